From an optimization exercise on the open Yosys and OpenROAD flow, aimed at small area; shortcuts taken in it are not production practice. The RTL was checked by simulation tests, not by an equivalence proof against the original design. Runs are listed by start time; runs that overlapped did not see each other's results, and the first one shown may already differ from the original design. Not every run is shown, and edits may drop behaviour that the tests do not exercise.

**flow/run.sh**
```bash
#!/bin/bash
# synth_recipe.tcl (not shown) runs the flow's synth.tcl, then flattens the netlist and writes it again
# the make line also repeats each setting of config.mk as NAME=value (left out here)
make -C /OpenROAD-flow-scripts/flow DESIGN_CONFIG=/design/flow/config.mk WORK_HOME=/design/flow/orfs CLKGATE_MAP_FILE= SYNTH_SCRIPT=/design/flow/synth_recipe.tcl finish
```
**flow/config.mk**
```make
export PLATFORM = sky130hd
export DESIGN_NAME = CORDIC_top
export DESIGN_NICKNAME = CORDIC_top
export VERILOG_FILES = /design/flow/design.v
export SDC_FILE = /design/flow/constraint.sdc
export NUM_CORES = 4
export LEC_CHECK = 0
export CAP_MARGIN = 20
export CORE_MARGIN = 2
export CORE_UTILIZATION = 40
export SLEW_MARGIN = 20
```
**flow/constraint.sdc**
```tcl
create_clock -name core_clock -period 6.0 [get_ports {clk}]
set_input_delay 1.2000 -clock core_clock [delete_from_list [all_inputs] [get_ports {clk}]]
set_output_delay 1.2000 -clock core_clock [all_outputs]
set_load 0.01 [all_outputs]
```
**flow/design.v**
```verilog
module quad_logic (
    input signed [31:0] angle_in,               
    output reg signed [31:0] angle_cordic_out,  
    output reg sin_sign, cos_sign              
);
localparam signed [31:0] PI = 32'h1921FB54;            
localparam signed [31:0] PI_2 = 32'h0C90FDAA;          
localparam signed [31:0] TWO_PI = 32'h3243F6A9;        
localparam signed [31:0] THREE_PI_2 = 32'h25B2F8FE;    
reg signed [31:0] angle_norm;
always @(*) begin
    if (angle_in < 0) begin
        angle_norm = angle_in + TWO_PI;
    end
    else if (angle_in >= TWO_PI) begin
        angle_norm = angle_in - TWO_PI;
    end
    else begin
        angle_norm = angle_in;
    end
    if (angle_norm <= PI_2) begin   
        angle_cordic_out = angle_norm;
        sin_sign = 1'b0;   
        cos_sign = 1'b0;   
    end
    else if (angle_norm <= PI) begin   
        angle_cordic_out = PI - angle_norm;
        sin_sign = 1'b0;   
        cos_sign = 1'b1;   
    end
    else if (angle_norm <= THREE_PI_2) begin   
        angle_cordic_out = angle_norm - PI;
        sin_sign = 1'b1;   
        cos_sign = 1'b1;   
    end
    else begin   
        angle_cordic_out = TWO_PI - angle_norm;
        sin_sign = 1'b1;   
        cos_sign = 1'b0;   
    end
end
endmodule
module CORDIC #(parameter WIDTH = 16 , parameter ITERATIONS = 32) (
    input clk,                               
    input signed [WIDTH-1:0] x_start,        
    input signed [WIDTH-1:0] y_start,        
    input signed [31:0] angle_after_map,     
    input sin_sign, cos_sign,                
    output reg signed [WIDTH-1:0] sine,      
    output reg signed [WIDTH-1:0] cosine     
);
reg signed [31:0] x [0:ITERATIONS];
reg signed [31:0] y [0:ITERATIONS];  
reg signed [31:0] z [0:ITERATIONS];
integer i;
reg [ITERATIONS:0] sin_sign_d;
reg [ITERATIONS:0] cos_sign_d;
function signed [31:0] atan_table;
    input integer idx;
    begin
        case (idx)
             0: atan_table = 32'h06487ED5;
             1: atan_table = 32'h03B58CE1;
             2: atan_table = 32'h01F5B760;
             3: atan_table = 32'h00FEADD5;
             4: atan_table = 32'h007FD56F;
             5: atan_table = 32'h003FFAAB;
             6: atan_table = 32'h001FFF55;
             7: atan_table = 32'h000FFFEB;
             8: atan_table = 32'h0007FFFD;
             9: atan_table = 32'h00040000;
            10: atan_table = 32'h00020000;
            11: atan_table = 32'h00010000;
            12: atan_table = 32'h00008000;
            13: atan_table = 32'h00004000;
            14: atan_table = 32'h00002000;
            15: atan_table = 32'h00001000;
            16: atan_table = 32'h00000800;
            17: atan_table = 32'h00000400;
            18: atan_table = 32'h00000200;
            19: atan_table = 32'h00000100;
            20: atan_table = 32'h00000080;
            21: atan_table = 32'h00000040;
            22: atan_table = 32'h00000020;
            23: atan_table = 32'h00000010;
            24: atan_table = 32'h00000008;
            25: atan_table = 32'h00000004;
            26: atan_table = 32'h00000002;
            27: atan_table = 32'h00000001;
            28: atan_table = 32'h00000000;
            29: atan_table = 32'h00000000;
            30: atan_table = 32'h00000000;
            31: atan_table = 32'h00000000;
            default: atan_table = 32'h00000000;
        endcase
    end
endfunction
always @(posedge clk) begin
    x[0] <= {{1{x_start[WIDTH-1]}}, x_start, 15'b0};
    y[0] <= {{1{y_start[WIDTH-1]}}, y_start, 15'b0};
    z[0] <= angle_after_map;
    sin_sign_d <= {sin_sign_d[ITERATIONS-1:0], sin_sign};
    cos_sign_d <= {cos_sign_d[ITERATIONS-1:0], cos_sign};
    for (i = 0; i < ITERATIONS; i = i + 1) begin
        if (z[i][31] == 1'b1) begin      
            x[i+1] <= x[i] + (y[i] >>> i);
            y[i+1] <= y[i] - (x[i] >>> i);
            z[i+1] <= z[i] + atan_table(i);
        end
        else begin                       
            x[i+1] <= x[i] - (y[i] >>> i);
            y[i+1] <= y[i] + (x[i] >>> i);
            z[i+1] <= z[i] - atan_table(i);
        end
    end
    if (sin_sign_d[ITERATIONS]) begin
        sine <= -y[ITERATIONS][30:15];   
    end else begin
        sine <= y[ITERATIONS][30:15];
    end
    if (cos_sign_d[ITERATIONS]) begin
        cosine <= -x[ITERATIONS][30:15];
    end else begin
        cosine <= x[ITERATIONS][30:15];
    end
end
endmodule
module CORDIC_top #(parameter WIDTH = 16 , parameter ITERATIONS = 32) (
    input clk,
    input signed [WIDTH-1:0] x_start,
    input signed [WIDTH-1:0] y_start,
    input signed [31:0] angle_in,
    output signed [WIDTH-1:0] sine,
    output signed [WIDTH-1:0] cosine
);
wire signed [31:0] angle_cordic_out;
wire sin_sign, cos_sign;
quad_logic quad_logic_DUT(
    .angle_in(angle_in),
    .angle_cordic_out(angle_cordic_out),
    .sin_sign(sin_sign),
    .cos_sign(cos_sign)
);
CORDIC #(.WIDTH(WIDTH), .ITERATIONS(ITERATIONS)) CORDIC_DUT(
    .clk(clk),
    .x_start(x_start),
    .y_start(y_start),
    .angle_after_map(angle_cordic_out),
    .sin_sign(sin_sign),
    .cos_sign(cos_sign),
    .sine(sine),
    .cosine(cosine)
);
endmodule
```
==> out/metrics.yaml, run 1 <==
synthesis:
  ys_ff_latch: 2930
  yosys_warnings: 5
  synth_top_area_frac: 0.300
  async_flop_share: 0
  ys_top_cells_by_count: "dfxtp_1, ha_1, a21oi_1"
  yosysMostFrequentCell: "dfxtp_1"
  syn_inst: 22300
  netlist_area_um2: 195000
  ys_types: 104
  synth_top_cell_by_area: "dfxtp_1"
  synth_flop_cell: "dfxtp_1"
  synth_edf_count: 0
  yosysSeqAreaShare: 0.300
  ys_top_cells_by_area: "dfxtp_1, ha_1, xnor2_1, a21oi_1, xor2_1"
  synth.avg_cell_area_um2: 8.76
sta:
  fin_skew_ps: 64.1
  worst_pin_slew_ps: 1120
  rsz0062_at_grt: "no"
  maxSlewViolCount: 0
  hold_violations: 0
  slew_headroom: 0.249
  setup_viol: 0
  fin_crit_ps: 5530
  fin_crit_sh: 0.922
  timing.fmax_ghz: 0.181
drt:
  num_vias: 158000
  wirelength_mm: 492
  drt_iter0_markers: 8366
  remaining_drc_errors: 0
  drt-vias-per-instance: 5.32
  dr.pass1.iters: 5
  ant_nets: 0
  routedWlPerCell_um: 16.6
global_route:
  grt_start_max_net_pins: 61
  grt_pass1_vias: 151000
  grt.total_usage: 0.192
  grt-ovfl-total: 0
  grt_pass1_wl_mm: 786
  antenna_found_initial: 10
die:
  die_height_um: 703
  num_rows: 256
  start_util: 0.402
  die-area_um2: 494000
  pin_count: 97
  core_area_um2: 486000
  die_x_um: 703
setup_path:
  cp.arrival_ps: 6450
  end_kind: "register"
  critPathRequiredTime_ps: 6920
  r2r_slack_ps: 470
  crit_type: "reg2reg"
  crit_start: "CORDIC_DUT.x[21][22]"
  r2r_start: "CORDIC_DUT.x[21][22]"
  crit_fanout: 6
  critPathLaunchType: "register"
clock_tree:
  cts-buffers-inserted: 344
  root_buffer: "clkbuf_16"
  h-tree-depth: 5
  clock_path_buffers: 4
  cts.sinks: 2930
  cts.clk_slew.worst_paths_ps: 60
  cts_tree: "yes"
  clk-insertion-delay-late_ps: 1010
job:
  cap_violations: 0
placement:
  port_buffers: 96
  gp_congestion: 0.898
  dpl.hpwl_mm: 397
layout:
  fin_nets: 25800
  area_delta_synth_final_pct: 11.9
  fill_cells: 47400
  drive_above_1_share: 0.0581
  final_util: 0.450
hold_path:
  hold_path_class: "reg2reg"
  min_from: "CORDIC_DUT.cos_sign_d[28]"
status:
  outcome: "finished clean"
==> path summary, 6_finish.rpt <==
kind	to	cells after the start
hold / removal	CORDIC_DUT.cos_sign_d[29]	0
setup reg to reg	CORDIC_DUT.y[22][31]	21
setup / recovery	CORDIC_DUT.y[22][31]	21
hold reg to reg	CORDIC_DUT.cos_sign_d[29]	0
==> metal layers <==
layer	part of all wire	global-route usage
met4	0.037	0.0663
met2	0.49	0.350
met1	0.44	0.234
met5	0.000053	0
met3	0.035	0.0186
==> worst max-delay path, stage by stage, from the launching register on <==
cell and delay (ps):
dfxtp_1 370, inv_1 80, ha_1 150, nor3b_1 400, or4b_2 740, nand2b_1 200
ha_1 290, inv_1 30, o21ai_0 260, ha_1 340, a21o_1 170, a21oi_1 190
o21ai_0 100, a311oi_1 460, a21oi_1 210, a41oi_1 330, a21oi_1 180, a211o_1 290
a21oi_1 250, o21bai_1 90, a21oi_1 180, xnor2_1 130
==> sequential cells by signal (all words and copies together), names as in the netlist <==
name,flops
CORDIC_DUT.cos_sign_d,33
CORDIC_DUT.cosine,16
CORDIC_DUT.sin_sign_d,33
CORDIC_DUT.sine,16
CORDIC_DUT.x,964
CORDIC_DUT.y,968
CORDIC_DUT.z,900
==> through the flow <==
| stage | TNS, ps | area, um^2 | hold WS [ps] | setup WS, ps | std cells |
|---|---|---|---|---|---|
| after detailed placement | -6780 | 207000 | 312 | -383 | 29000 |
| after floorplan | 0 | 195000 | 310 | 367 | 22300 |
| final | 0 | 219000 | 304 | 469 | 29600 |
| after CTS | 0 | 219000 | 310 | 205 | 29600 |
| after global routing | 0 | 219000 | 319 | 58.0 | 29600 |
| after global placement | -9250 | 207000 | 310 | -451 | 29000 |
==> final cells by class <==
cell class	instances	area, um^2	area share
Clock inverter	151	2080	0.00953
Sequential cell	2930	58700	0.268
Timing Repair Buffer	559	4490	0.0205
Antenna cell	9	22.5	0.000103
Clock buffer	467	9730	0.0445
Tap cell	6450	8070	0.0369
Multi-Input combinational cell	18000	131000	0.601
Inverter	1108	4160	0.0190
==> logic make-up (layout without fill, tap and decap cells) <==
| logic type | Yosys count | in the layout | share of synthesized area |
|---|---|---|---|
| xor+xnor | 3039 | 3039 | 0.136 |
| fa+ha+maj | 2811 | 2811 | 0.183 |
| simple gates | 5717 | 5717 | 0.140 |
| buf+inv | 1408 | 2285 | 0.0273 |
| flops | 2930 | 2930 | 0.300 |
| compound gates | 6261 | 6261 | 0.205 |
| other cells | 0 | 9 | 0 |
| mux | 137 | 137 | 0.00747 |
==> repair_timing <==
item | CTS | global route
endpoints found under the setup margin | 0 | 5
setup buffers | 0 | 0
gates resized for setup | 0 | 7
hold buffers | 0 | 0
==> cells in the final DEF, fill, tap and decap left out, types with 238 or more instances in the layout <==
master and n:
o21bai_1 375, inv_1 1091, xnor2_1 2192, nand3_1 573
dfxtp_1 2918, nor3_1 673, o21ai_0 995, a21o_1 616
nand2_1 1047, buf_4 459, nor2b_1 238, xor2_1 845
nand2b_1 317, nor2_1 1880, a21oi_1 2236, o21a_1 443
clkbuf_16 345, ha_1 2726
Power of run 1 is left out: the tool's default activity adds up to more than one toggle a clock period on the data nets, which glitch-free logic cannot reach.
==> inputs of run 2 (changes only) <==
==> flow/design.v (replaced) <==
module quad_logic (
    input signed [31:0] angle_in,
    output [27:0] z1_out,
    output reg sin_sign, cos_sign
);
localparam signed [31:0] PI = 32'h1921FB54;
localparam signed [31:0] PI_2 = 32'h0C90FDAA;
localparam signed [31:0] TWO_PI = 32'h3243F6A9;
localparam signed [31:0] THREE_PI_2 = 32'h25B2F8FE;
localparam signed [31:0] AT0 = 32'h06487ED5;
reg signed [31:0] f;      
reg signed [31:0] c;      
reg neg;
always @(*) begin
    if (angle_in < 0) f = TWO_PI;
    else if (angle_in >= TWO_PI) f = -TWO_PI;
    else f = 32'sd0;
    if (angle_in <= PI_2 - f) begin
        neg = 1'b0; c = f - AT0; sin_sign = 1'b0; cos_sign = 1'b0;
    end else if (angle_in <= PI - f) begin
        neg = 1'b1; c = PI - f - AT0 + 1; sin_sign = 1'b0; cos_sign = 1'b1;
    end else if (angle_in <= THREE_PI_2 - f) begin
        neg = 1'b0; c = f - PI - AT0; sin_sign = 1'b1; cos_sign = 1'b1;
    end else begin
        neg = 1'b1; c = TWO_PI - f - AT0 + 1; sin_sign = 1'b1; cos_sign = 1'b0;
    end
end
wire [31:0] z1 = (angle_in ^ {32{neg}}) + c;
assign z1_out = z1[27:0];
endmodule
module CORDIC (
    input clk,
    input signed [15:0] x_start,
    input signed [15:0] y_start,
    input [27:0] z1_in,       
    input sin_sign, cos_sign,
    output [15:0] sine,
    output [15:0] cosine
);
function [31:0] add32;
    input [31:0] a, b;
    input cin;
    add32 = a + b + {31'b0, cin};
endfunction
wire signed [31:0] x0 = {x_start[15], x_start, 15'b0};
wire signed [31:0] y0 = {y_start[15], y_start, 15'b0};
reg [31:15] x1, y1;
reg signed [27:0] z1;
wire [31:0] x1_n = add32(x0, ~y0, 1'b1);
wire [31:0] y1_n = add32(y0, x0, 1'b0);
reg [31:0] sgn_s, sgn_c;   
always @(posedge clk) begin
    x1 <= x1_n[31:15]; y1 <= y1_n[31:15]; z1 <= z1_in;
    sgn_s <= {sgn_s[30:0], sin_sign}; sgn_c <= {sgn_c[30:0], cos_sign};
end
wire s1 = ~z1[27];
wire [27:0] z2_n = s1 ? z1 - 28'd62229729 : z1 + 28'd62229729;
reg signed [26:0] z2;
always @(posedge clk) z2 <= z2_n[26:0];
wire signed [31:0] xk1 = {x1, 15'b0};
wire signed [31:0] yk1 = {y1, 15'b0};
wire [31:0] xsh1 = xk1 >>> 1;
wire [31:0] ysh1 = yk1 >>> 1;
wire [31:0] x2_n = add32(xk1, ysh1 ^ {32{s1}}, s1);
wire [31:0] y2_n = add32(yk1, xsh1 ^ {32{~s1}}, ~s1);
reg [31:14] x2, y2;
always @(posedge clk) begin x2 <= x2_n[31:14]; y2 <= y2_n[31:14]; end
wire s2 = ~z2[26];
wire [26:0] z3_n = s2 ? z2 - 27'd32880480 : z2 + 27'd32880480;
reg signed [25:0] z3;
always @(posedge clk) z3 <= z3_n[25:0];
wire signed [31:0] xk2 = {x2, 14'b0};
wire signed [31:0] yk2 = {y2, 14'b0};
wire [31:0] xsh2 = xk2 >>> 2;
wire [31:0] ysh2 = yk2 >>> 2;
wire [31:0] x3_n = add32(xk2, ysh2 ^ {32{s2}}, s2);
wire [31:0] y3_n = add32(yk2, xsh2 ^ {32{~s2}}, ~s2);
reg [31:12] x3, y3;
always @(posedge clk) begin x3 <= x3_n[31:12]; y3 <= y3_n[31:12]; end
wire s3 = ~z3[25];
wire [25:0] z4_n = s3 ? z3 - 26'd16690645 : z3 + 26'd16690645;
reg signed [24:0] z4;
always @(posedge clk) z4 <= z4_n[24:0];
wire signed [31:0] xk3 = {x3, 12'b0};
wire signed [31:0] yk3 = {y3, 12'b0};
wire [31:0] xsh3 = xk3 >>> 3;
wire [31:0] ysh3 = yk3 >>> 3;
wire [31:0] x4_n = add32(xk3, ysh3 ^ {32{s3}}, s3);
wire [31:0] y4_n = add32(yk3, xsh3 ^ {32{~s3}}, ~s3);
reg [31:9] x4, y4;
always @(posedge clk) begin x4 <= x4_n[31:9]; y4 <= y4_n[31:9]; end
wire s4 = ~z4[24];
wire [24:0] z5_n = s4 ? z4 - 25'd8377711 : z4 + 25'd8377711;
reg signed [23:0] z5;
always @(posedge clk) z5 <= z5_n[23:0];
wire signed [31:0] xk4 = {x4, 9'b0};
wire signed [31:0] yk4 = {y4, 9'b0};
wire [31:0] xsh4 = xk4 >>> 4;
wire [31:0] ysh4 = yk4 >>> 4;
wire [31:0] x5_n = add32(xk4, ysh4 ^ {32{s4}}, s4);
wire [31:0] y5_n = add32(yk4, xsh4 ^ {32{~s4}}, ~s4);
reg [31:5] x5, y5;
always @(posedge clk) begin x5 <= x5_n[31:5]; y5 <= y5_n[31:5]; end
wire s5 = ~z5[23];
wire [23:0] z6_n = s5 ? z5 - 24'd4192939 : z5 + 24'd4192939;
reg signed [22:0] z6;
always @(posedge clk) z6 <= z6_n[22:0];
wire signed [31:0] xk5 = {x5, 5'b0};
wire signed [31:0] yk5 = {y5, 5'b0};
wire [31:0] xsh5 = xk5 >>> 5;
wire [31:0] ysh5 = yk5 >>> 5;
wire [31:0] x6_n = add32(xk5, ysh5 ^ {32{s5}}, s5);
wire [31:0] y6_n = add32(yk5, xsh5 ^ {32{~s5}}, ~s5);
reg [31:0] x6, y6;
always @(posedge clk) begin x6 <= x6_n[31:0]; y6 <= y6_n[31:0]; end
wire s6 = ~z6[22];
wire [22:0] z7_n = s6 ? z6 - 23'd2096981 : z6 + 23'd2096981;
reg signed [21:0] z7;
always @(posedge clk) z7 <= z7_n[21:0];
wire signed [31:0] xk6 = x6;
wire signed [31:0] yk6 = y6;
wire [31:0] xsh6 = xk6 >>> 6;
wire [31:0] ysh6 = yk6 >>> 6;
wire [31:0] x7_n = add32(xk6, ysh6 ^ {32{s6}}, s6);
wire [31:0] y7_n = add32(yk6, xsh6 ^ {32{~s6}}, ~s6);
reg [31:0] x7, y7;
always @(posedge clk) begin x7 <= x7_n[31:0]; y7 <= y7_n[31:0]; end
wire s7 = ~z7[21];
wire [21:0] z8_n = s7 ? z7 - 22'd1048555 : z7 + 22'd1048555;
reg signed [20:0] z8;
always @(posedge clk) z8 <= z8_n[20:0];
wire signed [31:0] xk7 = x7;
wire signed [31:0] yk7 = y7;
wire [31:0] xsh7 = xk7 >>> 7;
wire [31:0] ysh7 = yk7 >>> 7;
wire [31:0] x8_n = add32(xk7, ysh7 ^ {32{s7}}, s7);
wire [31:0] y8_n = add32(yk7, xsh7 ^ {32{~s7}}, ~s7);
reg [31:0] x8, y8;
always @(posedge clk) begin x8 <= x8_n[31:0]; y8 <= y8_n[31:0]; end
wire s8 = ~z8[20];
wire [20:0] z9_n = s8 ? z8 - 21'd524285 : z8 + 21'd524285;
reg [19:0] u9;
always @(posedge clk) u9 <= {~z9_n[19], z9_n[18:0]};
wire signed [31:0] xk8 = x8;
wire signed [31:0] yk8 = y8;
wire [31:0] xsh8 = xk8 >>> 8;
wire [31:0] ysh8 = yk8 >>> 8;
wire [31:0] x9_n = add32(xk8, ysh8 ^ {32{s8}}, s8);
wire [31:0] y9_n = add32(yk8, xsh8 ^ {32{~s8}}, ~s8);
reg [31:0] x9, y9;
always @(posedge clk) begin x9 <= x9_n[31:0]; y9 <= y9_n[31:0]; end
wire s9 = u9[19];
reg [18:0] u10;
always @(posedge clk) u10 <= u9[18:0];
wire signed [31:0] xk9 = x9;
wire signed [31:0] yk9 = y9;
wire [31:0] xsh9 = xk9 >>> 9;
wire [31:0] ysh9 = yk9 >>> 9;
wire [31:0] x10_n = add32(xk9, ysh9 ^ {32{s9}}, s9);
wire [31:0] y10_n = add32(yk9, xsh9 ^ {32{~s9}}, ~s9);
reg [31:0] x10, y10;
always @(posedge clk) begin x10 <= x10_n[31:0]; y10 <= y10_n[31:0]; end
wire s10 = u10[18];
reg [17:0] u11;
always @(posedge clk) u11 <= u10[17:0];
wire signed [31:0] xk10 = x10;
wire signed [31:0] yk10 = y10;
wire [31:0] xsh10 = xk10 >>> 10;
wire [31:0] ysh10 = yk10 >>> 10;
wire [31:0] x11_n = add32(xk10, ysh10 ^ {32{s10}}, s10);
wire [31:0] y11_n = add32(yk10, xsh10 ^ {32{~s10}}, ~s10);
reg [31:0] x11, y11;
always @(posedge clk) begin x11 <= x11_n[31:0]; y11 <= y11_n[31:0]; end
wire s11 = u11[17];
reg [16:0] u12;
always @(posedge clk) u12 <= u11[16:0];
wire signed [31:0] xk11 = x11;
wire signed [31:0] yk11 = y11;
wire [31:0] xsh11 = xk11 >>> 11;
wire [31:0] ysh11 = yk11 >>> 11;
wire [31:0] x12_n = add32(xk11, ysh11 ^ {32{s11}}, s11);
wire [31:0] y12_n = add32(yk11, xsh11 ^ {32{~s11}}, ~s11);
reg [31:0] x12, y12;
always @(posedge clk) begin x12 <= x12_n[31:0]; y12 <= y12_n[31:0]; end
wire s12 = u12[16];
reg [15:0] u13;
always @(posedge clk) u13 <= u12[15:0];
wire signed [31:0] xk12 = x12;
wire signed [31:0] yk12 = y12;
wire [31:0] xsh12 = xk12 >>> 12;
wire [31:0] ysh12 = yk12 >>> 12;
wire [31:0] x13_n = add32(xk12, ysh12 ^ {32{s12}}, s12);
wire [31:0] y13_n = add32(yk12, xsh12 ^ {32{~s12}}, ~s12);
reg [31:0] x13, y13;
always @(posedge clk) begin x13 <= x13_n[31:0]; y13 <= y13_n[31:0]; end
wire s13 = u13[15];
reg [14:0] u14;
always @(posedge clk) u14 <= u13[14:0];
wire signed [31:0] xk13 = x13;
wire signed [31:0] yk13 = y13;
wire [31:0] xsh13 = xk13 >>> 13;
wire [31:0] ysh13 = yk13 >>> 13;
wire [31:0] x14_n = add32(xk13, ysh13 ^ {32{s13}}, s13);
wire [31:0] y14_n = add32(yk13, xsh13 ^ {32{~s13}}, ~s13);
reg [31:0] x14, y14;
always @(posedge clk) begin x14 <= x14_n[31:0]; y14 <= y14_n[31:0]; end
wire s14 = u14[14];
reg [13:0] u15;
always @(posedge clk) u15 <= u14[13:0];
wire signed [31:0] xk14 = x14;
wire signed [31:0] yk14 = y14;
wire [31:0] xsh14 = xk14 >>> 14;
wire [31:0] ysh14 = yk14 >>> 14;
wire [31:0] x15_n = add32(xk14, ysh14 ^ {32{s14}}, s14);
wire [31:0] y15_n = add32(yk14, xsh14 ^ {32{~s14}}, ~s14);
reg [31:0] x15, y15;
always @(posedge clk) begin x15 <= x15_n[31:0]; y15 <= y15_n[31:0]; end
wire s15 = u15[13];
reg [12:0] u16;
always @(posedge clk) u16 <= u15[12:0];
wire signed [31:0] xk15 = x15;
wire signed [31:0] yk15 = y15;
wire [31:0] xsh15 = xk15 >>> 15;
wire [31:0] ysh15 = yk15 >>> 15;
wire [31:0] x16_n = add32(xk15, ysh15 ^ {32{s15}}, s15);
wire [31:0] y16_n = add32(yk15, xsh15 ^ {32{~s15}}, ~s15);
reg [31:0] x16, y16;
always @(posedge clk) begin x16 <= x16_n[31:0]; y16 <= y16_n[31:0]; end
wire s16 = u16[12];
reg [11:0] u17;
always @(posedge clk) u17 <= u16[11:0];
wire signed [31:0] xk16 = x16;
wire signed [31:0] yk16 = y16;
wire [31:0] xsh16 = xk16 >>> 16;
wire [31:0] ysh16 = yk16 >>> 16;
wire [31:0] x17_n = add32(xk16, ysh16 ^ {32{s16}}, s16);
wire [31:0] y17_n = add32(yk16, xsh16 ^ {32{~s16}}, ~s16);
reg [31:0] x17, y17;
always @(posedge clk) begin x17 <= x17_n[31:0]; y17 <= y17_n[31:0]; end
wire s17 = u17[11];
reg [10:0] u18;
always @(posedge clk) u18 <= u17[10:0];
wire signed [31:0] xk17 = x17;
wire signed [31:0] yk17 = y17;
wire [31:0] xsh17 = xk17 >>> 17;
wire [31:0] ysh17 = yk17 >>> 17;
wire [31:0] x18_n = add32(xk17, ysh17 ^ {32{s17}}, s17);
wire [31:0] y18_n = add32(yk17, xsh17 ^ {32{~s17}}, ~s17);
reg [31:0] x18, y18;
always @(posedge clk) begin x18 <= x18_n[31:0]; y18 <= y18_n[31:0]; end
wire s18 = u18[10];
reg [9:0] u19;
always @(posedge clk) u19 <= u18[9:0];
wire signed [31:0] xk18 = x18;
wire signed [31:0] yk18 = y18;
wire [31:0] xsh18 = xk18 >>> 18;
wire [31:0] ysh18 = yk18 >>> 18;
wire [31:0] x19_n = add32(xk18, ysh18 ^ {32{s18}}, s18);
wire [31:0] y19_n = add32(yk18, xsh18 ^ {32{~s18}}, ~s18);
reg [31:0] x19, y19;
always @(posedge clk) begin x19 <= x19_n[31:0]; y19 <= y19_n[31:0]; end
wire s19 = u19[9];
reg [8:0] u20;
always @(posedge clk) u20 <= u19[8:0];
wire signed [31:0] xk19 = x19;
wire signed [31:0] yk19 = y19;
wire [31:0] xsh19 = xk19 >>> 19;
wire [31:0] ysh19 = yk19 >>> 19;
wire [31:0] x20_n = add32(xk19, ysh19 ^ {32{s19}}, s19);
wire [31:0] y20_n = add32(yk19, xsh19 ^ {32{~s19}}, ~s19);
reg [31:0] x20, y20;
always @(posedge clk) begin x20 <= x20_n[31:0]; y20 <= y20_n[31:0]; end
wire s20 = u20[8];
reg [7:0] u21;
always @(posedge clk) u21 <= u20[7:0];
wire signed [31:0] xk20 = x20;
wire signed [31:0] yk20 = y20;
wire [31:0] xsh20 = xk20 >>> 20;
wire [31:0] ysh20 = yk20 >>> 20;
wire [31:0] x21_n = add32(xk20, ysh20 ^ {32{s20}}, s20);
wire [31:0] y21_n = add32(yk20, xsh20 ^ {32{~s20}}, ~s20);
reg [31:0] x21, y21;
always @(posedge clk) begin x21 <= x21_n[31:0]; y21 <= y21_n[31:0]; end
wire s21 = u21[7];
reg [6:0] u22;
always @(posedge clk) u22 <= u21[6:0];
wire signed [31:0] xk21 = x21;
wire signed [31:0] yk21 = y21;
wire [31:0] xsh21 = xk21 >>> 21;
wire [31:0] ysh21 = yk21 >>> 21;
wire [31:0] x22_n = add32(xk21, ysh21 ^ {32{s21}}, s21);
wire [31:0] y22_n = add32(yk21, xsh21 ^ {32{~s21}}, ~s21);
reg [31:0] x22, y22;
always @(posedge clk) begin x22 <= x22_n[31:0]; y22 <= y22_n[31:0]; end
wire s22 = u22[6];
reg [5:0] u23;
always @(posedge clk) u23 <= u22[5:0];
wire signed [31:0] xk22 = x22;
wire signed [31:0] yk22 = y22;
wire [31:0] xsh22 = xk22 >>> 22;
wire [31:0] ysh22 = yk22 >>> 22;
wire [31:0] x23_n = add32(xk22, ysh22 ^ {32{s22}}, s22);
wire [31:0] y23_n = add32(yk22, xsh22 ^ {32{~s22}}, ~s22);
reg [31:0] x23, y23;
always @(posedge clk) begin x23 <= x23_n[31:0]; y23 <= y23_n[31:0]; end
wire s23 = u23[5];
reg [4:0] u24;
always @(posedge clk) u24 <= u23[4:0];
wire signed [31:0] xk23 = x23;
wire signed [31:0] yk23 = y23;
wire [31:0] xsh23 = xk23 >>> 23;
wire [31:0] ysh23 = yk23 >>> 23;
wire [31:0] x24_n = add32(xk23, ysh23 ^ {32{s23}}, s23);
wire [31:0] y24_n = add32(yk23, xsh23 ^ {32{~s23}}, ~s23);
reg [31:0] x24, y24;
always @(posedge clk) begin x24 <= x24_n[31:0]; y24 <= y24_n[31:0]; end
wire s24 = u24[4];
reg [3:0] u25;
always @(posedge clk) u25 <= u24[3:0];
wire signed [31:0] xk24 = x24;
wire signed [31:0] yk24 = y24;
wire [31:0] xsh24 = xk24 >>> 24;
wire [31:0] ysh24 = yk24 >>> 24;
wire [31:0] x25_n = add32(xk24, ysh24 ^ {32{s24}}, s24);
wire [31:0] y25_n = add32(yk24, xsh24 ^ {32{~s24}}, ~s24);
reg [31:0] x25, y25;
always @(posedge clk) begin x25 <= x25_n[31:0]; y25 <= y25_n[31:0]; end
wire s25 = u25[3];
reg [2:0] u26;
always @(posedge clk) u26 <= u25[2:0];
wire signed [31:0] xk25 = x25;
wire signed [31:0] yk25 = y25;
wire [31:0] xsh25 = xk25 >>> 25;
wire [31:0] ysh25 = yk25 >>> 25;
wire [31:0] x26_n = add32(xk25, ysh25 ^ {32{s25}}, s25);
wire [31:0] y26_n = add32(yk25, xsh25 ^ {32{~s25}}, ~s25);
reg [31:0] x26, y26;
always @(posedge clk) begin x26 <= x26_n[31:0]; y26 <= y26_n[31:0]; end
wire s26 = u26[2];
reg [1:0] u27;
always @(posedge clk) u27 <= u26[1:0];
wire signed [31:0] xk26 = x26;
wire signed [31:0] yk26 = y26;
wire [31:0] xsh26 = xk26 >>> 26;
wire [31:0] ysh26 = yk26 >>> 26;
wire [31:0] x27_n = add32(xk26, ysh26 ^ {32{s26}}, s26);
wire [31:0] y27_n = add32(yk26, xsh26 ^ {32{~s26}}, ~s26);
reg [31:0] x27, y27;
always @(posedge clk) begin x27 <= x27_n[31:0]; y27 <= y27_n[31:0]; end
wire s27 = u27[1];
reg [0:0] u28;
always @(posedge clk) u28 <= u27[0:0];
wire signed [31:0] xk27 = x27;
wire signed [31:0] yk27 = y27;
wire [31:0] xsh27 = xk27 >>> 27;
wire [31:0] ysh27 = yk27 >>> 27;
wire [31:0] x28_n = add32(xk27, ysh27 ^ {32{s27}}, s27);
wire [31:0] y28_n = add32(yk27, xsh27 ^ {32{~s27}}, ~s27);
reg [31:0] x28, y28;
always @(posedge clk) begin x28 <= x28_n[31:0]; y28 <= y28_n[31:0]; end
wire s28 = u28[0];
reg [0:0] u29;
always @(posedge clk) u29 <= u28[0:0];
wire signed [31:0] xk28 = x28;
wire signed [31:0] yk28 = y28;
wire [31:0] xsh28 = xk28 >>> 28;
wire [31:0] ysh28 = yk28 >>> 28;
wire [31:0] x29_n = add32(xk28, ysh28 ^ {32{s28}}, s28);
wire [31:0] y29_n = add32(yk28, xsh28 ^ {32{~s28}}, ~s28);
reg [31:0] x29, y29;
always @(posedge clk) begin x29 <= x29_n[31:0]; y29 <= y29_n[31:0]; end
wire s29 = u29[0];
reg [0:0] u30;
always @(posedge clk) u30 <= u29[0:0];
wire signed [31:0] xk29 = x29;
wire signed [31:0] yk29 = y29;
wire [31:0] xsh29 = xk29 >>> 29;
wire [31:0] ysh29 = yk29 >>> 29;
wire [31:0] x30_n = add32(xk29, ysh29 ^ {32{s29}}, s29);
wire [31:0] y30_n = add32(yk29, xsh29 ^ {32{~s29}}, ~s29);
reg [31:0] x30, y30;
always @(posedge clk) begin x30 <= x30_n[31:0]; y30 <= y30_n[31:0]; end
wire s30 = u30[0];
reg [0:0] u31;
always @(posedge clk) u31 <= u30[0:0];
wire signed [31:0] xk30 = x30;
wire signed [31:0] yk30 = y30;
wire [31:0] xsh30 = xk30 >>> 30;
wire [31:0] ysh30 = yk30 >>> 30;
wire [31:0] x31_n = add32(xk30, ysh30 ^ {32{s30}}, s30);
wire [31:0] y31_n = add32(yk30, xsh30 ^ {32{~s30}}, ~s30);
reg [31:0] x31, y31;
always @(posedge clk) begin x31 <= x31_n[31:0]; y31 <= y31_n[31:0]; end
wire s31 = u31[0];
wire [31:0] x32_n = add32(x31, {32{y31[31]}} ^ {32{s31}}, s31);
wire [31:0] y32_n = add32(y31, {32{x31[31]}} ^ {32{~s31}}, ~s31);
reg [15:0] r31s, r31c, r32s, r32c, r33s, r33c;
reg [32:31] ng_s, ng_c;
always @(posedge clk) begin
    r31s <= y32_n[30:15]; r31c <= x32_n[30:15];
    ng_s <= {ng_s[31], sgn_s[30]}; ng_c <= {ng_c[31], sgn_c[30]};
    r32s <= r31s; r32c <= r31c;
    r33s <= ng_s[32] ? -r32s : r32s;
    r33c <= ng_c[32] ? -r32c : r32c;
end
assign sine = r33s;
assign cosine = r33c;
endmodule
module CORDIC_top #(parameter WIDTH = 16 , parameter ITERATIONS = 32) (
    input clk,
    input signed [WIDTH-1:0] x_start,
    input signed [WIDTH-1:0] y_start,
    input signed [31:0] angle_in,
    output signed [WIDTH-1:0] sine,
    output signed [WIDTH-1:0] cosine
);
wire [27:0] z1;
wire sin_sign, cos_sign;
quad_logic quad_logic_DUT(
    .angle_in(angle_in),
    .z1_out(z1),
    .sin_sign(sin_sign),
    .cos_sign(cos_sign)
);
CORDIC CORDIC_DUT(
    .clk(clk),
    .x_start(x_start),
    .y_start(y_start),
    .z1_in(z1),
    .sin_sign(sin_sign),
    .cos_sign(cos_sign),
    .sine(sine),
    .cosine(cosine)
);
endmodule
==> run 2 against run 1 <==
Now fails the layout checks on negative setup slack; clock-buffer cell count fell by 84; flip-flop and latch count shrank 486; fmax is 11% lower; critical endpoint is now CORDIC_DUT.z1[22]; utilization is 0.37 points higher; first-iteration DRC count is 26% lower.
==> out/metrics.yaml, run 2 <==
clock_tree:
  ctsHoldBuffers: 0  # unchanged
  clock_path_buffers: 4  # unchanged
  cts.clk_slew.worst_paths_ps: 60  # about the same
  root_buffer: "clkbuf_16"
  h-tree-depth: 5  # unchanged
  clk-insertion-delay-late_ps: 930  # -80 ps
  cts-buffers-inserted: 291  # -15%
  cts.sinks: 2444  # -17%
  cts_tree: "yes"
synthesis:
  async_flop_share: 0  # unchanged
  synth_edf_count: 0  # unchanged
  ys_types: 101  # -2.9%
  ys_top_cells_by_count: "dfxtp_1, ha_1, xnor2_1"
  synth.avg_cell_area_um2: 9.19  # +4.9%
  netlist_area_um2: 153000  # -21%
  synth_flop_cell: "dfxtp_1"
  yosysMostFrequentCell: "dfxtp_1"
  yosysSeqAreaShare: 0.319  # +0.0187
  ys_ff_latch: 2444  # -17%
  syn_inst: 16700  # -25%
  ys_top_cells_by_area: "dfxtp_1, ha_1, xnor2_1, xor2_1, a21oi_1"
  yosys_warnings: 2  # -3
  synth_top_area_frac: 0.319  # +0.0187
  synth_top_cell_by_area: "dfxtp_1"
hold_path:
  min_from: "CORDIC_DUT.u11[13]"
  hold_path_class: "reg2reg"
sta:
  setup_viol: 8  # +8
  layout_setup_ws_ps: -245  # -714 ps
  hold_violations: 0  # unchanged
  fin_hold_ws_ps: 286  # -17.9 ps
  fin_crit_sh: 1.04  # +0.119
  worst_pin_slew_ps: 1090  # -27.2 ps
  slew_headroom: 0.275  # +0.0260
  fin_crit_ps: 6250  # +714 ps
  fin_skew_ps: 61.6  # -2.52 ps
  rsz0062_at_grt: "yes"
  timing.fmax_ghz: 0.160  # -11%
  maxSlewViolCount: 0  # unchanged
drt:
  remaining_drc_errors: 0  # unchanged
  drt_iter0_markers: 6163  # -26%
  wirelength_mm: 370  # -25%
  routedWlPerCell_um: 16.5  # -0.79%
  dr.pass1.iters: 6  # +1
  ant_nets: 0  # unchanged
  num_vias: 118000  # -25%
  drt-vias-per-instance: 5.26  # -1.1%
status:
  so_faults: "negative setup slack"
  outcome: "finished with violations"
setup_path:
  r2r_start: "CORDIC_DUT.u13[15]"
  crit_path_max_incr_delay_ps: 540  # -200 ps
  cp.arrival_ps: 7090  # +640 ps
  crit_fanout: 5  # -1
  critPathRequiredTime_ps: 6840  # -80 ps
  crit_type: "in2reg"
  crit_start: "angle_in[19]"
  end_kind: "register"
  critPathLaunchType: "primary input"
  crit_slowest_cell: "or4_4"
die:
  core_area_um2: 382000  # -21%
  die-area_um2: 388000  # -21%
  die_x_um: 623  # -11%
  start_util: 0.402  # about the same
  num_rows: 227  # -11%
  pin_count: 97  # unchanged
  die_height_um: 623  # -11%
layout:
  layout_commonest_cell: "dfxtp_1"
  final_cells: 22500  # -24%
  regArea_um2: 49000  # -17%
  fin_nets: 19400  # -25%
  final_util: 0.453  # +0.00372
  area_delta_synth_final_pct: 12.9
  multi_input_area_um2: 102000  # -22%
  final_cell_mix: "dfxtp_1, ha_1, xnor2_1"
  drive_above_1_share: 0.0619  # +0.00374
  fill_cells: 36800  # -22%
global_route:
  grt_pass1_wl_mm: 598  # -24%
  grt_start_max_net_pins: 70  # +15%
  antenna_found_initial: 4  # -6
  grt-ovfl-total: 0  # unchanged
  grt_pass1_vias: 114000  # -25%
  grt.total_usage: 0.185  # -0.00681
placement:
  dpl.hpwl_mm: 297  # -25%
  dp.cells: 21900  # -24%
  port_buffers: 96  # unchanged
  gp_congestion: 0.882  # -1.8%
job:
  cap_violations: 0  # unchanged
run 2: changes by cell type in the layout (fill, tap and decap cells not counted), moves of 187 or more:
cell	change
inv_1	-526
xnor2_1	-448
a21oi_1	-685
buf_4	-208
nor3_1	-311
dfxtp_1	-491
ha_1	-664
o21ai_0	-286
nand3_1	-295
a21o_1	+187
nor2_1	-904
run 2: logic make-up (layout without fill, tap and decap cells):
logic type / Yosys count / count (layout) / share of synthesized area
flip-flops: 2444 / 2444 / 0.319
AND/OR/NAND/NOR: 3760 / 3760 / 0.120
multiplexers: 53 / 53 / 0.00371
XOR/XNOR: 2717 / 2717 / 0.155
buffers and inverters: 713 / 1456 / 0.0177
adder cells (fa/ha/maj): 2134 / 2134 / 0.177
other: 2 / 29 / 0.0000490
AO/OA/AOI/OAI: 4874 / 4874 / 0.208
run 2: path summary, 6_finish.rpt:
check / to / slack, ps / depth (start not counted)
max: CORDIC_DUT.z1[22] / -250 / 31
min: CORDIC_DUT.u12[13] / 290 / 0
max reg2reg: CORDIC_DUT.y14[30] / 1410 / 12
min reg2reg: CORDIC_DUT.u12[13] / 290 / 0
run 2: per-layer routing:
| layer | vias up | routed length [um] | global-route usage |
|---|---|---|---|
| met5 | - | 9 | 0 |
| met4 | 2 | 10600 | 0.0538 |
| met3 | 558 | 12400 | 0.0194 |
| met2 | 1815 | 173000 | 0.321 |
| met1 | 54500 | 174000 | 0.242 |
| li1 | 61600 | - | - |
run 2: per-stage QoR:
step	area, um^2	setup TNS [ps]	setup WS, ps
floorplan	154000	-8250	-899
global placement	162000	-32290	-1870
detailed placement	162000	-32830	-1880
CTS	173000	-1320	-289
global route	173000	-4210	-521
finish	173000	-1170	-245
run 2: worst max-delay path: cells and delay by family:
family	cells	cell delay, ps
buffers and inverters	4	440
and+or+nand+nor	11	2370
AOI/OAI and AO/OA	13	2450
adders and majority gates	2	500
xor gates and xnor gates	1	120
run 2: repair_timing:
item	in CTS	in global routing
setup endpoints to repair	19	17
gates resized for setup	75	18
gates cloned	1	0
pin swaps	46	22
setup buffers	14	2
run 2: area by class of cell:
type / count / share of cell area
inverter: 568 / 0.0123
clock inverter: 146 / 0.0120
sequential: 2444 / 0.283
multi-input combinational: 13500 / 0.591
tap: 5038 / 0.0364
timing repair buffer: 359 / 0.0173
clock buffer: 383 / 0.0476
antenna: 22 / 0.000318
Power of run 2 is left out for the same reason.
==> inputs of run 3 (changes only) <==
--- a/flow/design.v
+++ b/flow/design.v
@@ -1,7 +1,10 @@
 module quad_logic (
     input signed [31:0] angle_in,
-    output [27:0] z1_out,
+    output [27:0] za_out,
+    output [3:0] zsel_out,
+    output reg s1_out,
     output reg sin_sign, cos_sign
 );
+reg [1:0] quad;
 localparam signed [31:0] PI = 32'h1921FB54;
 localparam signed [31:0] PI_2 = 32'h0C90FDAA;
@@ -9,23 +12,26 @@
 localparam signed [31:0] THREE_PI_2 = 32'h25B2F8FE;
 localparam signed [31:0] AT0 = 32'h06487ED5;
-reg signed [31:0] f;      
-reg signed [31:0] c;      
-reg neg;
+wire fl_p = angle_in < 0;
+wire fl_m = angle_in >= TWO_PI;
+wire q1 = fl_p ? (angle_in <= PI_2 - TWO_PI) : fl_m ? (angle_in <= PI_2 + TWO_PI) : (angle_in <= PI_2);
+wire q2 = fl_p ? (angle_in <= PI - TWO_PI) : fl_m ? (angle_in <= PI + TWO_PI) : (angle_in <= PI);
+wire q3 = fl_p ? (angle_in <= THREE_PI_2 - TWO_PI) : fl_m ? (angle_in <= THREE_PI_2 + TWO_PI) : (angle_in <= THREE_PI_2);
+wire t0 = fl_p ? (angle_in >= AT0 - TWO_PI) : fl_m ? (angle_in >= AT0 + TWO_PI) : (angle_in >= AT0);
+wire t1 = fl_p ? (angle_in <= PI - AT0 - TWO_PI) : fl_m ? (angle_in <= PI - AT0 + TWO_PI) : (angle_in <= PI - AT0);
+wire t2 = fl_p ? (angle_in >= AT0 + PI - TWO_PI) : fl_m ? (angle_in >= AT0 + PI + TWO_PI) : (angle_in >= AT0 + PI);
+wire t3 = fl_p ? (angle_in <= -AT0) : fl_m ? (angle_in <= TWO_PI + TWO_PI - AT0) : (angle_in <= TWO_PI - AT0);
 always @(*) begin
-    if (angle_in < 0) f = TWO_PI;
-    else if (angle_in >= TWO_PI) f = -TWO_PI;
-    else f = 32'sd0;
-    if (angle_in <= PI_2 - f) begin
-        neg = 1'b0; c = f - AT0; sin_sign = 1'b0; cos_sign = 1'b0;
-    end else if (angle_in <= PI - f) begin
-        neg = 1'b1; c = PI - f - AT0 + 1; sin_sign = 1'b0; cos_sign = 1'b1;
-    end else if (angle_in <= THREE_PI_2 - f) begin
-        neg = 1'b0; c = f - PI - AT0; sin_sign = 1'b1; cos_sign = 1'b1;
+    if (q1) begin
+        quad = 2'd0; sin_sign = 1'b0; cos_sign = 1'b0; s1_out = t0;
+    end else if (q2) begin
+        quad = 2'd1; sin_sign = 1'b0; cos_sign = 1'b1; s1_out = t1;
+    end else if (q3) begin
+        quad = 2'd2; sin_sign = 1'b1; cos_sign = 1'b1; s1_out = t2;
     end else begin
-        neg = 1'b1; c = TWO_PI - f - AT0 + 1; sin_sign = 1'b1; cos_sign = 1'b0;
+        quad = 2'd3; sin_sign = 1'b1; cos_sign = 1'b0; s1_out = t3;
     end
 end
-wire [31:0] z1 = (angle_in ^ {32{neg}}) + c;
-assign z1_out = z1[27:0];
+assign za_out = angle_in[27:0] ^ {28{quad[0]}};
+assign zsel_out = {fl_m, fl_p, quad};
 endmodule
 module CORDIC (
@@ -33,27 +39,68 @@
     input signed [15:0] x_start,
     input signed [15:0] y_start,
-    input [27:0] z1_in,       
+    input [27:0] za_in,       
+    input [3:0] zsel_in,      
+    input s1_in,              
     input sin_sign, cos_sign,
     output [15:0] sine,
     output [15:0] cosine
 );
-function [31:0] add32;
+function [31:0] add32;   
     input [31:0] a, b;
     input cin;
-    add32 = a + b + {31'b0, cin};
+    integer k, j;
+    reg c, cb, G, P;
+    reg [31:0] p, g;
+    begin
+        p = a ^ b; g = a & b; c = cin;
+        for (k = 0; k < 32; k = k + 2) begin
+            cb = c;
+            for (j = k; j < k + 2 && j < 32; j = j + 1) begin
+                add32[j] = p[j] ^ cb; cb = g[j] | (p[j] & cb);
+            end
+            G = 1'b0; P = 1'b1;
+            for (j = k; j < k + 2 && j < 32; j = j + 1) begin
+                G = g[j] | (p[j] & G); P = P & p[j];
+            end
+            c = G | (P & c);
+        end
+    end
+endfunction
+function [27:0] quad_offset;
+    input [3:0] sel;
+    input s1;
+    reg [31:0] f, c;
+    begin
+        case (sel[3:2])
+            2'd1: f = 32'h3243F6A9;
+            2'd2: f = -32'h3243F6A9;
+            default: f = 32'h0;
+        endcase
+        case (sel[1:0])
+            2'd0: c = f - 32'h06487ED5;
+            2'd1: c = 32'h1921FB54 - f - 32'h06487ED5 + 1;
+            2'd2: c = f - 32'h1921FB54 - 32'h06487ED5;
+            default: c = 32'h3243F6A9 - f - 32'h06487ED5 + 1;
+        endcase
+        if (s1) c = c - 32'h03B58CE1;
+        else c = c + 32'h03B58CE1;
+        quad_offset = c[27:0];
+    end
 endfunction
 wire signed [31:0] x0 = {x_start[15], x_start, 15'b0};
 wire signed [31:0] y0 = {y_start[15], y_start, 15'b0};
 reg [31:15] x1, y1;
-reg signed [27:0] z1;
+reg [27:0] za;
+reg [3:0] zsel;
+reg s1r;         
 wire [31:0] x1_n = add32(x0, ~y0, 1'b1);
 wire [31:0] y1_n = add32(y0, x0, 1'b0);
 reg [31:0] sgn_s, sgn_c;   
 always @(posedge clk) begin
-    x1 <= x1_n[31:15]; y1 <= y1_n[31:15]; z1 <= z1_in;
+    x1 <= x1_n[31:15]; y1 <= y1_n[31:15]; za <= za_in; zsel <= zsel_in; s1r <= s1_in;
     sgn_s <= {sgn_s[30:0], sin_sign}; sgn_c <= {sgn_c[30:0], cos_sign};
 end
-wire s1 = ~z1[27];
-wire [27:0] z2_n = s1 ? z1 - 28'd62229729 : z1 + 28'd62229729;
+wire s1 = s1r;
+wire [27:0] z2_n = za + quad_offset(zsel, s1r);
 reg signed [26:0] z2;
 always @(posedge clk) z2 <= z2_n[26:0];
@@ -415,9 +462,13 @@
     output signed [WIDTH-1:0] cosine
 );
-wire [27:0] z1;
+wire [27:0] za;
+wire [3:0] zsel;
+wire s1;
 wire sin_sign, cos_sign;
 quad_logic quad_logic_DUT(
     .angle_in(angle_in),
-    .z1_out(z1),
+    .za_out(za),
+    .zsel_out(zsel),
+    .s1_out(s1),
     .sin_sign(sin_sign),
     .cos_sign(cos_sign)
@@ -427,5 +478,7 @@
     .x_start(x_start),
     .y_start(y_start),
-    .z1_in(z1),
+    .za_in(za),
+    .zsel_in(zsel),
+    .s1_in(s1),
     .sin_sign(sin_sign),
     .cos_sign(cos_sign),
==> flow/flow/run.sh (new file) <==
#!/bin/bash
# Own flow: the standard layout, with synthesis run through flow/my_synth.tcl
# (a different ABC script and no full-adder extraction). Registers and their
# names are those of the standard synthesis.
set -euo pipefail
W=$(pwd)
export MY_WORK=$W
export MY_ABC_SCRIPT=$W/flow/abc_area.script
# synthesis only, with our script; the remaining steps are standard.sh
make -C "$FLOW_HOME" DESIGN_CONFIG="$W/config.mk" WORK_HOME="$W/orfs" CLKGATE_MAP_FILE= \
  SYNTH_SCRIPT="$W/flow/my_synth.tcl" synth > "$W/own_synth.log" 2>&1
bash "$W/standard.sh" > "$W/own_standard.log" 2>&1
==> flow/flow/abc_area.script (new file) <==
strash
dch
map -D 4500
topo
buffer -N 10
upsize -D 4500
dnsize -D 4500
stime -p
==> flow/flow/my_synth.tcl (new file) <==
# The standard synthesis (synth_recipe.tcl) with two changes for area:
# Yosys's abc calls use this flow's ABC script, and full/half adders are not
# extracted into fa/ha cells (ABC maps the adder logic itself).
proc abc {args} {
  set i [lsearch -exact $args -script]
  if {$i >= 0} { lset args [expr {$i + 1}] $::env(MY_ABC_SCRIPT) }
  puts "flow/my_synth.tcl: abc $args"
  yosys abc {*}$args
}
proc extract_fa {args} { puts "flow/my_synth.tcl: extract_fa skipped" }
source $::env(MY_WORK)/synth_recipe.tcl
==> flow/standard.sh (new file) <==
#!/bin/bash
# synth_recipe.tcl (not shown) runs the flow's synth.tcl, then flattens the netlist and writes it again
# the make line also repeats each setting of config.mk as NAME=value (left out here)
make -C /OpenROAD-flow-scripts/flow DESIGN_CONFIG=/design/flow/config.mk WORK_HOME=/design/flow/orfs CLKGATE_MAP_FILE= SYNTH_SCRIPT=/design/flow/synth_recipe.tcl "${@:-finish}"
removed: flow/run.sh
==> run 3 against run 2 <==
The run now finishes clean; final cell count up 1.1%; worst setup slack better by 760 ps; via count down 14%; fmax up 14%; sequential share of layout area up 4.9 points; worst hold slack better by 30 ps; register-to-register slack worse by 900 ps; design area down 15%; routed wire length down 22%; critical path depth down 9; clock skew up 35 ps; synthesized cell count up 7.3%; largest cell class unchanged.
==> out/metrics.yaml, run 3 <==
setup_path:
  path_delay_family: "compound AO/OA/AOI/OAI gates"
  critPathRequiredTime_ps: 6750  # -90 ps
  critPathLaunchType: "register"
  path_depth: 22  # -29%
  rr_worst_depth: 22  # +10
  crit_buf_inv: 0  # -4
  cp_cell_sequence: "xnor2_1 > xor2_1 > nand2_1 > o21ai_0 > nand3_1 > a31oi_1 > a311oi_1 > o31ai_2 > a311oi_2 > o31ai_2 > a311oi_1 > o31ai_2 > a311oi_2 > o31ai_4 > a311oi_2 > o21bai_1 > a311oi_1 > o21bai_1 > nand3_1 > a31oi_1 > a21oi_1 > xnor2_1"
  crit_slowest_cell: "dfxtp_4"
  crit_fanout: 16  # +11
  end_kind: "register"
  r2r_slack_ps: 510  # -900 ps
  crit_path_max_incr_delay_ps: 520  # -20 ps
  cp.arrival_ps: 6240  # -850 ps
  crit_type: "reg2reg"
die:
  die_height_um: 576  # -7.6%
  core_area_um2: 327000  # -15%
  start_util: 0.401  # -0.000690
  die-area_um2: 332000  # -15%
  pin_count: 97  # unchanged
  num_rows: 210  # -7.5%
  die_x_um: 576  # -7.6%
layout:
  regArea_um2: 49000  # +0.18%
  final_cell_mix: "nor2_1, inv_1, dfxtp_1"
  fin_nets: 18200  # -6.0%
  multi_input_area_um2: 70100  # -32%
  area_delta_synth_final_pct: 12.9  # about the same
  fill_cells: 32500  # -12%
  layout_commonest_cell: "nor2_1"
  drive_above_1_share: 0.0484  # -0.0135
job:
  cap_violations: 0  # unchanged
synthesis:
  ys_top_cells_by_area: "dfxtp_1, xor2_1, nor2_1, xnor2_1, inv_1"
  ys_types: 65  # -36%
  ys_ff_latch: 2448  # +0.16%
  yosysSeqAreaShare: 0.374  # +0.0554
  yosysMostFrequentCell: "nor2_1"
  synth_edf_count: 0  # unchanged
  yosys_warnings: 2  # unchanged
  synth_top_cell_by_area: "dfxtp_1"
  synth_top_area_frac: 0.374  # +0.0554
  netlist_area_um2: 131000  # -15%
  synth.avg_cell_area_um2: 7.31  # -20%
  async_flop_share: 0  # unchanged
  syn_inst: 17900  # +7.3%
  ys_top_cells_by_count: "nor2_1, inv_1, dfxtp_1"
  synth_flop_cell: "dfxtp_1"
drt:
  ant_nets: 0  # unchanged
  num_vias: 102000  # -14%
  dr.pass1.iters: 5  # -1
  drt_iter0_markers: 4299  # -30%
  drt-vias-per-instance: 4.46  # -15%
  wirelength_mm: 289  # -22%
  routedWlPerCell_um: 12.7  # -23%
  remaining_drc_errors: 0  # unchanged
global_route:
  antenna_found_initial: 11  # +7
  grt_pass1_wl_mm: 471  # -21%
  grt_start_max_net_pins: 61  # -13%
  grt.total_usage: 0.172  # -0.0138
  grt-ovfl-total: 0  # unchanged
  grt_pass1_vias: 96400  # -16%
placement:
  port_buffers: 96  # unchanged
  pre_cts_ws_ps: 225  # +2100 ps
  gp_congestion: 0.888  # +0.66%
  dpl.hpwl_mm: 229  # -23%
sta:
  fin_crit_sh: 0.915  # -0.126
  worst_pin_slew_ps: 882  # -206 ps
  layout_setup_ws_ps: 512  # +757 ps
  maxSlewViolCount: 0  # unchanged
  timing.fmax_ghz: 0.182  # +14%
  hold_violations: 0  # unchanged
  slew_headroom: 0.408  # +0.133
  fin_crit_ps: 5490  # -757 ps
  setup_viol: 0  # -8
  fin_skew_ps: 96.6  # +35.0 ps
hold_path:
  hold_depth: 0  # unchanged
  hold_path_class: "reg2reg"
clock_tree:
  cts_tree: "yes"
  clock_path_buffers: 4  # unchanged
  cts-buffers-inserted: 283  # -2.7%
  h-tree-depth: 5  # unchanged
  post-cts-setup-buffers: 0  # -14
  clk-insertion-delay-late_ps: 920  # about the same
  cts.sinks: 2448  # +0.16%
  ctsHoldBuffers: 0  # unchanged
  cts.clk_slew.worst_paths_ps: 60  # about the same
  root_buffer: "clkbuf_16"
status:
  outcome: "finished clean"
[run 3: through the flow]
step / hold WS (ps) / instances / utilization / cell area [um^2] / setup TNS [ps]
floorplan: 310 / 17900 / - / 131000 / 0
global placement: 310 / 22200 / 0.421 / 137000 / 0
detailed placement: 312 / 22200 / 0.421 / 137000 / 0
CTS: 307 / 22800 / 0.451 / 147000 / 0
global route: 313 / 22800 / 0.452 / 148000 / -58.1
finish: 315 / 22800 / 0.452 / 148000 / 0
[run 3: cell families (layout without fill, tap and decap cells)]
family / Yosys count / count (layout) / share of synthesized area
flip-flops: 2448 / 2448 / 0.374
buffers and inverters: 3220 / 3708 / 0.0935
other: 0 / 11 / 0
AO/OA/AOI/OAI: 2177 / 2177 / 0.102
adder cells (fa/ha/maj): 5 / 5 / 0.000382
AND/OR/NAND/NOR: 6551 / 6551 / 0.195
XOR/XNOR: 3516 / 3516 / 0.235
[run 3: what timing repair did]
action / CTS / global route
setup endpoints to repair: 0 / 92
hold endpoints to repair: 0 / 0
resized for setup: 0 / 84
[run 3: worst paths after layout]
path,from,end
hold reg to reg,CORDIC_DUT.u11[10],CORDIC_DUT.u12[10]
setup reg to reg,CORDIC_DUT.u11[17],CORDIC_DUT.x12[31]
setup / recovery,CORDIC_DUT.u11[17],CORDIC_DUT.x12[31]
hold / removal,CORDIC_DUT.u11[10],CORDIC_DUT.u12[10]
[run 3: area by class of cell]
cell class,instances,share of cell area
Sequential cell,2448,0.332
Inverter,2914,0.0740
Tap cell,4346,0.0368
Antenna cell,11,0.000186
Clock buffer,382,0.0549
Multi-Input combinational cell,12200,0.474
Clock inverter,125,0.0114
Timing Repair Buffer,287,0.0164
[run 3: routing by layer]
layer	track usage	share of wire	vias up
met4	0.0523	0.029	0
met3	0.0209	0.031	458
met5	0	0	-
met2	0.319	0.49	1134
met1	0.204	0.45	44500
li1	-	-	55400
Power of run 3 is left out for the same reason.
==> inputs of run 4 (changes only) <==
==> flow/run.sh (new file) <==
#!/bin/bash
# synth_recipe.tcl (not shown) runs the flow's synth.tcl, then flattens the netlist and writes it again
# the make line also repeats each setting of config.mk as NAME=value (left out here)
make -C /OpenROAD-flow-scripts/flow DESIGN_CONFIG=/design/flow/config.mk WORK_HOME=/design/flow/orfs CLKGATE_MAP_FILE= SYNTH_SCRIPT=/design/flow/synth_recipe.tcl finish
removed: flow/flow/run.sh
removed: flow/flow/abc_area.script
removed: flow/flow/my_synth.tcl
removed: flow/standard.sh
==> run 4 against run 3 <==
Synthesized area is 14% higher; first-iteration DRC count decreased by 9.6%; via count fell by 3.7%; register-to-register slack gained 120 ps; non-clock buffer count down 80; worst setup slack improved by 120 ps; routed wire length grew 5.7%; flip-flop and latch count is the same; clock-buffer cell count down 21; synthesized cell count down 17%; clock skew is 24 ps lower; critical path depth stayed put; critical path type unchanged.
==> out/metrics.yaml, run 4 <==
status:
  outcome: "finished clean"
hold_path:
  hold_depth: 0  # unchanged
  min_from: "CORDIC_DUT.sgn_s[29]"
  holdPathEnd: "CORDIC_DUT.sgn_s[30]"
  hold_path_class: "reg2reg"
drt:
  remaining_drc_errors: 0  # unchanged
  drt-vias-per-instance: 4.77  # +7.0%
  wirelength_mm: 305  # +5.7%
  ant_nets: 0  # unchanged
  dr.pass1.iters: 7  # +2
  drt_iter0_markers: 3888  # -9.6%
  routedWlPerCell_um: 14.9  # +18%
  num_vias: 97700  # -3.7%
sta:
  slew_headroom: 0.312  # -0.0959
  fin_hold_ws_ps: 309  # -6.50 ps
  hold_violations: 0  # unchanged
  tns_ps: 0  # unchanged
  fin_crit_ps: 5370  # -118 ps
  maxSlewViolCount: 0  # unchanged
  setup_viol: 0  # unchanged
  rsz0062_at_grt: "no"
  timing.fmax_ghz: 0.186  # +2.2%
  fin_crit_sh: 0.895  # -0.0197
  worst_pin_slew_ps: 1020  # +143 ps
  fin_skew_ps: 72.8  # -23.8 ps
setup_path:
  r2r_start: "CORDIC_DUT.zsel[1]"
  rr_worst_depth: 22  # unchanged
  crit_path_max_incr_delay_ps: 460  # -60 ps
  crit_fanout: 11  # -5
  r2r_slack_ps: 630  # +120 ps
  critPathRequiredTime_ps: 6820  # +70 ps
  path_delay_family: "compound AO/OA/AOI/OAI gates"
  crit_buf_inv: 2  # +2
  crit_type: "reg2reg"
  end_kind: "register"
  crit_start: "CORDIC_DUT.zsel[1]"
  cp.arrival_ps: 6190  # -50 ps
  cp_cell_sequence: "inv_1 > ha_1 > buf_4 > o31a_1 > or2_2 > fa_1 > a211oi_1 > o211ai_1 > nand2_1 > a31oi_1 > o211ai_1 > nand2b_1 > a21oi_1 > xnor2_1 > ha_1 > a21o_1 > a21o_1 > or3_1 > nor3_1 > o41ai_1 > a21oi_1 > xnor2_1"
  critPathLaunchType: "register"
  timing.rr.end: "CORDIC_DUT.z2[25]"
  crit_slowest_cell: "fa_1"
synthesis:
  yosys_warnings: 2  # unchanged
  ys_top_cells_by_count: "dfxtp_1, inv_1, ha_1"
  synth_edf_count: 0  # unchanged
  yosysMostFrequentCell: "dfxtp_1"
  synth_top_area_frac: 0.329  # -0.0457
  async_flop_share: 0  # unchanged
  netlist_area_um2: 149000  # +14%
  synth.avg_cell_area_um2: 9.97  # +36%
  ys_top_cells_by_area: "dfxtp_1, ha_1, fa_1, xnor2_1, inv_1"
  ys_types: 95  # +46%
  syn_inst: 15000  # -17%
  ys_ff_latch: 2448  # unchanged
  synth_flop_cell: "dfxtp_1"
  synth_top_cell_by_area: "dfxtp_1"
  yosysSeqAreaShare: 0.329  # -0.0457
clock_tree:
  postCtsResizedCells: 0  # unchanged
  post-cts-setup-buffers: 0  # unchanged
  cts.sinks: 2448  # unchanged
  h-tree-depth: 5  # unchanged
  clk-insertion-delay-late_ps: 900  # -20 ps
  cts_tree: "yes"
  ctsHoldBuffers: 0  # unchanged
  cts-buffers-inserted: 286  # +1.1%
  cts.clk_slew.worst_paths_ps: 60  # about the same
  clock_path_buffers: 4  # unchanged
  root_buffer: "clkbuf_16"
die:
  die_height_um: 615  # +6.7%
  die-area_um2: 378000  # +14%
  core_area_um2: 372000  # +14%
  start_util: 0.401  # +0.000458
  pin_count: 97  # unchanged
  die_x_um: 615  # +6.7%
  num_rows: 224  # +6.7%
global_route:
  grt_pass1_wl_mm: 512  # +8.6%
  antenna_found_initial: 1  # -10
  grt_start_max_net_pins: 48  # -21%
  grt-ovfl-total: 0  # unchanged
  grt.total_usage: 0.163  # -0.00894
  grt_pass1_vias: 101000  # +4.8%
layout:
  fin_nets: 18200  # -0.038%
  layout_commonest_cell: "dfxtp_1"
  drive_above_1_share: 0.0474  # -0.000974
  final_cell_mix: "dfxtp_1, inv_1, ha_1"
  area_delta_synth_final_pct: 11.8
  final_util: 0.448  # -0.00392
job:
  cap_violations: 0  # unchanged
placement:
  port_buffers: 96  # unchanged
  gp_congestion: 0.857  # -3.4%
  dpl.hpwl_mm: 247  # +7.9%
==> run 4: cell count changes in the layout (fill, tap and decap cells not counted), moves of 147 or more <==
cell and delta:
inv_1 -529, o21ai_0 -147, a21oi_1 +206, nand2_1 -1724, ha_1 +2007, nor2_1 -3235
nand2b_1 +148, xor2_1 -1488, a21o_1 +379, fa_1 +893
==> run 4: worst reg2reg max path: stages, from the launching register on <==
cell      delay, ps
dfxtp_1         380
inv_1            80
ha_1            190
buf_4           180
o31a_1          290
or2_2           340
fa_1            460
a211oi_1        370
o211ai_1        200
nand2_1         180
a31oi_1         190
o211ai_1        300
nand2b_1         80
a21oi_1         190
xnor2_1          90
ha_1            380
a21o_1          170
a21o_1          200
or3_1           310
nor3_1          250
o41ai_1         130
a21oi_1         190
xnor2_1         130
==> run 4: kinds of logic (layout without fill, tap and decap cells) <==
family	count (synthesis)	after routing	share of synthesized area
AOI/OAI and AO/OA	2718	2718	0.119
xor gates and xnor gates	2181	2181	0.128
DFF	2448	2448	0.329
muxes	28	28	0.00189
adders and majority gates	2900	2900	0.288
and+or+nand+nor	2142	2142	0.0703
other	0	7	0
buffers and inverters	2540	3074	0.0643
==> run 4: final cells by class <==
cell class / count / area (um^2)
clock inverters: 142 / 2000
flip-flops and latches: 2448 / 49000
diodes: 7 / 17.5
repair buffers: 207 / 1810
fillers: 35500 / 205000
well taps: 4972 / 6220
multi-input cells: 9969 / 90700
inverters: 2364 / 8870
clock buffers: 361 / 7980
==> run 4: metal layers <==
| metal | wire (um) | global-route usage | up-vias |
|---|---|---|---|
| met2 | 155000 | 0.303 | 1065 |
| met5 | 0 | 0 | - |
| met1 | 135000 | 0.199 | 46000 |
| met4 | 6990 | 0.0398 | 0 |
| met3 | 8400 | 0.0172 | 429 |
| li1 | - | - | 50200 |
==> run 4: stage by stage <==
stage          setup WS [ps]  cell area (um^2)  cells
2_1_floorplan            877            149000  15000
3_3_place_gp             628            157000  20000
3_5_place_dp             683            157000  20000
4_1_cts                  659            167000  20500
5_1_grt                  119            167000  20500
6_report                 631            167000  20500
==> run 4: worst max-delay path by stage <==
stage | to | depth (start not counted)
2_1_floorplan | CORDIC_DUT.y28[30] | 16
3_3_place_gp | CORDIC_DUT.z2[26] | 23
3_5_place_dp | CORDIC_DUT.z2[26] | 23
4_1_cts | CORDIC_DUT.z2[25] | 22
5_1_grt | CORDIC_DUT.z2[26] | 23
6_report | CORDIC_DUT.z2[25] | 22
Power of run 4 is left out for the same reason.
==> inputs of run 5 (changes only) <==
--- a/flow/design.v
+++ b/flow/design.v
@@ -316,138 +316,521 @@
 wire [31:0] x20_n = add32(xk19, ysh19 ^ {32{s19}}, s19);
 wire [31:0] y20_n = add32(yk19, xsh19 ^ {32{~s19}}, ~s19);
-reg [31:0] x20, y20;
-always @(posedge clk) begin x20 <= x20_n[31:0]; y20 <= y20_n[31:0]; end
+reg [16:0] xh20;         
+reg [11:0] xl20;         
+reg xz20, xa20;         
+always @(posedge clk) begin
+    xh20 <= x20_n[31:15]; xl20 <= x20_n[11:0];
+    xz20 <= ~|x20_n[14:12]; xa20 <= &x20_n[14:12];
+end
+reg [16:0] yh20;         
+reg [11:0] yl20;         
+reg yz20, ya20;         
+always @(posedge clk) begin
+    yh20 <= y20_n[31:15]; yl20 <= y20_n[11:0];
+    yz20 <= ~|y20_n[14:12]; ya20 <= &y20_n[14:12];
+end
 wire s20 = u20[8];
 reg [7:0] u21;
 always @(posedge clk) u21 <= u20[7:0];
-wire signed [31:0] xk20 = x20;
-wire signed [31:0] yk20 = y20;
-wire [31:0] xsh20 = xk20 >>> 20;
-wire [31:0] ysh20 = yk20 >>> 20;
-wire [31:0] x21_n = add32(xk20, ysh20 ^ {32{s20}}, s20);
-wire [31:0] y21_n = add32(yk20, xsh20 ^ {32{~s20}}, ~s20);
-reg [31:0] x21, y21;
-always @(posedge clk) begin x21 <= x21_n[31:0]; y21 <= y21_n[31:0]; end
+wire signed [16:0] yq20 = yh20;
+wire signed [13:0] ysh20 = yq20 >>> 5;    
+wire signed [13:0] xt20 = s20 ? -ysh20 : ysh20;
+wire [13:0] xS20 = {2'b00, xl20} + xt20;
+wire xcp20 = xS20[13:12] == 2'b01;    
+wire xcm20 = xS20[13:12] == 2'b11;    
+wire xop20 = xa20 & xcp20;    
+wire xom20 = xz20 & xcm20;    
+wire xz20_c = (xz20 & ~xcp20 & ~xcm20) | xop20;
+wire xa20_c = (xa20 & ~xcp20 & ~xcm20) | xom20;
+wire [16:0] xh21_n = xh20 + {{16{xom20}}, xop20 | xom20};
+reg [16:0] xh21;
+reg [10:0] xl21;
+reg xz21, xa21;
+always @(posedge clk) begin
+    xh21 <= xh21_n;
+    xl21 <= xS20[10:0];
+    xz21 <= xz20_c & ~xS20[11];
+    xa21 <= xa20_c & xS20[11];
+end
+wire signed [16:0] xq20 = xh20;
+wire signed [13:0] xsh20 = xq20 >>> 5;    
+wire signed [13:0] yt20 = ~s20 ? -xsh20 : xsh20;
+wire [13:0] yS20 = {2'b00, yl20} + yt20;
+wire ycp20 = yS20[13:12] == 2'b01;    
+wire ycm20 = yS20[13:12] == 2'b11;    
+wire yop20 = ya20 & ycp20;    
+wire yom20 = yz20 & ycm20;    
+wire yz20_c = (yz20 & ~ycp20 & ~ycm20) | yop20;
+wire ya20_c = (ya20 & ~ycp20 & ~ycm20) | yom20;
+wire [16:0] yh21_n = yh20 + {{16{yom20}}, yop20 | yom20};
+reg [16:0] yh21;
+reg [10:0] yl21;
+reg yz21, ya21;
+always @(posedge clk) begin
+    yh21 <= yh21_n;
+    yl21 <= yS20[10:0];
+    yz21 <= yz20_c & ~yS20[11];
+    ya21 <= ya20_c & yS20[11];
+end
 wire s21 = u21[7];
 reg [6:0] u22;
 always @(posedge clk) u22 <= u21[6:0];
-wire signed [31:0] xk21 = x21;
-wire signed [31:0] yk21 = y21;
-wire [31:0] xsh21 = xk21 >>> 21;
-wire [31:0] ysh21 = yk21 >>> 21;
-wire [31:0] x22_n = add32(xk21, ysh21 ^ {32{s21}}, s21);
-wire [31:0] y22_n = add32(yk21, xsh21 ^ {32{~s21}}, ~s21);
-reg [31:0] x22, y22;
-always @(posedge clk) begin x22 <= x22_n[31:0]; y22 <= y22_n[31:0]; end
+wire signed [16:0] yq21 = yh21;
+wire signed [12:0] ysh21 = yq21 >>> 6;    
+wire signed [12:0] xt21 = s21 ? -ysh21 : ysh21;
+wire [12:0] xS21 = {2'b00, xl21} + xt21;
+wire xcp21 = xS21[12:11] == 2'b01;    
+wire xcm21 = xS21[12:11] == 2'b11;    
+wire xop21 = xa21 & xcp21;    
+wire xom21 = xz21 & xcm21;    
+wire xz21_c = (xz21 & ~xcp21 & ~xcm21) | xop21;
+wire xa21_c = (xa21 & ~xcp21 & ~xcm21) | xom21;
+wire [16:0] xh22_n = xh21 + {{16{xom21}}, xop21 | xom21};
+reg [16:0] xh22;
+reg [9:0] xl22;
+reg xz22, xa22;
+always @(posedge clk) begin
+    xh22 <= xh22_n;
+    xl22 <= xS21[9:0];
+    xz22 <= xz21_c & ~xS21[10];
+    xa22 <= xa21_c & xS21[10];
+end
+wire signed [16:0] xq21 = xh21;
+wire signed [12:0] xsh21 = xq21 >>> 6;    
+wire signed [12:0] yt21 = ~s21 ? -xsh21 : xsh21;
+wire [12:0] yS21 = {2'b00, yl21} + yt21;
+wire ycp21 = yS21[12:11] == 2'b01;    
+wire ycm21 = yS21[12:11] == 2'b11;    
+wire yop21 = ya21 & ycp21;    
+wire yom21 = yz21 & ycm21;    
+wire yz21_c = (yz21 & ~ycp21 & ~ycm21) | yop21;
+wire ya21_c = (ya21 & ~ycp21 & ~ycm21) | yom21;
+wire [16:0] yh22_n = yh21 + {{16{yom21}}, yop21 | yom21};
+reg [16:0] yh22;
+reg [9:0] yl22;
+reg yz22, ya22;
+always @(posedge clk) begin
+    yh22 <= yh22_n;
+    yl22 <= yS21[9:0];
+    yz22 <= yz21_c & ~yS21[10];
+    ya22 <= ya21_c & yS21[10];
+end
 wire s22 = u22[6];
 reg [5:0] u23;
 always @(posedge clk) u23 <= u22[5:0];
-wire signed [31:0] xk22 = x22;
-wire signed [31:0] yk22 = y22;
-wire [31:0] xsh22 = xk22 >>> 22;
-wire [31:0] ysh22 = yk22 >>> 22;
-wire [31:0] x23_n = add32(xk22, ysh22 ^ {32{s22}}, s22);
-wire [31:0] y23_n = add32(yk22, xsh22 ^ {32{~s22}}, ~s22);
-reg [31:0] x23, y23;
-always @(posedge clk) begin x23 <= x23_n[31:0]; y23 <= y23_n[31:0]; end
+wire signed [16:0] yq22 = yh22;
+wire signed [11:0] ysh22 = yq22 >>> 7;    
+wire signed [11:0] xt22 = s22 ? -ysh22 : ysh22;
+wire [11:0] xS22 = {2'b00, xl22} + xt22;
+wire xcp22 = xS22[11:10] == 2'b01;    
+wire xcm22 = xS22[11:10] == 2'b11;    
+wire xop22 = xa22 & xcp22;    
+wire xom22 = xz22 & xcm22;    
+wire xz22_c = (xz22 & ~xcp22 & ~xcm22) | xop22;
+wire xa22_c = (xa22 & ~xcp22 & ~xcm22) | xom22;
+wire [16:0] xh23_n = xh22 + {{16{xom22}}, xop22 | xom22};
+reg [16:0] xh23;
+reg [8:0] xl23;
+reg xz23, xa23;
+always @(posedge clk) begin
+    xh23 <= xh23_n;
+    xl23 <= xS22[8:0];
+    xz23 <= xz22_c & ~xS22[9];
+    xa23 <= xa22_c & xS22[9];
+end
+wire signed [16:0] xq22 = xh22;
+wire signed [11:0] xsh22 = xq22 >>> 7;    
+wire signed [11:0] yt22 = ~s22 ? -xsh22 : xsh22;
+wire [11:0] yS22 = {2'b00, yl22} + yt22;
+wire ycp22 = yS22[11:10] == 2'b01;    
+wire ycm22 = yS22[11:10] == 2'b11;    
+wire yop22 = ya22 & ycp22;    
+wire yom22 = yz22 & ycm22;    
+wire yz22_c = (yz22 & ~ycp22 & ~ycm22) | yop22;
+wire ya22_c = (ya22 & ~ycp22 & ~ycm22) | yom22;
+wire [16:0] yh23_n = yh22 + {{16{yom22}}, yop22 | yom22};
+reg [16:0] yh23;
+reg [8:0] yl23;
+reg yz23, ya23;
+always @(posedge clk) begin
+    yh23 <= yh23_n;
+    yl23 <= yS22[8:0];
+    yz23 <= yz22_c & ~yS22[9];
+    ya23 <= ya22_c & yS22[9];
+end
 wire s23 = u23[5];
 reg [4:0] u24;
 always @(posedge clk) u24 <= u23[4:0];
-wire signed [31:0] xk23 = x23;
-wire signed [31:0] yk23 = y23;
-wire [31:0] xsh23 = xk23 >>> 23;
-wire [31:0] ysh23 = yk23 >>> 23;
-wire [31:0] x24_n = add32(xk23, ysh23 ^ {32{s23}}, s23);
-wire [31:0] y24_n = add32(yk23, xsh23 ^ {32{~s23}}, ~s23);
-reg [31:0] x24, y24;
-always @(posedge clk) begin x24 <= x24_n[31:0]; y24 <= y24_n[31:0]; end
+wire signed [16:0] yq23 = yh23;
+wire signed [10:0] ysh23 = yq23 >>> 8;    
+wire signed [10:0] xt23 = s23 ? -ysh23 : ysh23;
+wire [10:0] xS23 = {2'b00, xl23} + xt23;
+wire xcp23 = xS23[10:9] == 2'b01;    
+wire xcm23 = xS23[10:9] == 2'b11;    
+wire xop23 = xa23 & xcp23;    
+wire xom23 = xz23 & xcm23;    
+wire xz23_c = (xz23 & ~xcp23 & ~xcm23) | xop23;
+wire xa23_c = (xa23 & ~xcp23 & ~xcm23) | xom23;
+wire [16:0] xh24_n = xh23 + {{16{xom23}}, xop23 | xom23};
+reg [16:0] xh24;
+reg [7:0] xl24;
+reg xz24, xa24;
+always @(posedge clk) begin
+    xh24 <= xh24_n;
+    xl24 <= xS23[7:0];
+    xz24 <= xz23_c & ~xS23[8];
+    xa24 <= xa23_c & xS23[8];
+end
+wire signed [16:0] xq23 = xh23;
+wire signed [10:0] xsh23 = xq23 >>> 8;    
+wire signed [10:0] yt23 = ~s23 ? -xsh23 : xsh23;
+wire [10:0] yS23 = {2'b00, yl23} + yt23;
+wire ycp23 = yS23[10:9] == 2'b01;    
+wire ycm23 = yS23[10:9] == 2'b11;    
+wire yop23 = ya23 & ycp23;    
+wire yom23 = yz23 & ycm23;    
+wire yz23_c = (yz23 & ~ycp23 & ~ycm23) | yop23;
+wire ya23_c = (ya23 & ~ycp23 & ~ycm23) | yom23;
+wire [16:0] yh24_n = yh23 + {{16{yom23}}, yop23 | yom23};
+reg [16:0] yh24;
+reg [7:0] yl24;
+reg yz24, ya24;
+always @(posedge clk) begin
+    yh24 <= yh24_n;
+    yl24 <= yS23[7:0];
+    yz24 <= yz23_c & ~yS23[8];
+    ya24 <= ya23_c & yS23[8];
+end
 wire s24 = u24[4];
 reg [3:0] u25;
 always @(posedge clk) u25 <= u24[3:0];
-wire signed [31:0] xk24 = x24;
-wire signed [31:0] yk24 = y24;
-wire [31:0] xsh24 = xk24 >>> 24;
-wire [31:0] ysh24 = yk24 >>> 24;
-wire [31:0] x25_n = add32(xk24, ysh24 ^ {32{s24}}, s24);
-wire [31:0] y25_n = add32(yk24, xsh24 ^ {32{~s24}}, ~s24);
-reg [31:0] x25, y25;
-always @(posedge clk) begin x25 <= x25_n[31:0]; y25 <= y25_n[31:0]; end
+wire signed [16:0] yq24 = yh24;
+wire signed [9:0] ysh24 = yq24 >>> 9;    
+wire signed [9:0] xt24 = s24 ? -ysh24 : ysh24;
+wire [9:0] xS24 = {2'b00, xl24} + xt24;
+wire xcp24 = xS24[9:8] == 2'b01;    
+wire xcm24 = xS24[9:8] == 2'b11;    
+wire xop24 = xa24 & xcp24;    
+wire xom24 = xz24 & xcm24;    
+wire xz24_c = (xz24 & ~xcp24 & ~xcm24) | xop24;
+wire xa24_c = (xa24 & ~xcp24 & ~xcm24) | xom24;
+wire [16:0] xh25_n = xh24 + {{16{xom24}}, xop24 | xom24};
+reg [16:0] xh25;
+reg [6:0] xl25;
+reg xz25, xa25;
+always @(posedge clk) begin
+    xh25 <= xh25_n;
+    xl25 <= xS24[6:0];
+    xz25 <= xz24_c & ~xS24[7];
+    xa25 <= xa24_c & xS24[7];
+end
+wire signed [16:0] xq24 = xh24;
+wire signed [9:0] xsh24 = xq24 >>> 9;    
+wire signed [9:0] yt24 = ~s24 ? -xsh24 : xsh24;
+wire [9:0] yS24 = {2'b00, yl24} + yt24;
+wire ycp24 = yS24[9:8] == 2'b01;    
+wire ycm24 = yS24[9:8] == 2'b11;    
+wire yop24 = ya24 & ycp24;    
+wire yom24 = yz24 & ycm24;    
+wire yz24_c = (yz24 & ~ycp24 & ~ycm24) | yop24;
+wire ya24_c = (ya24 & ~ycp24 & ~ycm24) | yom24;
+wire [16:0] yh25_n = yh24 + {{16{yom24}}, yop24 | yom24};
+reg [16:0] yh25;
+reg [6:0] yl25;
+reg yz25, ya25;
+always @(posedge clk) begin
+    yh25 <= yh25_n;
+    yl25 <= yS24[6:0];
+    yz25 <= yz24_c & ~yS24[7];
+    ya25 <= ya24_c & yS24[7];
+end
 wire s25 = u25[3];
 reg [2:0] u26;
 always @(posedge clk) u26 <= u25[2:0];
-wire signed [31:0] xk25 = x25;
-wire signed [31:0] yk25 = y25;
-wire [31:0] xsh25 = xk25 >>> 25;
-wire [31:0] ysh25 = yk25 >>> 25;
-wire [31:0] x26_n = add32(xk25, ysh25 ^ {32{s25}}, s25);
-wire [31:0] y26_n = add32(yk25, xsh25 ^ {32{~s25}}, ~s25);
-reg [31:0] x26, y26;
-always @(posedge clk) begin x26 <= x26_n[31:0]; y26 <= y26_n[31:0]; end
+wire signed [16:0] yq25 = yh25;
+wire signed [8:0] ysh25 = yq25 >>> 10;    
+wire signed [8:0] xt25 = s25 ? -ysh25 : ysh25;
+wire [8:0] xS25 = {2'b00, xl25} + xt25;
+wire xcp25 = xS25[8:7] == 2'b01;    
+wire xcm25 = xS25[8:7] == 2'b11;    
+wire xop25 = xa25 & xcp25;    
+wire xom25 = xz25 & xcm25;    
+wire xz25_c = (xz25 & ~xcp25 & ~xcm25) | xop25;
+wire xa25_c = (xa25 & ~xcp25 & ~xcm25) | xom25;
+wire [16:0] xh26_n = xh25 + {{16{xom25}}, xop25 | xom25};
+reg [16:0] xh26;
+reg [5:0] xl26;
+reg xz26, xa26;
+always @(posedge clk) begin
+    xh26 <= xh26_n;
+    xl26 <= xS25[5:0];
+    xz26 <= xz25_c & ~xS25[6];
+    xa26 <= xa25_c & xS25[6];
+end
+wire signed [16:0] xq25 = xh25;
+wire signed [8:0] xsh25 = xq25 >>> 10;    
+wire signed [8:0] yt25 = ~s25 ? -xsh25 : xsh25;
+wire [8:0] yS25 = {2'b00, yl25} + yt25;
+wire ycp25 = yS25[8:7] == 2'b01;    
+wire ycm25 = yS25[8:7] == 2'b11;    
+wire yop25 = ya25 & ycp25;    
+wire yom25 = yz25 & ycm25;    
+wire yz25_c = (yz25 & ~ycp25 & ~ycm25) | yop25;
+wire ya25_c = (ya25 & ~ycp25 & ~ycm25) | yom25;
+wire [16:0] yh26_n = yh25 + {{16{yom25}}, yop25 | yom25};
+reg [16:0] yh26;
+reg [5:0] yl26;
+reg yz26, ya26;
+always @(posedge clk) begin
+    yh26 <= yh26_n;
+    yl26 <= yS25[5:0];
+    yz26 <= yz25_c & ~yS25[6];
+    ya26 <= ya25_c & yS25[6];
+end
 wire s26 = u26[2];
 reg [1:0] u27;
 always @(posedge clk) u27 <= u26[1:0];
-wire signed [31:0] xk26 = x26;
-wire signed [31:0] yk26 = y26;
-wire [31:0] xsh26 = xk26 >>> 26;
-wire [31:0] ysh26 = yk26 >>> 26;
-wire [31:0] x27_n = add32(xk26, ysh26 ^ {32{s26}}, s26);
-wire [31:0] y27_n = add32(yk26, xsh26 ^ {32{~s26}}, ~s26);
-reg [31:0] x27, y27;
-always @(posedge clk) begin x27 <= x27_n[31:0]; y27 <= y27_n[31:0]; end
+wire signed [16:0] yq26 = yh26;
+wire signed [7:0] ysh26 = yq26 >>> 11;    
+wire signed [7:0] xt26 = s26 ? -ysh26 : ysh26;
+wire [7:0] xS26 = {2'b00, xl26} + xt26;
+wire xcp26 = xS26[7:6] == 2'b01;    
+wire xcm26 = xS26[7:6] == 2'b11;    
+wire xop26 = xa26 & xcp26;    
+wire xom26 = xz26 & xcm26;    
+wire xz26_c = (xz26 & ~xcp26 & ~xcm26) | xop26;
+wire xa26_c = (xa26 & ~xcp26 & ~xcm26) | xom26;
+wire [16:0] xh27_n = xh26 + {{16{xom26}}, xop26 | xom26};
+reg [16:0] xh27;
+reg [4:0] xl27;
+reg xz27, xa27;
+always @(posedge clk) begin
+    xh27 <= xh27_n;
+    xl27 <= xS26[4:0];
+    xz27 <= xz26_c & ~xS26[5];
+    xa27 <= xa26_c & xS26[5];
+end
+wire signed [16:0] xq26 = xh26;
+wire signed [7:0] xsh26 = xq26 >>> 11;    
+wire signed [7:0] yt26 = ~s26 ? -xsh26 : xsh26;
+wire [7:0] yS26 = {2'b00, yl26} + yt26;
+wire ycp26 = yS26[7:6] == 2'b01;    
+wire ycm26 = yS26[7:6] == 2'b11;    
+wire yop26 = ya26 & ycp26;    
+wire yom26 = yz26 & ycm26;    
+wire yz26_c = (yz26 & ~ycp26 & ~ycm26) | yop26;
+wire ya26_c = (ya26 & ~ycp26 & ~ycm26) | yom26;
+wire [16:0] yh27_n = yh26 + {{16{yom26}}, yop26 | yom26};
+reg [16:0] yh27;
+reg [4:0] yl27;
+reg yz27, ya27;
+always @(posedge clk) begin
+    yh27 <= yh27_n;
+    yl27 <= yS26[4:0];
+    yz27 <= yz26_c & ~yS26[5];
+    ya27 <= ya26_c & yS26[5];
+end
 wire s27 = u27[1];
 reg [0:0] u28;
 always @(posedge clk) u28 <= u27[0:0];
-wire signed [31:0] xk27 = x27;
-wire signed [31:0] yk27 = y27;
-wire [31:0] xsh27 = xk27 >>> 27;
-wire [31:0] ysh27 = yk27 >>> 27;
-wire [31:0] x28_n = add32(xk27, ysh27 ^ {32{s27}}, s27);
-wire [31:0] y28_n = add32(yk27, xsh27 ^ {32{~s27}}, ~s27);
-reg [31:0] x28, y28;
-always @(posedge clk) begin x28 <= x28_n[31:0]; y28 <= y28_n[31:0]; end
+wire signed [16:0] yq27 = yh27;
+wire signed [6:0] ysh27 = yq27 >>> 12;    
+wire signed [6:0] xt27 = s27 ? -ysh27 : ysh27;
+wire [6:0] xS27 = {2'b00, xl27} + xt27;
+wire xcp27 = xS27[6:5] == 2'b01;    
+wire xcm27 = xS27[6:5] == 2'b11;    
+wire xop27 = xa27 & xcp27;    
+wire xom27 = xz27 & xcm27;    
+wire xz27_c = (xz27 & ~xcp27 & ~xcm27) | xop27;
+wire xa27_c = (xa27 & ~xcp27 & ~xcm27) | xom27;
+wire [16:0] xh28_n = xh27 + {{16{xom27}}, xop27 | xom27};
+reg [16:0] xh28;
+reg [3:0] xl28;
+reg xz28, xa28;
+always @(posedge clk) begin
+    xh28 <= xh28_n;
+    xl28 <= xS27[3:0];
+    xz28 <= xz27_c & ~xS27[4];
+    xa28 <= xa27_c & xS27[4];
+end
+wire signed [16:0] xq27 = xh27;
+wire signed [6:0] xsh27 = xq27 >>> 12;    
+wire signed [6:0] yt27 = ~s27 ? -xsh27 : xsh27;
+wire [6:0] yS27 = {2'b00, yl27} + yt27;
+wire ycp27 = yS27[6:5] == 2'b01;    
+wire ycm27 = yS27[6:5] == 2'b11;    
+wire yop27 = ya27 & ycp27;    
+wire yom27 = yz27 & ycm27;    
+wire yz27_c = (yz27 & ~ycp27 & ~ycm27) | yop27;
+wire ya27_c = (ya27 & ~ycp27 & ~ycm27) | yom27;
+wire [16:0] yh28_n = yh27 + {{16{yom27}}, yop27 | yom27};
+reg [16:0] yh28;
+reg [3:0] yl28;
+reg yz28, ya28;
+always @(posedge clk) begin
+    yh28 <= yh28_n;
+    yl28 <= yS27[3:0];
+    yz28 <= yz27_c & ~yS27[4];
+    ya28 <= ya27_c & yS27[4];
+end
 wire s28 = u28[0];
 reg [0:0] u29;
 always @(posedge clk) u29 <= u28[0:0];
-wire signed [31:0] xk28 = x28;
-wire signed [31:0] yk28 = y28;
-wire [31:0] xsh28 = xk28 >>> 28;
-wire [31:0] ysh28 = yk28 >>> 28;
-wire [31:0] x29_n = add32(xk28, ysh28 ^ {32{s28}}, s28);
-wire [31:0] y29_n = add32(yk28, xsh28 ^ {32{~s28}}, ~s28);
-reg [31:0] x29, y29;
-always @(posedge clk) begin x29 <= x29_n[31:0]; y29 <= y29_n[31:0]; end
+wire signed [16:0] yq28 = yh28;
+wire signed [5:0] ysh28 = yq28 >>> 13;    
+wire signed [5:0] xt28 = s28 ? -ysh28 : ysh28;
+wire [5:0] xS28 = {2'b00, xl28} + xt28;
+wire xcp28 = xS28[5:4] == 2'b01;    
+wire xcm28 = xS28[5:4] == 2'b11;    
+wire xop28 = xa28 & xcp28;    
+wire xom28 = xz28 & xcm28;    
+wire xz28_c = (xz28 & ~xcp28 & ~xcm28) | xop28;
+wire xa28_c = (xa28 & ~xcp28 & ~xcm28) | xom28;
+wire [16:0] xh29_n = xh28 + {{16{xom28}}, xop28 | xom28};
+reg [16:0] xh29;
+reg [2:0] xl29;
+reg xz29, xa29;
+always @(posedge clk) begin
+    xh29 <= xh29_n;
+    xl29 <= xS28[2:0];
+    xz29 <= xz28_c & ~xS28[3];
+    xa29 <= xa28_c & xS28[3];
+end
+wire signed [16:0] xq28 = xh28;
+wire signed [5:0] xsh28 = xq28 >>> 13;    
+wire signed [5:0] yt28 = ~s28 ? -xsh28 : xsh28;
+wire [5:0] yS28 = {2'b00, yl28} + yt28;
+wire ycp28 = yS28[5:4] == 2'b01;    
+wire ycm28 = yS28[5:4] == 2'b11;    
+wire yop28 = ya28 & ycp28;    
+wire yom28 = yz28 & ycm28;    
+wire yz28_c = (yz28 & ~ycp28 & ~ycm28) | yop28;
+wire ya28_c = (ya28 & ~ycp28 & ~ycm28) | yom28;
+wire [16:0] yh29_n = yh28 + {{16{yom28}}, yop28 | yom28};
+reg [16:0] yh29;
+reg [2:0] yl29;
+reg yz29, ya29;
+always @(posedge clk) begin
+    yh29 <= yh29_n;
+    yl29 <= yS28[2:0];
+    yz29 <= yz28_c & ~yS28[3];
+    ya29 <= ya28_c & yS28[3];
+end
 wire s29 = u29[0];
 reg [0:0] u30;
 always @(posedge clk) u30 <= u29[0:0];
-wire signed [31:0] xk29 = x29;
-wire signed [31:0] yk29 = y29;
-wire [31:0] xsh29 = xk29 >>> 29;
-wire [31:0] ysh29 = yk29 >>> 29;
-wire [31:0] x30_n = add32(xk29, ysh29 ^ {32{s29}}, s29);
-wire [31:0] y30_n = add32(yk29, xsh29 ^ {32{~s29}}, ~s29);
-reg [31:0] x30, y30;
-always @(posedge clk) begin x30 <= x30_n[31:0]; y30 <= y30_n[31:0]; end
+wire signed [16:0] yq29 = yh29;
+wire signed [4:0] ysh29 = yq29 >>> 14;    
+wire signed [4:0] xt29 = s29 ? -ysh29 : ysh29;
+wire [4:0] xS29 = {2'b00, xl29} + xt29;
+wire xcp29 = xS29[4:3] == 2'b01;    
+wire xcm29 = xS29[4:3] == 2'b11;    
+wire xop29 = xa29 & xcp29;    
+wire xom29 = xz29 & xcm29;    
+wire xz29_c = (xz29 & ~xcp29 & ~xcm29) | xop29;
+wire xa29_c = (xa29 & ~xcp29 & ~xcm29) | xom29;
+wire [16:0] xh30_n = xh29 + {{16{xom29}}, xop29 | xom29};
+reg [16:0] xh30;
+reg [1:0] xl30;
+reg xz30, xa30;
+always @(posedge clk) begin
+    xh30 <= xh30_n;
+    xl30 <= xS29[1:0];
+    xz30 <= xz29_c & ~xS29[2];
+    xa30 <= xa29_c & xS29[2];
+end
+wire signed [16:0] xq29 = xh29;
+wire signed [4:0] xsh29 = xq29 >>> 14;    
+wire signed [4:0] yt29 = ~s29 ? -xsh29 : xsh29;
+wire [4:0] yS29 = {2'b00, yl29} + yt29;
+wire ycp29 = yS29[4:3] == 2'b01;    
+wire ycm29 = yS29[4:3] == 2'b11;    
+wire yop29 = ya29 & ycp29;    
+wire yom29 = yz29 & ycm29;    
+wire yz29_c = (yz29 & ~ycp29 & ~ycm29) | yop29;
+wire ya29_c = (ya29 & ~ycp29 & ~ycm29) | yom29;
+wire [16:0] yh30_n = yh29 + {{16{yom29}}, yop29 | yom29};
+reg [16:0] yh30;
+reg [1:0] yl30;
+reg yz30, ya30;
+always @(posedge clk) begin
+    yh30 <= yh30_n;
+    yl30 <= yS29[1:0];
+    yz30 <= yz29_c & ~yS29[2];
+    ya30 <= ya29_c & yS29[2];
+end
 wire s30 = u30[0];
 reg [0:0] u31;
 always @(posedge clk) u31 <= u30[0:0];
-wire signed [31:0] xk30 = x30;
-wire signed [31:0] yk30 = y30;
-wire [31:0] xsh30 = xk30 >>> 30;
-wire [31:0] ysh30 = yk30 >>> 30;
-wire [31:0] x31_n = add32(xk30, ysh30 ^ {32{s30}}, s30);
-wire [31:0] y31_n = add32(yk30, xsh30 ^ {32{~s30}}, ~s30);
-reg [31:0] x31, y31;
-always @(posedge clk) begin x31 <= x31_n[31:0]; y31 <= y31_n[31:0]; end
+wire signed [16:0] yq30 = yh30;
+wire signed [3:0] ysh30 = yq30 >>> 15;    
+wire signed [3:0] xt30 = s30 ? -ysh30 : ysh30;
+wire [3:0] xS30 = {2'b00, xl30} + xt30;
+wire xcp30 = xS30[3:2] == 2'b01;    
+wire xcm30 = xS30[3:2] == 2'b11;    
+wire xop30 = xa30 & xcp30;    
+wire xom30 = xz30 & xcm30;    
+wire xz30_c = (xz30 & ~xcp30 & ~xcm30) | xop30;
+wire xa30_c = (xa30 & ~xcp30 & ~xcm30) | xom30;
+wire [16:0] xh31_n = xh30 + {{16{xom30}}, xop30 | xom30};
+reg [16:0] xh31;
+reg [0:0] xl31;
+reg xz31, xa31;
+always @(posedge clk) begin
+    xh31 <= xh31_n;
+    xl31 <= xS30[0:0];
+    xz31 <= xz30_c & ~xS30[1];
+    xa31 <= xa30_c & xS30[1];
+end
+wire signed [16:0] xq30 = xh30;
+wire signed [3:0] xsh30 = xq30 >>> 15;    
+wire signed [3:0] yt30 = ~s30 ? -xsh30 : xsh30;
+wire [3:0] yS30 = {2'b00, yl30} + yt30;
+wire ycp30 = yS30[3:2] == 2'b01;    
+wire ycm30 = yS30[3:2] == 2'b11;    
+wire yop30 = ya30 & ycp30;    
+wire yom30 = yz30 & ycm30;    
+wire yz30_c = (yz30 & ~ycp30 & ~ycm30) | yop30;
+wire ya30_c = (ya30 & ~ycp30 & ~ycm30) | yom30;
+wire [16:0] yh31_n = yh30 + {{16{yom30}}, yop30 | yom30};
+reg [16:0] yh31;
+reg [0:0] yl31;
+reg yz31, ya31;
+always @(posedge clk) begin
+    yh31 <= yh31_n;
+    yl31 <= yS30[0:0];
+    yz31 <= yz30_c & ~yS30[1];
+    ya31 <= ya30_c & yS30[1];
+end
 wire s31 = u31[0];
-wire [31:0] x32_n = add32(x31, {32{y31[31]}} ^ {32{s31}}, s31);
-wire [31:0] y32_n = add32(y31, {32{x31[31]}} ^ {32{~s31}}, ~s31);
+wire signed [16:0] yq31 = yh31;
+wire signed [2:0] ysh31 = yq31 >>> 16;    
+wire signed [2:0] xt31 = s31 ? -ysh31 : ysh31;
+wire [2:0] xS31 = {2'b00, xl31} + xt31;
+wire xcp31 = xS31[2:1] == 2'b01;    
+wire xcm31 = xS31[2:1] == 2'b11;    
+wire xop31 = xa31 & xcp31;    
+wire xom31 = xz31 & xcm31;    
+wire xz31_c = (xz31 & ~xcp31 & ~xcm31) | xop31;
+wire xa31_c = (xa31 & ~xcp31 & ~xcm31) | xom31;
+wire [16:0] xh32_n = xh31 + {{16{xom31}}, xop31 | xom31};
+wire signed [16:0] xq31 = xh31;
+wire signed [2:0] xsh31 = xq31 >>> 16;    
+wire signed [2:0] yt31 = ~s31 ? -xsh31 : xsh31;
+wire [2:0] yS31 = {2'b00, yl31} + yt31;
+wire ycp31 = yS31[2:1] == 2'b01;    
+wire ycm31 = yS31[2:1] == 2'b11;    
+wire yop31 = ya31 & ycp31;    
+wire yom31 = yz31 & ycm31;    
+wire yz31_c = (yz31 & ~ycp31 & ~ycm31) | yop31;
+wire ya31_c = (ya31 & ~ycp31 & ~ycm31) | yom31;
+wire [16:0] yh32_n = yh31 + {{16{yom31}}, yop31 | yom31};
+wire [15:0] c32 = xh32_n[15:0], s32 = yh32_n[15:0];
 reg [15:0] r31s, r31c, r32s, r32c, r33s, r33c;
-reg [32:31] ng_s, ng_c;
 always @(posedge clk) begin
-    r31s <= y32_n[30:15]; r31c <= x32_n[30:15];
-    ng_s <= {ng_s[31], sgn_s[30]}; ng_c <= {ng_c[31], sgn_c[30]};
+    r31s <= sgn_s[30] ? -s32 : s32;
+    r31c <= sgn_c[30] ? -c32 : c32;
     r32s <= r31s; r32c <= r31c;
-    r33s <= ng_s[32] ? -r32s : r32s;
-    r33c <= ng_c[32] ? -r32c : r32c;
+    r33s <= r32s; r33c <= r32c;
 end
 assign sine = r33s;
==> flow/flow/run.sh (new file) <==
#!/bin/bash
# Own flow: the standard layout, with synthesis run through flow/my_synth.tcl
# (a different ABC script and no full-adder extraction). Registers and their
# names are those of the standard synthesis.
set -euo pipefail
W=$(pwd)
export MY_WORK=$W
export MY_ABC_SCRIPT=$W/flow/abc_area.script
# synthesis only, with our script; the remaining steps are standard.sh
make -C "$FLOW_HOME" DESIGN_CONFIG="$W/config.mk" WORK_HOME="$W/orfs" CLKGATE_MAP_FILE= \
  SYNTH_SCRIPT="$W/flow/my_synth.tcl" synth > "$W/own_synth.log" 2>&1
bash "$W/standard.sh" > "$W/own_standard.log" 2>&1
==> flow/flow/abc_area.script (new file) <==
strash
dch
map -D 4500
topo
buffer -N 10
upsize -D 4500
dnsize -D 4500
stime -p
==> flow/flow/my_synth.tcl (new file) <==
# The standard synthesis (synth_recipe.tcl) with two changes for area:
# Yosys's abc calls use this flow's ABC script, and full/half adders are not
# extracted into fa/ha cells (ABC maps the adder logic itself).
proc abc {args} {
  set i [lsearch -exact $args -script]
  if {$i >= 0} { lset args [expr {$i + 1}] $::env(MY_ABC_SCRIPT) }
  puts "flow/my_synth.tcl: abc $args"
  yosys abc {*}$args
}
proc extract_fa {args} { puts "flow/my_synth.tcl: extract_fa skipped" }
source $::env(MY_WORK)/synth_recipe.tcl
==> flow/standard.sh (new file) <==
#!/bin/bash
# synth_recipe.tcl (not shown) runs the flow's synth.tcl, then flattens the netlist and writes it again
# the make line also repeats each setting of config.mk as NAME=value (left out here)
make -C /OpenROAD-flow-scripts/flow DESIGN_CONFIG=/design/flow/config.mk WORK_HOME=/design/flow/orfs CLKGATE_MAP_FILE= SYNTH_SCRIPT=/design/flow/synth_recipe.tcl "${@:-finish}"
removed: flow/run.sh
==> run 5 against run 4 <==
Die area shrank 16%; routed wire length shrank 5.3%; register-to-register slack lost 98 ps; fmax shrank 1.8%; global-route usage grew 1.6 points; critical endpoint is now CORDIC_DUT.x14[31]; highest routed layer unchanged; sequential share of layout area grew 2.9 points; worst setup slack lost 98 ps; synthesized cell count grew 18%; non-clock buffer count grew 91; final cell count grew 9.0%; utilization grew 0.60 points; clock skew grew 28 ps.
==> out/metrics.yaml, run 5 <==
setup_path:
  crit_type: "reg2reg"
  crit_path_max_incr_delay_ps: 420  # -40 ps
  crit_fanout: 14  # +3
  cp_cell_sequence: "xnor2_1 > xor2_1 > nand2_1 > o21ai_0 > nand3_1 > a31oi_2 > a311oi_2 > o31ai_2 > a311oi_2 > o31ai_2 > a311oi_2 > o31ai_2 > a311oi_1 > o21bai_1 > a311oi_1 > o21bai_1 > a311oi_1 > o21bai_1 > nand3_1 > a31oi_1 > a21oi_1 > xnor2_1"
  rr_worst_depth: 22  # unchanged
  critPathLaunchType: "register"
  end_kind: "register"
  crit_slowest_cell: "dfxtp_4"
  cp.arrival_ps: 6150  # -40 ps
  critPathRequiredTime_ps: 6680  # -140 ps
hold_path:
  hold_path_class: "reg2reg"
  hold_depth: 0  # unchanged
placement:
  dp.cells: 21800  # +9.3%
  port_buffers: 96  # unchanged
  gp_congestion: 0.913  # +6.5%
  dpl.hpwl_mm: 230  # -6.8%
layout:
  area_delta_synth_final_pct: 13.1
  layout_commonest_cell: "nor2_1"
  final_util: 0.455  # +0.00605
  final_cells: 22300  # +9.0%
  drive_above_1_share: 0.0466  # -0.000820
  final_cell_mix: "nor2_1, inv_1, dfxtp_1"
  fin_nets: 18000  # -1.2%
status:
  outcome: "finished clean"
global_route:
  grt_start_max_net_pins: 68  # +42%
  grt.total_usage: 0.179  # +0.0164
  antenna_found_initial: 6  # +5
  grt_pass1_wl_mm: 471  # -8.1%
  grt_pass1_vias: 96100  # -4.9%
  grt-ovfl-total: 0  # unchanged
synthesis:
  ys_top_cells_by_area: "dfxtp_1, xor2_1, nor2_1, inv_1, xnor2_1"
  yosysSeqAreaShare: 0.366  # +0.0370
  syn_inst: 17700  # +18%
  synth_top_area_frac: 0.366  # +0.0370
  async_flop_share: 0  # unchanged
  synth_edf_count: 0  # unchanged
  netlist_area_um2: 125000  # -16%
  ys_top_cells_by_count: "nor2_1, inv_1, dfxtp_1"
  synth_top_cell_by_area: "dfxtp_1"
  synth.avg_cell_area_um2: 7.10  # -29%
  ys_types: 65  # -32%
  ys_ff_latch: 2288  # -6.5%
  yosys_warnings: 2  # unchanged
  yosysMostFrequentCell: "nor2_1"
  synth_flop_cell: "dfxtp_1"
sta:
  tns_ps: 0  # unchanged
  maxSlewViolCount: 0  # unchanged
  fin_crit_ps: 5470  # +98.0 ps
  fin_hold_ws_ps: 262  # -46.5 ps
  fin_skew_ps: 101  # +28.2 ps
  timing.fmax_ghz: 0.183  # -1.8%
  setup_viol: 0  # unchanged
  hold_violations: 0  # unchanged
  fin_crit_sh: 0.911  # +0.0163
  slew_headroom: 0.362  # +0.0503
  worst_pin_slew_ps: 957  # -68.1 ps
die:
  core_area_um2: 312000  # -16%
  die_height_um: 564  # -8.3%
  pin_count: 97  # unchanged
  start_util: 0.402  # +0.000674
  die_x_um: 564  # -8.3%
  die-area_um2: 318000  # -16%
  num_rows: 205  # -8.5%
clock_tree:
  root_buffer: "clkbuf_16"
  cts.clk_slew.worst_paths_ps: 60  # about the same
  cts_tree: "yes"
  ctsHoldBuffers: 0  # unchanged
  clk-insertion-delay-late_ps: 900  # about the same
  cts-buffers-inserted: 267  # -6.6%
  clock_path_buffers: 4  # unchanged
  h-tree-depth: 5  # unchanged
  cts.sinks: 2288  # -6.5%
drt:
  drt_iter0_markers: 4862  # +25%
  num_vias: 101000  # +3.5%
  remaining_drc_errors: 0  # unchanged
  routedWlPerCell_um: 13.0  # -13%
  drt-vias-per-instance: 4.53  # -5.0%
  ant_nets: 0  # unchanged
  dr.pass1.iters: 6  # -1
  wirelength_mm: 289  # -5.3%
job:
  cap_violations: 0  # unchanged
==> run 5: timing repair <==
| item | CTS | global route |
|---|---|---|
| buffers inserted | 0 | 12 |
| gates resized for setup | 0 | 102 |
| endpoints found under the setup margin | 0 | 100 |
==> run 5: cell type report <==
cell class                 count  area (um^2)
timing repair buffer         298         2530
tap                         4140         5180
fill                       31400       170000
sequential                  2288        45900
multi-input combinational  12100        67600
inverter                    2992        11200
clock buffer                 345         7490
antenna                        4         10.0
clock inverter               139         1770
==> run 5: path summary, 6_finish.rpt <==
kind | slack (ps) | from | endpoint
hold reg to reg | 260 | CORDIC_DUT.sgn_s[16] | CORDIC_DUT.sgn_s[17]
setup / recovery | 530 | CORDIC_DUT.u13[15] | CORDIC_DUT.x14[31]
setup reg to reg | 530 | CORDIC_DUT.u13[15] | CORDIC_DUT.x14[31]
hold / removal | 260 | CORDIC_DUT.sgn_s[16] | CORDIC_DUT.sgn_s[17]
==> run 5: cells by family (layout without fill, tap and decap cells) <==
group,count (synthesis),after routing,synth area share
compound gates,2052,2052,0.102
xor+xnor,3089,3089,0.216
flops,2288,2288,0.366
simple gates,6949,6949,0.217
fa+ha+maj,17,17,0.00136
other cells,0,4,0
buf+inv,3255,3774,0.0984
==> run 5: critical path: cells and delay by family (launching register included) <==
family | cells | cell delay (ps)
compound gates | 16 | 3850
xor+xnor | 3 | 610
flops | 1 | 420
simple gates | 3 | 380
==> run 5: per-layer routing <==
metal | track usage | up-vias | wire (um)
met5 | 0 | - | 0
met4 | 0.0573 | 0 | 8980
met3 | 0.0180 | 497 | 8900
met2 | 0.336 | 1325 | 144000
met1 | 0.212 | 44600 | 127000
li1 | - | 54800 | -
==> run 5: stage by stage <==
step	setup WS (ps)	instance area, um^2
final	533	142000
after global routing	-20.8	142000
after CTS	111	141000
after detailed placement	238	132000
after global placement	317	132000
after floorplan	1150	125000
Power of run 5 is left out for the same reason.
==> inputs of run 6 (changes only) <==
==> flow/flow/abc_area.script (replaced) <==
&get -n
&st
&dch
&nf -R 1000
&put
topo
buffer -N 10
upsize -D 4500
dnsize -D 4500
stime -p
==> run 6 against run 5 <==
Still clean; synthesized area shrank 5.0%; clock-buffer cell count shrank 17; worst hold slack lost 14 ps; global-route usage shrank 1.2 points; flip-flop and latch count is the same.
==> out/metrics.yaml, run 6 <==
sta:
  worst_pin_slew_ps: 935  # -21.8 ps
  setup_viol: 0  # unchanged
  maxSlewViolCount: 0  # unchanged
  slew_headroom: 0.372  # +0.0100
  fin_skew_ps: 108  # +7.48 ps
  fin_crit_ps: 5750  # +284 ps
  tns_ps: 0  # unchanged
  hold_violations: 0  # unchanged
  fin_crit_sh: 0.959  # +0.0473
  timing.fmax_ghz: 0.174  # -4.9%
  rsz0062_at_grt: "yes"
  fin_hold_ws_ps: 249  # -13.7 ps
setup_path:
  cp.arrival_ps: 6540  # +390 ps
  crit_slowest_cell: "o311a_4"
  end_kind: "register"
  critPathLaunchType: "register"
  critPathRequiredTime_ps: 6790  # +110 ps
  cp_cell_sequence: "buf_12 > buf_4 > xor2_2 > xnor2_1 > nor2_1 > a21oi_1 > o31ai_4 > nor3b_2 > a211oi_1 > o31ai_2 > nor3b_2 > a211oi_1 > nor3b_2 > a211oi_1 > o311a_1 > o311a_1 > o311a_1 > o311a_1 > o311a_1 > o311a_1 > o311a_4 > o311ai_4 > maj3_2 > xnor2_1"
  crit_type: "reg2reg"
  critPathMostFrequentCell: "o311a_1"
  crit_fanout: 7  # -7
  crit_path_max_incr_delay_ps: 410  # about the same
  path_delay_family: "compound AO/OA/AOI/OAI gates"
  crit_buf_inv: 2  # +2
placement:
  dpl.hpwl_mm: 202  # -12%
  port_buffers: 96  # unchanged
  gp_congestion: 0.874  # -4.3%
clock_tree:
  h-tree-depth: 4  # -1
  cts_tree: "yes"
  clock_path_buffers: 4  # unchanged
  clk-insertion-delay-late_ps: 920  # +20 ps
  ctsHoldBuffers: 0  # unchanged
  cts-buffers-inserted: 245  # -8.2%
  cts.sinks: 2288  # unchanged
  cts.clk_slew.worst_paths_ps: 60  # about the same
  root_buffer: "clkbuf_16"
drt:
  num_vias: 85100  # -16%
  routedWlPerCell_um: 14.4  # +11%
  wirelength_mm: 258  # -11%
  ant_nets: 0  # unchanged
  drt-vias-per-instance: 4.74  # +4.5%
  dr.pass1.iters: 6  # unchanged
  drt_iter0_markers: 3739  # -23%
  remaining_drc_errors: 0  # unchanged
global_route:
  antenna_found_initial: 7  # +1
  globalRouteMet1Util: 0.204  # -0.00792
  grt_pass1_wl_mm: 417  # -11%
  grt.total_usage: 0.167  # -0.0122
  grt.met2_usage: 0.303  # -0.0324
  grt_pass1_vias: 82600  # -14%
  grt-busiest-layer: "met2"
  grt_use_met3: 0.0188  # +0.000746
  grt_start_max_net_pins: 65  # -4.4%
  grt-ovfl-total: 0  # unchanged
synthesis:
  synth_flop_cell: "dfxtp_1"
  synth_top_cell_by_area: "dfxtp_1"
  yosysMostFrequentCell: "xnor2_1"
  synth_edf_count: 0  # unchanged
  ys_top_cells_by_count: "xnor2_1, dfxtp_1, xor2_1"
  yosys_warnings: 2  # unchanged
  async_flop_share: 0  # unchanged
  ys_types: 97  # +49%
  ys_ff_latch: 2288  # unchanged
  synth_top_area_frac: 0.385  # +0.0191
  ys_top_cells_by_area: "dfxtp_1, xnor2_1, xor2_1, nand2_1, o21ai_0"
  netlist_area_um2: 119000  # -5.0%
  syn_inst: 13300  # -25%
  synth.avg_cell_area_um2: 8.98  # +26%
  yosysSeqAreaShare: 0.385  # +0.0191
job:
  cap_violations: 0  # unchanged
layout:
  layout_commonest_cell: "xnor2_1"
  area_delta_synth_final_pct: 16.7
  final_cell_mix: "xnor2_1, dfxtp_1, xor2_1"
  drive_above_1_share: 0.102  # +0.0552
  fin_nets: 13900  # -23%
die:
  die_height_um: 550  # -2.5%
  die-area_um2: 302000  # -4.9%
  die_x_um: 550  # -2.5%
  pin_count: 97  # unchanged
  core_area_um2: 297000  # -4.8%
  start_util: 0.401  # -0.000528
  num_rows: 200  # -2.4%
status:
  outcome: "finished clean"
hold_path:
  hold_path_class: "reg2reg"
## run 6: changes by cell type in the layout (fill, tap and decap cells not counted), sizes merged, moves of 241 or more
cell   delta
nor2   -3192
inv    -2676
xnor2  +1523
nand2   -710
buf     +408
a21oi   -244
maj3    +241
## run 6: cell type report
class                           instances  area, um^2
Sequential cell                      2288       45900
Fill cell                           28300      158000
Timing Repair Buffer                  707        5690
Multi-Input combinational cell      10300       72200
Clock buffer                          328        7020
Clock inverter                        126        2090
Antenna cell                            2        5.00
Tap cell                             3939        4930
Inverter                              300        1130
## run 6: path summary, 6_finish.rpt
kind	from	end	slack, ps	cells after the start
setup / recovery	CORDIC_DUT.u18[10]	CORDIC_DUT.x19[31]	250	24
hold / removal	CORDIC_DUT.sgn_c[10]	CORDIC_DUT.sgn_c[11]	250	0
setup reg to reg	CORDIC_DUT.u18[10]	CORDIC_DUT.x19[31]	250	24
hold reg to reg	CORDIC_DUT.sgn_c[10]	CORDIC_DUT.sgn_c[11]	250	0
## run 6: per-layer routing
layer | share of wire | vias to the layer above
met5 | 0 | -
met4 | 0.030 | 0
met3 | 0.030 | 447
met2 | 0.49 | 1053
met1 | 0.45 | 38600
li1 | - | 45000
## run 6: through the flow
| step | utilization | std cells | area, um^2 | setup WS (ps) |
|---|---|---|---|---|
| global placement | 0.432 | 17500 | 128000 | -132 |
| CTS | 0.463 | 17900 | 137000 | -26.6 |
| floorplan | - | 13300 | 119000 | -11.8 |
| global route | 0.468 | 18000 | 139000 | -90.7 |
| detailed placement | 0.432 | 17500 | 128000 | -125 |
| finish | 0.468 | 18000 | 139000 | 248 |
## run 6: cell families (layout without fill, tap and decap cells)
kind of cell,after synthesis,after routing,synth area share
muxes,19,19,0.00161
adders and majority gates,258,258,0.0217
buffers and inverters,697,1461,0.0236
and+or+nand+nor,3352,3352,0.124
AOI/OAI and AO/OA,2158,2158,0.114
xor gates and xnor gates,4489,4489,0.331
other,0,2,0
DFF,2288,2288,0.385
## run 6: timing repair
item	CTS	global route
setup endpoints to repair	12	161
pin swaps	6	115
buffers inserted	1	35
resized for setup	15	276
Power of run 6 is left out for the same reason.
==> inputs of run 7 (changes only) <==
--- a/flow/config.mk
+++ b/flow/config.mk
@@ -8,4 +8,6 @@
 export CAP_MARGIN = 20
 export CORE_MARGIN = 2
-export CORE_UTILIZATION = 40
+export CORE_UTILIZATION = 55
+export CTS_BUF_LIST = sky130_fd_sc_hd__clkbuf_4 sky130_fd_sc_hd__clkbuf_8
+export CTS_CLUSTER_SIZE = 20
 export SLEW_MARGIN = 20
==> run 7 against run 6 <==
Critical path depth increased by 8; routed wire length increased by 11%; utilization increased by 17 points; sequential share of layout area increased by 0.37 points; clock skew decreased by 4.4 ps; via count increased by 4.6%; global-route usage increased by 8.3 points; synthesized area unchanged; non-clock buffer count decreased by 4; first-iteration DRC count increased by 2.0%; highest routed layer unchanged.
==> out/metrics.yaml, run 7 <==
status:
  outcome: "finished clean"
layout:
  area_delta_synth_final_pct: 15.4
  fin_nets: 14000  # +0.99%
  final_cells: 17100  # -4.9%
  final_cell_mix: "xnor2_1, dfxtp_1, xor2_1"
  final_area_um2: 137000  # -1.1%
  drive_above_1_share: 0.122  # +0.0199
  final_util: 0.640  # +0.171
  layout_commonest_cell: "xnor2_1"
synthesis:
  synth_edf_count: 0  # unchanged
  ys_ff_latch: 2288  # unchanged
  synth.avg_cell_area_um2: 8.98  # unchanged
  async_flop_share: 0  # unchanged
  synth_top_area_frac: 0.385  # unchanged
  ys_top_cells_by_area: "dfxtp_1, xnor2_1, xor2_1, nand2_1, o21ai_0"
  netlist_area_um2: 119000  # unchanged
  yosysSeqAreaShare: 0.385  # unchanged
  synth_top_cell_by_area: "dfxtp_1"
  ys_types: 97  # unchanged
  yosysMostFrequentCell: "xnor2_1"
  synth_flop_cell: "dfxtp_1"
  ys_top_cells_by_count: "xnor2_1, dfxtp_1, xor2_1"
  syn_inst: 13300  # unchanged
  yosys_warnings: 2  # unchanged
drt:
  num_vias: 89000  # +4.6%
  dr.pass1.iters: 7  # +1
  remaining_drc_errors: 0  # unchanged
  routedWlPerCell_um: 16.8  # +17%
  drt_iter0_markers: 3815  # +2.0%
  ant_nets: 0  # unchanged
  wirelength_mm: 287  # +11%
  drt-vias-per-instance: 5.21  # +9.9%
setup_path:
  end_kind: "register"
  critPathRequiredTime_ps: 6890  # +100 ps
  cp.arrival_ps: 6690  # +150 ps
  crit_path_max_incr_delay_ps: 410  # about the same
  crit_buf_inv: 4  # +2
  r2r_start: "CORDIC_DUT.u10[18]"
  crit_start: "CORDIC_DUT.u10[18]"
  crit_fanout: 8  # +1
  critPathLaunchType: "register"
  crit_type: "reg2reg"
  crit_slowest_cell: "dfxtp_4"
  path_delay_family: "compound AO/OA/AOI/OAI gates"
clock_tree:
  clk-insertion-delay-late_ps: 1070  # +150 ps
  cts.sinks: 2288  # unchanged
  clock_path_buffers: 4  # unchanged
  cts_tree: "yes"
  cts.clk_slew.worst_paths_ps: 60  # about the same
  cts-buffers-inserted: 386  # +58%
  h-tree-depth: 5  # +1
  root_buffer: "clkbuf_8"
  ctsHoldBuffers: 0  # unchanged
sta:
  worst_pin_slew_ps: 1070  # +136 ps
  fin_skew_ps: 104  # -4.36 ps
  fin_crit_sh: 0.967  # +0.00817
  rsz0062_at_grt: "yes"
  fin_crit_ps: 5800  # +49.0 ps
  setup_viol: 0  # unchanged
  fin_hold_ws_ps: 248  # -1.10 ps
  hold_violations: 0  # unchanged
  slew_headroom: 0.281  # -0.0913
  timing.fmax_ghz: 0.172  # -0.84%
  maxSlewViolCount: 0  # unchanged
placement:
  port_buffers: 96  # unchanged
  dp.cells: 16400  # -6.4%
  gp_congestion: 0.892  # +2.0%
  dpl.hpwl_mm: 223  # +11%
  post_dp_cell_area_um2: 126000  # -1.2%
global_route:
  antenna_found_initial: 5  # -2
  grt-ovfl-total: 0  # unchanged
  grt_pass1_wl_mm: 451  # +8.1%
  grt_start_max_net_pins: 78  # +20%
  grt_pass1_vias: 89000  # +7.8%
  grt.total_usage: 0.250  # +0.0834
die:
  pin_count: 97  # unchanged
  die-area_um2: 220000  # -27%
  num_rows: 170  # -15%
  die_height_um: 469  # -15%
  die_x_um: 469  # -15%
  core_area_um2: 215000  # -28%
  start_util: 0.554  # +0.153
hold_path:
  hold_path_class: "reg2reg"
  min_from: "CORDIC_DUT.sgn_s[7]"
job:
  cap_violations: 0  # unchanged
## run 7: final timing paths
kind,endpoint,slack [ps],cells after the start
worst max-delay path,CORDIC_DUT.y11[31],200,32
worst min-delay path,CORDIC_DUT.sgn_s[8],250,0
worst max register to register,CORDIC_DUT.y11[31],200,32
worst min register to register,CORDIC_DUT.sgn_s[8],250,0
## run 7: metal layers
| layer | GRT usage | wire, um |
|---|---|---|
| met5 | 0 | 0 |
| met4 | 0.103 | 11200 |
| met3 | 0.0288 | 8220 |
| met2 | 0.474 | 149000 |
| met1 | 0.282 | 118000 |
## run 7: worst reg2reg max path: cells and delay by family (launching register included)
family / cells / cell delay [ps]
compound gates: 13 / 2700
xor+xnor: 3 / 460
simple gates: 11 / 990
fa+ha+maj: 1 / 390
buf+inv: 4 / 710
flops: 1 / 410
## run 7: area by class of cell
class                   instances  area (um^2)
clock inverters               102         1210
well taps                    2838         3550
fillers                     18100        77400
multi-input cells           10300        72500
clock buffers                 575         7400
flip-flops and latches       2288        45900
diodes                         11         27.5
repair buffers                703         5700
inverters                     300         1130
## run 7: cells by family (layout without fill, tap and decap cells)
kind of cell	after synthesis	after routing	synth area share
buf+inv	697	1680	0.0236
fa+ha+maj	258	258	0.0217
flops	2288	2288	0.385
other cells	0	11	0
mux	19	19	0.00161
xor+xnor	4489	4489	0.331
simple gates	3352	3352	0.124
compound gates	2158	2158	0.114
## run 7: what timing repair did
item                                   CTS  global route
cloned                                   0             2
endpoints found under the hold margin    0             0
buffers inserted                         2            49
pin swaps                               14           138
gates resized for setup                 33           330
setup endpoints to repair               27           168
## run 7: stage by stage
step                worst slack [ps]  TNS, ps
finish                           199        0
global route                    -128     -858
CTS                             1.61        0
detailed placement              -430    -2390
global placement                -174     -598
floorplan                      -11.8    -11.8
Power of run 7 is left out for the same reason.
==> inputs of run 8 (changes only) <==
==> flow/config.mk (replaced) <==
export PLATFORM = sky130hd
export DESIGN_NAME = CORDIC_top
export DESIGN_NICKNAME = CORDIC_top
export VERILOG_FILES = /design/flow/design.v
export SDC_FILE = /design/flow/constraint.sdc
export NUM_CORES = 4
export LEC_CHECK = 0
export CAP_MARGIN = 5
export CORE_MARGIN = 2
export CORE_UTILIZATION = 40
export SLEW_MARGIN = 5
==> run 8 against run 7 <==
Synthesized cell count did not move; design area up 1.1%; routed wire length is 10% lower; synthesized area did not move; first-iteration DRC count decreased by 1.1%.
==> out/metrics.yaml, run 8 <==
hold_path:
  hold_path_class: "reg2reg"
setup_path:
  end_kind: "register"
  crit_slowest_cell: "o311a_4"
  crit_type: "reg2reg"
  crit_end: "CORDIC_DUT.x19[31]"
  crit_fanout: 7  # -1
  critPathRequiredTime_ps: 6790  # -100 ps
  crit_path_max_incr_delay_ps: 410  # about the same
  r2r_slack_ps: 250  # +50 ps
  cp_cell_sequence: "buf_12 > buf_4 > xor2_2 > xnor2_1 > nor2_1 > a21oi_1 > o31ai_4 > nor3b_2 > a211oi_1 > o31ai_2 > nor3b_2 > a211oi_1 > nor3b_2 > a211oi_1 > o311a_1 > o311a_1 > o311a_1 > o311a_1 > o311a_1 > o311a_1 > o311a_4 > o311ai_4 > maj3_2 > xnor2_1"
  r2r_start: "CORDIC_DUT.u18[10]"
  critPathLaunchType: "register"
  critPathMostFrequentCell: "o311a_1"
  crit_start: "CORDIC_DUT.u18[10]"
  cp.arrival_ps: 6540  # -150 ps
  rr_worst_depth: 24  # -25%
  timing.rr.end: "CORDIC_DUT.x19[31]"
die:
  die_x_um: 550  # +17%
  start_util: 0.401  # -0.153
  die_height_um: 550  # +17%
  die-area_um2: 302000  # +37%
  core_area_um2: 297000  # +38%
  pin_count: 97  # unchanged
  num_rows: 200  # +18%
clock_tree:
  cts.clk_slew.worst_paths_ps: 60  # about the same
  cts.sinks: 2288  # unchanged
  ctsHoldBuffers: 0  # unchanged
  root_buffer: "clkbuf_16"
  clock_path_buffers: 4  # unchanged
  h-tree-depth: 4  # -1
  cts_tree: "yes"
  cts-buffers-inserted: 245  # -37%
  clk-insertion-delay-late_ps: 920  # -150 ps
layout:
  final_cell_mix: "xnor2_1, dfxtp_1, xor2_1"
  area_delta_synth_final_pct: 16.7
  fin_nets: 13900  # -0.98%
  fill_cells: 28300  # +57%
  layout_commonest_cell: "xnor2_1"
  drive_above_1_share: 0.102  # -0.0198
synthesis:
  yosysSeqAreaShare: 0.385  # unchanged
  ys_types: 97  # unchanged
  synth_flop_cell: "dfxtp_1"
  ys_top_cells_by_area: "dfxtp_1, xnor2_1, xor2_1, nand2_1, o21ai_0"
  synth_top_cell_by_area: "dfxtp_1"
  yosys_warnings: 2  # unchanged
  synth_top_area_frac: 0.385  # unchanged
  synth.avg_cell_area_um2: 8.98  # unchanged
  synth_edf_count: 0  # unchanged
  syn_inst: 13300  # unchanged
  ys_top_cells_by_count: "xnor2_1, dfxtp_1, xor2_1"
  netlist_area_um2: 119000  # unchanged
  ys_ff_latch: 2288  # unchanged
  async_flop_share: 0  # unchanged
  yosysMostFrequentCell: "xnor2_1"
placement:
  dpl.hpwl_mm: 202  # -9.7%
  gp_congestion: 0.874  # -1.9%
  port_buffers: 96  # unchanged
sta:
  setup_viol: 0  # unchanged
  worst_pin_slew_ps: 1160  # +85.1 ps
  hold_violations: 0  # unchanged
  rsz0062_at_grt: "yes"
  fin_crit_ps: 5750  # -47.5 ps
  tns_ps: 0  # unchanged
  maxSlewViolCount: 0  # unchanged
  slew_headroom: 0.225  # -0.0554
  fin_crit_sh: 0.959  # -0.00792
  fin_skew_ps: 108  # +3.59 ps
  timing.fmax_ghz: 0.174  # +0.83%
drt:
  drt_iter0_markers: 3773  # -1.1%
  dr.pass1.iters: 7  # unchanged
  num_vias: 85100  # -4.4%
  wirelength_mm: 258  # -10%
  drt-vias-per-instance: 4.73  # -9.0%
  ant_nets: 0  # unchanged
  remaining_drc_errors: 0  # unchanged
  routedWlPerCell_um: 14.4  # -14%
global_route:
  grt-ovfl-total: 0  # unchanged
  grt_start_max_net_pins: 65  # -17%
  antenna_found_initial: 7  # +2
  grt_pass1_vias: 82600  # -7.2%
  grt.total_usage: 0.167  # -0.0834
  grt_pass1_wl_mm: 417  # -7.5%
status:
  outcome: "finished clean"
job:
  cap_violations: 0  # unchanged
-- run 8: cells by family (layout without fill, tap and decap cells) --
family | Yosys count | in the layout | share of synthesized area
other | 0 | 3 | 0
multiplexers | 19 | 19 | 0.00161
XOR/XNOR | 4489 | 4489 | 0.331
AO/OA/AOI/OAI | 2158 | 2158 | 0.114
flip-flops | 2288 | 2288 | 0.385
buffers and inverters | 697 | 1461 | 0.0236
adder cells (fa/ha/maj) | 258 | 258 | 0.0217
AND/OR/NAND/NOR | 3352 | 3352 | 0.124
-- run 8: per-layer routing --
metal	vias to the layer above	global-route usage	wire length, um
li1	45000	-	-
met1	38600	0.204	115000
met2	1023	0.303	127000
met3	450	0.0188	7650
met4	0	0.0530	7830
met5	-	0	0
-- run 8: critical path, delay by kind of cell (launching register included) --
family	cells	cell delay [ps]
buffers and inverters	2	340
and+or+nand+nor	4	700
adders and majority gates	1	240
xor gates and xnor gates	3	450
DFF	1	320
AOI/OAI and AO/OA	14	3560
-- run 8: repair_timing --
action | 4_1_cts | 5_1_grt
pin swaps | 6 | 115
resized for setup | 15 | 278
buffers inserted | 1 | 35
setup endpoints to repair | 12 | 161
-- run 8: cell type report --
type / count / area [um^2] / area share
Clock buffer: 328 / 7020 / 0.0505
Antenna cell: 3 / 7.51 / 0.0000540
Inverter: 300 / 1130 / 0.00811
Sequential cell: 2288 / 45900 / 0.330
Timing Repair Buffer: 707 / 5690 / 0.0409
Tap cell: 3939 / 4930 / 0.0355
Clock inverter: 126 / 2090 / 0.0151
Multi-Input combinational cell: 10300 / 72200 / 0.519
-- run 8: how the worst min path moves through the flow --
stage                               from                    to  slack [ps]  depth (start not counted)
finish              CORDIC_DUT.sgn_c[10]  CORDIC_DUT.sgn_c[11]         250                          0
CTS                 CORDIC_DUT.sgn_c[10]  CORDIC_DUT.sgn_c[11]         240                          0
global route        CORDIC_DUT.sgn_c[10]  CORDIC_DUT.sgn_c[11]         250                          0
floorplan             CORDIC_DUT.r31c[0]    CORDIC_DUT.r32c[0]         310                          0
detailed placement    CORDIC_DUT.r32s[0]    CORDIC_DUT.r33s[0]         310                          0
global placement       CORDIC_DUT.u20[4]     CORDIC_DUT.u21[4]         310                          0
-- run 8: metrics by stage --
stage / util / cell area [um^2] / worst slack [ps] / cells / hold slack, ps
final: 0.468 / 139000 / 247 / 18000 / 251
after global routing: 0.468 / 139000 / -90.7 / 18000 / 249
after CTS: 0.463 / 137000 / -26.6 / 17900 / 238
after detailed placement: 0.432 / 128000 / -125 / 17500 / 312
after global placement: 0.432 / 128000 / -132 / 17500 / 310
after floorplan: - / 119000 / -11.8 / 13300 / 310
Power of run 8 is left out for the same reason.
==> inputs of run 9 (changes only) <==
==> flow/flow/run.sh (replaced) <==
#!/bin/bash
# Own flow: the standard layout, with synthesis run through flow/my_synth.tcl
# (a different ABC script and no full-adder extraction) and clock tree
# synthesis without dummy loads and with small clock buffers. Registers and
# their names are those of the standard synthesis.
set -euo pipefail
W=$(pwd)
export MY_WORK=$W
export MY_ABC_SCRIPT=$W/flow/abc_area.script
# synthesis only, with our script; the remaining steps are standard.sh
make -C "$FLOW_HOME" DESIGN_CONFIG="$W/config.mk" WORK_HOME="$W/orfs" CLKGATE_MAP_FILE= \
  SYNTH_SCRIPT="$W/flow/my_synth.tcl" synth > "$W/own_synth.log" 2>&1
export CTS_ARGS="-sink_clustering_enable -repair_clock_nets -dont_use_dummy_load -buf_list {sky130_fd_sc_hd__clkbuf_4 sky130_fd_sc_hd__clkbuf_8} -sink_clustering_size 20"
bash "$W/standard.sh" > "$W/own_standard.log" 2>&1
==> flow/flow/abc_area.script (replaced) <==
&get -n
&st
&dch
&nf -R 20
&put
topo
buffer -N 10
upsize -D 4500
dnsize -D 4500
stime -p
--- a/flow/config.mk
+++ b/flow/config.mk
@@ -6,6 +6,6 @@
 export NUM_CORES = 4
 export LEC_CHECK = 0
-export CAP_MARGIN = 5
+export CAP_MARGIN = 20
 export CORE_MARGIN = 2
 export CORE_UTILIZATION = 40
-export SLEW_MARGIN = 5
+export SLEW_MARGIN = 20
==> run 9 against run 8 <==
Non-clock buffer count decreased by 177; first-iteration DRC count up 5.6%; sequential share of layout area is 1.5 points higher; global-route usage fell by 0.19 points; synthesized area about the same; fmax is 0.44% lower; design area is 4.4% lower; largest cell class unchanged; highest routed layer is now met5.
==> out/metrics.yaml, run 9 <==
sta:
  rsz0062_at_grt: "yes"
  fin_crit_sh: 0.963  # +0.00421
  slew_headroom: 0.279  # +0.0534
  hold_violations: 0  # unchanged
  maxSlewViolCount: 0  # unchanged
  setup_viol: 0  # unchanged
  timing.fmax_ghz: 0.173  # -0.44%
  layout_setup_ws_ps: 222  # -25.3 ps
  tns_ps: 0  # unchanged
  worst_pin_slew_ps: 1070  # -82.1 ps
  fin_skew_ps: 160  # +52.1 ps
  fin_crit_ps: 5780  # +25.3 ps
job:
  cap_violations: 0  # unchanged
placement:
  dp.cells: 17300  # -1.1%
  port_buffers: 96  # unchanged
  dpl.hpwl_mm: 201  # -0.20%
  pre_cts_ws_ps: -95.1  # +29.8 ps
  gp_congestion: 0.915  # +4.7%
layout:
  final_cell_mix: "xnor2_1, dfxtp_1, xor2_1"
  final_cells: 17700  # -1.5%
  fill_cells: 29100  # +2.7%
  drive_above_1_share: 0.0792  # -0.0226
  fin_nets: 13800  # -0.44%
  area_delta_synth_final_pct: 11.7
  layout_commonest_cell: "xnor2_1"
clock_tree:
  cts.clk_slew.worst_paths_ps: 50  # about the same
  h-tree-depth: 5  # +1
  cts_tree: "yes"
  clk-insertion-delay-late_ps: 1040  # +120 ps
  clock_path_buffers: 4  # unchanged
  cts.sinks: 2288  # unchanged
  root_buffer: "clkbuf_8"
  cts-buffers-inserted: 388  # +58%
setup_path:
  critPathMostFrequentCell: "o311a_1"
  crit_end: "CORDIC_DUT.x19[31]"
  crit_start: "CORDIC_DUT.u18[10]"
  path_delay_family: "compound AO/OA/AOI/OAI gates"
  crit_path_max_incr_delay_ps: 410  # about the same
  rr_worst_depth: 24  # unchanged
  critPathRequiredTime_ps: 6870  # +80 ps
  timing.rr.end: "CORDIC_DUT.x19[31]"
  end_kind: "register"
  critPathLaunchType: "register"
  crit_buf_inv: 2  # unchanged
  crit_type: "reg2reg"
  crit_slowest_cell: "dfxtp_4"
  cp.arrival_ps: 6650  # +110 ps
  r2r_slack_ps: 220  # -30 ps
  cp_cell_sequence: "buf_4 > buf_4 > xor2_2 > maj3_2 > nand2_1 > nand3_1 > o21ai_2 > o31ai_4 > a21oi_4 > o31ai_4 > nor3b_2 > a211oi_1 > nor3b_2 > a211oi_1 > o311a_1 > o311a_1 > o311a_1 > o311a_1 > o311a_1 > o311a_1 > o311a_1 > o311ai_4 > maj3_2 > xnor2_1"
  r2r_start: "CORDIC_DUT.u18[10]"
  path_depth: 24  # unchanged
  crit_fanout: 7  # unchanged
global_route:
  grt_pass1_wl_mm: 411  # -1.4%
  grt.total_usage: 0.165  # -0.00191
  grt_pass1_vias: 82000  # -0.71%
  grt-ovfl-total: 0  # unchanged
  grt_start_max_net_pins: 71  # +9.2%
  antenna_found_initial: 9  # +2
synthesis:
  yosysSeqAreaShare: 0.385  # about the same
  synth_flop_cell: "dfxtp_1"
  async_flop_share: 0  # unchanged
  ys_ff_latch: 2288  # unchanged
  synth.avg_cell_area_um2: 8.98  # about the same
  synth_top_cell_by_area: "dfxtp_1"
  ys_top_cells_by_count: "xnor2_1, dfxtp_1, xor2_1"
  netlist_area_um2: 119000  # about the same
  syn_inst: 13200  # -0.13%
  synth_top_area_frac: 0.385  # about the same
  yosys_warnings: 2  # unchanged
  ys_types: 90  # -7.2%
  yosysMostFrequentCell: "xnor2_1"
  ys_top_cells_by_area: "dfxtp_1, xnor2_1, xor2_1, nand2_1, o21ai_0"
  synth_edf_count: 0  # unchanged
die:
  die_x_um: 549  # about the same
  die-area_um2: 302000  # about the same
  num_rows: 200  # unchanged
  core_area_um2: 296000  # about the same
  pin_count: 97  # unchanged
  die_height_um: 549  # about the same
  start_util: 0.402  # about the same
drt:
  wirelength_mm: 256  # -0.81%
  dr.pass1.iters: 5  # -2
  drt_iter0_markers: 3983  # +5.6%
  routedWlPerCell_um: 14.5  # +0.71%
  drt-vias-per-instance: 4.79  # +1.2%
  num_vias: 84800  # -0.33%
  remaining_drc_errors: 0  # unchanged
  ant_nets: 0  # unchanged
status:
  outcome: "finished clean"
hold_path:
  hold_path_class: "reg2reg"
==> run 9: cell count changes after synthesis, moves of 30 or more <==
cell      before   now
nor2_1       892   842
nand2_1     1520  1551
xnor2_1     2593  2563
nor2b_1      151   104
o311ai_1      61    29
a211oi_1     105    39
==> run 9: logic make-up after synthesis <==
logic type,synth area share
xor+xnor,0.330
simple gates,0.120
flops,0.385
compound gates,0.117
buf+inv,0.0224
fa+ha+maj,0.0233
mux,0.00190
==> run 9: how the worst min path moves through the flow <==
stage / from / end / depth (start not counted)
2_1_floorplan: CORDIC_DUT.r31c[0] / CORDIC_DUT.r32c[0] / 0
3_3_place_gp: CORDIC_DUT.u15[7] / CORDIC_DUT.u16[7] / 0
3_5_place_dp: CORDIC_DUT.r32c[0] / CORDIC_DUT.r33c[0] / 0
4_1_cts: CORDIC_DUT.z2[1] / CORDIC_DUT.z3[1] / 0
5_1_grt: CORDIC_DUT.u13[11] / CORDIC_DUT.u14[11] / 0
6_report: CORDIC_DUT.z2[1] / CORDIC_DUT.z3[1] / 0
==> run 9: cell type report <==
class,count,area (um^2),area share
inverters,283,1060,0.00800
multi-input cells,10300,71400,0.537
diodes,2,5.00,0.0000377
flip-flops and latches,2288,45900,0.345
repair buffers,530,4260,0.0320
well taps,3939,4930,0.0371
clock buffers,388,5340,0.0402
==> run 9: metrics by stage <==
stage / instance area (um^2) / utilization / hold WS (ps)
final: 133000 / 0.448 / 249
after global routing: 133000 / 0.448 / 251
after CTS: 132000 / 0.446 / 236
after detailed placement: 127000 / 0.428 / 312
after global placement: 127000 / 0.428 / 310
after floorplan: 119000 / - / 310
==> run 9: metal layers <==
layer	wire length, um	track usage	up-vias
met5	27	0	-
met4	8530	0.0579	4
met3	8490	0.0207	511
met2	125000	0.299	1224
met1	114000	0.198	38400
li1	-	-	44600
==> run 9: repair_timing <==
action / 4_1_cts / 5_1_grt
pin swaps: 1 / 43
endpoints found under the setup margin: 4 / 83
setup buffers: 0 / 18
gates resized for setup: 4 / 152
hold buffers: 0 / 0
Power of run 9 is left out for the same reason.
==> inputs of run 10 (changes only) <==
--- a/flow/flow/run.sh
+++ b/flow/flow/run.sh
@@ -2,5 +2,5 @@
 # Own flow: the standard layout, with synthesis run through flow/my_synth.tcl
 # (a different ABC script and no full-adder extraction) and clock tree
-# synthesis without dummy loads and with small clock buffers. Registers and
+# synthesis without dummy loads and with small clock buffers; ports get the smallest buffer. Registers and
 # their names are those of the standard synthesis.
 set -euo pipefail
@@ -12,3 +12,4 @@
   SYNTH_SCRIPT="$W/flow/my_synth.tcl" synth > "$W/own_synth.log" 2>&1
 export CTS_ARGS="-sink_clustering_enable -repair_clock_nets -dont_use_dummy_load -buf_list {sky130_fd_sc_hd__clkbuf_4 sky130_fd_sc_hd__clkbuf_8} -sink_clustering_size 20"
+export BUFFER_PORTS_ARGS="-buffer_cell sky130_fd_sc_hd__buf_1"
 bash "$W/standard.sh" > "$W/own_standard.log" 2>&1
==> run 10 against run 9 <==
Utilization down 0.12 points; final cell count about the same; clock-buffer cell count up 1; sequential share of layout area up 0.087 points; via count about the same; flip-flop and latch count unchanged; fmax up 0.65%; non-clock buffer count down 6; synthesized cell count unchanged; critical path depth down 1; routed wire length up 0.45%; worst hold slack better by 20 ps; critical path type unchanged; critical endpoint is now CORDIC_DUT.y19[31].
==> out/metrics.yaml, run 10 <==
status:
  outcome: "finished clean"
sta:
  slew_headroom: 0.283  # +0.00449
  setup_viol: 0  # unchanged
  fin_crit_ps: 5740  # -37.3 ps
  fin_skew_ps: 147  # -12.4 ps
  tns_ps: 0  # unchanged
  timing.fmax_ghz: 0.174  # +0.65%
  maxSlewViolCount: 0  # unchanged
  fin_hold_ws_ps: 270  # +20.5 ps
  fin_crit_sh: 0.957  # -0.00622
  hold_violations: 0  # unchanged
  rsz0062_at_grt: "yes"
  worst_pin_slew_ps: 1050  # -26.1 ps
drt:
  remaining_drc_errors: 0  # unchanged
  drt-vias-per-instance: 4.79  # about the same
  routedWlPerCell_um: 14.5  # +0.44%
  dr.pass1.iters: 6  # +1
  drt_iter0_markers: 3664  # -8.0%
  wirelength_mm: 257  # +0.45%
  ant_nets: 0  # unchanged
  num_vias: 84700  # -0.075%
placement:
  dpl.hpwl_mm: 201  # -0.14%
  port_buffers: 96  # unchanged
  gp_congestion: 0.909  # -0.73%
setup_path:
  critPathRequiredTime_ps: 6900  # +30 ps
  crit_slowest_cell: "o311a_4"
  crit_path_max_incr_delay_ps: 420  # about the same
  crit_fanout: 4  # -3
  end_kind: "register"
  critPathMostFrequentCell: "o311a_1"
  crit_type: "reg2reg"
  cp.arrival_ps: 6640  # about the same
  cp_cell_sequence: "buf_4 > xnor2_4 > nor2_1 > o21ai_1 > nand2_1 > a31oi_4 > a31oi_4 > nor2_2 > a211oi_1 > o211a_1 > o211a_1 > nor2_1 > a211oi_1 > o311a_1 > o311a_1 > o311a_1 > o311a_1 > o311a_1 > o311a_1 > o311a_4 > o311ai_4 > maj3_2 > xor2_1"
  critPathLaunchType: "register"
die:
  core_area_um2: 296000  # unchanged
  die_height_um: 549  # unchanged
  num_rows: 200  # unchanged
  pin_count: 97  # unchanged
  start_util: 0.402  # unchanged
  die_x_um: 549  # unchanged
  die-area_um2: 302000  # unchanged
layout:
  regArea_um2: 45900  # about the same
  fill_cells: 29000  # -0.19%
  area_delta_synth_final_pct: 11.4
  drive_above_1_share: 0.0800  # +0.000829
  final_cell_mix: "xnor2_1, dfxtp_1, xor2_1"
  layout_commonest_cell: "xnor2_1"
  multi_input_area_um2: 71600  # +0.29%
  fin_nets: 13800  # -0.036%
synthesis:
  synth_edf_count: 0  # unchanged
  yosysSeqAreaShare: 0.385  # unchanged
  ys_ff_latch: 2288  # unchanged
  synth_top_area_frac: 0.385  # unchanged
  ys_types: 90  # unchanged
  ys_top_cells_by_area: "dfxtp_1, xnor2_1, xor2_1, nand2_1, o21ai_0"
  synth_flop_cell: "dfxtp_1"
  yosysMostFrequentCell: "xnor2_1"
  synth.avg_cell_area_um2: 8.98  # unchanged
  synth_top_cell_by_area: "dfxtp_1"
  netlist_area_um2: 119000  # unchanged
  yosys_warnings: 2  # unchanged
  syn_inst: 13200  # unchanged
  async_flop_share: 0  # unchanged
  ys_top_cells_by_count: "xnor2_1, dfxtp_1, xor2_1"
clock_tree:
  clock_path_buffers: 4  # unchanged
  cts-buffers-inserted: 389  # +0.26%
  cts.clk_slew.worst_paths_ps: 60  # about the same
  cts_tree: "yes"
  clk-insertion-delay-late_ps: 1060  # +20 ps
  root_buffer: "clkbuf_8"
  h-tree-depth: 5  # unchanged
  cts.sinks: 2288  # unchanged
hold_path:
  hold_path_class: "reg2reg"
job:
  cap_violations: 0  # unchanged
global_route:
  antenna_found_initial: 9  # unchanged
  grt_pass1_vias: 81400  # -0.71%
  grt.total_usage: 0.165  # +0.000244
  grt_start_max_net_pins: 63  # -11%
  grt-ovfl-total: 0  # unchanged
  grt_pass1_wl_mm: 411  # about the same
-- run 10: kinds of logic after synthesis --
logic type               share of synthesized area
multiplexers                               0.00190
AND/OR/NAND/NOR                              0.120
XOR/XNOR                                     0.330
adder cells (fa/ha/maj)                     0.0233
buffers and inverters                       0.0224
AO/OA/AOI/OAI                                0.117
flip-flops                                   0.385
-- run 10: final cells by class --
cell class,instances,area share
timing repair buffer,524,0.0278
tap,3939,0.0372
sequential,2288,0.346
multi-input combinational,10300,0.540
clock buffer,389,0.0404
inverter,283,0.00802
antenna,8,0.000151
-- run 10: metrics by stage --
stage | area [um^2] | utilization | instances | worst slack (ps)
floorplan | 119000 | - | 13200 | 106
global placement | 126000 | 0.425 | 17300 | 17.8
detailed placement | 126000 | 0.425 | 17300 | -57.9
CTS | 131000 | 0.443 | 17700 | 1.37
global route | 133000 | 0.447 | 17700 | -63.3
finish | 133000 | 0.447 | 17700 | 259
-- run 10: final timing paths --
check	start	end	slack [ps]	cells past startpoint
min reg2reg	CORDIC_DUT.r31s[5]	CORDIC_DUT.r32s[5]	270	0
min	CORDIC_DUT.r31s[5]	CORDIC_DUT.r32s[5]	270	0
max	CORDIC_DUT.u18[10]	CORDIC_DUT.y19[31]	260	23
max reg2reg	CORDIC_DUT.u18[10]	CORDIC_DUT.y19[31]	260	23
-- run 10: routing by layer --
layer	GRT usage	up-vias	routed length (um)
li1	-	44700	-
met1	0.199	38300	114000
met2	0.300	1222	126000
met3	0.0200	517	7900
met4	0.0594	4	9020
met5	0	-	278
-- run 10: critical path, delay by kind of cell, from the launching register on --
| kind | cells | cell delay (ps) |
|---|---|---|
| buf+inv | 1 | 160 |
| simple gates | 4 | 410 |
| compound gates | 15 | 4150 |
| xor+xnor | 2 | 320 |
| flops | 1 | 370 |
| fa+ha+maj | 1 | 250 |
-- run 10: timing repair --
action                                  CTS  global route
gates resized for setup                   3           169
hold buffers                              0             0
endpoints found under the setup margin    4            82
setup buffers                             0            30
gates cloned                              0             1
pin swaps                                 0            70
Power of run 10 is left out for the same reason.
==> inputs of run 11 (changes only) <==
--- a/flow/flow/run.sh
+++ b/flow/flow/run.sh
@@ -11,5 +11,5 @@
 make -C "$FLOW_HOME" DESIGN_CONFIG="$W/config.mk" WORK_HOME="$W/orfs" CLKGATE_MAP_FILE= \
   SYNTH_SCRIPT="$W/flow/my_synth.tcl" synth > "$W/own_synth.log" 2>&1
-export CTS_ARGS="-sink_clustering_enable -repair_clock_nets -dont_use_dummy_load -buf_list {sky130_fd_sc_hd__clkbuf_4 sky130_fd_sc_hd__clkbuf_8} -sink_clustering_size 20"
+export CTS_ARGS="-sink_clustering_enable -repair_clock_nets -dont_use_dummy_load -buf_list {sky130_fd_sc_hd__clkbuf_8} -sink_clustering_size 14 -sink_clustering_max_diameter 70"
 export BUFFER_PORTS_ARGS="-buffer_cell sky130_fd_sc_hd__buf_1"
 bash "$W/standard.sh" > "$W/own_standard.log" 2>&1
==> run 11 against run 10 <==
Worst setup slack worse by 25 ps; non-clock buffer count down 1; first-iteration DRC count grew 3.2%; die area did not move; flip-flop and latch count did not move; critical path depth up 1; highest routed layer unchanged; sequential share of layout area up 0.73 points; synthesized area unchanged; worst hold slack worse by 14 ps; fmax decreased by 0.43%.
==> out/metrics.yaml, run 11 <==
status:
  outcome: "finished clean"
sta:
  fin_hold_ws_ps: 255  # -14.5 ps
  fin_crit_ps: 5770  # +24.6 ps
  maxSlewViolCount: 0  # unchanged
  setup_viol: 0  # unchanged
  timing.fmax_ghz: 0.173  # -0.43%
  fin_crit_sh: 0.961  # +0.00411
  tns_ps: 0  # unchanged
  worst_pin_slew_ps: 1020  # -31.1 ps
  rsz0062_at_grt: "yes"
  hold_violations: 0  # unchanged
  fin_skew_ps: 175  # +27.6 ps
  slew_headroom: 0.319  # +0.0355
synthesis:
  ys_types: 90  # unchanged
  synth_fa_ha_area_frac: 0.0233  # unchanged
  netlist_area_um2: 119000  # unchanged
  synth-compound-area-share: 0.117  # unchanged
  synth_top_area_frac: 0.385  # unchanged
  ys_ff_latch: 2288  # unchanged
  yosys_warnings: 2  # unchanged
  synth_xor_area_frac: 0.330  # unchanged
  ys_top_cells_by_area: "dfxtp_1, xnor2_1, xor2_1, nand2_1, o21ai_0"
  synth_flop_cell: "dfxtp_1"
  synth-simple-area-share: 0.120  # unchanged
  async_flop_share: 0  # unchanged
  synth_edf_count: 0  # unchanged
  synth_top_cell_by_area: "dfxtp_1"
  muxShareOfSynthArea: 0.00190  # unchanged
  yosysSeqAreaShare: 0.385  # unchanged
  ys_top_cells_by_count: "xnor2_1, dfxtp_1, xor2_1"
  yosysMostFrequentCell: "xnor2_1"
  synth_top_family_by_area: "XOR/XNOR gates"
  syn_inst: 13200  # unchanged
  synth.avg_cell_area_um2: 8.98  # unchanged
clock_tree:
  clock_path_buffers: 4  # unchanged
  cts_tree: "yes"
  clk-insertion-delay-late_ps: 1020  # -40 ps
  h-tree-depth: 4  # -1
  cts-buffers-inserted: 197  # -49%
  ctsHoldBuffers: 0  # unchanged
  cts.clk_slew.worst_paths_ps: 90  # +30 ps
  cts.sinks: 2288  # unchanged
  root_buffer: "clkbuf_8"
placement:
  gp_congestion: 0.909  # unchanged
  port_buffers: 96  # unchanged
  post_dp_cell_area_um2: 126000  # unchanged
  dpl.hpwl_mm: 201  # unchanged
global_route:
  grt.total_usage: 0.164  # -0.00121
  grt-ovfl-total: 0  # unchanged
  grt_pass1_wl_mm: 408  # -0.88%
  grt_start_max_net_pins: 63  # unchanged
  antenna_found_initial: 9  # unchanged
  grt_pass1_vias: 79700  # -2.1%
setup_path:
  r2r_slack_ps: 230  # -20 ps
  crit_end: "CORDIC_DUT.y19[31]"
  end_kind: "register"
  crit_start: "CORDIC_DUT.u18[10]"
  critPathRequiredTime_ps: 6930  # +30 ps
  critPathLaunchType: "register"
  cp.arrival_ps: 6690  # +50 ps
  r2r_start: "CORDIC_DUT.u18[10]"
  crit_type: "reg2reg"
  rr_worst_depth: 24  # +4.3%
  crit_fanout: 6  # +2
  timing.rr.end: "CORDIC_DUT.y19[31]"
layout:
  area_delta_synth_final_pct: 9.08
  layout_commonest_cell: "xnor2_1"
  regArea_um2: 45900  # about the same
  final_area_um2: 130000  # -2.1%
  final_cell_mix: "xnor2_1, dfxtp_1, xor2_1"
  fin_nets: 13600  # -1.4%
  multi_input_area_um2: 71500  # -0.12%
  drive_above_1_share: 0.0666  # -0.0134
  fill_cells: 29300  # +0.90%
  final_util: 0.438  # -0.00924
drt:
  wirelength_mm: 255  # -0.79%
  ant_nets: 0  # unchanged
  num_vias: 83800  # -1.1%
  drt_iter0_markers: 3781  # +3.2%
  drt-vias-per-instance: 4.79  # about the same
  routedWlPerCell_um: 14.6  # +0.31%
  dr.pass1.iters: 5  # -1
  remaining_drc_errors: 0  # unchanged
die:
  die_height_um: 549  # unchanged
  die-area_um2: 302000  # unchanged
  pin_count: 97  # unchanged
  num_rows: 200  # unchanged
  die_x_um: 549  # unchanged
  start_util: 0.402  # unchanged
  core_area_um2: 296000  # unchanged
job:
  cap_violations: 0  # unchanged
hold_path:
  hold_depth: 0  # unchanged
  hold_path_class: "reg2reg"
-- run 11: cell counts after synthesis --
No cell type changed its count.
-- run 11: how the worst min path moves through the flow --
stage | start | to | slack [ps]
2_1_floorplan | CORDIC_DUT.r31c[0] | CORDIC_DUT.r32c[0] | 310
3_3_place_gp | CORDIC_DUT.u24[3] | CORDIC_DUT.u25[3] | 310
3_5_place_dp | CORDIC_DUT.sgn_c[10] | CORDIC_DUT.sgn_c[11] | 310
4_1_cts | CORDIC_DUT.u10[10] | CORDIC_DUT.u11[10] | 250
5_1_grt | CORDIC_DUT.u12[10] | CORDIC_DUT.u13[10] | 260
6_report | CORDIC_DUT.r31s[9] | CORDIC_DUT.r32s[9] | 260
-- run 11: timing repair --
item | in CTS | in global routing
endpoints found under the setup margin | 4 | 78
setup buffers | 0 | 29
resized for setup | 3 | 165
cloned | 0 | 1
pin swaps | 0 | 71
-- run 11: cells by family (layout without fill, tap and decap cells) --
logic type               Yosys count  after routing
other                              0              8
AND/OR/NAND/NOR                 3283           3283
flip-flops                      2288           2288
AO/OA/AOI/OAI                   2211           2211
multiplexers                      21             21
XOR/XNOR                        4475           4475
adder cells (fa/ha/maj)          276            276
buffers and inverters            690           1003
-- run 11: layout make-up --
class | instances | share of cell area
Inverter | 283 | 0.00819
Multi-Input combinational cell | 10300 | 0.551
Clock buffer | 197 | 0.0209
Timing Repair Buffer | 523 | 0.0282
Sequential cell | 2288 | 0.353
Antenna cell | 8 | 0.000154
Tap cell | 3939 | 0.0380
-- run 11: worst max-delay path: stages (launching register included) --
cell and delay (ps):
dfxtp_4 400, buf_4 150, buf_4 130, nor2_1 100, a21oi_1 60, o21ai_1 190
nand2_1 130, a31oi_4 230, a31oi_4 130, nor2_2 100, a211oi_1 60, o211a_1 260
o211a_1 260, nor2_1 120, a211oi_1 80, o311a_1 380, o311a_1 370, o311a_1 370
o311a_1 370, o311a_1 370, o311a_1 380, o311a_4 410, o311ai_4 260, maj3_2 250
xor2_1 130
-- run 11: layer usage --
| layer | GRT usage | routed length (um) | vias up |
|---|---|---|---|
| li1 | - | - | 44300 |
| met1 | 0.200 | 114000 | 38100 |
| met2 | 0.300 | 126000 | 1073 |
| met3 | 0.0178 | 7540 | 411 |
| met4 | 0.0488 | 8000 | 2 |
| met5 | 0 | 13 | - |
-- run 11: per-stage QoR --
step	worst slack, ps	std cells
2_1_floorplan	106	13200
3_3_place_gp	17.8	17300
3_5_place_dp	-57.9	17300
4_1_cts	15.7	17500
5_1_grt	-111	17500
6_report	234	17500
Power of run 11 is left out for the same reason.
==> inputs of run 12 (changes only) <==
--- a/flow/flow/run.sh
+++ b/flow/flow/run.sh
@@ -11,5 +11,5 @@
 make -C "$FLOW_HOME" DESIGN_CONFIG="$W/config.mk" WORK_HOME="$W/orfs" CLKGATE_MAP_FILE= \
   SYNTH_SCRIPT="$W/flow/my_synth.tcl" synth > "$W/own_synth.log" 2>&1
-export CTS_ARGS="-sink_clustering_enable -repair_clock_nets -dont_use_dummy_load -buf_list {sky130_fd_sc_hd__clkbuf_8} -sink_clustering_size 14 -sink_clustering_max_diameter 70"
+export CTS_ARGS="-sink_clustering_enable -repair_clock_nets -dont_use_dummy_load -buf_list {sky130_fd_sc_hd__clkbuf_8 sky130_fd_sc_hd__clkbuf_16} -sink_clustering_size 30 -sink_clustering_max_diameter 100"
 export BUFFER_PORTS_ARGS="-buffer_cell sky130_fd_sc_hd__buf_1"
 bash "$W/standard.sh" > "$W/own_standard.log" 2>&1
==> run 12 against run 11 <==
Still clean on timing, DRC and antenna; design area barely moved; non-clock buffer count rose by 2; die area did not move; synthesized cell count did not move; clock skew fell by 53 ps; worst hold slack improved by 18 ps; register-to-register slack improved by 20 ps; synthesized area did not move; utilization barely moved.
==> out/metrics.yaml, run 12 <==
setup_path:
  cp.arrival_ps: 6530  # -160 ps
  crit_slowest_cell: "o311a_4"
  critPathRequiredTime_ps: 6790  # -140 ps
  rr_worst_depth: 24  # unchanged
  cp_cell_sequence: "buf_12 > buf_4 > nor2_1 > a21oi_1 > o21ai_1 > nand2_1 > a31oi_4 > a31oi_4 > nor2_2 > a211oi_1 > o211a_1 > o211a_1 > nor2_1 > a211oi_1 > o311a_1 > o311a_1 > o311a_1 > o311a_1 > o311a_1 > o311a_1 > o311a_4 > o311ai_4 > maj3_2 > xor2_1"
  path_delay_family: "compound AO/OA/AOI/OAI gates"
  crit_type: "reg2reg"
  r2r_slack_ps: 260  # +20 ps
  critPathLaunchType: "register"
  critPathMostFrequentCell: "o311a_1"
  crit_path_max_incr_delay_ps: 410  # about the same
  r2r_start: "CORDIC_DUT.u18[10]"
  end_kind: "register"
  timing.rr.end: "CORDIC_DUT.y19[31]"
  crit_fanout: 3  # -3
  crit_buf_inv: 2  # unchanged
die:
  start_util: 0.402  # unchanged
  core_area_um2: 296000  # unchanged
  num_rows: 200  # unchanged
  die_height_um: 549  # unchanged
  die_x_um: 549  # unchanged
  pin_count: 97  # unchanged
  die-area_um2: 302000  # unchanged
placement:
  post_dp_cell_area_um2: 126000  # unchanged
  dpl.hpwl_mm: 201  # unchanged
  port_buffers: 96  # unchanged
  gp_congestion: 0.909  # unchanged
drt:
  wirelength_mm: 252  # -1.1%
  drt_iter0_markers: 3869  # +2.3%
  routedWlPerCell_um: 14.5  # -0.61%
  dr.pass1.iters: 5  # unchanged
  remaining_drc_errors: 0  # unchanged
  ant_nets: 0  # unchanged
  num_vias: 83200  # -0.75%
  drt-vias-per-instance: 4.78  # -0.24%
synthesis:
  async_flop_share: 0  # unchanged
  synth_top_area_frac: 0.385  # unchanged
  synth_edf_count: 0  # unchanged
  ys_ff_latch: 2288  # unchanged
  synth_top_cell_by_area: "dfxtp_1"
  ys_top_cells_by_area: "dfxtp_1, xnor2_1, xor2_1, nand2_1, o21ai_0"
  synth.avg_cell_area_um2: 8.98  # unchanged
  synth-simple-area-share: 0.120  # unchanged
  synth_fa_ha_area_frac: 0.0233  # unchanged
  syn_inst: 13200  # unchanged
  yosys_warnings: 2  # unchanged
  netlist_area_um2: 119000  # unchanged
  yosysSeqAreaShare: 0.385  # unchanged
  muxShareOfSynthArea: 0.00190  # unchanged
  yosysMostFrequentCell: "xnor2_1"
  synth_flop_cell: "dfxtp_1"
  synth_top_family_by_area: "XOR/XNOR gates"
  ys_types: 90  # unchanged
  synth-compound-area-share: 0.117  # unchanged
  ys_top_cells_by_count: "xnor2_1, dfxtp_1, xor2_1"
  synth_xor_area_frac: 0.330  # unchanged
sta:
  fin_crit_ps: 5740  # -23.4 ps
  slew_headroom: 0.318  # -0.000893
  fin_crit_sh: 0.957  # -0.00391
  setup_viol: 0  # unchanged
  fin_skew_ps: 122  # -53.0 ps
  hold_violations: 0  # unchanged
  maxSlewViolCount: 0  # unchanged
  rsz0062_at_grt: "yes"
  timing.fmax_ghz: 0.174  # +0.41%
  worst_pin_slew_ps: 997  # -19.4 ps
clock_tree:
  clock_path_buffers: 4  # unchanged
  cts-buffers-inserted: 106  # -46%
  root_buffer: "clkbuf_16"
  ctsHoldBuffers: 0  # unchanged
  cts.sinks: 2288  # unchanged
  h-tree-depth: 3  # -1
  clk-insertion-delay-late_ps: 880  # -140 ps
  cts.clk_slew.worst_paths_ps: 110  # +20 ps
  cts_tree: "yes"
status:
  outcome: "finished clean"
hold_path:
  min_from: "CORDIC_DUT.sgn_s[15]"
  hold_depth: 0  # unchanged
  hold_path_class: "reg2reg"
  holdPathEnd: "CORDIC_DUT.sgn_s[16]"
global_route:
  grt_pass1_wl_mm: 403  # -1.1%
  grt_pass1_vias: 78800  # -1.1%
  grt_start_max_net_pins: 63  # unchanged
  antenna_found_initial: 7  # -2
  grt-ovfl-total: 0  # unchanged
  grt.total_usage: 0.162  # -0.00205
layout:
  layout_commonest_cell: "xnor2_1"
  final_area_um2: 130000  # about the same
  fin_nets: 13500  # -0.65%
  final_cell_mix: "xnor2_1, dfxtp_1, xor2_1"
  drive_above_1_share: 0.0610  # -0.00557
  fill_cells: 29200  # -0.11%
  area_delta_synth_final_pct: 9.10  # about the same
job:
  cap_violations: 0  # unchanged
-- run 12: cell counts after synthesis --
No cell type changed its count.
-- run 12: worst max-delay path by stage --
stage / startpoint / endpoint / slack [ps] / cells after the start
floorplan: CORDIC_DUT.u13[15] / CORDIC_DUT.y14[31] / 110 / 20
global placement: CORDIC_DUT.u18[10] / CORDIC_DUT.y19[31] / 20 / 22
detailed placement: CORDIC_DUT.u19[9] / CORDIC_DUT.yh20[16] / -60 / 22
CTS: CORDIC_DUT.u19[9] / CORDIC_DUT.yh20[16] / 3 / 22
global route: CORDIC_DUT.z7[21] / CORDIC_DUT.y8[31] / -130 / 23
finish: CORDIC_DUT.u18[10] / CORDIC_DUT.y19[31] / 260 / 24
-- run 12: timing repair --
| item | CTS | global route |
|---|---|---|
| setup buffers | 0 | 32 |
| pin swaps | 0 | 71 |
| gates resized for setup | 3 | 174 |
| setup endpoints to repair | 4 | 85 |
-- run 12: cell type report --
cell class / instances / area, um^2 / share of cell area
repair buffers: 525 / 3680 / 0.0283
well taps: 3939 / 4930 / 0.0380
flip-flops and latches: 2288 / 45900 / 0.353
multi-input cells: 10300 / 71600 / 0.552
clock buffers: 106 / 2650 / 0.0204
diodes: 7 / 17.5 / 0.000135
inverters: 283 / 1060 / 0.00818
-- run 12: through the flow --
| stage | TNS (ps) | std cells | utilization | setup WS, ps | hold WS, ps |
|---|---|---|---|---|---|
| floorplan | 0 | 13200 | - | 106 | 310 |
| global placement | 0 | 17300 | 0.425 | 17.8 | 310 |
| detailed placement | -57.9 | 17300 | 0.425 | -57.9 | 312 |
| CTS | 0 | 17400 | 0.434 | 3.45 | 259 |
| global route | -340 | 17400 | 0.438 | -133 | 257 |
| finish | 0 | 17400 | 0.438 | 258 | 273 |
-- run 12: cells by family (layout without fill, tap and decap cells) --
group / count (synthesis) / after routing
fa+ha+maj: 276 / 276
xor+xnor: 4475 / 4475
simple gates: 3283 / 3283
buf+inv: 690 / 914
other cells: 0 / 7
flops: 2288 / 2288
compound gates: 2211 / 2211
mux: 21 / 21
-- run 12: metal layers --
metal | wire length (um) | vias up | GRT usage
met1 | 114000 | 37900 | 0.200
met4 | 6790 | 2 | 0.0433
met2 | 125000 | 868 | 0.299
met5 | 13 | - | 0
met3 | 5770 | 304 | 0.0129
li1 | - | 44100 | -
Power of run 12 is left out for the same reason.
==> inputs of run 13 (changes only) <==
--- a/flow/flow/run.sh
+++ b/flow/flow/run.sh
@@ -11,5 +11,5 @@
 make -C "$FLOW_HOME" DESIGN_CONFIG="$W/config.mk" WORK_HOME="$W/orfs" CLKGATE_MAP_FILE= \
   SYNTH_SCRIPT="$W/flow/my_synth.tcl" synth > "$W/own_synth.log" 2>&1
-export CTS_ARGS="-sink_clustering_enable -repair_clock_nets -dont_use_dummy_load -buf_list {sky130_fd_sc_hd__clkbuf_8 sky130_fd_sc_hd__clkbuf_16} -sink_clustering_size 30 -sink_clustering_max_diameter 100"
+export CTS_ARGS="-sink_clustering_enable -repair_clock_nets -dont_use_dummy_load -buf_list {sky130_fd_sc_hd__clkbuf_8} -sink_clustering_size 14 -sink_clustering_max_diameter 70"
 export BUFFER_PORTS_ARGS="-buffer_cell sky130_fd_sc_hd__buf_1"
 bash "$W/standard.sh" > "$W/own_standard.log" 2>&1
==> flow/flow/abc_area.script (replaced) <==
&get -n
&st
&dch
&nf -R 20 -p -F 8 -A 4
&put
topo
buffer -N 10
upsize -D 4500
dnsize -D 4500
stime -p
==> run 13 against run 12 <==
Critical path type unchanged; first-iteration DRC count is 3.6% lower; worst setup slack lost 33 ps; via count decreased by 0.32%; worst hold slack got worse by 13 ps; sequential share of layout area grew 0.35 points; highest routed layer is now met4; still clean; largest cell class unchanged.
==> out/metrics.yaml, run 13 <==
setup_path:
  crit_slowest_cell: "o311a_1"
  cp.arrival_ps: 6670  # +140 ps
  crit_type: "reg2reg"
  critPathLaunchType: "register"
  crit_fanout: 4  # +1
  crit_path_max_incr_delay_ps: 400  # about the same
  end_kind: "register"
  rr_worst_depth: 21  # -13%
  timing.rr.end: "CORDIC_DUT.y19[31]"
  path_delay_family: "compound AO/OA/AOI/OAI gates"
  cp_cell_sequence: "clkbuf_4 > o21ai_4 > maj3_2 > nand2_1 > a31oi_2 > a31oi_1 > nor2_1 > a211oi_1 > o221a_2 > o221a_2 > o221a_2 > o311a_1 > o311a_1 > o311a_1 > o311a_1 > o311a_1 > o311a_1 > o311a_1 > o311ai_2 > maj3_2 > xor2_1"
  critPathMostFrequentCell: "o311a_1"
  r2r_slack_ps: 220  # -30 ps
  critPathRequiredTime_ps: 6890  # +100 ps
  r2r_start: "CORDIC_DUT.u18[10]"
  crit_buf_inv: 1  # -1
drt:
  dr.pass1.iters: 8  # +3
  num_vias: 82900  # -0.32%
  ant_nets: 0  # unchanged
  routed.top_layer: "met4"
  drt_iter0_markers: 3731  # -3.6%
  drt-vias-per-instance: 4.79  # +0.21%
  wl_met3_mm: 6.95  # +20%
  remaining_drc_errors: 0  # unchanged
  met2WireLength_mm: 125  # -0.32%
  wirelength_mm: 253  # +0.40%
  wl_met1_mm: 114  # -0.48%
  routedWlPerCell_um: 14.6  # +0.93%
layout:
  final_cell_mix: "xnor2_1, dfxtp_1, xor2_1"
  area_delta_synth_final_pct: 8.80
  layout_commonest_cell: "xnor2_1"
  final_util: 0.437  # -0.000633
  final_area_um2: 129000  # -0.98%
  drive_above_1_share: 0.0651  # +0.00411
  fin_nets: 13500  # -0.50%
clock_tree:
  cts.sinks: 2288  # unchanged
  cts_tree: "yes"
  clock_path_buffers: 4  # unchanged
  cts.clk_slew.worst_paths_ps: 90  # -20 ps
  clk-insertion-delay-late_ps: 1030  # +150 ps
  cts-buffers-inserted: 194  # +83%
  h-tree-depth: 4  # +1
  ctsHoldBuffers: 0  # unchanged
  root_buffer: "clkbuf_8"
synthesis:
  yosysSeqAreaShare: 0.388  # +0.00272
  yosys_warnings: 2  # unchanged
  async_flop_share: 0  # unchanged
  ys_ff_latch: 2288  # unchanged
  synth_top_area_frac: 0.388  # +0.00272
  synth.avg_cell_area_um2: 9.00  # +0.21%
  ys_types: 91  # +1.1%
  synth_top_cell_by_area: "dfxtp_1"
  syn_inst: 13100  # -0.91%
  netlist_area_um2: 118000  # -0.70%
  ys_top_cells_by_count: "xnor2_1, dfxtp_1, xor2_1"
  ys_top_cells_by_area: "dfxtp_1, xnor2_1, xor2_1, nand2_1, o21ai_0"
  synth_edf_count: 0  # unchanged
  yosysMostFrequentCell: "xnor2_1"
  synth_flop_cell: "dfxtp_1"
die:
  die-area_um2: 300000  # -0.70%
  num_rows: 199  # -0.50%
  die_x_um: 547  # -0.35%
  start_util: 0.402  # +0.000545
  core_area_um2: 294000  # -0.84%
  pin_count: 97  # unchanged
  die_height_um: 547  # -0.35%
sta:
  slew_headroom: 0.290  # -0.0278
  fin_skew_ps: 152  # +30.0 ps
  setup_viol: 0  # unchanged
  layout_setup_ws_ps: 225  # -33.3 ps
  hold_violations: 0  # unchanged
  fin_crit_ps: 5780  # +33.3 ps
  worst_pin_slew_ps: 1060  # +59.8 ps
  fin_crit_sh: 0.963  # +0.00554
  maxSlewViolCount: 0  # unchanged
  timing.fmax_ghz: 0.173  # -0.58%
hold_path:
  hold_path_class: "reg2reg"
  hold_depth: 0  # unchanged
  min_from: "CORDIC_DUT.u11[2]"
  holdPathEnd: "CORDIC_DUT.u12[2]"
placement:
  post_dp_cell_area_um2: 125000  # -0.95%
  gp_congestion: 0.886  # -2.5%
  port_buffers: 96  # unchanged
  dpl.hpwl_mm: 200  # -0.54%
  pre_cts_ws_ps: -105  # -47.0 ps
status:
  outcome: "finished clean"
job:
  cap_violations: 0  # unchanged
global_route:
  grt_pass1_wl_mm: 406  # +0.73%
  grt-ovfl-total: 0  # unchanged
  grt_pass1_vias: 79700  # +1.2%
  antenna_found_initial: 5  # -2
  grt.total_usage: 0.164  # +0.00205
  grt_start_max_net_pins: 78  # +24%
==> run 13: cell type report <==
class	instances	area [um^2]
inverter	229	860
sequential	2288	45900
clock buffer	194	2670
multi-input combinational	10200	70900
timing repair buffer	472	3270
tap	3919	4900
antenna	2	5.00
fill	28900	165000
==> run 13: cells by family after synthesis <==
family | count (synthesis) | synth area share
xor+xnor | 4219 | 0.313
fa+ha+maj | 294 | 0.0249
simple gates | 3461 | 0.134
buf+inv | 617 | 0.0205
compound gates | 2224 | 0.118
mux | 20 | 0.00182
flops | 2288 | 0.388
==> run 13: worst max path at each step <==
stage	from	end	slack [ps]	depth (start not counted)
final	CORDIC_DUT.u18[10]	CORDIC_DUT.y19[31]	220	21
after global routing	CORDIC_DUT.x7[8]	CORDIC_DUT.y8[31]	-140	23
after CTS	CORDIC_DUT.u12[16]	CORDIC_DUT.x13[31]	1	22
after detailed placement	CORDIC_DUT.u13[15]	CORDIC_DUT.y14[31]	-100	23
after global placement	CORDIC_DUT.u15[13]	CORDIC_DUT.y16[31]	-50	22
after floorplan	CORDIC_DUT.u31	CORDIC_DUT.r31c[15]	40	18
==> run 13: routing by layer <==
layer | up-vias | track usage
met5 | - | 0
met4 | 0 | 0.0500
met3 | 414 | 0.0179
met2 | 963 | 0.300
met1 | 37600 | 0.200
li1 | 43900 | -
==> run 13: through the flow <==
step	cells	hold slack [ps]	setup TNS, ps
6_report	17300	260	0
5_1_grt	17300	257	-235
4_1_cts	17300	271	0
3_5_place_dp	17100	312	-184
3_3_place_gp	17100	310	-53.5
2_1_floorplan	13100	310	0
==> run 13: repair_timing <==
item                                    CTS  global route
gates resized for setup                   9           166
setup buffers                             0            22
endpoints found under the setup margin    8           100
pin swaps                                 0            25
Power of run 13 is left out for the same reason.
==> inputs of run 14 (changes only) <==
--- a/flow/flow/run.sh
+++ b/flow/flow/run.sh
@@ -13,3 +13,5 @@
 export CTS_ARGS="-sink_clustering_enable -repair_clock_nets -dont_use_dummy_load -buf_list {sky130_fd_sc_hd__clkbuf_8} -sink_clustering_size 14 -sink_clustering_max_diameter 70"
 export BUFFER_PORTS_ARGS="-buffer_cell sky130_fd_sc_hd__buf_1"
+# timing-driven placement guides the placement but leaves no buffers behind
+export GPL_KEEP_OVERFLOW=0
 bash "$W/standard.sh" > "$W/own_standard.log" 2>&1
==> run 14 against run 13 <==
Highest routed layer is now met5; critical path depth is the same; fmax is essentially flat; routed wire length shrank 0.28%; critical endpoint unchanged; via count shrank 0.31%; global-route usage shrank 0.22 points; flip-flop and latch count is the same; register-to-register slack is essentially flat; first-iteration DRC count grew 6.3%.
==> out/metrics.yaml, run 14 <==
status:
  outcome: "finished clean"
layout:
  area_delta_synth_final_pct: 9.15
  final_cell_mix: "xnor2_1, dfxtp_1, xor2_1"
  drive_above_1_share: 0.0626  # -0.00256
  fin_nets: 13300  # -1.5%
  final_util: 0.439  # +0.00143
  layout_commonest_cell: "xnor2_1"
drt:
  dr.pass1.iters: 6  # -2
  drt_iter0_markers: 3965  # +6.3%
  num_vias: 82700  # -0.31%
  remaining_drc_errors: 0  # unchanged
  wirelength_mm: 252  # -0.28%
  ant_nets: 0  # unchanged
  routedWlPerCell_um: 14.7  # +0.87%
  drt-vias-per-instance: 4.83  # +0.84%
synthesis:
  yosysSeqAreaShare: 0.388  # unchanged
  ys_top_cells_by_count: "xnor2_1, dfxtp_1, xor2_1"
  yosys_warnings: 2  # unchanged
  ys_types: 91  # unchanged
  ys_top_cells_by_area: "dfxtp_1, xnor2_1, xor2_1, nand2_1, o21ai_0"
  synth_top_cell_by_area: "dfxtp_1"
  synth.avg_cell_area_um2: 9.00  # unchanged
  synth_top_area_frac: 0.388  # unchanged
  synth_flop_cell: "dfxtp_1"
  yosysMostFrequentCell: "xnor2_1"
  ys_ff_latch: 2288  # unchanged
  async_flop_share: 0  # unchanged
  netlist_area_um2: 118000  # unchanged
  synth_edf_count: 0  # unchanged
  syn_inst: 13100  # unchanged
setup_path:
  timing.rr.end: "CORDIC_DUT.y19[31]"
  r2r_slack_ps: 220  # about the same
  end_kind: "register"
  r2r_start: "CORDIC_DUT.u18[10]"
  rr_worst_depth: 21  # unchanged
  critPathLaunchType: "register"
  critPathRequiredTime_ps: 6970  # +80 ps
  crit_type: "reg2reg"
  crit_fanout: 7  # +3
  cp.arrival_ps: 6750  # +80 ps
die:
  die_x_um: 547  # unchanged
  core_area_um2: 294000  # unchanged
  die_height_um: 547  # unchanged
  num_rows: 199  # unchanged
  die-area_um2: 300000  # unchanged
  start_util: 0.402  # unchanged
  pin_count: 97  # unchanged
hold_path:
  hold_path_class: "reg2reg"
  min_from: "CORDIC_DUT.sgn_c[1]"
  hold_depth: 0  # unchanged
  holdPathEnd: "CORDIC_DUT.sgn_c[2]"
sta:
  slew_headroom: 0.250  # -0.0400
  fin_skew_ps: 153  # +1.11 ps
  timing.fmax_ghz: 0.173  # about the same
  fin_crit_ps: 5780  # +1.36 ps
  tns_ps: 0  # unchanged
  maxSlewViolCount: 0  # unchanged
  setup_viol: 0  # unchanged
  worst_pin_slew_ps: 1120  # +67.6 ps
  fin_crit_sh: 0.963  # about the same
  hold_violations: 0  # unchanged
clock_tree:
  cts_tree: "yes"
  cts-buffers-inserted: 195  # +0.52%
  h-tree-depth: 4  # unchanged
  root_buffer: "clkbuf_8"
  cts.clk_slew.worst_paths_ps: 90  # about the same
  clock_path_buffers: 4  # unchanged
  clk-insertion-delay-late_ps: 1030  # about the same
  cts.sinks: 2288  # unchanged
  ctsHoldBuffers: 0  # unchanged
global_route:
  grt.total_usage: 0.162  # -0.00220
  grt_pass1_wl_mm: 401  # -1.2%
  grt_pass1_vias: 78900  # -1.0%
  grt-ovfl-total: 0  # unchanged
  antenna_found_initial: 11  # +6
  grt_start_max_net_pins: 50  # -36%
placement:
  dpl.hpwl_mm: 192  # -4.1%
  port_buffers: 96  # unchanged
  gp_congestion: 0.875  # -1.3%
job:
  cap_violations: 0  # unchanged
==> run 14: how the worst max path moves through the flow <==
stage	from	endpoint	slack (ps)	depth (start not counted)
final	CORDIC_DUT.u18[10]	CORDIC_DUT.y19[31]	220	21
after global routing	CORDIC_DUT.u15[13]	CORDIC_DUT.x16[31]	-100	23
after CTS	CORDIC_DUT.z4[24]	CORDIC_DUT.y5[31]	0.1	23
after detailed placement	CORDIC_DUT.u10[18]	CORDIC_DUT.x11[31]	-1540	22
after global placement	CORDIC_DUT.z6[22]	CORDIC_DUT.y7[31]	-4320	20
after floorplan	CORDIC_DUT.u31	CORDIC_DUT.r31c[15]	40	18
==> run 14: cell type report <==
type / count / area (um^2)
multi-input cells: 10200 / 72100
flip-flops and latches: 2288 / 45900
clock buffers: 195 / 2680
well taps: 3919 / 4900
fillers: 28800 / 165000
inverters: 229 / 866
diodes: 7 / 17.5
repair buffers: 267 / 2490
==> run 14: cell families (layout without fill, tap and decap cells) <==
family / Yosys count / after routing / share of synthesized area
xor gates and xnor gates: 4219 / 4219 / 0.313
and+or+nand+nor: 3461 / 3463 / 0.134
DFF: 2288 / 2288 / 0.388
AOI/OAI and AO/OA: 2224 / 2224 / 0.118
buffers and inverters: 617 / 691 / 0.0205
adders and majority gates: 294 / 294 / 0.0249
muxes: 20 / 20 / 0.00182
other: 0 / 7 / 0
==> run 14: timing repair <==
item / CTS / global route
pin swaps: 35 / 101
resized for setup: 168 / 190
gates cloned: 5 / 4
setup endpoints to repair: 167 / 161
setup buffers: 43 / 81
==> run 14: worst max-delay path: stages, from the launching register on <==
cell and delay [ps]:
dfxtp_4 370, buf_6 160, o21ai_2 180, maj3_2 250, nand2_1 110, a31oi_4 210, a31oi_4 130, nor2_1 130
a211oi_1 80, o221a_2 280, o221a_2 260, o221a_2 270, o311a_1 400, o311a_1 350, o311a_1 350, o311a_1 400
o311a_1 400, o311a_1 400, o311a_4 350, o311ai_4 250, maj3_2 240, xor2_1 130
==> run 14: per-layer routing <==
layer  wire (um)  vias up  GRT usage
met4        7470        2     0.0475
met3        7460      418     0.0187
met5          13        -          0
li1            -    43600          -
met1      111000    37600      0.194
met2      126000     1045      0.300
==> run 14: metrics by stage <==
step	hold slack [ps]	setup WS [ps]	instance area [um^2]	instances
2_1_floorplan	310	36.8	118000	13100
3_3_place_gp	310	-4320	122000	16800
3_5_place_dp	312	-1540	123000	16800
4_1_cts	173	0.103	127000	17000
5_1_grt	162	-99.6	129000	17100
6_report	197	223	129000	17100
Power of run 14 is left out for the same reason.
==> inputs of run 15 (changes only) <==
--- a/flow/flow/run.sh
+++ b/flow/flow/run.sh
@@ -13,5 +13,3 @@
 export CTS_ARGS="-sink_clustering_enable -repair_clock_nets -dont_use_dummy_load -buf_list {sky130_fd_sc_hd__clkbuf_8} -sink_clustering_size 14 -sink_clustering_max_diameter 70"
 export BUFFER_PORTS_ARGS="-buffer_cell sky130_fd_sc_hd__buf_1"
-# timing-driven placement guides the placement but leaves no buffers behind
-export GPL_KEEP_OVERFLOW=0
 bash "$W/standard.sh" > "$W/own_standard.log" 2>&1
--- a/flow/config.mk
+++ b/flow/config.mk
@@ -8,4 +8,5 @@
 export CAP_MARGIN = 20
 export CORE_MARGIN = 2
-export CORE_UTILIZATION = 40
+export CORE_UTILIZATION = 60
+export PLACE_DENSITY = 0.72
 export SLEW_MARGIN = 20
==> run 15 against run 14 <==
Utilization increased by 21 points; final cell count decreased by 6.5%; clock-buffer cell count decreased by 7; worst setup slack got worse by 49 ps; design area decreased by 1.6%; worst hold slack improved by 57 ps; critical endpoint is now CORDIC_DUT.x19[31]; die area decreased by 33%; flip-flop and latch count unchanged; routed wire length increased by 9.2%; sequential share of layout area increased by 0.55 points; register-to-register slack got worse by 50 ps; via count increased by 5.6%.
==> out/metrics.yaml, run 15 <==
die:
  die-area_um2: 200000  # -33%
  start_util: 0.605  # +0.203
  pin_count: 97  # unchanged
  die_height_um: 448  # -18%
  die_x_um: 448  # -18%
  core_area_um2: 195000  # -34%
  num_rows: 162  # -19%
clock_tree:
  cts_tree: "yes"
  cts-buffers-inserted: 188  # -3.6%
  cts.clk_slew.worst_paths_ps: 90  # about the same
  ctsHoldBuffers: 0  # unchanged
  root_buffer: "clkbuf_8"
  h-tree-depth: 4  # unchanged
  clk-insertion-delay-late_ps: 970  # -60 ps
  clock_path_buffers: 3  # -1
  cts.sinks: 2288  # unchanged
synthesis:
  netlist_area_um2: 118000  # unchanged
  yosysMostFrequentCell: "xnor2_1"
  synth_flop_cell: "dfxtp_1"
  synth-compound-area-share: 0.118  # unchanged
  synth_top_area_frac: 0.388  # unchanged
  ys_top_cells_by_area: "dfxtp_1, xnor2_1, xor2_1, nand2_1, o21ai_0"
  synth_fa_ha_area_frac: 0.0249  # unchanged
  synth.avg_cell_area_um2: 9.00  # unchanged
  yosysSeqAreaShare: 0.388  # unchanged
  ys_top_cells_by_count: "xnor2_1, dfxtp_1, xor2_1"
  synth-simple-area-share: 0.134  # unchanged
  muxShareOfSynthArea: 0.00182  # unchanged
  synth_xor_area_frac: 0.313  # unchanged
  synth_top_family_by_area: "XOR/XNOR gates"
  syn_inst: 13100  # unchanged
  synth_edf_count: 0  # unchanged
  async_flop_share: 0  # unchanged
  ys_ff_latch: 2288  # unchanged
  yosys_warnings: 2  # unchanged
  synth_top_cell_by_area: "dfxtp_1"
  ys_types: 91  # unchanged
global_route:
  grt-ovfl-total: 0  # unchanged
  grt.total_usage: 0.269  # +0.107
  grt_start_max_net_pins: 73  # +46%
  antenna_found_initial: 12  # +1
  grt_pass1_wl_mm: 436  # +8.7%
  grt_pass1_vias: 85700  # +8.6%
placement:
  port_buffers: 96  # unchanged
  dpl.hpwl_mm: 217  # +13%
  post_dp_cell_area_um2: 123000  # about the same
  pre_cts_ws_ps: -184  # +1360 ps
  gp_congestion: 0.926  # +5.8%
layout:
  drive_above_1_share: 0.0659  # +0.00332
  final_cell_mix: "xnor2_1, dfxtp_1, xor2_1"
  final_area_um2: 127000  # -1.6%
  final_util: 0.650  # +0.211
  fin_nets: 13500  # +1.4%
  layout_commonest_cell: "xnor2_1"
  area_delta_synth_final_pct: 7.46
hold_path:
  hold_depth: 0  # unchanged
  hold_path_class: "reg2reg"
drt:
  dr.pass1.iters: 6  # unchanged
  num_vias: 87300  # +5.6%
  drt_iter0_markers: 5021  # +27%
  remaining_drc_errors: 0  # unchanged
  wirelength_mm: 276  # +9.2%
  routedWlPerCell_um: 17.2  # +17%
  drt-vias-per-instance: 5.45  # +13%
  ant_nets: 0  # unchanged
sta:
  worst_pin_slew_ps: 1060  # -64.2 ps
  slew_headroom: 0.291  # +0.0404
  timing.fmax_ghz: 0.172  # -0.84%
  hold_violations: 0  # unchanged
  fin_skew_ps: 109  # -44.4 ps
  fin_crit_sh: 0.971  # +0.00819
  setup_viol: 0  # unchanged
  layout_setup_ws_ps: 174  # -49.1 ps
  fin_crit_ps: 5830  # +49.1 ps
  maxSlewViolCount: 0  # unchanged
  fin_hold_ws_ps: 254  # +57.2 ps
setup_path:
  crit_type: "reg2reg"
  rr_worst_depth: 22  # +4.8%
  critPathRequiredTime_ps: 6850  # -120 ps
  cp.arrival_ps: 6680  # -70 ps
  end_kind: "register"
  critPathLaunchType: "register"
  crit_fanout: 5  # -2
job:
  cap_violations: 0  # unchanged
status:
  outcome: "finished clean"
[run 15: cell count changes in the layout (fill, tap and decap cells not counted), moves of 18 or more]
cell,previous run,this run
buf_16,19,0
buf_4,100,352
buf_6,24,5
o311ai_1,0,19
o311ai_2,52,34
o31ai_1,60,78
[run 15: final timing paths]
path | start | end | slack, ps
setup / recovery | CORDIC_DUT.u18[10] | CORDIC_DUT.x19[31] | 170
hold / removal | CORDIC_DUT.sgn_c[1] | CORDIC_DUT.sgn_c[2] | 250
setup reg to reg | CORDIC_DUT.u18[10] | CORDIC_DUT.x19[31] | 170
hold reg to reg | CORDIC_DUT.sgn_c[1] | CORDIC_DUT.sgn_c[2] | 250
[run 15: repair_timing]
item                       CTS  global route
setup buffers                3            22
gates resized for setup     20           194
setup endpoints to repair   10           115
pin swaps                    4            37
gates cloned                 0             0
[run 15: per-layer routing]
| layer | global-route usage | share of wire | vias to the layer above |
|---|---|---|---|
| met1 | 0.320 | 0.42 | 41100 |
| met5 | 0 | 0.000091 | - |
| li1 | - | - | 43900 |
| met3 | 0.0321 | 0.037 | 607 |
| met2 | 0.481 | 0.49 | 1657 |
| met4 | 0.126 | 0.049 | 4 |
[run 15: layout make-up]
| type | instances | area, um^2 |
|---|---|---|
| multi-input cells | 10200 | 71100 |
| flip-flops and latches | 2288 | 45900 |
| repair buffers | 461 | 3210 |
| well taps | 2624 | 3280 |
| fillers | 16100 | 68300 |
| inverters | 229 | 860 |
| clock buffers | 188 | 2590 |
| diodes | 5 | 12.5 |
[run 15: critical path, stage by stage, from the launching register on]
cell and delay [ps]:
dfxtp_4 370, buf_12 140, buf_4 130, buf_4 160
xor2_2 190, xnor2_2 180, o31ai_4 290, a21oi_2 120
o31ai_4 260, nor3b_2 190, a211oi_1 90, nor3b_2 190
a211oi_1 80, o311a_1 400, o311a_1 380, o311a_1 400
o311a_1 340, o311a_1 400, o311a_1 360, o311a_4 420
o311ai_4 320, maj3_2 240, xnor2_1 60
[run 15: logic make-up after synthesis]
| group | count (synthesis) |
|---|---|
| compound gates | 2224 |
| xor+xnor | 4219 |
| fa+ha+maj | 294 |
| buf+inv | 617 |
| flops | 2288 |
| mux | 20 |
| simple gates | 3461 |
[run 15: stage by stage]
step	instances	TNS, ps
after global placement	15800	-138
after detailed placement	15800	-567
after global routing	16000	-377
after floorplan	13100	0
after CTS	16000	0
final	16000	0
Power of run 15 is left out for the same reason.
==> inputs of run 16 (changes only) <==
==> flow/flow/abc_area.script (replaced) <==
&get -n
&st
&dch
&nf -R 20 -p -F 8 -A 4
&put
topo
buffer -N 16
upsize -D 5000
dnsize -D 5000
stime -p
--- a/flow/config.mk
+++ b/flow/config.mk
@@ -8,5 +8,4 @@
 export CAP_MARGIN = 20
 export CORE_MARGIN = 2
-export CORE_UTILIZATION = 60
-export PLACE_DENSITY = 0.72
+export CORE_UTILIZATION = 40
 export SLEW_MARGIN = 20
==> run 16 against run 15 <==
Clock skew rose by 37 ps; routed wire length shrank 8.8%; die area rose by 49%; worst hold slack got worse by 54 ps; synthesized area is 0.28% lower; utilization down 21 points; register-to-register slack got worse by 50 ps; critical path depth unchanged; worst setup slack worse by 50 ps; non-clock buffer count shrank 18; synthesized cell count fell by 0.85%; critical path type unchanged.
==> out/metrics.yaml, run 16 <==
status:
  outcome: "finished clean"
synthesis:
  synth_flop_cell: "dfxtp_1"
  ys_ff_latch: 2288  # unchanged
  ys_types: 93  # +2.2%
  synth_top_cell_by_area: "dfxtp_1"
  async_flop_share: 0  # unchanged
  yosysSeqAreaShare: 0.389  # +0.00111
  netlist_area_um2: 118000  # -0.28%
  yosys_warnings: 2  # unchanged
  syn_inst: 13000  # -0.85%
  ys_top_cells_by_area: "dfxtp_1, xnor2_1, xor2_1, nand2_1, o21ai_0"
  synth_edf_count: 0  # unchanged
  synth.avg_cell_area_um2: 9.05  # +0.57%
  yosysMostFrequentCell: "xnor2_1"
  synth_top_area_frac: 0.389  # +0.00111
  ys_top_cells_by_count: "xnor2_1, dfxtp_1, xor2_1"
sta:
  rsz0062_at_grt: "yes"
  fin_hold_ws_ps: 200  # -53.5 ps
  fin_skew_ps: 146  # +37.4 ps
  slew_headroom: 0.301  # +0.00999
  hold_violations: 0  # unchanged
  worst_pin_slew_ps: 1040  # -18.9 ps
  maxSlewViolCount: 0  # unchanged
  timing.fmax_ghz: 0.170  # -0.85%
  setup_viol: 0  # unchanged
  fin_crit_sh: 0.979  # +0.00834
  fin_crit_ps: 5880  # +50.0 ps
global_route:
  antenna_found_initial: 4  # -8
  grt_pass1_wl_mm: 403  # -7.8%
  grt_pass1_vias: 79400  # -7.4%
  grt-ovfl-total: 0  # unchanged
  grt_start_max_net_pins: 58  # -21%
  grt.total_usage: 0.163  # -0.107
setup_path:
  critPathRequiredTime_ps: 6890  # +40 ps
  crit_fanout: 5  # unchanged
  end_kind: "register"
  crit_type: "reg2reg"
  critPathLaunchType: "register"
  cp.arrival_ps: 6770  # +90 ps
layout:
  final_util: 0.437  # -0.213
  fin_nets: 13400  # -0.067%
  final_cell_mix: "xnor2_1, dfxtp_1, xor2_1"
  layout_commonest_cell: "xnor2_1"
  final_area_um2: 128000  # +1.1%
  drive_above_1_share: 0.0630  # -0.00287
  final_cells: 17300  # +8.0%
  area_delta_synth_final_pct: 8.97
clock_tree:
  cts.sinks: 2288  # unchanged
  clock_path_buffers: 4  # +1
  cts.clk_slew.worst_paths_ps: 90  # about the same
  root_buffer: "clkbuf_8"
  h-tree-depth: 4  # unchanged
  ctsHoldBuffers: 0  # unchanged
  cts-buffers-inserted: 197  # +4.8%
  cts_tree: "yes"
  clk-insertion-delay-late_ps: 1030  # +60 ps
drt:
  drt_iter0_markers: 3997  # -20%
  routedWlPerCell_um: 14.5  # -16%
  remaining_drc_errors: 0  # unchanged
  drt-vias-per-instance: 4.81  # -12%
  wirelength_mm: 251  # -8.8%
  num_vias: 83100  # -4.7%
  ant_nets: 0  # unchanged
  dr.pass1.iters: 8  # +2
die:
  start_util: 0.401  # -0.204
  die-area_um2: 299000  # +49%
  core_area_um2: 294000  # +50%
  pin_count: 97  # unchanged
  die_height_um: 547  # +22%
  die_x_um: 547  # +22%
  num_rows: 199  # +23%
placement:
  port_buffers: 96  # unchanged
  dpl.hpwl_mm: 199  # -8.6%
  gp_congestion: 0.878  # -5.2%
  post_dp_cell_area_um2: 125000  # +1.3%
  dp.cells: 17100  # +8.2%
hold_path:
  hold_path_class: "reg2reg"
job:
  cap_violations: 0  # unchanged
## run 16: kinds of logic (layout without fill, tap and decap cells)
| family | count (synthesis) | after routing | synth area share |
|---|---|---|---|
| simple gates | 3461 | 3461 | 0.134 |
| compound gates | 2224 | 2224 | 0.119 |
| xor+xnor | 4219 | 4219 | 0.315 |
| flops | 2288 | 2288 | 0.389 |
| other cells | 0 | 4 | 0 |
| buf+inv | 506 | 869 | 0.0172 |
| fa+ha+maj | 294 | 294 | 0.0250 |
| mux | 20 | 20 | 0.00183 |
## run 16: path summary, 6_finish.rpt
path / cells after the start / slack [ps] / start / endpoint
max reg2reg: 22 / 120 / CORDIC_DUT.u18[10] / CORDIC_DUT.y19[31]
min reg2reg: 0 / 200 / CORDIC_DUT.u13[10] / CORDIC_DUT.u14[10]
max: 22 / 120 / CORDIC_DUT.u18[10] / CORDIC_DUT.y19[31]
min: 0 / 200 / CORDIC_DUT.u13[10] / CORDIC_DUT.u14[10]
## run 16: layout make-up
| class | instances | area, um^2 |
|---|---|---|
| Clock buffer | 197 | 2710 |
| Fill cell | 28700 | 165000 |
| Antenna cell | 4 | 10.0 |
| Multi-Input combinational cell | 10200 | 71000 |
| Inverter | 229 | 860 |
| Tap cell | 3919 | 4900 |
| Timing Repair Buffer | 443 | 3040 |
| Sequential cell | 2288 | 45900 |
## run 16: worst max-delay path, stage by stage (launching register included)
cell and delay (ps):
dfxtp_4 400, buf_4 150, buf_4 130, xnor2_2 180, maj3_2 230, nand2_1 100, a31oi_4 190, a31oi_2 140
nor2_1 120, a211oi_1 90, o221a_2 280, o221a_2 270, o221a_2 260, o311a_1 380, o311a_1 380, o311a_1 370
o311a_1 380, o311a_1 340, o311a_1 330, o311a_4 410, o311ai_4 250, maj3_2 240, xor2_1 140
## run 16: per-stage QoR
stage / setup slack, ps / TNS [ps]
after CTS: -7.19 / -12.4
after global placement: -24.6 / -24.6
after floorplan: 111 / 0
final: 124 / 0
after detailed placement: -81.4 / -171
after global routing: -102 / -501
## run 16: routing by layer
layer  part of all wire  vias to the layer above  track usage
met4              0.025                        0       0.0428
li1                   -                    43900            -
met1               0.45                    37800        0.200
met3              0.030                      375       0.0167
met5                  0                        -            0
met2               0.50                     1067        0.299
## run 16: what timing repair did
action,4_1_cts,5_1_grt
setup buffers,0,12
pin swaps,1,30
endpoints found under the setup margin,6,84
gates resized for setup,4,153
Power of run 16 is left out for the same reason.
==> inputs of run 17 (changes only) <==
--- a/flow/design.v
+++ b/flow/design.v
@@ -827,8 +827,10 @@
 wire [16:0] yh32_n = yh31 + {{16{yom31}}, yop31 | yom31};
 wire [15:0] c32 = xh32_n[15:0], s32 = yh32_n[15:0];
+wire [2:0] es = sgn_s[30] ? (yom31 ? 3'd2 : yop31 ? 3'd0 : 3'd1) : (yop31 ? 3'd1 : yom31 ? 3'b111 : 3'd0);
+wire [2:0] ec = sgn_c[30] ? (xom31 ? 3'd2 : xop31 ? 3'd0 : 3'd1) : (xop31 ? 3'd1 : xom31 ? 3'b111 : 3'd0);
 reg [15:0] r31s, r31c, r32s, r32c, r33s, r33c;
 always @(posedge clk) begin
-    r31s <= sgn_s[30] ? -s32 : s32;
-    r31c <= sgn_c[30] ? -c32 : c32;
+    r31s <= (yh31[15:0] ^ {16{sgn_s[30]}}) + {{13{es[2]}}, es};
+    r31c <= (xh31[15:0] ^ {16{sgn_c[30]}}) + {{13{ec[2]}}, ec};
     r32s <= r31s; r32c <= r31c;
     r33s <= r32s; r33c <= r32c;
==> flow/flow/abc_area.script (replaced) <==
&get -n
&st
&dch
&nf -R 20 -p -F 8 -A 4
&put
topo
buffer -N 10
upsize -D 4500
dnsize -D 4500
stime -p
==> run 17 against run 16 <==
Critical path depth shrank 1; synthesized cell count about the same; die area fell by 0.24%; first-iteration DRC count fell by 8.7%; global-route usage fell by 0.070 points; fmax increased by 1.5%; critical path type unchanged.
==> out/metrics.yaml, run 17 <==
placement:
  port_buffers: 96  # unchanged
  dpl.hpwl_mm: 197  # -1.0%
  dp.cells: 17000  # -0.36%
  gp_congestion: 0.894  # +1.9%
drt:
  ant_nets: 0  # unchanged
  drt_iter0_markers: 3651  # -8.7%
  routedWlPerCell_um: 14.5  # -0.35%
  drt-vias-per-instance: 4.80  # -0.11%
  wirelength_mm: 250  # -0.70%
  remaining_drc_errors: 0  # unchanged
  num_vias: 82700  # -0.46%
  dr.pass1.iters: 5  # -3
synthesis:
  yosysMostFrequentCell: "xnor2_1"
  synth.avg_cell_area_um2: 9.03  # -0.25%
  synth_edf_count: 0  # unchanged
  async_flop_share: 0  # unchanged
  synth_top_area_frac: 0.390  # +0.000940
  synth_flop_cell: "dfxtp_1"
  ys_top_cells_by_area: "dfxtp_1, xnor2_1, xor2_1, nand2_1, o21ai_0"
  syn_inst: 13000  # +0.0077%
  ys_ff_latch: 2288  # unchanged
  yosysSeqAreaShare: 0.390  # +0.000940
  netlist_area_um2: 118000  # -0.24%
  yosys_warnings: 2  # unchanged
  ys_top_cells_by_count: "xnor2_1, dfxtp_1, xor2_1"
  ys_types: 83  # -11%
  synth_top_cell_by_area: "dfxtp_1"
global_route:
  grt.met2_usage: 0.296  # -0.00324
  grt_pass1_vias: 79200  # -0.25%
  antenna_found_initial: 4  # unchanged
  grt_use_met3: 0.0202  # +0.00354
  grt.total_usage: 0.162  # -0.000696
  grt-busiest-layer: "met2"
  grt_pass1_wl_mm: 401  # -0.28%
  grt_start_max_net_pins: 60  # +3.4%
  grt-ovfl-total: 0  # unchanged
  globalRouteMet1Util: 0.199  # -0.000888
clock_tree:
  cts.clk_slew.worst_paths_ps: 100  # about the same
  cts_tree: "yes"
  root_buffer: "clkbuf_8"
  h-tree-depth: 4  # unchanged
  cts.sinks: 2288  # unchanged
  cts-buffers-inserted: 193  # -2.0%
  clock_path_buffers: 4  # unchanged
  ctsHoldBuffers: 0  # unchanged
  clk-insertion-delay-late_ps: 990  # -40 ps
layout:
  final_cells: 17200  # -0.35%
  final_cell_mix: "xnor2_1, dfxtp_1, xor2_1"
  drive_above_1_share: 0.0660  # +0.00298
  area_delta_synth_final_pct: 9.14
  regArea_um2: 45900  # about the same
  fin_nets: 13400  # -0.44%
  layout_commonest_cell: "xnor2_1"
  fill_cells: 28800  # +0.48%
  multi_input_area_um2: 70500  # -0.65%
  final_util: 0.438  # about the same
sta:
  rsz0062_at_grt: "yes"
  fin_skew_ps: 147  # +0.718 ps
  hold_violations: 0  # unchanged
  maxSlewViolCount: 0  # unchanged
  fin_crit_sh: 0.965  # -0.0148
  fin_crit_ps: 5790  # -88.8 ps
  slew_headroom: 0.303  # +0.00266
  worst_pin_slew_ps: 1040  # -1.63 ps
  timing.fmax_ghz: 0.173  # +1.5%
  setup_viol: 0  # unchanged
setup_path:
  cp_cell_sequence: "buf_12 > o21ai_1 > maj3_1 > nand2_1 > a31oi_4 > a31oi_1 > nor2_1 > a211oi_1 > o221a_2 > o221a_2 > o221a_2 > o311a_1 > o311a_1 > o311a_1 > o311a_1 > o311a_1 > o311a_1 > o311a_1 > o311ai_2 > maj3_1 > xor2_1"
  critPathLaunchType: "register"
  crit_type: "reg2reg"
  end_kind: "register"
  critPathRequiredTime_ps: 6910  # +20 ps
  path_delay_family: "compound AO/OA/AOI/OAI gates"
  crit_buf_inv: 1  # -1
  critPathMostFrequentCell: "o311a_1"
  crit_fanout: 9  # +4
  crit_slowest_cell: "o311a_1"
  cp.arrival_ps: 6690  # -80 ps
  crit_path_max_incr_delay_ps: 390  # -20 ps
job:
  cap_violations: 0  # unchanged
die:
  die-area_um2: 298000  # -0.24%
  die_height_um: 546  # -0.12%
  die_x_um: 546  # -0.12%
  core_area_um2: 293000  # -0.17%
  num_rows: 199  # unchanged
  start_util: 0.401  # about the same
  pin_count: 97  # unchanged
hold_path:
  hold_path_class: "reg2reg"
status:
  outcome: "finished clean"
[run 17: timing repair]
item                       CTS  global route
setup buffers                0            18
cloned                       0             1
setup endpoints to repair    5            88
pin swaps                    0            43
hold endpoints to repair     0             0
resized for setup            5           184
[run 17: cells by family (layout without fill, tap and decap cells)]
family	Yosys count	after routing	synth area share
other	0	3	0
DFF	2288	2288	0.390
buffers and inverters	602	905	0.0200
muxes	24	24	0.00217
and+or+nand+nor	3383	3383	0.130
AOI/OAI and AO/OA	2230	2230	0.120
xor gates and xnor gates	4218	4218	0.314
adders and majority gates	268	268	0.0228
[run 17: through the flow]
stage          setup slack [ps]  instance area, um^2  hold WS [ps]  TNS, ps
2_1_floorplan               188               118000           310        0
3_3_place_gp              -7.54               124000           310    -7.54
3_5_place_dp              -30.1               124000           312    -43.9
4_1_cts                    7.70               127000           276        0
5_1_grt                   -65.7               128000           275     -253
6_report                    213               128000           272        0
[run 17: layout make-up]
type | count | area share
Clock buffer | 193 | 0.0207
Inverter | 222 | 0.00650
Tap cell | 3919 | 0.0382
Antenna cell | 3 | 0.0000585
Timing Repair Buffer | 490 | 0.0270
Multi-Input combinational cell | 10100 | 0.550
Sequential cell | 2288 | 0.358
[run 17: layer usage]
metal | vias up | routed length, um
met4 | 0 | 6190
met1 | 37600 | 112000
met3 | 377 | 8300
li1 | 43700 | -
met5 | - | 0
met2 | 1049 | 123000
[run 17: final timing paths]
check,depth (start not counted),slack (ps),end,from
worst max-delay path,21,210,CORDIC_DUT.y19[31],CORDIC_DUT.u18[10]
worst min-delay path,0,270,CORDIC_DUT.u17[8],CORDIC_DUT.u16[8]
worst max register to register,21,210,CORDIC_DUT.y19[31],CORDIC_DUT.u18[10]
worst min register to register,0,270,CORDIC_DUT.u17[8],CORDIC_DUT.u16[8]
Power of run 17 is left out for the same reason.
==> inputs of run 18 (changes only) <==
==> flow/flow/abc_area.script (replaced) <==
&get -n
&st
&dch
&nf -R 20 -p -F 8 -A 4
&put
topo
buffer -N 16
upsize -D 5000
dnsize -D 5000
stime -p
==> run 18 against run 17 <==
Synthesized cell count shrank 0.83%; worst setup slack better by 36 ps; sequential share of layout area barely moved; design area is essentially flat; global-route usage grew 0.18 points; final cell count down 0.14%; synthesized area fell by 0.25%; critical endpoint is now CORDIC_DUT.y12[31]; highest routed layer is now met5.
==> out/metrics.yaml, run 18 <==
die:
  die_height_um: 545  # -0.13%
  die_x_um: 545  # -0.13%
  die-area_um2: 297000  # -0.25%
  core_area_um2: 291000  # -0.59%
  num_rows: 198  # -0.50%
  pin_count: 97  # unchanged
  start_util: 0.402  # +0.00134
setup_path:
  cp.arrival_ps: 6580  # -110 ps
  end_kind: "register"
  cp_cell_sequence: "buf_12 > buf_12 > xnor2_1 > nor2_1 > nor2b_2 > a31oi_2 > nor3_1 > a211oi_1 > o31a_1 > o31a_1 > o31a_1 > o31a_1 > o31a_1 > o31a_1 > o311a_1 > o311a_1 > o311ai_2 > nand3b_1 > nand2_1 > a31o_2 > maj3_1 > xor2_1"
  critPathRequiredTime_ps: 6830  # -80 ps
  crit_path_max_incr_delay_ps: 420  # +30 ps
  critPathMostFrequentCell: "o31a_1"
  crit_type: "reg2reg"
  crit_fanout: 18  # +9
  crit_slowest_cell: "dfxtp_4"
  critPathLaunchType: "register"
global_route:
  grt_pass1_vias: 79900  # +0.94%
  antenna_found_initial: 6  # +2
  grt.total_usage: 0.164  # +0.00175
  grt_start_max_net_pins: 80  # +33%
  grt_pass1_wl_mm: 404  # +0.52%
  grt-ovfl-total: 0  # unchanged
drt:
  wirelength_mm: 251  # +0.71%
  drt-vias-per-instance: 4.81  # +0.14%
  remaining_drc_errors: 0  # unchanged
  num_vias: 82700  # -0.0012%
  drt_iter0_markers: 3795  # +3.9%
  ant_nets: 0  # unchanged
  dr.pass1.iters: 6  # +1
  routedWlPerCell_um: 14.6  # +0.85%
synthesis:
  netlist_area_um2: 117000  # -0.25%
  ys_types: 85  # +2.4%
  ys_top_cells_by_area: "dfxtp_1, xnor2_1, xor2_1, nand2_1, o21ai_0"
  synth_fa_ha_area_frac: 0.0229  # +0.0000582
  syn_inst: 12900  # -0.83%
  yosysSeqAreaShare: 0.391  # +0.000994
  synth.avg_cell_area_um2: 9.08  # +0.58%
  synth_flop_cell: "dfxtp_1"
  ys_ff_latch: 2288  # unchanged
  synth-compound-area-share: 0.121  # +0.000702
  synth_xor_area_frac: 0.315  # +0.000930
  async_flop_share: 0  # unchanged
  synth_top_family_by_area: "XOR/XNOR gates"
  synth_top_area_frac: 0.391  # +0.000994
  synth-simple-area-share: 0.131  # +0.000333
  synth_top_cell_by_area: "dfxtp_1"
  yosysMostFrequentCell: "xnor2_1"
  yosys_warnings: 2  # unchanged
  ys_top_cells_by_count: "xnor2_1, dfxtp_1, xor2_1"
  muxShareOfSynthArea: 0.00218  # +0.00000554
  synth_edf_count: 0  # unchanged
clock_tree:
  clk-insertion-delay-late_ps: 1030  # +40 ps
  root_buffer: "clkbuf_8"
  cts.sinks: 2288  # unchanged
  cts-buffers-inserted: 196  # +1.6%
  clock_path_buffers: 4  # unchanged
  h-tree-depth: 4  # unchanged
  cts.clk_slew.worst_paths_ps: 90  # about the same
  cts_tree: "yes"
placement:
  port_buffers: 96  # unchanged
  gp_congestion: 0.904  # +1.1%
  dpl.hpwl_mm: 198  # +0.75%
sta:
  fin_skew_ps: 174  # +27.2 ps
  fin_crit_sh: 0.959  # -0.00599
  maxSlewViolCount: 0  # unchanged
  fin_hold_ws_ps: 270  # -2.26 ps
  hold_violations: 0  # unchanged
  setup_viol: 0  # unchanged
  fin_crit_ps: 5750  # -35.9 ps
  slew_headroom: 0.341  # +0.0381
  worst_pin_slew_ps: 981  # -59.1 ps
  timing.fmax_ghz: 0.174  # +0.62%
hold_path:
  hold_path_class: "reg2reg"
layout:
  area_delta_synth_final_pct: 9.50
  multi_input_area_um2: 70600  # +0.14%
  fill_cells: 28600  # -0.65%
  fin_nets: 13400  # -0.022%
  drive_above_1_share: 0.0672  # +0.00114
  layout_commonest_cell: "xnor2_1"
  regArea_um2: 45900  # about the same
  final_cell_mix: "xnor2_1, dfxtp_1, xor2_1"
status:
  outcome: "finished clean"
job:
  cap_violations: 0  # unchanged
## run 18: per-layer routing
layer / wire, um / vias to the layer above / global-route usage
met1: 112000 / 37500 / 0.200
met2: 123000 / 1119 / 0.297
li1: - / 43700 / -
met3: 8300 / 439 / 0.0180
met4: 7880 / 2 / 0.0523
met5: 17 / - / 0
## run 18: cell type report
class,instances,share of cell area
timing repair buffer,484,0.0269
antenna,1,0.0000195
multi-input combinational,10100,0.550
inverter,222,0.00649
clock buffer,196,0.0210
sequential,2288,0.357
tap,3900,0.0380
## run 18: final timing paths
path	start	end	slack [ps]	depth (start not counted)
setup / recovery	CORDIC_DUT.u11[17]	CORDIC_DUT.y12[31]	250	22
hold / removal	CORDIC_DUT.u23[4]	CORDIC_DUT.u24[4]	270	0
setup reg to reg	CORDIC_DUT.u11[17]	CORDIC_DUT.y12[31]	250	22
hold reg to reg	CORDIC_DUT.u23[4]	CORDIC_DUT.u24[4]	270	0
## run 18: critical path, delay by kind of cell (launching register included)
family | cells | cell delay [ps]
compound gates | 12 | 3620
simple gates | 5 | 730
flops | 1 | 420
buf+inv | 2 | 360
xor+xnor | 2 | 280
fa+ha+maj | 1 | 180
## run 18: cells by family after synthesis
group / after synthesis
XOR/XNOR: 4218
adder cells (fa/ha/maj): 268
flip-flops: 2288
AND/OR/NAND/NOR: 3383
AO/OA/AOI/OAI: 2230
multiplexers: 24
buffers and inverters: 494
## run 18: timing repair
action	4_1_cts	5_1_grt
resized for setup	16	197
hold buffers	0	0
pin swaps	3	69
cloned	0	0
setup buffers	0	38
setup endpoints to repair	11	93
## run 18: per-stage QoR
stage	util	area [um^2]	setup slack [ps]	instances	setup TNS (ps)
6_report	0.441	128000	249	17200	0
5_1_grt	0.441	128000	-67.7	17200	-242
4_1_cts	0.436	127000	0.356	17200	0
3_5_place_dp	0.426	124000	-165	17000	-415
3_3_place_gp	0.426	124000	-76.7	17000	-110
2_1_floorplan	-	117000	237	12900	0
Power of run 18 is left out for the same reason.

-- separate check: timing with driven ports --
How much do the figures lean on ideal ports? The routed layouts below were timed once more, with nothing changed but the port constraints.
Step 1: set_driving_cell puts a clkbuf_16 on clk and a buf_2 on each other input, an assumption about the parent block.
Step 2 adds t to the input delays and takes it off the output delays; t is the mean of the earliest and latest rising clock arrival at the registers after step 1. Input paths then give back, and output paths get back, about the clock's delay inside the block.
Three values: ideal ports, drivers, drivers and shift; two values: the first two.
run	shift t [ns]	setup slack, ns	worst setup path after step 2
run 1	1.084	0.469 / 0.469 / -0.416	input to register
run 2	1.005	-0.245 / -0.175 / -1.180	input to register
run 3	0.978	0.512 / 0.512 / 0.512	register to register
run 4	0.980	0.631 / 0.631 / 0.631	register to register
run 5	0.950	0.533 / 0.533 / 0.533	register to register
run 6	0.963	0.248 / 0.248 / 0.248	register to register
run 7	1.121	0.199 / 0.199 / 0.199	register to register
run 8	0.961	0.247 / 0.247 / 0.247	register to register
run 9	1.052	0.222 / 0.222 / 0.222	register to register
run 10	1.066	0.259 / 0.259 / 0.259	register to register
run 11	1.038	0.234 / 0.234 / 0.234	register to register
run 12	0.922	0.258 / 0.258 / 0.258	register to register
run 13	1.048	0.225 / 0.225 / 0.225	register to register
run 14	1.053	0.223 / 0.223 / -0.117	input to register
run 15	1.014	0.174 / 0.174 / 0.174	register to register
run 16	1.040	0.124 / 0.124 / 0.124	register to register
run 17	1.016	0.213 / 0.213 / 0.213	register to register
run 18	1.042	0.249 / 0.249 / 0.249	register to register
Met with ideal ports but missed after step 2: setup timing in run 1 and run 14. The setup slack of run 2, which loses most, moves by +0.070 ns with the drivers and by -0.935 ns with both steps.
